Source: an optimization exercise on an open RTL-to-GDS flow (aim: small area). Production flows keep margins and buffers that such runs may drop. In this exercise RTL edits were held to simulation tests only and were not proved equivalent to the original. Runs are listed by start time; runs that overlapped did not see each other's results, and the first one shown may already differ from the original design. Not every run is shown, and edits may drop behaviour that the tests do not exercise. No driver is modelled on the clock port, so clocking that relies on it looks cheaper here than on a real chip. Power is estimated from default activity; no workload was simulated.

## flow/run.sh

```bash
#!/bin/bash
# synth_recipe.tcl (not shown) runs the flow's synth.tcl, then flattens the netlist and writes it again
# the make line also repeats each setting of config.mk as NAME=value (left out here)
make -C /OpenROAD-flow-scripts/flow DESIGN_CONFIG=/design/flow/config.mk WORK_HOME=/design/flow/orfs CLKGATE_MAP_FILE= SYNTH_SCRIPT=/design/flow/synth_recipe.tcl finish
```

## flow/config.mk

```make
export PLATFORM = sky130hd
export DESIGN_NAME = gemm_datapath
export DESIGN_NICKNAME = gemm_datapath
export VERILOG_FILES = /design/flow/design.v
export SDC_FILE = /design/flow/constraint.sdc
export NUM_CORES = 4
export LEC_CHECK = 0
export CAP_MARGIN = 20
export CORE_MARGIN = 2
export CORE_UTILIZATION = 40
export SLEW_MARGIN = 20
```

## flow/constraint.sdc

```tcl
create_clock -name core_clock -period 7.0 [get_ports {clk}]
set_input_delay 1.4000 -clock core_clock [delete_from_list [all_inputs] [get_ports {clk}]]
set_output_delay 1.4000 -clock core_clock [all_outputs]
set_load 0.01 [all_outputs]
```

## flow/design.v

```verilog
`timescale 1ns/1ps
module register_sync #(
  parameter integer WIDTH                 = 8
) (
  input  wire                             clk,
  input  wire        [ WIDTH -1 : 0 ]     in,
  output wire        [ WIDTH -1 : 0 ]     out
);
  reg [ WIDTH -1 : 0 ] out_reg;
  always @(posedge clk)
  begin
      out_reg <= in;
  end
  assign out = out_reg;
endmodule
`timescale 1ns/1ps
module mem_data_sync
#(
  parameter integer DATA_WIDTH           = 8,
  parameter integer ARRAY                = 32,
  parameter integer MEM_DATA_WIDTH       = DATA_WIDTH*ARRAY
)
(
  input   wire                             clk,
  input   wire [ MEM_DATA_WIDTH  -1 : 0 ]  data_in,
  output  wire [ MEM_DATA_WIDTH  -1 : 0 ]  data_out
);
  genvar n, m;
  generate
    for (n = 0; n < ARRAY; n = n + 1)
    begin: SYNC_N
      for (m = 0; m <= n; m = m + 1)
      begin: SYNC_M
        wire [ DATA_WIDTH           -1 : 0 ]        a;
        wire [ DATA_WIDTH           -1 : 0 ]        a_dly;
        wire [ DATA_WIDTH           -1 : 0 ]        a_dly_fwd;
        assign a = data_in[n*DATA_WIDTH+:DATA_WIDTH];     
        if (m == 0)
          assign a_dly = a;
        else 
          assign a_dly = SYNC_N[n].SYNC_M[m-1].a_dly_fwd;
        if (m == n)
          assign data_out[n*DATA_WIDTH+:DATA_WIDTH] = SYNC_N[n].SYNC_M[m].a_dly_fwd; 
        register_sync #(DATA_WIDTH) read_addr_fwd (clk, a_dly, a_dly_fwd);
      end
    end
  endgenerate
  endmodule
`timescale 1ns/1ps
module mem_data_sync_out
#(
  parameter integer DATA_WIDTH           = 8,
  parameter integer ARRAY                = 32,
  parameter integer MEM_DATA_WIDTH       = DATA_WIDTH*ARRAY
)
(
  input   wire                             clk,
  input   wire [ MEM_DATA_WIDTH  -1 : 0 ]  data_in,
  output  wire [ MEM_DATA_WIDTH  -1 : 0 ]  data_out
);
  genvar n, m;
  generate
    for (n = 0; n < ARRAY; n = n + 1)
    begin: SYNC_N
      for (m = 0; m < (ARRAY - n); m = m + 1)
      begin: SYNC_M
        wire [ DATA_WIDTH           -1 : 0 ]        a;
        wire [ DATA_WIDTH           -1 : 0 ]        a_dly;
        wire [ DATA_WIDTH           -1 : 0 ]        a_dly_fwd;
        assign a = data_in[n*DATA_WIDTH+:DATA_WIDTH];     
        if (m == 0)
          assign a_dly = a;
        else 
          assign a_dly = SYNC_N[n].SYNC_M[m-1].a_dly_fwd;
        if (m == (ARRAY - 1 - n))
          assign data_out[n*DATA_WIDTH+:DATA_WIDTH] = SYNC_N[n].SYNC_M[m].a_dly_fwd; 
        register_sync #(DATA_WIDTH) read_addr_fwd (clk, a_dly, a_dly_fwd);
      end
  end
  endgenerate
  endmodule
`timescale 1ns/1ps
module pe #(
  parameter integer  INP_DATA_WIDTH                    = 8,
  parameter integer  WGT_DATA_WIDTH                    = 8,
  parameter integer  MULT_OUT_WIDTH               = INP_DATA_WIDTH + WGT_DATA_WIDTH,
  parameter integer  PE_OUT_WIDTH                 = MULT_OUT_WIDTH
) (
  input  wire                                         clk,
  input  wire  [ INP_DATA_WIDTH       -1 : 0 ]        a_in,
  output wire  [ INP_DATA_WIDTH       -1 : 0 ]        a_out,  
  input  wire                                         b_en_in,
  output wire                                         b_en_out,    
  input  wire  [ WGT_DATA_WIDTH       -1 : 0 ]        b_path_in,
  output wire  [ WGT_DATA_WIDTH       -1 : 0 ]        b_path_out, 
  input  wire                                         b_path_en_in,
  output wire                                         b_path_en_out,   
  input wire  signed  [ PE_OUT_WIDTH         -1 : 0 ]        c_in,
  output wire signed  [ PE_OUT_WIDTH         -1 : 0 ]        c_out
);
  reg signed [ PE_OUT_WIDTH       -1 : 0 ]            mult_out_reg;
  reg signed [ PE_OUT_WIDTH       -1 : 0 ]            mult_add_out;
  reg signed [ INP_DATA_WIDTH            -1 : 0 ]            a_reg;
  reg signed [ WGT_DATA_WIDTH            -1 : 0 ]            b_reg;
  reg [ WGT_DATA_WIDTH            -1 : 0 ]            b_path_reg;
  reg                                                 b_en_reg;
  reg                                                 b_path_en_reg;
  assign a_out = a_reg;
  assign b_en_out = b_en_reg;
  assign b_path_en_out = b_path_en_reg;
  assign b_path_out = b_path_reg;
  assign c_out = mult_add_out;  
  always @(posedge clk)
  begin
    a_reg <= a_in;
    b_en_reg <= b_en_in;
    b_path_en_reg <= b_path_en_in;
  end
  always @(posedge clk)
  begin
    if (b_path_en_reg)
      b_path_reg <= b_path_in;
    else
      b_path_reg <= b_path_reg;
  end
  always @(posedge clk)
  begin
    if (b_en_reg)
        b_reg <= b_path_reg;
    else
      b_reg <= b_reg;
  end
  always @(posedge clk)
  begin
    mult_out_reg <= a_reg * b_reg;
    mult_add_out <= mult_out_reg + c_in;
  end
endmodule
`timescale 1ns/1ps
module systolic_array #(
  parameter integer  ARRAY_M                      = 16,
  parameter integer  ARRAY_N                      = 16,
  parameter integer  INP_DATA_WIDTH               = 8,
  parameter integer  WGT_DATA_WIDTH               = 8,
  parameter integer  MULT_OUT_WIDTH               = INP_DATA_WIDTH + WGT_DATA_WIDTH,
  parameter integer  PE_OUT_WIDTH                 = INP_DATA_WIDTH + WGT_DATA_WIDTH + $clog2(ARRAY_N),
  parameter integer  INP_MEM_DATA_WIDTH           = ARRAY_N * INP_DATA_WIDTH,
  parameter integer  WGT_MEM_DATA_WIDTH           = ARRAY_N * WGT_DATA_WIDTH,
  parameter integer  PE_OUT_DATA_WIDTH            = ARRAY_N * PE_OUT_WIDTH 
) (
  input  wire                                         clk,
  input  wire  [ INP_MEM_DATA_WIDTH             -1 : 0 ]        a,
  input  wire  [ WGT_MEM_DATA_WIDTH             -1 : 0 ]        b,  
  input  wire  [ ARRAY_N                        -1 : 0 ]        b_en,
  input  wire  [ ARRAY_N                        -1 : 0 ]        b_path_en,  
  output wire  [ PE_OUT_DATA_WIDTH              -1 : 0 ]        systolic_out
);
genvar n, m;
generate
for (m=0; m<ARRAY_M; m=m+1)
begin: LOOP_INPUT_FORWARD
for (n=0; n<ARRAY_N; n=n+1)
begin: LOOP_OUTPUT_FORWARD
  wire [ INP_DATA_WIDTH       -1 : 0 ]        a_in;   
  wire [ INP_DATA_WIDTH       -1 : 0 ]        a_out;     
  wire                                        b_en_in;      
  wire                                        b_en_out;  
  wire [ WGT_DATA_WIDTH       -1 : 0 ]        b_path_in;
  wire [ WGT_DATA_WIDTH       -1 : 0 ]        b_path_out; 
  wire                                        b_path_en_in;   
  wire                                        b_path_en_out;   
  wire [ PE_OUT_WIDTH         -1 : 0 ]        c_in;  
  wire [ PE_OUT_WIDTH         -1 : 0 ]        c_out;     
  if (m == 0)
  begin
    assign a_in = a[n*INP_DATA_WIDTH+:INP_DATA_WIDTH];
    assign b_path_in = b[n*WGT_DATA_WIDTH+:WGT_DATA_WIDTH];
  end
  else
  begin
    assign a_in = LOOP_INPUT_FORWARD[m-1].LOOP_OUTPUT_FORWARD[n].a_out;
    assign b_path_in = LOOP_INPUT_FORWARD[m-1].LOOP_OUTPUT_FORWARD[n].b_path_out;
  end
  if (n == 0)
  begin
    assign c_in = 'd0;
    assign b_en_in = b_en[m+:1];
    assign b_path_en_in = b_path_en[m+:1];    
  end
  else
  begin
    assign c_in = LOOP_INPUT_FORWARD[m].LOOP_OUTPUT_FORWARD[n-1].c_out; 
    assign b_en_in = LOOP_INPUT_FORWARD[m].LOOP_OUTPUT_FORWARD[n-1].b_en_out;
    assign b_path_en_in = LOOP_INPUT_FORWARD[m].LOOP_OUTPUT_FORWARD[n-1].b_path_en_out;    
  end
  pe #(
    .INP_DATA_WIDTH                 ( INP_DATA_WIDTH                 ),
    .WGT_DATA_WIDTH                 ( WGT_DATA_WIDTH                 ),
    .PE_OUT_WIDTH                   ( PE_OUT_WIDTH                   )
  ) pe_inst (
    .clk                            ( clk                            ),  
    .a_in                           ( a_in                           ),  
    .a_out                          ( a_out                          ),  
    .b_en_in                        ( b_en_in                        ),  
    .b_en_out                       ( b_en_out                       ),  
    .b_path_in                      ( b_path_in                      ),  
    .b_path_out                     ( b_path_out                     ),  
    .b_path_en_in                   ( b_path_en_in                   ),  
    .b_path_en_out                  ( b_path_en_out                  ),  
    .c_in                           ( c_in                           ),  
    .c_out                          ( c_out                          )  
    );
  if (n == ARRAY_N - 1)
  begin
    assign systolic_out[m*PE_OUT_WIDTH+:PE_OUT_WIDTH] = c_out;
  end
end
end
endgenerate
endmodule
`timescale 1ns/1ps
module gemm_datapath #(
    parameter integer  ARRAY_N                            = 8,
    parameter integer  ARRAY_M                            = 8,
    parameter integer  INP_DATA_WIDTH                     = 8,
    parameter integer  WGT_DATA_WIDTH                     = 8,
    parameter integer  ACC_DATA_WIDTH                     = 32,
    parameter integer  PE_OUT_WIDTH                       = INP_DATA_WIDTH + WGT_DATA_WIDTH + $clog2(ARRAY_N),
    parameter integer  INP_MEM_DATA_WIDTH                 = ARRAY_N * INP_DATA_WIDTH,
    parameter integer  WGT_MEM_DATA_WIDTH                 = ARRAY_N * WGT_DATA_WIDTH,
    parameter integer  ACC_MEM_DATA_WIDTH                 = ARRAY_N * ACC_DATA_WIDTH,
    parameter integer  PE_OUT_DATA_WIDTH                  = ARRAY_N * PE_OUT_WIDTH
) (
    input   wire                                                      clk,
    input   wire                                                      reset_n,
    input   wire  [ INP_MEM_DATA_WIDTH              -1 : 0 ]          inp_mem_read_DOUT,
    input   wire  [ WGT_MEM_DATA_WIDTH              -1 : 0 ]          wgt_mem_read_DOUT,
    input   wire  [ ARRAY_N                         -1 : 0 ]          b_en,
    input   wire  [ ARRAY_N                         -1 : 0 ]          b_path_en,
    input   wire  [ ACC_MEM_DATA_WIDTH              -1 : 0 ]          acc_mem_read_DOUT,
    output  wire  [ ACC_MEM_DATA_WIDTH              -1 : 0 ]          acc_mem_write_DIN
);
  wire  [ INP_MEM_DATA_WIDTH        -1 : 0 ]        inp_mem_DOUT_dly;
  wire  [ WGT_MEM_DATA_WIDTH        -1 : 0 ]        wgt_mem_read_DOUT_dly;
  wire  [ PE_OUT_DATA_WIDTH         -1 : 0 ]        systolic_out;
  wire  [ PE_OUT_DATA_WIDTH         -1 : 0 ]        systolic_out_dly;
  mem_data_sync #(
    .DATA_WIDTH                       ( INP_DATA_WIDTH                ),
    .ARRAY                            ( ARRAY_M                       )
  ) inp_sync (
    .clk                              ( clk                           ),
    .data_in                          ( inp_mem_read_DOUT             ),
    .data_out                         ( inp_mem_DOUT_dly              )
    );
  mem_data_sync #(
    .DATA_WIDTH                       ( WGT_DATA_WIDTH                ),
    .ARRAY                            ( ARRAY_M                       )
  ) wgt_sync (
    .clk                              ( clk                           ),
    .data_in                          ( wgt_mem_read_DOUT             ),
    .data_out                         ( wgt_mem_read_DOUT_dly         )
    );
  mem_data_sync_out #(
    .DATA_WIDTH                       ( PE_OUT_WIDTH                  ),
    .ARRAY                            ( ARRAY_M                       )
  ) acc_sync (
    .clk                              ( clk                           ),
    .data_in                          ( systolic_out                  ),
    .data_out                         ( systolic_out_dly              )
    );
  systolic_array #(
    .ARRAY_M                          ( ARRAY_M                       ),
    .ARRAY_N                          ( ARRAY_N                       ),
    .INP_DATA_WIDTH                   ( INP_DATA_WIDTH                ),
    .WGT_DATA_WIDTH                   ( WGT_DATA_WIDTH                )
  ) systolic_array (
    .clk                              ( clk                           ),
    .a                                ( inp_mem_DOUT_dly              ),
    .b                                ( wgt_mem_read_DOUT_dly         ),
    .b_en                             ( b_en                          ),
    .b_path_en                        ( b_path_en                     ),
    .systolic_out                     ( systolic_out                  )
    );
genvar p;
generate
for (p=0; p<ARRAY_M; p=p+1)
begin: ADD
  wire signed [ ACC_DATA_WIDTH                 -1 : 0 ]        acc_in;
  reg  signed [ ACC_DATA_WIDTH                 -1 : 0 ]        acc_out;
  wire signed [ PE_OUT_WIDTH                   -1 : 0 ]        acc_systolic;
  assign acc_systolic = systolic_out_dly[p*PE_OUT_WIDTH+:PE_OUT_WIDTH];
  assign acc_in = acc_mem_read_DOUT[p*ACC_DATA_WIDTH+:ACC_DATA_WIDTH];
  always @(posedge clk)
  begin
    if(!reset_n)
      acc_out <= 'd0;
    else
      acc_out <= acc_in + acc_systolic;
  end
  assign acc_mem_write_DIN[p*ACC_DATA_WIDTH+:ACC_DATA_WIDTH] = acc_out;
end
endgenerate
endmodule
```

==> results of run 1 <==
## critical path: cells and delay by family (launching register included)
kind	cells	cell delay [ps]
compound gates	7	1300
xor+xnor	1	130
fa+ha+maj	5	2320
buf+inv	4	190
flops	1	520
simple gates	2	290
## through the flow
| step | util [%] | instances | setup WS [ps] | hold WS [ps] | instance area (um^2) |
|---|---|---|---|---|---|
| 2_1_floorplan | - | 30700 | 2640 | 310 | 328000 |
| 3_3_place_gp | 42.6 | 42100 | 1760 | 310 | 348000 |
| 3_5_place_dp | 42.6 | 42100 | 1760 | 312 | 348000 |
| 4_1_cts | 45.2 | 43200 | 2130 | 261 | 370000 |
| 5_1_grt | 45.2 | 43300 | 1770 | 265 | 370000 |
| 6_report | 45.2 | 43300 | 2140 | 264 | 370000 |
## cell type report
cell class,count,share of cell area [%]
Antenna cell,28,0.0189
Timing Repair Buffer,661,1.79
Clock buffer,778,4.56
Multi-Input combinational cell,19400,50.8
Tap cell,10900,3.67
Clock inverter,338,1.24
Sequential cell,5396,32.0
Inverter,5839,5.93
## cell usage in the layout, fill, tap and decap left out, types with 44 or more instances in the layout
cell and n:
sky130_fd_sc_hd__o41a_1 45, sky130_fd_sc_hd__nand4_1 44, sky130_fd_sc_hd__nor2b_1 556, sky130_fd_sc_hd__a211oi_1 69, sky130_fd_sc_hd__clkbuf_16 619, sky130_fd_sc_hd__ha_1 3096
sky130_fd_sc_hd__edfxtp_1 1024, sky130_fd_sc_hd__nand3_1 182, sky130_fd_sc_hd__or2_2 49, sky130_fd_sc_hd__a21boi_0 231, sky130_fd_sc_hd__or3_1 73, sky130_fd_sc_hd__xor2_1 317
sky130_fd_sc_hd__a21oi_1 1062, sky130_fd_sc_hd__clkbuf_8 77, sky130_fd_sc_hd__o31a_1 49, sky130_fd_sc_hd__clkinv_2 93, sky130_fd_sc_hd__o31ai_1 85, sky130_fd_sc_hd__bufinv_16 56
sky130_fd_sc_hd__o21ai_0 718, sky130_fd_sc_hd__and2_1 2747, sky130_fd_sc_hd__o21a_1 158, sky130_fd_sc_hd__mux2_2 58, sky130_fd_sc_hd__nor2_1 1261, sky130_fd_sc_hd__a21o_1 393
sky130_fd_sc_hd__and3_1 74, sky130_fd_sc_hd__clkdlybuf4s50_1 656, sky130_fd_sc_hd__nand2b_1 328, sky130_fd_sc_hd__nor3_1 282, sky130_fd_sc_hd__dfxtp_1 4372, sky130_fd_sc_hd__a31oi_1 59
sky130_fd_sc_hd__inv_1 5837, sky130_fd_sc_hd__fa_1 3584, sky130_fd_sc_hd__xnor2_1 1709, sky130_fd_sc_hd__nand2_1 1591, sky130_fd_sc_hd__clkbuf_1 82, sky130_fd_sc_hd__o21bai_1 110
## cells by family (layout without fill, tap and decap cells)
logic type	count (synthesis)	count (layout)	synth area share [%]
muxes	70	70	0.236
buffers and inverters	5889	7616	6.73
AOI/OAI and AO/OA	3329	3329	6.42
and+or+nand+nor	7263	7263	11.5
xor gates and xnor gates	2026	2026	5.41
other	0	28	0
adders and majority gates	6680	6680	33.7
DFF	5396	5396	36.0
## metal layers
layer / vias to the layer above / track usage (%) / share of wire, %
met5: - / 0 / 0.019
met4: 20 / 4.61 / 2.8
met3: 998 / 2.00 / 3.6
met2: 3051 / 30.0 / 49
met1: 99900 / 22.6 / 45
li1: 98900 / - / -
## power groups by stage
stage / sequential [mW] / clock [mW] / combinational [mW]
after detailed placement: 50.5 / 0 / 89.4
after floorplan: 46.5 / 0 / 69.1
after CTS: 49.8 / 34.3 / 90.1
after global routing: 50.2 / 35.5 / 102
final: 49.4 / 33.2 / 88.9
after global placement: 50.4 / 0 / 88.1
## final timing paths
path	slack [ps]	depth (start not counted)	end	from
worst max register to register	2140	19	flip-flop	flip-flop
worst min-delay path	260	0	flip-flop	flip-flop
worst max-delay path	2140	19	flip-flop	flip-flop
worst min register to register	260	0	flip-flop	flip-flop
==> metrics list, run 1 <==
* Boundary pin count: between 600 and 700
- In this run, synthesis inferred 1024 flip-flops with an integrated enable.
- Power per cell area: between 400 and 500 mW/mm^2
* Hold Path Class: flip-flop to flip-flop
* Starting utilization of the core area: approximately two fifths
* Die Y: 910 um
- Static Leakage: approximately 170 nW
- Max-Cap Viols: 0
* Core area: between 0.8 and 0.9 mm^2
- Clock-pin transition on the worst setup and hold timing paths: around 60 ps
- Count of hold-fix buffers inserted at cts: 0
* Period minus WS final: between 4000 and 5000 ps
- The final layout contains routed wiring with a total length of 709000 um.
- The flow ran to the end and the layout has no timing, DRC or antenna violations.
* Detailed Route Iter0 Violations: 8844
- Comb pwr share: 51.8%
* RSZ-0062 raised after global routing: no
* Clock network power share: about a fifth
* Pin count of the biggest net entering global routing: 110
- Worst EP arrival: about 5900 ps
* First-pass GRT wire length: around 1100000 um
- Area taken by multi-input logic gates: roughly 0.19 mm^2
* Total Neg Setup Slack: 0 ps
- In the global route stage, overall resource usage came out at approximately 17%.
- Antenna violations before repair: 53
* Sort of element at the start of the critical path: flip-flop
- Final max-slew violation count: 0
- Final global-route overflow total: 0
* Worst path required time: 7980 ps
- Net Sw Power: roughly 68 mW
* Port Buffers: around 660
* Vias per Instance: ~4.7
* Number of cells produced by synthesis: around 31000
* Count of antenna-violating nets left after detailed routing: 0
* Post-cts sizing count: 0
* Die width: a little over 900 um
* Capturing element type of the critical path: flip-flop
- Switching portion of total power: 39.8%
* CTS root buf: sky130_fd_sc_hd__clkbuf_16
* Tot Pwr: 171 mW
- Max IR drop VDD: between 0.3 and 0.4 mV
- Among all cell types in the netlist, the one instantiated most often is sky130_fd_sc_hd__inv_1.
- Clock skew on the completed layout was measured at 77.9 ps.
* Detailed-routing iteration count for the pre-antenna-repair pass: 6
* Clock latency reported for the late side of the worst-skew pair: between 1000 and 1500 ps
- GP Congestion: 0.874
* Avg Inst Size Synth: about 11 um^2
- In the post-synthesis netlist, the biggest area contributors are sky130_fd_sc_hd__dfxtp_1, sky130_fd_sc_hd__fa_1, sky130_fd_sc_hd__ha_1.
- Total CTS buffers: 600
- Clock Sinks: ~5400
- Portion of total power attributed to sequential cells: between 20% and 30%
- Summed over its instances, the top area cell type makes up a little over a quarter of the synthesized netlist area.
- Final-report setup violation count: 0
- The final route contains between 200k and 250k vias.
- At the pin with the least slew margin, the transition time is around 900 ps.
- For this design, the slowest cell found on the critical path is sky130_fd_sc_hd__fa_1.
- The number of hold-slack violations in the final timing report is 0.
* Routed wirelength normalized by instance count: around 16 um
* Area added between synthesis and finish: 12.7%
* Via count of the first global-routing pass: 212000
* Post-CTS Repair Setup Buffers: 0
- In this run the tightest slew margin relative to its limit is a little under two fifths.
* Filler Cells Inserted: 76000
- Crit Path Category: flip-flop to flip-flop
- CP Cell Sequence: and2_1 > fa_1 > inv_1 > fa_1 > inv_1 > fa_1 > inv_1 > fa_1 > inv_1 > ha_1 > o21ai_0 > a21boi_0 > o21ai_0 > a21boi_0 > o21a_1 > o21ai_0 > nand2b_1 > a21oi_1 > xnor2_1
* Top cells by count, synth: sky130_fd_sc_hd__inv_1, sky130_fd_sc_hd__dfxtp_1, sky130_fd_sc_hd__fa_1
- Number of nets in the final layout: slightly below 40000
* Area of the mapped netlist: ~0.33 mm^2
* DRC errors left: 0
- Sequential area share after synthesis: between 30% and 40%
* Period utilisation layout: between 60% and 70%
* Die area: around 0.83 mm^2
* Internal Power: just over 100 mW
- Register cell area after layout: between 0.1 and 0.15 mm^2
* Synth Register Bits: 5396
* Share of layout cells above drive strength 1: under 10%
- For this run, the top clock speed supported by timing is just over 0.2 GHz.
- In this run the worst path has a maximum fanout of 8.
* Cell taking the most area after synthesis: sky130_fd_sc_hd__dfxtp_1
- Netlist cell types: 84
- TritonCTS built the clock tree.
* Yosys warning count: 4
- Delay of the slowest critical-path stage: ~540 ps
- Estimated wirelength of the detail-placed design: approximately 590000 um
- For this run, the leading register cell type out of synthesis is sky130_fd_sc_hd__dfxtp_1.
- The clock passes through at most 4 buffers.
- The H-tree was split into 6 levels.
- Floorplan row count: about 330
- Share of flip-flops with an asynchronous set or reset after synthesis: 0%
==> run 2, diff against run 1 <==
==> flow/design.v (replaced) <==
module gemm_dot8 (
  input  wire [31:0] one, two, neg,
  input  wire [ 9:0] nsum,
  input  wire [63:0] w,
  output wire [18:0] s
);
  wire t0 = (one[0] & w[0]) ^ neg[0];
  wire t1 = ((one[0] & w[1]) | (two[0] & w[0])) ^ neg[0];
  wire t2 = ((one[0] & w[2]) | (two[0] & w[1])) ^ neg[0];
  wire t3 = ((one[0] & w[3]) | (two[0] & w[2])) ^ neg[0];
  wire t4 = ((one[0] & w[4]) | (two[0] & w[3])) ^ neg[0];
  wire t5 = ((one[0] & w[5]) | (two[0] & w[4])) ^ neg[0];
  wire t6 = ((one[0] & w[6]) | (two[0] & w[5])) ^ neg[0];
  wire t7 = ((one[0] & w[7]) | (two[0] & w[6])) ^ neg[0];
  wire t8 = ~(((one[0] & w[7]) | (two[0] & w[7])) ^ neg[0]);
  wire t9 = (one[1] & w[0]) ^ neg[1];
  wire t10 = ((one[1] & w[1]) | (two[1] & w[0])) ^ neg[1];
  wire t11 = ((one[1] & w[2]) | (two[1] & w[1])) ^ neg[1];
  wire t12 = ((one[1] & w[3]) | (two[1] & w[2])) ^ neg[1];
  wire t13 = ((one[1] & w[4]) | (two[1] & w[3])) ^ neg[1];
  wire t14 = ((one[1] & w[5]) | (two[1] & w[4])) ^ neg[1];
  wire t15 = ((one[1] & w[6]) | (two[1] & w[5])) ^ neg[1];
  wire t16 = ((one[1] & w[7]) | (two[1] & w[6])) ^ neg[1];
  wire t17 = ~(((one[1] & w[7]) | (two[1] & w[7])) ^ neg[1]);
  wire t18 = (one[2] & w[0]) ^ neg[2];
  wire t19 = ((one[2] & w[1]) | (two[2] & w[0])) ^ neg[2];
  wire t20 = ((one[2] & w[2]) | (two[2] & w[1])) ^ neg[2];
  wire t21 = ((one[2] & w[3]) | (two[2] & w[2])) ^ neg[2];
  wire t22 = ((one[2] & w[4]) | (two[2] & w[3])) ^ neg[2];
  wire t23 = ((one[2] & w[5]) | (two[2] & w[4])) ^ neg[2];
  wire t24 = ((one[2] & w[6]) | (two[2] & w[5])) ^ neg[2];
  wire t25 = ((one[2] & w[7]) | (two[2] & w[6])) ^ neg[2];
  wire t26 = ~(((one[2] & w[7]) | (two[2] & w[7])) ^ neg[2]);
  wire t27 = (one[3] & w[0]) ^ neg[3];
  wire t28 = ((one[3] & w[1]) | (two[3] & w[0])) ^ neg[3];
  wire t29 = ((one[3] & w[2]) | (two[3] & w[1])) ^ neg[3];
  wire t30 = ((one[3] & w[3]) | (two[3] & w[2])) ^ neg[3];
  wire t31 = ((one[3] & w[4]) | (two[3] & w[3])) ^ neg[3];
  wire t32 = ((one[3] & w[5]) | (two[3] & w[4])) ^ neg[3];
  wire t33 = ((one[3] & w[6]) | (two[3] & w[5])) ^ neg[3];
  wire t34 = ((one[3] & w[7]) | (two[3] & w[6])) ^ neg[3];
  wire t35 = ~(((one[3] & w[7]) | (two[3] & w[7])) ^ neg[3]);
  wire t36 = (one[4] & w[8]) ^ neg[4];
  wire t37 = ((one[4] & w[9]) | (two[4] & w[8])) ^ neg[4];
  wire t38 = ((one[4] & w[10]) | (two[4] & w[9])) ^ neg[4];
  wire t39 = ((one[4] & w[11]) | (two[4] & w[10])) ^ neg[4];
  wire t40 = ((one[4] & w[12]) | (two[4] & w[11])) ^ neg[4];
  wire t41 = ((one[4] & w[13]) | (two[4] & w[12])) ^ neg[4];
  wire t42 = ((one[4] & w[14]) | (two[4] & w[13])) ^ neg[4];
  wire t43 = ((one[4] & w[15]) | (two[4] & w[14])) ^ neg[4];
  wire t44 = ~(((one[4] & w[15]) | (two[4] & w[15])) ^ neg[4]);
  wire t45 = (one[5] & w[8]) ^ neg[5];
  wire t46 = ((one[5] & w[9]) | (two[5] & w[8])) ^ neg[5];
  wire t47 = ((one[5] & w[10]) | (two[5] & w[9])) ^ neg[5];
  wire t48 = ((one[5] & w[11]) | (two[5] & w[10])) ^ neg[5];
  wire t49 = ((one[5] & w[12]) | (two[5] & w[11])) ^ neg[5];
  wire t50 = ((one[5] & w[13]) | (two[5] & w[12])) ^ neg[5];
  wire t51 = ((one[5] & w[14]) | (two[5] & w[13])) ^ neg[5];
  wire t52 = ((one[5] & w[15]) | (two[5] & w[14])) ^ neg[5];
  wire t53 = ~(((one[5] & w[15]) | (two[5] & w[15])) ^ neg[5]);
  wire t54 = (one[6] & w[8]) ^ neg[6];
  wire t55 = ((one[6] & w[9]) | (two[6] & w[8])) ^ neg[6];
  wire t56 = ((one[6] & w[10]) | (two[6] & w[9])) ^ neg[6];
  wire t57 = ((one[6] & w[11]) | (two[6] & w[10])) ^ neg[6];
  wire t58 = ((one[6] & w[12]) | (two[6] & w[11])) ^ neg[6];
  wire t59 = ((one[6] & w[13]) | (two[6] & w[12])) ^ neg[6];
  wire t60 = ((one[6] & w[14]) | (two[6] & w[13])) ^ neg[6];
  wire t61 = ((one[6] & w[15]) | (two[6] & w[14])) ^ neg[6];
  wire t62 = ~(((one[6] & w[15]) | (two[6] & w[15])) ^ neg[6]);
  wire t63 = (one[7] & w[8]) ^ neg[7];
  wire t64 = ((one[7] & w[9]) | (two[7] & w[8])) ^ neg[7];
  wire t65 = ((one[7] & w[10]) | (two[7] & w[9])) ^ neg[7];
  wire t66 = ((one[7] & w[11]) | (two[7] & w[10])) ^ neg[7];
  wire t67 = ((one[7] & w[12]) | (two[7] & w[11])) ^ neg[7];
  wire t68 = ((one[7] & w[13]) | (two[7] & w[12])) ^ neg[7];
  wire t69 = ((one[7] & w[14]) | (two[7] & w[13])) ^ neg[7];
  wire t70 = ((one[7] & w[15]) | (two[7] & w[14])) ^ neg[7];
  wire t71 = ~(((one[7] & w[15]) | (two[7] & w[15])) ^ neg[7]);
  wire t72 = (one[8] & w[16]) ^ neg[8];
  wire t73 = ((one[8] & w[17]) | (two[8] & w[16])) ^ neg[8];
  wire t74 = ((one[8] & w[18]) | (two[8] & w[17])) ^ neg[8];
  wire t75 = ((one[8] & w[19]) | (two[8] & w[18])) ^ neg[8];
  wire t76 = ((one[8] & w[20]) | (two[8] & w[19])) ^ neg[8];
  wire t77 = ((one[8] & w[21]) | (two[8] & w[20])) ^ neg[8];
  wire t78 = ((one[8] & w[22]) | (two[8] & w[21])) ^ neg[8];
  wire t79 = ((one[8] & w[23]) | (two[8] & w[22])) ^ neg[8];
  wire t80 = ~(((one[8] & w[23]) | (two[8] & w[23])) ^ neg[8]);
  wire t81 = (one[9] & w[16]) ^ neg[9];
  wire t82 = ((one[9] & w[17]) | (two[9] & w[16])) ^ neg[9];
  wire t83 = ((one[9] & w[18]) | (two[9] & w[17])) ^ neg[9];
  wire t84 = ((one[9] & w[19]) | (two[9] & w[18])) ^ neg[9];
  wire t85 = ((one[9] & w[20]) | (two[9] & w[19])) ^ neg[9];
  wire t86 = ((one[9] & w[21]) | (two[9] & w[20])) ^ neg[9];
  wire t87 = ((one[9] & w[22]) | (two[9] & w[21])) ^ neg[9];
  wire t88 = ((one[9] & w[23]) | (two[9] & w[22])) ^ neg[9];
  wire t89 = ~(((one[9] & w[23]) | (two[9] & w[23])) ^ neg[9]);
  wire t90 = (one[10] & w[16]) ^ neg[10];
  wire t91 = ((one[10] & w[17]) | (two[10] & w[16])) ^ neg[10];
  wire t92 = ((one[10] & w[18]) | (two[10] & w[17])) ^ neg[10];
  wire t93 = ((one[10] & w[19]) | (two[10] & w[18])) ^ neg[10];
  wire t94 = ((one[10] & w[20]) | (two[10] & w[19])) ^ neg[10];
  wire t95 = ((one[10] & w[21]) | (two[10] & w[20])) ^ neg[10];
  wire t96 = ((one[10] & w[22]) | (two[10] & w[21])) ^ neg[10];
  wire t97 = ((one[10] & w[23]) | (two[10] & w[22])) ^ neg[10];
  wire t98 = ~(((one[10] & w[23]) | (two[10] & w[23])) ^ neg[10]);
  wire t99 = (one[11] & w[16]) ^ neg[11];
  wire t100 = ((one[11] & w[17]) | (two[11] & w[16])) ^ neg[11];
  wire t101 = ((one[11] & w[18]) | (two[11] & w[17])) ^ neg[11];
  wire t102 = ((one[11] & w[19]) | (two[11] & w[18])) ^ neg[11];
  wire t103 = ((one[11] & w[20]) | (two[11] & w[19])) ^ neg[11];
  wire t104 = ((one[11] & w[21]) | (two[11] & w[20])) ^ neg[11];
  wire t105 = ((one[11] & w[22]) | (two[11] & w[21])) ^ neg[11];
  wire t106 = ((one[11] & w[23]) | (two[11] & w[22])) ^ neg[11];
  wire t107 = ~(((one[11] & w[23]) | (two[11] & w[23])) ^ neg[11]);
  wire t108 = (one[12] & w[24]) ^ neg[12];
  wire t109 = ((one[12] & w[25]) | (two[12] & w[24])) ^ neg[12];
  wire t110 = ((one[12] & w[26]) | (two[12] & w[25])) ^ neg[12];
  wire t111 = ((one[12] & w[27]) | (two[12] & w[26])) ^ neg[12];
  wire t112 = ((one[12] & w[28]) | (two[12] & w[27])) ^ neg[12];
  wire t113 = ((one[12] & w[29]) | (two[12] & w[28])) ^ neg[12];
  wire t114 = ((one[12] & w[30]) | (two[12] & w[29])) ^ neg[12];
  wire t115 = ((one[12] & w[31]) | (two[12] & w[30])) ^ neg[12];
  wire t116 = ~(((one[12] & w[31]) | (two[12] & w[31])) ^ neg[12]);
  wire t117 = (one[13] & w[24]) ^ neg[13];
  wire t118 = ((one[13] & w[25]) | (two[13] & w[24])) ^ neg[13];
  wire t119 = ((one[13] & w[26]) | (two[13] & w[25])) ^ neg[13];
  wire t120 = ((one[13] & w[27]) | (two[13] & w[26])) ^ neg[13];
  wire t121 = ((one[13] & w[28]) | (two[13] & w[27])) ^ neg[13];
  wire t122 = ((one[13] & w[29]) | (two[13] & w[28])) ^ neg[13];
  wire t123 = ((one[13] & w[30]) | (two[13] & w[29])) ^ neg[13];
  wire t124 = ((one[13] & w[31]) | (two[13] & w[30])) ^ neg[13];
  wire t125 = ~(((one[13] & w[31]) | (two[13] & w[31])) ^ neg[13]);
  wire t126 = (one[14] & w[24]) ^ neg[14];
  wire t127 = ((one[14] & w[25]) | (two[14] & w[24])) ^ neg[14];
  wire t128 = ((one[14] & w[26]) | (two[14] & w[25])) ^ neg[14];
  wire t129 = ((one[14] & w[27]) | (two[14] & w[26])) ^ neg[14];
  wire t130 = ((one[14] & w[28]) | (two[14] & w[27])) ^ neg[14];
  wire t131 = ((one[14] & w[29]) | (two[14] & w[28])) ^ neg[14];
  wire t132 = ((one[14] & w[30]) | (two[14] & w[29])) ^ neg[14];
  wire t133 = ((one[14] & w[31]) | (two[14] & w[30])) ^ neg[14];
  wire t134 = ~(((one[14] & w[31]) | (two[14] & w[31])) ^ neg[14]);
  wire t135 = (one[15] & w[24]) ^ neg[15];
  wire t136 = ((one[15] & w[25]) | (two[15] & w[24])) ^ neg[15];
  wire t137 = ((one[15] & w[26]) | (two[15] & w[25])) ^ neg[15];
  wire t138 = ((one[15] & w[27]) | (two[15] & w[26])) ^ neg[15];
  wire t139 = ((one[15] & w[28]) | (two[15] & w[27])) ^ neg[15];
  wire t140 = ((one[15] & w[29]) | (two[15] & w[28])) ^ neg[15];
  wire t141 = ((one[15] & w[30]) | (two[15] & w[29])) ^ neg[15];
  wire t142 = ((one[15] & w[31]) | (two[15] & w[30])) ^ neg[15];
  wire t143 = ~(((one[15] & w[31]) | (two[15] & w[31])) ^ neg[15]);
  wire t144 = (one[16] & w[32]) ^ neg[16];
  wire t145 = ((one[16] & w[33]) | (two[16] & w[32])) ^ neg[16];
  wire t146 = ((one[16] & w[34]) | (two[16] & w[33])) ^ neg[16];
  wire t147 = ((one[16] & w[35]) | (two[16] & w[34])) ^ neg[16];
  wire t148 = ((one[16] & w[36]) | (two[16] & w[35])) ^ neg[16];
  wire t149 = ((one[16] & w[37]) | (two[16] & w[36])) ^ neg[16];
  wire t150 = ((one[16] & w[38]) | (two[16] & w[37])) ^ neg[16];
  wire t151 = ((one[16] & w[39]) | (two[16] & w[38])) ^ neg[16];
  wire t152 = ~(((one[16] & w[39]) | (two[16] & w[39])) ^ neg[16]);
  wire t153 = (one[17] & w[32]) ^ neg[17];
  wire t154 = ((one[17] & w[33]) | (two[17] & w[32])) ^ neg[17];
  wire t155 = ((one[17] & w[34]) | (two[17] & w[33])) ^ neg[17];
  wire t156 = ((one[17] & w[35]) | (two[17] & w[34])) ^ neg[17];
  wire t157 = ((one[17] & w[36]) | (two[17] & w[35])) ^ neg[17];
  wire t158 = ((one[17] & w[37]) | (two[17] & w[36])) ^ neg[17];
  wire t159 = ((one[17] & w[38]) | (two[17] & w[37])) ^ neg[17];
  wire t160 = ((one[17] & w[39]) | (two[17] & w[38])) ^ neg[17];
  wire t161 = ~(((one[17] & w[39]) | (two[17] & w[39])) ^ neg[17]);
  wire t162 = (one[18] & w[32]) ^ neg[18];
  wire t163 = ((one[18] & w[33]) | (two[18] & w[32])) ^ neg[18];
  wire t164 = ((one[18] & w[34]) | (two[18] & w[33])) ^ neg[18];
  wire t165 = ((one[18] & w[35]) | (two[18] & w[34])) ^ neg[18];
  wire t166 = ((one[18] & w[36]) | (two[18] & w[35])) ^ neg[18];
  wire t167 = ((one[18] & w[37]) | (two[18] & w[36])) ^ neg[18];
  wire t168 = ((one[18] & w[38]) | (two[18] & w[37])) ^ neg[18];
  wire t169 = ((one[18] & w[39]) | (two[18] & w[38])) ^ neg[18];
  wire t170 = ~(((one[18] & w[39]) | (two[18] & w[39])) ^ neg[18]);
  wire t171 = (one[19] & w[32]) ^ neg[19];
  wire t172 = ((one[19] & w[33]) | (two[19] & w[32])) ^ neg[19];
  wire t173 = ((one[19] & w[34]) | (two[19] & w[33])) ^ neg[19];
  wire t174 = ((one[19] & w[35]) | (two[19] & w[34])) ^ neg[19];
  wire t175 = ((one[19] & w[36]) | (two[19] & w[35])) ^ neg[19];
  wire t176 = ((one[19] & w[37]) | (two[19] & w[36])) ^ neg[19];
  wire t177 = ((one[19] & w[38]) | (two[19] & w[37])) ^ neg[19];
  wire t178 = ((one[19] & w[39]) | (two[19] & w[38])) ^ neg[19];
  wire t179 = ~(((one[19] & w[39]) | (two[19] & w[39])) ^ neg[19]);
  wire t180 = (one[20] & w[40]) ^ neg[20];
  wire t181 = ((one[20] & w[41]) | (two[20] & w[40])) ^ neg[20];
  wire t182 = ((one[20] & w[42]) | (two[20] & w[41])) ^ neg[20];
  wire t183 = ((one[20] & w[43]) | (two[20] & w[42])) ^ neg[20];
  wire t184 = ((one[20] & w[44]) | (two[20] & w[43])) ^ neg[20];
  wire t185 = ((one[20] & w[45]) | (two[20] & w[44])) ^ neg[20];
  wire t186 = ((one[20] & w[46]) | (two[20] & w[45])) ^ neg[20];
  wire t187 = ((one[20] & w[47]) | (two[20] & w[46])) ^ neg[20];
  wire t188 = ~(((one[20] & w[47]) | (two[20] & w[47])) ^ neg[20]);
  wire t189 = (one[21] & w[40]) ^ neg[21];
  wire t190 = ((one[21] & w[41]) | (two[21] & w[40])) ^ neg[21];
  wire t191 = ((one[21] & w[42]) | (two[21] & w[41])) ^ neg[21];
  wire t192 = ((one[21] & w[43]) | (two[21] & w[42])) ^ neg[21];
  wire t193 = ((one[21] & w[44]) | (two[21] & w[43])) ^ neg[21];
  wire t194 = ((one[21] & w[45]) | (two[21] & w[44])) ^ neg[21];
  wire t195 = ((one[21] & w[46]) | (two[21] & w[45])) ^ neg[21];
  wire t196 = ((one[21] & w[47]) | (two[21] & w[46])) ^ neg[21];
  wire t197 = ~(((one[21] & w[47]) | (two[21] & w[47])) ^ neg[21]);
  wire t198 = (one[22] & w[40]) ^ neg[22];
  wire t199 = ((one[22] & w[41]) | (two[22] & w[40])) ^ neg[22];
  wire t200 = ((one[22] & w[42]) | (two[22] & w[41])) ^ neg[22];
  wire t201 = ((one[22] & w[43]) | (two[22] & w[42])) ^ neg[22];
  wire t202 = ((one[22] & w[44]) | (two[22] & w[43])) ^ neg[22];
  wire t203 = ((one[22] & w[45]) | (two[22] & w[44])) ^ neg[22];
  wire t204 = ((one[22] & w[46]) | (two[22] & w[45])) ^ neg[22];
  wire t205 = ((one[22] & w[47]) | (two[22] & w[46])) ^ neg[22];
  wire t206 = ~(((one[22] & w[47]) | (two[22] & w[47])) ^ neg[22]);
  wire t207 = (one[23] & w[40]) ^ neg[23];
  wire t208 = ((one[23] & w[41]) | (two[23] & w[40])) ^ neg[23];
  wire t209 = ((one[23] & w[42]) | (two[23] & w[41])) ^ neg[23];
  wire t210 = ((one[23] & w[43]) | (two[23] & w[42])) ^ neg[23];
  wire t211 = ((one[23] & w[44]) | (two[23] & w[43])) ^ neg[23];
  wire t212 = ((one[23] & w[45]) | (two[23] & w[44])) ^ neg[23];
  wire t213 = ((one[23] & w[46]) | (two[23] & w[45])) ^ neg[23];
  wire t214 = ((one[23] & w[47]) | (two[23] & w[46])) ^ neg[23];
  wire t215 = ~(((one[23] & w[47]) | (two[23] & w[47])) ^ neg[23]);
  wire t216 = (one[24] & w[48]) ^ neg[24];
  wire t217 = ((one[24] & w[49]) | (two[24] & w[48])) ^ neg[24];
  wire t218 = ((one[24] & w[50]) | (two[24] & w[49])) ^ neg[24];
  wire t219 = ((one[24] & w[51]) | (two[24] & w[50])) ^ neg[24];
  wire t220 = ((one[24] & w[52]) | (two[24] & w[51])) ^ neg[24];
  wire t221 = ((one[24] & w[53]) | (two[24] & w[52])) ^ neg[24];
  wire t222 = ((one[24] & w[54]) | (two[24] & w[53])) ^ neg[24];
  wire t223 = ((one[24] & w[55]) | (two[24] & w[54])) ^ neg[24];
  wire t224 = ~(((one[24] & w[55]) | (two[24] & w[55])) ^ neg[24]);
  wire t225 = (one[25] & w[48]) ^ neg[25];
  wire t226 = ((one[25] & w[49]) | (two[25] & w[48])) ^ neg[25];
  wire t227 = ((one[25] & w[50]) | (two[25] & w[49])) ^ neg[25];
  wire t228 = ((one[25] & w[51]) | (two[25] & w[50])) ^ neg[25];
  wire t229 = ((one[25] & w[52]) | (two[25] & w[51])) ^ neg[25];
  wire t230 = ((one[25] & w[53]) | (two[25] & w[52])) ^ neg[25];
  wire t231 = ((one[25] & w[54]) | (two[25] & w[53])) ^ neg[25];
  wire t232 = ((one[25] & w[55]) | (two[25] & w[54])) ^ neg[25];
  wire t233 = ~(((one[25] & w[55]) | (two[25] & w[55])) ^ neg[25]);
  wire t234 = (one[26] & w[48]) ^ neg[26];
  wire t235 = ((one[26] & w[49]) | (two[26] & w[48])) ^ neg[26];
  wire t236 = ((one[26] & w[50]) | (two[26] & w[49])) ^ neg[26];
  wire t237 = ((one[26] & w[51]) | (two[26] & w[50])) ^ neg[26];
  wire t238 = ((one[26] & w[52]) | (two[26] & w[51])) ^ neg[26];
  wire t239 = ((one[26] & w[53]) | (two[26] & w[52])) ^ neg[26];
  wire t240 = ((one[26] & w[54]) | (two[26] & w[53])) ^ neg[26];
  wire t241 = ((one[26] & w[55]) | (two[26] & w[54])) ^ neg[26];
  wire t242 = ~(((one[26] & w[55]) | (two[26] & w[55])) ^ neg[26]);
  wire t243 = (one[27] & w[48]) ^ neg[27];
  wire t244 = ((one[27] & w[49]) | (two[27] & w[48])) ^ neg[27];
  wire t245 = ((one[27] & w[50]) | (two[27] & w[49])) ^ neg[27];
  wire t246 = ((one[27] & w[51]) | (two[27] & w[50])) ^ neg[27];
  wire t247 = ((one[27] & w[52]) | (two[27] & w[51])) ^ neg[27];
  wire t248 = ((one[27] & w[53]) | (two[27] & w[52])) ^ neg[27];
  wire t249 = ((one[27] & w[54]) | (two[27] & w[53])) ^ neg[27];
  wire t250 = ((one[27] & w[55]) | (two[27] & w[54])) ^ neg[27];
  wire t251 = ~(((one[27] & w[55]) | (two[27] & w[55])) ^ neg[27]);
  wire t252 = (one[28] & w[56]) ^ neg[28];
  wire t253 = ((one[28] & w[57]) | (two[28] & w[56])) ^ neg[28];
  wire t254 = ((one[28] & w[58]) | (two[28] & w[57])) ^ neg[28];
  wire t255 = ((one[28] & w[59]) | (two[28] & w[58])) ^ neg[28];
  wire t256 = ((one[28] & w[60]) | (two[28] & w[59])) ^ neg[28];
  wire t257 = ((one[28] & w[61]) | (two[28] & w[60])) ^ neg[28];
  wire t258 = ((one[28] & w[62]) | (two[28] & w[61])) ^ neg[28];
  wire t259 = ((one[28] & w[63]) | (two[28] & w[62])) ^ neg[28];
  wire t260 = ~(((one[28] & w[63]) | (two[28] & w[63])) ^ neg[28]);
  wire t261 = (one[29] & w[56]) ^ neg[29];
  wire t262 = ((one[29] & w[57]) | (two[29] & w[56])) ^ neg[29];
  wire t263 = ((one[29] & w[58]) | (two[29] & w[57])) ^ neg[29];
  wire t264 = ((one[29] & w[59]) | (two[29] & w[58])) ^ neg[29];
  wire t265 = ((one[29] & w[60]) | (two[29] & w[59])) ^ neg[29];
  wire t266 = ((one[29] & w[61]) | (two[29] & w[60])) ^ neg[29];
  wire t267 = ((one[29] & w[62]) | (two[29] & w[61])) ^ neg[29];
  wire t268 = ((one[29] & w[63]) | (two[29] & w[62])) ^ neg[29];
  wire t269 = ~(((one[29] & w[63]) | (two[29] & w[63])) ^ neg[29]);
  wire t270 = (one[30] & w[56]) ^ neg[30];
  wire t271 = ((one[30] & w[57]) | (two[30] & w[56])) ^ neg[30];
  wire t272 = ((one[30] & w[58]) | (two[30] & w[57])) ^ neg[30];
  wire t273 = ((one[30] & w[59]) | (two[30] & w[58])) ^ neg[30];
  wire t274 = ((one[30] & w[60]) | (two[30] & w[59])) ^ neg[30];
  wire t275 = ((one[30] & w[61]) | (two[30] & w[60])) ^ neg[30];
  wire t276 = ((one[30] & w[62]) | (two[30] & w[61])) ^ neg[30];
  wire t277 = ((one[30] & w[63]) | (two[30] & w[62])) ^ neg[30];
  wire t278 = ~(((one[30] & w[63]) | (two[30] & w[63])) ^ neg[30]);
  wire t279 = (one[31] & w[56]) ^ neg[31];
  wire t280 = ((one[31] & w[57]) | (two[31] & w[56])) ^ neg[31];
  wire t281 = ((one[31] & w[58]) | (two[31] & w[57])) ^ neg[31];
  wire t282 = ((one[31] & w[59]) | (two[31] & w[58])) ^ neg[31];
  wire t283 = ((one[31] & w[60]) | (two[31] & w[59])) ^ neg[31];
  wire t284 = ((one[31] & w[61]) | (two[31] & w[60])) ^ neg[31];
  wire t285 = ((one[31] & w[62]) | (two[31] & w[61])) ^ neg[31];
  wire t286 = ((one[31] & w[63]) | (two[31] & w[62])) ^ neg[31];
  wire t287 = ~(((one[31] & w[63]) | (two[31] & w[63])) ^ neg[31]);
  wire t288, t289;
  gemm_fa u0 (.a(nsum[0]), .b(t0), .c(t36), .s(t288), .co(t289));
  wire t290, t291;
  gemm_fa u1 (.a(t72), .b(t108), .c(t144), .s(t290), .co(t291));
  wire t292, t293;
  gemm_fa u2 (.a(t180), .b(t216), .c(t252), .s(t292), .co(t293));
  wire t294, t295;
  gemm_fa u3 (.a(t288), .b(t290), .c(t292), .s(t294), .co(t295));
  wire t296, t297;
  gemm_fa u4 (.a(nsum[1]), .b(t1), .c(t37), .s(t296), .co(t297));
  wire t298, t299;
  gemm_fa u5 (.a(t73), .b(t109), .c(t145), .s(t298), .co(t299));
  wire t300, t301;
  gemm_fa u6 (.a(t181), .b(t217), .c(t253), .s(t300), .co(t301));
  wire t302, t303;
  gemm_fa u7 (.a(t289), .b(t291), .c(t293), .s(t302), .co(t303));
  wire t304, t305;
  gemm_fa u8 (.a(t296), .b(t298), .c(t300), .s(t304), .co(t305));
  wire t306, t307;
  gemm_fa u9 (.a(t295), .b(t302), .c(t304), .s(t306), .co(t307));
  wire t308, t309;
  gemm_fa u10 (.a(nsum[2]), .b(t2), .c(t9), .s(t308), .co(t309));
  wire t310, t311;
  gemm_fa u11 (.a(t38), .b(t45), .c(t74), .s(t310), .co(t311));
  wire t312, t313;
  gemm_fa u12 (.a(t81), .b(t110), .c(t117), .s(t312), .co(t313));
  wire t314, t315;
  gemm_fa u13 (.a(t146), .b(t153), .c(t182), .s(t314), .co(t315));
  wire t316, t317;
  gemm_fa u14 (.a(t189), .b(t218), .c(t225), .s(t316), .co(t317));
  wire t318, t319;
  gemm_fa u15 (.a(t254), .b(t261), .c(t297), .s(t318), .co(t319));
  wire t320, t321;
  gemm_fa u16 (.a(t299), .b(t301), .c(t308), .s(t320), .co(t321));
  wire t322, t323;
  gemm_fa u17 (.a(t310), .b(t312), .c(t314), .s(t322), .co(t323));
  wire t324, t325;
  gemm_fa u18 (.a(t316), .b(t303), .c(t305), .s(t324), .co(t325));
  wire t326, t327;
  gemm_fa u19 (.a(t318), .b(t320), .c(t322), .s(t326), .co(t327));
  wire t328, t329;
  gemm_fa u20 (.a(t307), .b(t324), .c(t326), .s(t328), .co(t329));
  wire t330, t331;
  gemm_fa u21 (.a(nsum[3]), .b(t3), .c(t10), .s(t330), .co(t331));
  wire t332, t333;
  gemm_fa u22 (.a(t39), .b(t46), .c(t75), .s(t332), .co(t333));
  wire t334, t335;
  gemm_fa u23 (.a(t82), .b(t111), .c(t118), .s(t334), .co(t335));
  wire t336, t337;
  gemm_fa u24 (.a(t147), .b(t154), .c(t183), .s(t336), .co(t337));
  wire t338, t339;
  gemm_fa u25 (.a(t190), .b(t219), .c(t226), .s(t338), .co(t339));
  wire t340, t341;
  gemm_fa u26 (.a(t255), .b(t262), .c(t309), .s(t340), .co(t341));
  wire t342, t343;
  gemm_fa u27 (.a(t311), .b(t313), .c(t315), .s(t342), .co(t343));
  wire t344, t345;
  gemm_fa u28 (.a(t317), .b(t330), .c(t332), .s(t344), .co(t345));
  wire t346, t347;
  gemm_fa u29 (.a(t334), .b(t336), .c(t338), .s(t346), .co(t347));
  wire t348, t349;
  gemm_fa u30 (.a(t319), .b(t321), .c(t323), .s(t348), .co(t349));
  wire t350, t351;
  gemm_fa u31 (.a(t340), .b(t342), .c(t344), .s(t350), .co(t351));
  wire t352, t353;
  gemm_fa u32 (.a(t346), .b(t325), .c(t327), .s(t352), .co(t353));
  wire t354, t355;
  gemm_fa u33 (.a(t348), .b(t350), .c(t329), .s(t354), .co(t355));
  wire t356, t357;
  gemm_fa u34 (.a(nsum[4]), .b(t4), .c(t11), .s(t356), .co(t357));
  wire t358, t359;
  gemm_fa u35 (.a(t18), .b(t40), .c(t47), .s(t358), .co(t359));
  wire t360, t361;
  gemm_fa u36 (.a(t54), .b(t76), .c(t83), .s(t360), .co(t361));
  wire t362, t363;
  gemm_fa u37 (.a(t90), .b(t112), .c(t119), .s(t362), .co(t363));
  wire t364, t365;
  gemm_fa u38 (.a(t126), .b(t148), .c(t155), .s(t364), .co(t365));
  wire t366, t367;
  gemm_fa u39 (.a(t162), .b(t184), .c(t191), .s(t366), .co(t367));
  wire t368, t369;
  gemm_fa u40 (.a(t198), .b(t220), .c(t227), .s(t368), .co(t369));
  wire t370, t371;
  gemm_fa u41 (.a(t234), .b(t256), .c(t263), .s(t370), .co(t371));
  wire t372, t373;
  gemm_fa u42 (.a(t270), .b(t331), .c(t333), .s(t372), .co(t373));
  wire t374, t375;
  gemm_fa u43 (.a(t335), .b(t337), .c(t339), .s(t374), .co(t375));
  wire t376, t377;
  gemm_fa u44 (.a(t356), .b(t358), .c(t360), .s(t376), .co(t377));
  wire t378, t379;
  gemm_fa u45 (.a(t362), .b(t364), .c(t366), .s(t378), .co(t379));
  wire t380, t381;
  gemm_fa u46 (.a(t368), .b(t370), .c(t341), .s(t380), .co(t381));
  wire t382, t383;
  gemm_fa u47 (.a(t343), .b(t345), .c(t347), .s(t382), .co(t383));
  wire t384, t385;
  gemm_fa u48 (.a(t372), .b(t374), .c(t376), .s(t384), .co(t385));
  wire t386, t387;
  gemm_fa u49 (.a(t378), .b(t349), .c(t380), .s(t386), .co(t387));
  wire t388, t389;
  gemm_fa u50 (.a(t351), .b(t382), .c(t384), .s(t388), .co(t389));
  wire t390, t391;
  gemm_fa u51 (.a(t353), .b(t386), .c(t388), .s(t390), .co(t391));
  wire t392, t393;
  gemm_fa u52 (.a(nsum[5]), .b(t5), .c(t12), .s(t392), .co(t393));
  wire t394, t395;
  gemm_fa u53 (.a(t19), .b(t41), .c(t48), .s(t394), .co(t395));
  wire t396, t397;
  gemm_fa u54 (.a(t55), .b(t77), .c(t84), .s(t396), .co(t397));
  wire t398, t399;
  gemm_fa u55 (.a(t91), .b(t113), .c(t120), .s(t398), .co(t399));
  wire t400, t401;
  gemm_fa u56 (.a(t127), .b(t149), .c(t156), .s(t400), .co(t401));
  wire t402, t403;
  gemm_fa u57 (.a(t163), .b(t185), .c(t192), .s(t402), .co(t403));
  wire t404, t405;
  gemm_fa u58 (.a(t199), .b(t221), .c(t228), .s(t404), .co(t405));
  wire t406, t407;
  gemm_fa u59 (.a(t235), .b(t257), .c(t264), .s(t406), .co(t407));
  wire t408, t409;
  gemm_fa u60 (.a(t271), .b(t357), .c(t359), .s(t408), .co(t409));
  wire t410, t411;
  gemm_fa u61 (.a(t361), .b(t363), .c(t365), .s(t410), .co(t411));
  wire t412, t413;
  gemm_fa u62 (.a(t367), .b(t369), .c(t371), .s(t412), .co(t413));
  wire t414, t415;
  gemm_fa u63 (.a(t392), .b(t394), .c(t396), .s(t414), .co(t415));
  wire t416, t417;
  gemm_fa u64 (.a(t398), .b(t400), .c(t402), .s(t416), .co(t417));
  wire t418, t419;
  gemm_fa u65 (.a(t404), .b(t406), .c(t373), .s(t418), .co(t419));
  wire t420, t421;
  gemm_fa u66 (.a(t375), .b(t377), .c(t379), .s(t420), .co(t421));
  wire t422, t423;
  gemm_fa u67 (.a(t408), .b(t410), .c(t412), .s(t422), .co(t423));
  wire t424, t425;
  gemm_fa u68 (.a(t414), .b(t416), .c(t381), .s(t424), .co(t425));
  wire t426, t427;
  gemm_fa u69 (.a(t383), .b(t418), .c(t385), .s(t426), .co(t427));
  wire t428, t429;
  gemm_fa u70 (.a(t420), .b(t422), .c(t387), .s(t428), .co(t429));
  wire t430, t431;
  gemm_fa u71 (.a(t424), .b(t389), .c(t426), .s(t430), .co(t431));
  wire t432, t433;
  gemm_fa u72 (.a(t428), .b(t391), .c(t430), .s(t432), .co(t433));
  wire t434, t435;
  gemm_fa u73 (.a(nsum[6]), .b(t6), .c(t13), .s(t434), .co(t435));
  wire t436, t437;
  gemm_fa u74 (.a(t20), .b(t27), .c(t42), .s(t436), .co(t437));
  wire t438, t439;
  gemm_fa u75 (.a(t49), .b(t56), .c(t63), .s(t438), .co(t439));
  wire t440, t441;
  gemm_fa u76 (.a(t78), .b(t85), .c(t92), .s(t440), .co(t441));
  wire t442, t443;
  gemm_fa u77 (.a(t99), .b(t114), .c(t121), .s(t442), .co(t443));
  wire t444, t445;
  gemm_fa u78 (.a(t128), .b(t135), .c(t150), .s(t444), .co(t445));
  wire t446, t447;
  gemm_fa u79 (.a(t157), .b(t164), .c(t171), .s(t446), .co(t447));
  wire t448, t449;
  gemm_fa u80 (.a(t186), .b(t193), .c(t200), .s(t448), .co(t449));
  wire t450, t451;
  gemm_fa u81 (.a(t207), .b(t222), .c(t229), .s(t450), .co(t451));
  wire t452, t453;
  gemm_fa u82 (.a(t236), .b(t243), .c(t258), .s(t452), .co(t453));
  wire t454, t455;
  gemm_fa u83 (.a(t265), .b(t272), .c(t279), .s(t454), .co(t455));
  wire t456, t457;
  gemm_fa u84 (.a(t393), .b(t395), .c(t397), .s(t456), .co(t457));
  wire t458, t459;
  gemm_fa u85 (.a(t399), .b(t401), .c(t403), .s(t458), .co(t459));
  wire t460, t461;
  gemm_fa u86 (.a(t405), .b(t407), .c(t434), .s(t460), .co(t461));
  wire t462, t463;
  gemm_fa u87 (.a(t436), .b(t438), .c(t440), .s(t462), .co(t463));
  wire t464, t465;
  gemm_fa u88 (.a(t442), .b(t444), .c(t446), .s(t464), .co(t465));
  wire t466, t467;
  gemm_fa u89 (.a(t448), .b(t450), .c(t452), .s(t466), .co(t467));
  wire t468, t469;
  gemm_fa u90 (.a(t454), .b(t409), .c(t411), .s(t468), .co(t469));
  wire t470, t471;
  gemm_fa u91 (.a(t413), .b(t415), .c(t417), .s(t470), .co(t471));
  wire t472, t473;
  gemm_fa u92 (.a(t456), .b(t458), .c(t460), .s(t472), .co(t473));
  wire t474, t475;
  gemm_fa u93 (.a(t462), .b(t464), .c(t466), .s(t474), .co(t475));
  wire t476, t477;
  gemm_fa u94 (.a(t419), .b(t421), .c(t423), .s(t476), .co(t477));
  wire t478, t479;
  gemm_fa u95 (.a(t468), .b(t470), .c(t472), .s(t478), .co(t479));
  wire t480, t481;
  gemm_fa u96 (.a(t474), .b(t425), .c(t427), .s(t480), .co(t481));
  wire t482, t483;
  gemm_fa u97 (.a(t476), .b(t478), .c(t429), .s(t482), .co(t483));
  wire t484, t485;
  gemm_fa u98 (.a(t431), .b(t480), .c(t482), .s(t484), .co(t485));
  wire t486, t487;
  gemm_fa u99 (.a(nsum[7]), .b(t7), .c(t14), .s(t486), .co(t487));
  wire t488, t489;
  gemm_fa u100 (.a(t21), .b(t28), .c(t43), .s(t488), .co(t489));
  wire t490, t491;
  gemm_fa u101 (.a(t50), .b(t57), .c(t64), .s(t490), .co(t491));
  wire t492, t493;
  gemm_fa u102 (.a(t79), .b(t86), .c(t93), .s(t492), .co(t493));
  wire t494, t495;
  gemm_fa u103 (.a(t100), .b(t115), .c(t122), .s(t494), .co(t495));
  wire t496, t497;
  gemm_fa u104 (.a(t129), .b(t136), .c(t151), .s(t496), .co(t497));
  wire t498, t499;
  gemm_fa u105 (.a(t158), .b(t165), .c(t172), .s(t498), .co(t499));
  wire t500, t501;
  gemm_fa u106 (.a(t187), .b(t194), .c(t201), .s(t500), .co(t501));
  wire t502, t503;
  gemm_fa u107 (.a(t208), .b(t223), .c(t230), .s(t502), .co(t503));
  wire t504, t505;
  gemm_fa u108 (.a(t237), .b(t244), .c(t259), .s(t504), .co(t505));
  wire t506, t507;
  gemm_fa u109 (.a(t266), .b(t273), .c(t280), .s(t506), .co(t507));
  wire t508, t509;
  gemm_fa u110 (.a(t435), .b(t437), .c(t439), .s(t508), .co(t509));
  wire t510, t511;
  gemm_fa u111 (.a(t441), .b(t443), .c(t445), .s(t510), .co(t511));
  wire t512, t513;
  gemm_fa u112 (.a(t447), .b(t449), .c(t451), .s(t512), .co(t513));
  wire t514, t515;
  gemm_fa u113 (.a(t453), .b(t455), .c(t486), .s(t514), .co(t515));
  wire t516, t517;
  gemm_fa u114 (.a(t488), .b(t490), .c(t492), .s(t516), .co(t517));
  wire t518, t519;
  gemm_fa u115 (.a(t494), .b(t496), .c(t498), .s(t518), .co(t519));
  wire t520, t521;
  gemm_fa u116 (.a(t500), .b(t502), .c(t504), .s(t520), .co(t521));
  wire t522, t523;
  gemm_fa u117 (.a(t506), .b(t457), .c(t459), .s(t522), .co(t523));
  wire t524, t525;
  gemm_fa u118 (.a(t461), .b(t463), .c(t465), .s(t524), .co(t525));
  wire t526, t527;
  gemm_fa u119 (.a(t467), .b(t508), .c(t510), .s(t526), .co(t527));
  wire t528, t529;
  gemm_fa u120 (.a(t512), .b(t514), .c(t516), .s(t528), .co(t529));
  wire t530, t531;
  gemm_fa u121 (.a(t518), .b(t520), .c(t469), .s(t530), .co(t531));
  wire t532, t533;
  gemm_fa u122 (.a(t471), .b(t522), .c(t473), .s(t532), .co(t533));
  wire t534, t535;
  gemm_fa u123 (.a(t475), .b(t524), .c(t526), .s(t534), .co(t535));
  wire t536, t537;
  gemm_fa u124 (.a(t528), .b(t477), .c(t530), .s(t536), .co(t537));
  wire t538, t539;
  gemm_fa u125 (.a(t479), .b(t532), .c(t534), .s(t538), .co(t539));
  wire t540, t541;
  gemm_fa u126 (.a(t481), .b(t536), .c(t538), .s(t540), .co(t541));
  wire t542, t543;
  gemm_fa u127 (.a(t483), .b(t540), .c(t485), .s(t542), .co(t543));
  wire t544, t545;
  gemm_fa u128 (.a(nsum[8]), .b(t8), .c(t15), .s(t544), .co(t545));
  wire t546, t547;
  gemm_fa u129 (.a(t22), .b(t29), .c(t44), .s(t546), .co(t547));
  wire t548, t549;
  gemm_fa u130 (.a(t51), .b(t58), .c(t65), .s(t548), .co(t549));
  wire t550, t551;
  gemm_fa u131 (.a(t80), .b(t87), .c(t94), .s(t550), .co(t551));
  wire t552, t553;
  gemm_fa u132 (.a(t101), .b(t116), .c(t123), .s(t552), .co(t553));
  wire t554, t555;
  gemm_fa u133 (.a(t130), .b(t137), .c(t152), .s(t554), .co(t555));
  wire t556, t557;
  gemm_fa u134 (.a(t159), .b(t166), .c(t173), .s(t556), .co(t557));
  wire t558, t559;
  gemm_fa u135 (.a(t188), .b(t195), .c(t202), .s(t558), .co(t559));
  wire t560, t561;
  gemm_fa u136 (.a(t209), .b(t224), .c(t231), .s(t560), .co(t561));
  wire t562, t563;
  gemm_fa u137 (.a(t238), .b(t245), .c(t260), .s(t562), .co(t563));
  wire t564, t565;
  gemm_fa u138 (.a(t267), .b(t274), .c(t281), .s(t564), .co(t565));
  wire t566, t567;
  gemm_fa u139 (.a(t487), .b(t489), .c(t491), .s(t566), .co(t567));
  wire t568, t569;
  gemm_fa u140 (.a(t493), .b(t495), .c(t497), .s(t568), .co(t569));
  wire t570, t571;
  gemm_fa u141 (.a(t499), .b(t501), .c(t503), .s(t570), .co(t571));
  wire t572, t573;
  gemm_fa u142 (.a(t505), .b(t507), .c(t544), .s(t572), .co(t573));
  wire t574, t575;
  gemm_fa u143 (.a(t546), .b(t548), .c(t550), .s(t574), .co(t575));
  wire t576, t577;
  gemm_fa u144 (.a(t552), .b(t554), .c(t556), .s(t576), .co(t577));
  wire t578, t579;
  gemm_fa u145 (.a(t558), .b(t560), .c(t562), .s(t578), .co(t579));
  wire t580, t581;
  gemm_fa u146 (.a(t564), .b(t509), .c(t511), .s(t580), .co(t581));
  wire t582, t583;
  gemm_fa u147 (.a(t513), .b(t515), .c(t517), .s(t582), .co(t583));
  wire t584, t585;
  gemm_fa u148 (.a(t519), .b(t521), .c(t566), .s(t584), .co(t585));
  wire t586, t587;
  gemm_fa u149 (.a(t568), .b(t570), .c(t572), .s(t586), .co(t587));
  wire t588, t589;
  gemm_fa u150 (.a(t574), .b(t576), .c(t578), .s(t588), .co(t589));
  wire t590, t591;
  gemm_fa u151 (.a(t523), .b(t525), .c(t527), .s(t590), .co(t591));
  wire t592, t593;
  gemm_fa u152 (.a(t580), .b(t529), .c(t582), .s(t592), .co(t593));
  wire t594, t595;
  gemm_fa u153 (.a(t584), .b(t586), .c(t588), .s(t594), .co(t595));
  wire t596, t597;
  gemm_fa u154 (.a(t531), .b(t533), .c(t535), .s(t596), .co(t597));
  wire t598, t599;
  gemm_fa u155 (.a(t590), .b(t592), .c(t594), .s(t598), .co(t599));
  wire t600, t601;
  gemm_fa u156 (.a(t537), .b(t539), .c(t596), .s(t600), .co(t601));
  wire t602, t603;
  gemm_fa u157 (.a(t598), .b(t600), .c(t541), .s(t602), .co(t603));
  wire t604, t605;
  gemm_fa u158 (.a(nsum[9]), .b(t16), .c(t23), .s(t604), .co(t605));
  wire t606, t607;
  gemm_fa u159 (.a(t30), .b(t52), .c(t59), .s(t606), .co(t607));
  wire t608, t609;
  gemm_fa u160 (.a(t66), .b(t88), .c(t95), .s(t608), .co(t609));
  wire t610, t611;
  gemm_fa u161 (.a(t102), .b(t124), .c(t131), .s(t610), .co(t611));
  wire t612, t613;
  gemm_fa u162 (.a(t138), .b(t160), .c(t167), .s(t612), .co(t613));
  wire t614, t615;
  gemm_fa u163 (.a(t174), .b(t196), .c(t203), .s(t614), .co(t615));
  wire t616, t617;
  gemm_fa u164 (.a(t210), .b(t232), .c(t239), .s(t616), .co(t617));
  wire t618, t619;
  gemm_fa u165 (.a(t246), .b(t268), .c(t275), .s(t618), .co(t619));
  wire t620, t621;
  gemm_fa u166 (.a(t282), .b(t545), .c(t547), .s(t620), .co(t621));
  wire t622, t623;
  gemm_fa u167 (.a(t549), .b(t551), .c(t553), .s(t622), .co(t623));
  wire t624, t625;
  gemm_fa u168 (.a(t555), .b(t557), .c(t559), .s(t624), .co(t625));
  wire t626, t627;
  gemm_fa u169 (.a(t561), .b(t563), .c(t565), .s(t626), .co(t627));
  wire t628, t629;
  gemm_fa u170 (.a(t604), .b(t606), .c(t608), .s(t628), .co(t629));
  wire t630, t631;
  gemm_fa u171 (.a(t610), .b(t612), .c(t614), .s(t630), .co(t631));
  wire t632, t633;
  gemm_fa u172 (.a(t616), .b(t618), .c(t567), .s(t632), .co(t633));
  wire t634, t635;
  gemm_fa u173 (.a(t569), .b(t571), .c(t573), .s(t634), .co(t635));
  wire t636, t637;
  gemm_fa u174 (.a(t575), .b(t577), .c(t579), .s(t636), .co(t637));
  wire t638, t639;
  gemm_fa u175 (.a(t620), .b(t622), .c(t624), .s(t638), .co(t639));
  wire t640, t641;
  gemm_fa u176 (.a(t626), .b(t628), .c(t630), .s(t640), .co(t641));
  wire t642, t643;
  gemm_fa u177 (.a(t581), .b(t583), .c(t585), .s(t642), .co(t643));
  wire t644, t645;
  gemm_fa u178 (.a(t632), .b(t587), .c(t589), .s(t644), .co(t645));
  wire t646, t647;
  gemm_fa u179 (.a(t634), .b(t636), .c(t638), .s(t646), .co(t647));
  wire t648, t649;
  gemm_fa u180 (.a(t640), .b(t591), .c(t593), .s(t648), .co(t649));
  wire t650, t651;
  gemm_fa u181 (.a(t642), .b(t595), .c(t644), .s(t650), .co(t651));
  wire t652, t653;
  gemm_fa u182 (.a(t646), .b(t597), .c(t648), .s(t652), .co(t653));
  wire t654, t655;
  gemm_fa u183 (.a(t599), .b(t650), .c(t601), .s(t654), .co(t655));
  wire t656, t657;
  gemm_fa u184 (.a(t652), .b(t654), .c(t603), .s(t656), .co(t657));
  wire t658, t659;
  gemm_fa u185 (.a(t17), .b(t24), .c(t31), .s(t658), .co(t659));
  wire t660, t661;
  gemm_fa u186 (.a(t53), .b(t60), .c(t67), .s(t660), .co(t661));
  wire t662, t663;
  gemm_fa u187 (.a(t89), .b(t96), .c(t103), .s(t662), .co(t663));
  wire t664, t665;
  gemm_fa u188 (.a(t125), .b(t132), .c(t139), .s(t664), .co(t665));
  wire t666, t667;
  gemm_fa u189 (.a(t161), .b(t168), .c(t175), .s(t666), .co(t667));
  wire t668, t669;
  gemm_fa u190 (.a(t197), .b(t204), .c(t211), .s(t668), .co(t669));
  wire t670, t671;
  gemm_fa u191 (.a(t233), .b(t240), .c(t247), .s(t670), .co(t671));
  wire t672, t673;
  gemm_fa u192 (.a(t269), .b(t276), .c(t283), .s(t672), .co(t673));
  wire t674, t675;
  gemm_fa u193 (.a(t605), .b(t607), .c(t609), .s(t674), .co(t675));
  wire t676, t677;
  gemm_fa u194 (.a(t611), .b(t613), .c(t615), .s(t676), .co(t677));
  wire t678, t679;
  gemm_fa u195 (.a(t617), .b(t619), .c(t658), .s(t678), .co(t679));
  wire t680, t681;
  gemm_fa u196 (.a(t660), .b(t662), .c(t664), .s(t680), .co(t681));
  wire t682, t683;
  gemm_fa u197 (.a(t666), .b(t668), .c(t670), .s(t682), .co(t683));
  wire t684, t685;
  gemm_fa u198 (.a(t672), .b(t621), .c(t623), .s(t684), .co(t685));
  wire t686, t687;
  gemm_fa u199 (.a(t625), .b(t627), .c(t629), .s(t686), .co(t687));
  wire t688, t689;
  gemm_fa u200 (.a(t631), .b(t674), .c(t676), .s(t688), .co(t689));
  wire t690, t691;
  gemm_fa u201 (.a(t678), .b(t680), .c(t682), .s(t690), .co(t691));
  wire t692, t693;
  gemm_fa u202 (.a(t633), .b(t635), .c(t637), .s(t692), .co(t693));
  wire t694, t695;
  gemm_fa u203 (.a(t639), .b(t684), .c(t641), .s(t694), .co(t695));
  wire t696, t697;
  gemm_fa u204 (.a(t686), .b(t688), .c(t690), .s(t696), .co(t697));
  wire t698, t699;
  gemm_fa u205 (.a(t643), .b(t645), .c(t647), .s(t698), .co(t699));
  wire t700, t701;
  gemm_fa u206 (.a(t692), .b(t694), .c(t696), .s(t700), .co(t701));
  wire t702, t703;
  gemm_fa u207 (.a(t649), .b(t651), .c(t698), .s(t702), .co(t703));
  wire t704, t705;
  gemm_fa u208 (.a(t700), .b(t653), .c(t702), .s(t704), .co(t705));
  wire t706, t707;
  gemm_fa u209 (.a(t655), .b(t704), .c(t657), .s(t706), .co(t707));
  wire t708, t709;
  gemm_fa u210 (.a(1'b1), .b(t25), .c(t32), .s(t708), .co(t709));
  wire t710, t711;
  gemm_fa u211 (.a(t61), .b(t68), .c(t97), .s(t710), .co(t711));
  wire t712, t713;
  gemm_fa u212 (.a(t104), .b(t133), .c(t140), .s(t712), .co(t713));
  wire t714, t715;
  gemm_fa u213 (.a(t169), .b(t176), .c(t205), .s(t714), .co(t715));
  wire t716, t717;
  gemm_fa u214 (.a(t212), .b(t241), .c(t248), .s(t716), .co(t717));
  wire t718, t719;
  gemm_fa u215 (.a(t277), .b(t284), .c(t659), .s(t718), .co(t719));
  wire t720, t721;
  gemm_fa u216 (.a(t661), .b(t663), .c(t665), .s(t720), .co(t721));
  wire t722, t723;
  gemm_fa u217 (.a(t667), .b(t669), .c(t671), .s(t722), .co(t723));
  wire t724, t725;
  gemm_fa u218 (.a(t673), .b(t708), .c(t710), .s(t724), .co(t725));
  wire t726, t727;
  gemm_fa u219 (.a(t712), .b(t714), .c(t716), .s(t726), .co(t727));
  wire t728, t729;
  gemm_fa u220 (.a(t675), .b(t677), .c(t679), .s(t728), .co(t729));
  wire t730, t731;
  gemm_fa u221 (.a(t681), .b(t683), .c(t718), .s(t730), .co(t731));
  wire t732, t733;
  gemm_fa u222 (.a(t720), .b(t722), .c(t724), .s(t732), .co(t733));
  wire t734, t735;
  gemm_fa u223 (.a(t726), .b(t685), .c(t687), .s(t734), .co(t735));
  wire t736, t737;
  gemm_fa u224 (.a(t689), .b(t691), .c(t728), .s(t736), .co(t737));
  wire t738, t739;
  gemm_fa u225 (.a(t730), .b(t732), .c(t693), .s(t738), .co(t739));
  wire t740, t741;
  gemm_fa u226 (.a(t695), .b(t734), .c(t697), .s(t740), .co(t741));
  wire t742, t743;
  gemm_fa u227 (.a(t736), .b(t738), .c(t699), .s(t742), .co(t743));
  wire t744, t745;
  gemm_fa u228 (.a(t701), .b(t740), .c(t703), .s(t744), .co(t745));
  wire t746, t747;
  gemm_fa u229 (.a(t742), .b(t705), .c(t744), .s(t746), .co(t747));
  wire t748, t749;
  gemm_fa u230 (.a(1'b1), .b(t26), .c(t33), .s(t748), .co(t749));
  wire t750, t751;
  gemm_fa u231 (.a(t62), .b(t69), .c(t98), .s(t750), .co(t751));
  wire t752, t753;
  gemm_fa u232 (.a(t105), .b(t134), .c(t141), .s(t752), .co(t753));
  wire t754, t755;
  gemm_fa u233 (.a(t170), .b(t177), .c(t206), .s(t754), .co(t755));
  wire t756, t757;
  gemm_fa u234 (.a(t213), .b(t242), .c(t249), .s(t756), .co(t757));
  wire t758, t759;
  gemm_fa u235 (.a(t278), .b(t285), .c(t709), .s(t758), .co(t759));
  wire t760, t761;
  gemm_fa u236 (.a(t711), .b(t713), .c(t715), .s(t760), .co(t761));
  wire t762, t763;
  gemm_fa u237 (.a(t717), .b(t748), .c(t750), .s(t762), .co(t763));
  wire t764, t765;
  gemm_fa u238 (.a(t752), .b(t754), .c(t756), .s(t764), .co(t765));
  wire t766, t767;
  gemm_fa u239 (.a(t719), .b(t721), .c(t723), .s(t766), .co(t767));
  wire t768, t769;
  gemm_fa u240 (.a(t725), .b(t727), .c(t758), .s(t768), .co(t769));
  wire t770, t771;
  gemm_fa u241 (.a(t760), .b(t762), .c(t764), .s(t770), .co(t771));
  wire t772, t773;
  gemm_fa u242 (.a(t729), .b(t731), .c(t766), .s(t772), .co(t773));
  wire t774, t775;
  gemm_fa u243 (.a(t733), .b(t768), .c(t770), .s(t774), .co(t775));
  wire t776, t777;
  gemm_fa u244 (.a(t735), .b(t737), .c(t772), .s(t776), .co(t777));
  wire t778, t779;
  gemm_fa u245 (.a(t774), .b(t739), .c(t741), .s(t778), .co(t779));
  wire t780, t781;
  gemm_fa u246 (.a(t776), .b(t743), .c(t778), .s(t780), .co(t781));
  wire t782, t783;
  gemm_fa u247 (.a(t745), .b(t780), .c(t747), .s(t782), .co(t783));
  wire t784, t785;
  gemm_fa u248 (.a(t34), .b(t70), .c(t106), .s(t784), .co(t785));
  wire t786, t787;
  gemm_fa u249 (.a(t142), .b(t178), .c(t214), .s(t786), .co(t787));
  wire t788, t789;
  gemm_fa u250 (.a(t250), .b(t286), .c(t749), .s(t788), .co(t789));
  wire t790, t791;
  gemm_fa u251 (.a(t751), .b(t753), .c(t755), .s(t790), .co(t791));
  wire t792, t793;
  gemm_fa u252 (.a(t757), .b(t784), .c(t786), .s(t792), .co(t793));
  wire t794, t795;
  gemm_fa u253 (.a(t759), .b(t761), .c(t763), .s(t794), .co(t795));
  wire t796, t797;
  gemm_fa u254 (.a(t765), .b(t788), .c(t790), .s(t796), .co(t797));
  wire t798, t799;
  gemm_fa u255 (.a(t792), .b(t767), .c(t769), .s(t798), .co(t799));
  wire t800, t801;
  gemm_fa u256 (.a(t771), .b(t794), .c(t796), .s(t800), .co(t801));
  wire t802, t803;
  gemm_fa u257 (.a(t773), .b(t798), .c(t775), .s(t802), .co(t803));
  wire t804, t805;
  gemm_fa u258 (.a(t800), .b(t777), .c(t802), .s(t804), .co(t805));
  wire t806, t807;
  gemm_fa u259 (.a(t779), .b(t804), .c(t781), .s(t806), .co(t807));
  wire t808, t809;
  gemm_fa u260 (.a(1'b1), .b(t35), .c(t71), .s(t808), .co(t809));
  wire t810, t811;
  gemm_fa u261 (.a(t107), .b(t143), .c(t179), .s(t810), .co(t811));
  wire t812, t813;
  gemm_fa u262 (.a(t215), .b(t251), .c(t287), .s(t812), .co(t813));
  wire t814, t815;
  gemm_fa u263 (.a(t785), .b(t787), .c(t808), .s(t814), .co(t815));
  wire t816, t817;
  gemm_fa u264 (.a(t810), .b(t812), .c(t789), .s(t816), .co(t817));
  wire t818, t819;
  gemm_fa u265 (.a(t791), .b(t793), .c(t814), .s(t818), .co(t819));
  wire t820, t821;
  gemm_fa u266 (.a(t795), .b(t797), .c(t816), .s(t820), .co(t821));
  wire t822, t823;
  gemm_fa u267 (.a(t818), .b(t799), .c(t801), .s(t822), .co(t823));
  wire t824, t825;
  gemm_fa u268 (.a(t820), .b(t803), .c(t822), .s(t824), .co(t825));
  wire t826, t827;
  gemm_fa u269 (.a(t824), .b(t805), .c(t807), .s(t826), .co(t827));
  wire t828, t829;
  gemm_fa u270 (.a(t809), .b(t811), .c(t813), .s(t828), .co(t829));
  wire t830, t831;
  gemm_fa u271 (.a(t815), .b(t828), .c(t817), .s(t830), .co(t831));
  wire t832, t833;
  gemm_fa u272 (.a(t819), .b(t821), .c(t830), .s(t832), .co(t833));
  wire t834, t835;
  gemm_fa u273 (.a(t823), .b(t832), .c(t825), .s(t834), .co(t835));
  wire t836, t837;
  gemm_fa u274 (.a(1'b1), .b(t829), .c(t831), .s(t836), .co(t837));
  wire t838, t839;
  gemm_fa u275 (.a(t836), .b(t833), .c(t835), .s(t838), .co(t839));
  wire [18:0] ra = {1'b1, t837, t838, t827, t826, t783, t782, t707, t706, t656, t543, t542, t433, t432, t355, t352, t328, t306, t294};
  wire [18:0] rb = {1'b0, t839, 1'b0, t834, 1'b0, t806, 1'b0, t746, 1'b0, 1'b0, t602, 1'b0, t484, 1'b0, t390, t354, 1'b0, 1'b0, 1'b0};
  assign s = ra + rb;
endmodule
module gemm_negsum (
  input  wire [31:0] neg,
  output wire [ 9:0] nsum
);
  wire n0, n1;
  gemm_fa u0 (.a(neg[0]), .b(neg[4]), .c(neg[8]), .s(n0), .co(n1));
  wire n2, n3;
  gemm_fa u1 (.a(neg[12]), .b(neg[16]), .c(neg[20]), .s(n2), .co(n3));
  wire n4, n5;
  gemm_fa u2 (.a(neg[24]), .b(neg[28]), .c(n0), .s(n4), .co(n5));
  wire n6, n7;
  gemm_fa u3 (.a(n1), .b(n3), .c(n5), .s(n6), .co(n7));
  wire n8, n9;
  gemm_fa u4 (.a(neg[1]), .b(neg[5]), .c(neg[9]), .s(n8), .co(n9));
  wire n10, n11;
  gemm_fa u5 (.a(neg[13]), .b(neg[17]), .c(neg[21]), .s(n10), .co(n11));
  wire n12, n13;
  gemm_fa u6 (.a(neg[25]), .b(neg[29]), .c(n8), .s(n12), .co(n13));
  wire n14, n15;
  gemm_fa u7 (.a(n10), .b(n12), .c(n7), .s(n14), .co(n15));
  wire n16, n17;
  gemm_fa u8 (.a(n9), .b(n11), .c(n13), .s(n16), .co(n17));
  wire n18, n19;
  gemm_fa u9 (.a(neg[2]), .b(neg[6]), .c(neg[10]), .s(n18), .co(n19));
  wire n20, n21;
  gemm_fa u10 (.a(neg[14]), .b(neg[18]), .c(neg[22]), .s(n20), .co(n21));
  wire n22, n23;
  gemm_fa u11 (.a(neg[26]), .b(neg[30]), .c(n18), .s(n22), .co(n23));
  wire n24, n25;
  gemm_fa u12 (.a(n20), .b(n22), .c(n17), .s(n24), .co(n25));
  wire n26, n27;
  gemm_fa u13 (.a(n19), .b(n21), .c(n23), .s(n26), .co(n27));
  wire n28, n29;
  gemm_fa u14 (.a(neg[3]), .b(neg[7]), .c(neg[11]), .s(n28), .co(n29));
  wire n30, n31;
  gemm_fa u15 (.a(neg[15]), .b(neg[19]), .c(neg[23]), .s(n30), .co(n31));
  wire n32, n33;
  gemm_fa u16 (.a(neg[27]), .b(neg[31]), .c(n28), .s(n32), .co(n33));
  wire n34, n35;
  gemm_fa u17 (.a(n30), .b(n32), .c(n27), .s(n34), .co(n35));
  wire n36, n37;
  gemm_fa u18 (.a(n29), .b(n31), .c(n33), .s(n36), .co(n37));
  wire [9:0] ra = {1'b0, n37, n35, n34, n25, n24, n15, n14, n6, n2};
  wire [9:0] rb = {1'b0, 1'b0, n36, 1'b0, n26, 1'b0, n16, 1'b0, 1'b0, n4};
  assign nsum = ra + rb;
endmodule
module gemm_fa (input wire a, b, c, output wire s, co);
  assign s  = a ^ b ^ c;
  assign co = (a & b) | (c & (a ^ b));
endmodule
`timescale 1ns/1ps
module gemm_datapath (
    input   wire              clk,
    input   wire              reset_n,
    input   wire  [ 63 : 0 ]  inp_mem_read_DOUT,
    input   wire  [ 63 : 0 ]  wgt_mem_read_DOUT,
    input   wire  [  7 : 0 ]  b_en,
    input   wire  [  7 : 0 ]  b_path_en,
    input   wire  [255 : 0 ]  acc_mem_read_DOUT,
    output  wire  [255 : 0 ]  acc_mem_write_DIN
);
  localparam integer XD = 18;    
  localparam integer WD = 17;    
  localparam integer ED = 17;    
  genvar k, m, j;
  wire [63:0] xl [0:XD-1];
  assign xl[0] = inp_mem_read_DOUT;
  generate for (k = 1; k < XD; k = k + 1) begin: XLINE
    reg [63:0] r;
    always @(posedge clk) r <= xl[k-1];
    assign xl[k] = r;
  end endgenerate
  wire [63:0] wl [0:WD];
  assign wl[0] = wgt_mem_read_DOUT;
  generate for (k = 1; k <= WD; k = k + 1) begin: WLINE
    reg [63:0] r;
    always @(posedge clk) r <= wl[k-1];
    assign wl[k] = r;
  end endgenerate
  wire [7:0] bel [0:ED];
  wire [7:0] pel [0:ED];
  assign bel[0] = b_en;
  assign pel[0] = b_path_en;
  generate for (k = 1; k <= ED; k = k + 1) begin: ELINE
    reg [7:0] b, p;
    always @(posedge clk) begin
      b <= bel[k-1];
      p <= pel[k-1];
    end
    assign bel[k] = b;
    assign pel[k] = p;
  end endgenerate
  wire [31:0] one_d, two_d, neg_d;
  generate for (j = 0; j < 8; j = j + 1) begin: ENC
    wire [8:0] xe = {xl[XD-1][8*j+:8], 1'b0};
    for (k = 0; k < 4; k = k + 1) begin: DIG
      wire b2 = xe[2*k+2], b1 = xe[2*k+1], b0 = xe[2*k];
      assign one_d[4*j+k] = b1 ^ b0;
      assign two_d[4*j+k] = (b2 & ~b1 & ~b0) | (~b2 & b1 & b0);
      assign neg_d[4*j+k] = b2;
    end
  end endgenerate
  wire [9:0] nsum_d;
  gemm_negsum negsum (.neg(neg_d), .nsum(nsum_d));
  reg [31:0] one, two, neg;
  reg [ 9:0] nsum;
  always @(posedge clk) begin
    one  <= one_d;
    two  <= two_d;
    neg  <= neg_d;
    nsum <= nsum_d;
  end
  wire [63:0] sw_d [0:8];
  assign sw_d[0] = wl[WD];
  generate for (m = 0; m < 8; m = m + 1) begin: ROW
    wire pen = pel[ED-m][m];
    wire ben = bel[ED-m][m];
    reg  [63:0] sw;    
    reg  [63:0] aw;    
    assign sw_d[m+1] = pen ? sw_d[m] : sw;
    always @(posedge clk) begin
      sw <= sw_d[m+1];
      if (ben) aw <= sw;
    end
    wire [18:0] dot;
    gemm_dot8 dot8 (.one(one), .two(two), .neg(neg), .nsum(nsum), .w(aw), .s(dot));
    reg  [18:0] sum;
    always @(posedge clk) sum <= dot;
    reg [31:0] acc_out;
    always @(posedge clk)
      if (!reset_n) acc_out <= 32'd0;
      else          acc_out <= acc_mem_read_DOUT[32*m+:32] + {{13{sum[18]}}, sum};
    assign acc_mem_write_DIN[32*m+:32] = acc_out;
  end endgenerate
endmodule
--- a/flow/config.mk
+++ b/flow/config.mk
@@ -9,3 +9,6 @@
 export CORE_MARGIN = 2
-export CORE_UTILIZATION = 40
+export CORE_UTILIZATION = 55
+export PLACE_DENSITY = 0.65
 export SLEW_MARGIN = 20
+export SYNTH_HIERARCHICAL = 1
+export SYNTH_MINIMUM_KEEP_SIZE = 0
==> run 2 against run 1 <==
Compared with the run above: register-to-register slack lost 2000 ps; design area down 39%; global-route usage grew 18 points; final cell count decreased by 52%; hold slack gained 25 ps.
==> metrics list, run 2 <==
- Highest-count cells in the layout ignoring fill and taps: sky130_fd_sc_hd__dfxtp_1, sky130_fd_sc_hd__fa_1, sky130_fd_sc_hd__xnor2_1, sky130_fd_sc_hd__a22oi_1, sky130_fd_sc_hd__clkdlybuf4s50_1 (was sky130_fd_sc_hd__inv_1, sky130_fd_sc_hd__dfxtp_1, sky130_fd_sc_hd__fa_1, sky130_fd_sc_hd__ha_1, sky130_fd_sc_hd__and2_1)
- Total CTS buffers: 372 (was 600)
* Final-report setup violation count: 0 (unchanged)
- The top cell type's share of synthesized area was 34.3% (was 26.7%).
- Max-Cap Viols: 0 (unchanged)
* Clock latency reported for the late side of the worst-skew pair: 980 ps (was 1140 ps)
* Yosys warning count: 7 (was 4)
- The top-level I/O count is 658 (unchanged).
- The area added between synthesis and finish came to 14.8% (was 12.7%).
- Clock skew: 89.6 ps (was 77.9 ps)
* Crit Path Category: flip-flop to flip-flop (unchanged)
- Cell with the most instances after synthesis: sky130_fd_sc_hd__dfxtp_1 (was sky130_fd_sc_hd__inv_1)
- The time the final worst path needs with I/O delays and setup is 6870 ps (was 4860 ps).
* Number of hold violations in the final report: 0 (unchanged)
* Regs by FF count: WLINE.r: 1088 flops, XLINE.r: 1088 flops
- The initial standard-cell utilization of the core was 55.1% (was 40.2%).
- The routing usage on met1 was 47.1% (was 22.6%).
- Outcome: timing/DRC/antenna clean (unchanged)
* Slew at the pin closest to its max-slew limit: 1090 ps (was 904 ps)
- Die area: 0.361 mm^2 (was 0.828 mm^2)
- Port Buffers: 657 (unchanged)
- The number of global-route vias before repair was 127000 (was 212000).
- Top cells by area in the synthesized netlist: sky130_fd_sc_hd__dfxtp_1, sky130_fd_sc_hd__fa_1, sky130_fd_sc_hd__xnor2_1 (was sky130_fd_sc_hd__dfxtp_1, sky130_fd_sc_hd__fa_1, sky130_fd_sc_hd__ha_1)
* Pin count of the biggest net entering global routing: 90 (was 110)
* Final global-route overflow total: 0 (unchanged)
- The share of post-route cells with drive strength above 1 is 12.2% (was 3.58%).
- CTS tree: yes (unchanged)
* Total via count after detailed routing: 126000 (was 203000)
* Global-route usage over all layers: 35.4% (was 17.2%)
- Share of flip-flops with an asynchronous set or reset after synthesis: 0% (unchanged)
- Number of nets in the final layout: 18700 (was 38900)
- The total length of routed wires is 658000 um (was 709000 um).
* Primary FF master, synth: sky130_fd_sc_hd__dfxtp_1 (unchanged)
- The width of the die was 601 um (was 910 um).
- Period utilisation layout: 98.2% (was 69.5%)
- Total placed instance area: 0.211 mm^2 (was 0.348 mm^2)
- The gate count after technology mapping is 15300 (was 30700).
- The number of buffers between clock root and the deepest sink came to 4 (unchanged).
- Detailed-routing iteration count for the pre-antenna-repair pass: 7 (was 6)
- The cell area after synthesis was 0.196 mm^2 (was 0.328 mm^2).
* Filler Cells Inserted: 27300 (was 76000)
* Estimated wirelength of the detail-placed design: 501000 um (was 586000 um)
- H-Tree Level Count: 5 (was 6)
* GP Congestion: 1.03 (was 0.874)
- Worst path required time: 7810 ps (was 7980 ps)
* CTS root buf: sky130_fd_sc_hd__clkbuf_16 (unchanged)
* Area of all placed cells without fillers: 0.225 mm^2 (was 0.370 mm^2)
* Top cells by count, synth: sky130_fd_sc_hd__dfxtp_1, sky130_fd_sc_hd__fa_1, sky130_fd_sc_hd__xnor2_1 (was sky130_fd_sc_hd__inv_1, sky130_fd_sc_hd__dfxtp_1, sky130_fd_sc_hd__fa_1)
- DRC errors left: 0 (unchanged)
- The number of clock sinks seen by CTS came to 3930 (was 5396).
* Die Y: 601 um (was 910 um)
- First-pass GRT wire length: 915000 um (was 1150000 um)
* Netlist cell types: 83 (was 84)
- The placeable core region came to 0.355 mm^2 (was 0.818 mm^2).
- Cell taking the most area after synthesis: sky130_fd_sc_hd__dfxtp_1 (unchanged)
- The count of routing violations after the opening detailed-route iteration is 16200 (was 8844).
- Highest net fanout along the worst path: 27 (was 8)
- The met2 global-route usage came to 51.4% (was 30.0%).
- Layer with the highest usage after global routing: met2 (unchanged)
- Avg Inst Size Synth: 12.8 um^2 (was 10.7 um^2)
- The post-route antenna net violation count came to 0 (unchanged).
* Routed wirelength normalized by instance count: 31.6 um (was 16.4 um)
- Routing usage on met3: 9.26% (was 2.00%)
- Peak clock frequency supported by timing: 0.145 GHz (was 0.206 GHz)
- The placement row count came to 219 (was 332).
* Antenna violations before repair: 29 (was 53)
- The number of storage elements in the synthesis netlist came to 3930 (was 5396).
- The count of flip-flops with a built-in enable after synthesis is 576 (was 1024).
* Worst EP arrival: 7680 ps (was 5850 ps)
* Worst slew margin relative to its limit: 27.6% (was 38.1%)
- RSZ-0062 raised after global routing: yes (was no).
- The nature of the critical path startpoint was a flip-flop (unchanged).
- Sequential area share after synthesis: 43.1% (was 36.0%)
- The number of buffers inserted for hold repair after clock tree synthesis came to 0 (unchanged).
- Most frequent standard cell in the layout excluding fill and tap cells: sky130_fd_sc_hd__dfxtp_1 (was sky130_fd_sc_hd__inv_1)
- The via-per-instance ratio was 6.07 (was 4.69).
- Final max-slew violation count: 0 (unchanged)
- The type of element capturing the critical path is a flip-flop (unchanged).
* Hold Path Class: flip-flop to flip-flop (unchanged)
- Clock-pin transition on the worst setup and hold timing paths: 70 ps (was 60 ps)
-- run 2: metrics by stage --
| stage | TNS (ps) | hold slack (ps) | utilization [%] | std cells | setup WS (ps) |
|---|---|---|---|---|---|
| 2_1_floorplan | 0 | 310 | - | 15400 | 716 |
| 4_1_cts | 0 | 285 | 63.1 | 20800 | 19.4 |
| 3_3_place_gp | 0 | 309 | 59.4 | 20100 | 91.0 |
| 6_report | 0 | 289 | 63.3 | 20800 | 126 |
| 5_1_grt | -102 | 291 | 63.3 | 20800 | -70.0 |
| 3_5_place_dp | 0 | 312 | 59.4 | 20100 | 46.7 |
-- run 2: cell families after synthesis --
| logic type | Yosys count | share of synthesized area (%) |
|---|---|---|
| buffers and inverters | 1449 | 2.88 |
| XOR/XNOR | 2614 | 11.7 |
| other | 8 | 0.0153 |
| AO/OA/AOI/OAI | 3029 | 10.8 |
| adder cells (fa/ha/maj) | 2560 | 24.9 |
| multiplexers | 457 | 3.42 |
| AND/OR/NAND/NOR | 1282 | 3.20 |
| flip-flops | 3930 | 43.1 |
-- run 2: worst paths after layout --
| kind | start | to | slack [ps] | cells after the start |
|---|---|---|---|---|
| setup reg to reg | two[16]$_DFF_P_ | ROW[3].sum[15]$_DFF_P_ | 130 | 18 |
| hold reg to reg | ELINE[14].b[2]$_DFF_P_ | ELINE[15].b[2]$_DFF_P_ | 290 | 0 |
| hold / removal | ELINE[14].b[2]$_DFF_P_ | ELINE[15].b[2]$_DFF_P_ | 290 | 0 |
| setup / recovery | two[16]$_DFF_P_ | ROW[3].sum[15]$_DFF_P_ | 130 | 18 |
-- run 2: timing repair --
item                                    CTS  global route
buffers inserted                          0            20
endpoints found under the setup margin    0            32
hold endpoints to repair                  0             0
gates resized for setup                   0            38
-- run 2: worst max-delay path, stage by stage (launching register included) --
cell and delay [ps]:
sky130_fd_sc_hd__dfxtp_4 370, sky130_fd_sc_hd__buf_16 160, sky130_fd_sc_hd__buf_4 280, sky130_fd_sc_hd__o21ai_1 150, sky130_fd_sc_hd__xor2_1 310, sky130_fd_sc_hd__fa_1 520
sky130_fd_sc_hd__fa_1 570, sky130_fd_sc_hd__fa_1 450, sky130_fd_sc_hd__fa_1 400, sky130_fd_sc_hd__fa_1 440, sky130_fd_sc_hd__fa_1 480, sky130_fd_sc_hd__fa_1 410
sky130_fd_sc_hd__fa_1 420, sky130_fd_sc_hd__fa_1 390, sky130_fd_sc_hd__ha_1 370, sky130_fd_sc_hd__and2_1 200, sky130_fd_sc_hd__nor3b_1 160, sky130_fd_sc_hd__a221oi_1 310
sky130_fd_sc_hd__o311ai_1 140
-- run 2: modules after synthesis, one instance, submodules excluded --
module,cells,flip-flops and latches,cell area (um^2),times used
gemm_datapath,6578,3930,106000,1
gemm_dot8,812,0,5680,8
gemm_fa,1,0,20.0,2227
gemm_negsum,28,0,235,1
-- run 2: area by class of cell --
type / instances / area (um^2) / share of cell area, %
clock inverters: 162 / 2150 / 0.954
multi-input cells: 9974 / 106000 / 47.2
clock buffers: 525 / 10700 / 4.77
diodes: 14 / 35.0 / 0.0156
flip-flops and latches: 3930 / 84700 / 37.7
well taps: 4751 / 5940 / 2.64
inverters: 71 / 274 / 0.122
repair buffers: 1375 / 15000 / 6.68
-- run 2: layer usage --
metal  wire length, um  vias up
li1                  -    53000
met4             52000        6
met2            277000     7952
met3             79000     1646
met1            250000    63700
met5               314        -
Power of run 2 is left out: the tool's default activity adds up to more than one toggle a clock period on the data nets, which glitch-free logic cannot reach.
==> run 3, diff against run 2 <==
--- a/flow/design.v
+++ b/flow/design.v
@@ -896,2 +896,93 @@
 endmodule
+module gemm_acc (
+  input  wire        rst_n,
+  input  wire [31:0] a,
+  input  wire [18:0] s,
+  output wire [31:0] y
+);
+  wire k0 = a[0] ^ s[0];
+  wire k1 = a[0] & s[0];
+  wire k2, k3;
+  gemm_fa u0 (.a(a[1]), .b(s[1]), .c(k1), .s(k2), .co(k3));
+  wire k4, k5;
+  gemm_fa u1 (.a(a[2]), .b(s[2]), .c(k3), .s(k4), .co(k5));
+  wire k6, k7;
+  gemm_fa u2 (.a(a[3]), .b(s[3]), .c(k5), .s(k6), .co(k7));
+  wire k8, k9;
+  gemm_fa u3 (.a(a[4]), .b(s[4]), .c(k7), .s(k8), .co(k9));
+  wire k10, k11;
+  gemm_fa u4 (.a(a[5]), .b(s[5]), .c(k9), .s(k10), .co(k11));
+  wire k12, k13;
+  gemm_fa u5 (.a(a[6]), .b(s[6]), .c(k11), .s(k12), .co(k13));
+  wire k14 = a[7] ^ s[7];
+  wire k15 = a[7] & s[7];
+  wire k16, k17;
+  gemm_fa u6 (.a(a[8]), .b(s[8]), .c(k15), .s(k16), .co(k17));
+  wire k18, k19;
+  gemm_fa u7 (.a(a[9]), .b(s[9]), .c(k17), .s(k18), .co(k19));
+  wire k20, k21;
+  gemm_fa u8 (.a(a[10]), .b(s[10]), .c(k19), .s(k20), .co(k21));
+  wire k22, k23;
+  gemm_fa u9 (.a(a[11]), .b(s[11]), .c(k21), .s(k22), .co(k23));
+  wire k24, k25;
+  gemm_fa u10 (.a(a[12]), .b(s[12]), .c(k23), .s(k24), .co(k25));
+  wire k26 = ~(a[7] ^ s[7]);
+  wire k27 = a[7] | s[7];
+  wire k28, k29;
+  gemm_fa u11 (.a(a[8]), .b(s[8]), .c(k27), .s(k28), .co(k29));
+  wire k30, k31;
+  gemm_fa u12 (.a(a[9]), .b(s[9]), .c(k29), .s(k30), .co(k31));
+  wire k32, k33;
+  gemm_fa u13 (.a(a[10]), .b(s[10]), .c(k31), .s(k32), .co(k33));
+  wire k34, k35;
+  gemm_fa u14 (.a(a[11]), .b(s[11]), .c(k33), .s(k34), .co(k35));
+  wire k36, k37;
+  gemm_fa u15 (.a(a[12]), .b(s[12]), .c(k35), .s(k36), .co(k37));
+  wire k38 = a[13] ^ s[13];
+  wire k39 = a[13] & s[13];
+  wire k40, k41;
+  gemm_fa u16 (.a(a[14]), .b(s[14]), .c(k39), .s(k40), .co(k41));
+  wire k42, k43;
+  gemm_fa u17 (.a(a[15]), .b(s[15]), .c(k41), .s(k42), .co(k43));
+  wire k44, k45;
+  gemm_fa u18 (.a(a[16]), .b(s[16]), .c(k43), .s(k44), .co(k45));
+  wire k46, k47;
+  gemm_fa u19 (.a(a[17]), .b(s[17]), .c(k45), .s(k46), .co(k47));
+  wire k48, k49;
+  gemm_fa u20 (.a(a[18]), .b(s[18]), .c(k47), .s(k48), .co(k49));
+  wire k50 = ~(a[13] ^ s[13]);
+  wire k51 = a[13] | s[13];
+  wire k52, k53;
+  gemm_fa u21 (.a(a[14]), .b(s[14]), .c(k51), .s(k52), .co(k53));
+  wire k54, k55;
+  gemm_fa u22 (.a(a[15]), .b(s[15]), .c(k53), .s(k54), .co(k55));
+  wire k56, k57;
+  gemm_fa u23 (.a(a[16]), .b(s[16]), .c(k55), .s(k56), .co(k57));
+  wire k58, k59;
+  gemm_fa u24 (.a(a[17]), .b(s[17]), .c(k57), .s(k58), .co(k59));
+  wire k60, k61;
+  gemm_fa u25 (.a(a[18]), .b(s[18]), .c(k59), .s(k60), .co(k61));
+  wire c7 = k13;
+  wire [6:0] lo0 = {k12, k10, k8, k6, k4, k2, k0};
+  wire [5:0] lo1 = c7 ? {k36, k34, k32, k30, k28, k26} : {k24, k22, k20, k18, k16, k14};
+  wire c13 = c7 ? k37 : k25;
+  wire [5:0] lo2 = c13 ? {k60, k58, k56, k54, k52, k50} : {k48, k46, k44, k42, k40, k38};
+  wire c19 = c13 ? k61 : k49;
+  wire [12:0] ah = a[31:19];
+  wire [12:0] allone, allzero;    
+  assign allone[0] = 1'b1;
+  assign allzero[0] = 1'b1;
+  genvar i;
+  generate for (i = 1; i < 13; i = i + 1) begin: P
+    assign allone[i]  = allone[i-1] & ah[i-1];
+    assign allzero[i] = allzero[i-1] & ~ah[i-1];
+  end endgenerate
+  wire inc = c19 & ~s[18];
+  wire dec = ~c19 & s[18];
+  wire [12:0] hi = ah ^ (({13{inc}} & allone) | ({13{dec}} & allzero));
+  assign y = {32{rst_n}} & {hi, lo2, lo1, lo0};
+endmodule
+module gemm_mux64 (input wire s, input wire [63:0] a, b, output wire [63:0] y);
+  assign y = s ? a : b;
+endmodule
 module gemm_fa (input wire a, b, c, output wire s, co);
@@ -969,3 +1060,3 @@
     reg  [63:0] aw;    
-    assign sw_d[m+1] = pen ? sw_d[m] : sw;
+    gemm_mux64 swmux (.s(pen), .a(sw_d[m]), .b(sw), .y(sw_d[m+1]));
     always @(posedge clk) begin
@@ -978,6 +1069,6 @@
     always @(posedge clk) sum <= dot;
+    wire [31:0] acc_d;    
+    gemm_acc acc (.rst_n(reset_n), .a(acc_mem_read_DOUT[32*m+:32]), .s(sum), .y(acc_d));
     reg [31:0] acc_out;
-    always @(posedge clk)
-      if (!reset_n) acc_out <= 32'd0;
-      else          acc_out <= acc_mem_read_DOUT[32*m+:32] + {{13{sum[18]}}, sum};
+    always @(posedge clk) acc_out <= acc_d;
     assign acc_mem_write_DIN[32*m+:32] = acc_out;
--- a/flow/config.mk
+++ b/flow/config.mk
@@ -10,2 +10,4 @@
 export CORE_UTILIZATION = 55
+export CTS_CLUSTER_DIAMETER = 60
+export CTS_CLUSTER_SIZE = 30
 export PLACE_DENSITY = 0.65
==> run 3 against run 2 <==
Compared with the run above: via count is 5.6% lower; clock skew shrank 16 ps; clock-buffer cell count down 232; core utilization is 1.7 points lower; setup slack improved by 26 ps; hold slack lost 3.5 ps; still clean on timing, DRC and antenna; wire length fell by 0.38%; non-clock buffer count shrank 175; synthesized cell count fell by 5.5%; final cell count is 6.4% lower; sequential share of layout area is 1.2 points higher.
==> metrics list, run 3 <==
- Outcome: timing/DRC/antenna clean (unchanged)
- The number of storage elements in the synthesis netlist is 3930 (unchanged).
- The count of vias placed by the detailed router came to 119000 (was 126000).
- The end of the worst register-to-register path was ROW[6].sum[15]$_DFF_P_ (was ROW[3].sum[15]$_DFF_P_).
* Sort of element at the start of the critical path: flip-flop (unchanged)
- Detailed Route Iter0 Violations: 14200 (was 16200)
* Sequential area share after synthesis: 43.2% (was 43.1%)
- Cell taking the most area after synthesis: sky130_fd_sc_hd__dfxtp_1 (unchanged)
* Number of buffer and inverter stages on the critical path: 4 (was 2)
* Die Y: 598 um (was 601 um)
* Compound-Gate Fraction of Synth Area: 8.58% (was 10.8%)
- Largest family of logic cells by synthesized area: adder cells (unchanged)
- Total Neg Setup Slack: 0 ps (unchanged)
- The number of H-tree branching levels came to 5 (unchanged).
* Slew at the pin closest to its max-slew limit: 1200 ps (was 1090 ps)
* Floorplan row count: 218 (was 219)
* Port Buffers: 657 (unchanged)
* Adder and majority gate portion of the synthesized area: 26.0% (was 24.9%)
* Vias per Instance: 6.12 (was 6.07)
- Core area: 0.352 mm^2 (was 0.355 mm^2)
- Number of enable-type register cells in the synthesized netlist: 512 (was 576)
- DRC errors left: 0 (unchanged)
- Cell count of the worst reg-to-reg path: 20 (was 18)
- Netlist cell types: 61 (was 83)
- Highest-count cells in the layout ignoring fill and taps: sky130_fd_sc_hd__dfxtp_1, sky130_fd_sc_hd__fa_1, sky130_fd_sc_hd__xnor2_1, sky130_fd_sc_hd__a22oi_1, sky130_fd_sc_hd__clkdlybuf4s50_1 (unchanged).
- Maximum buffer depth of the clock tree: 4 (unchanged)
- Area fraction of the dominant cell type after synthesis: 35.2% (was 34.3%)
- Boundary pin count: 658 (unchanged)
* Share of layout cells above drive strength 1: 11.9% (was 12.2%)
* DRT Wirelength: 656000 um (was 658000 um)
- CTS root buf: sky130_fd_sc_hd__clkbuf_16 (unchanged)
- Die area: 0.358 mm^2 (was 0.361 mm^2)
* Estimated wirelength of the detail-placed design: 507000 um (was 501000 um)
* Cell with the largest stage delay on the worst path: sky130_fd_sc_hd__fa_1 (unchanged)
* Period minus WS final: 6850 ps (was 6870 ps)
- The number of global-route vias before repair came to 125000 (was 127000).
* Detailed-routing iteration count for the pre-antenna-repair pass: 7 (unchanged)
- Clock latency reported for the late side of the worst-skew pair: 970 ps (was 980 ps)
- Share of synthesized cell area in and, or, nand and nor gates: 2.82% (was 3.20%)
- The number of setup violations in the final report was 0 (unchanged).
- Multiplexer share of the synthesized area: 4.57% (was 3.42%)
* Gate family responsible for the most delay along the worst path: adder cells (unchanged)
- The type of element capturing the critical path is a flip-flop (unchanged).
- Top cells by area in the synthesized netlist: sky130_fd_sc_hd__dfxtp_1, sky130_fd_sc_hd__fa_1, sky130_fd_sc_hd__xnor2_1 (unchanged).
* Hold Path Class: flip-flop to flip-flop (unchanged)
- The gate count after technology mapping came to 14500 (was 15300).
- The clock transition at the registers of the reported paths is 100 ps (was 70 ps).
* Starting utilization of the core area: 55.2% (was 55.1%)
* Most frequent standard cell in the layout excluding fill and tap cells: sky130_fd_sc_hd__dfxtp_1 (unchanged)
- FF-to-FF setup slack: 150 ps (was 130 ps)
* Number of hold violations in the final report: 0 (unchanged)
- Top cells by count, synth: sky130_fd_sc_hd__dfxtp_1, sky130_fd_sc_hd__fa_1, sky130_fd_sc_hd__xnor2_1 (unchanged).
* Worst path required time: 7790 ps (was 7810 ps)
* Worst EP arrival: 7640 ps (was 7680 ps)
* Number of gates on the worst path with buffers counted: 20 (was 18)
- Clock skew: 73.4 ps (was 89.6 ps)
* Max-Cap Viols: 0 (unchanged)
- The average footprint of a synthesized cell came to 13.4 um^2 (was 12.8 um^2).
* Period utilisation layout: 97.8% (was 98.2%)
- Worst slew margin relative to its limit: 20.1% (was 27.6%)
* Yosys warning count: 7 (unchanged)
- Area added between synthesis and finish: 11.6% (was 14.8%)
- GP Congestion: 1.02 (was 1.03)
* Number of nets in the final layout: 17600 (was 18700)
* Share of flip-flops with an asynchronous set or reset after synthesis: 0% (unchanged)
- The delay of the slowest cell on the worst path is 500 ps (was 570 ps).
* Area of the mapped netlist: 0.194 mm^2 (was 0.196 mm^2)
- RSZ-0062 raised after global routing: no (was yes)
- The worst flop-to-flop path startpoint was one[12]$_DFF_P_ (was two[16]$_DFF_P_).
- Worst setup startpoint: one[12]$_DFF_P_ (was two[16]$_DFF_P_)
- Filler Cells Inserted: 26800 (was 27300)
* Die width: 598 um (was 601 um)
- Regs by FF count: WLINE.r: 1088 flops, XLINE.r: 1088 flops (unchanged)
- The most used standard cell by instance count after synthesis is sky130_fd_sc_hd__dfxtp_1 (unchanged).
* Crit Path Category: flip-flop to flip-flop (unchanged)
- CTS tree: yes (unchanged)
- Pin count of the biggest net entering global routing: 65 (was 90)
- The termination of the worst setup path is ROW[6].sum[15]$_DFF_P_ (was ROW[3].sum[15]$_DFF_P_).
- Clock Sinks: 3930 (unchanged)
- Highest net fanout along the worst path: 18 (was 27)
- Antenna violations before repair: 39 (was 29)
* Global-route usage over all layers: 36.5% (was 35.4%)
* Final global-route overflow total: 0 (unchanged)
- The count of pins over their slew limit is 0 (unchanged).
- The achievable frequency was 0.146 GHz (was 0.145 GHz).
- Cell depth of the worst min-delay path: 0 (unchanged)
- The prevailing post-synth register cell is sky130_fd_sc_hd__dfxtp_1 (unchanged).
- The per-cell routed wire length came to 33.7 um (was 31.6 um).
- The wire length of the first global-routing pass came to 920000 um (was 915000 um).
* Count of antenna-violating nets left after detailed routing: 0 (unchanged)
- CP Cell Sequence: buf_12 > buf_12 > buf_4 > a22oi_1 > xnor2_1 > fa_1 > fa_1 > fa_1 > fa_1 > fa_1 > fa_1 > fa_1 > fa_1 > fa_1 > ha_1 > nand3_1 > nor2_1 > buf_4 > a211o_2 > o2111ai_1 (was buf_16 > buf_4 > o21ai_1 > xor2_1 > fa_1 > fa_1 > fa_1 > fa_1 > fa_1 > fa_1 > fa_1 > fa_1 > fa_1 > ha_1 > and2_1 > nor3b_1 > a221oi_1 > o311ai_1).
* Critical path's most frequent cell: sky130_fd_sc_hd__fa_1 (unchanged)
* Area share of xor/xnor cells in the synthesized design: 11.2% (was 11.7%)
- Total CTS buffers: 265 (was 372)
## run 3: what timing repair did
action | in CTS | in global routing
endpoints found under the setup margin | 0 | 10
resized for setup | 0 | 5
buffers inserted | 0 | 12
hold buffers | 0 | 0
## run 3: worst min-delay path by stage
stage	endpoint	slack (ps)	from
after floorplan	ELINE[10].b[0]$_DFF_P_	310	ELINE[9].b[0]$_DFF_P_
after CTS	WLINE[14].r[46]$_DFF_P_	280	WLINE[13].r[46]$_DFF_P_
after global placement	XLINE[7].r[56]$_DFF_P_	310	XLINE[6].r[56]$_DFF_P_
after global routing	WLINE[16].r[49]$_DFF_P_	290	WLINE[15].r[49]$_DFF_P_
after detailed placement	ELINE[11].b[6]$_DFF_P_	310	ELINE[10].b[6]$_DFF_P_
final	WLINE[7].r[5]$_DFF_P_	290	WLINE[6].r[5]$_DFF_P_
## run 3: cell type report
type / count / area [um^2] / share of cell area, %
Antenna cell: 27 / 67.6 / 0.0312
Clock buffer: 293 / 6970 / 3.22
Clock inverter: 182 / 2800 / 1.29
Inverter: 137 / 514 / 0.237
Multi-Input combinational cell: 9079 / 103000 / 47.7
Sequential cell: 3930 / 84100 / 38.8
Tap cell: 4620 / 5780 / 2.67
Timing Repair Buffer: 1200 / 13100 / 6.03
## run 3: per-layer routing
layer	share of wire [%]	vias up	routed length [um]	track usage (%)
met3	12	1774	78800	12.1
met4	6.7	26	43900	20.3
met5	0.17	-	1090	1.04
met1	38	61100	248000	46.8
met2	43	7722	284000	54.4
li1	-	48600	-	-
## run 3: stage by stage
stage	instances	hold WS, ps	utilization, %	setup WS, ps	area (um^2)
6_report	19500	286	61.6	152	217000
5_1_grt	19400	290	61.6	9.76	217000
4_1_cts	19400	278	61.5	81.8	217000
3_5_place_dp	19000	312	58.8	95.5	207000
3_3_place_gp	19000	309	58.8	130	207000
2_1_floorplan	14500	310	-	807	194000
## run 3: cells by family (layout without fill, tap and decap cells)
kind of cell,Yosys count,after routing
adders and majority gates,2568,2568
buffers and inverters,1497,1812
other,8,59
DFF,3930,3930
and+or+nand+nor,1055,1055
muxes,640,640
AOI/OAI and AO/OA,2297,2297
xor gates and xnor gates,2487,2487
## run 3: Yosys stat by module, one instance, submodules excluded
module         cells inside  times used  cell area (um^2)  flip-flops and latches
gemm_acc                126           8               850                       0
gemm_datapath          4034           1             84500                    3930
gemm_negsum              29           1               240                       0
gemm_dot8               801           8              5650                       0
gemm_fa                   1        2435              20.0                       0
gemm_mux64               71           8              1080                       0
## run 3: worst register-to-register path: stages (launching register included)
cell and delay, ps:
sky130_fd_sc_hd__dfxtp_2 390, sky130_fd_sc_hd__buf_12 200, sky130_fd_sc_hd__buf_12 240, sky130_fd_sc_hd__buf_4 230, sky130_fd_sc_hd__a22oi_1 100, sky130_fd_sc_hd__xnor2_1 230, sky130_fd_sc_hd__fa_1 500, sky130_fd_sc_hd__fa_1 470
sky130_fd_sc_hd__fa_1 410, sky130_fd_sc_hd__fa_1 470, sky130_fd_sc_hd__fa_1 450, sky130_fd_sc_hd__fa_1 460, sky130_fd_sc_hd__fa_1 470, sky130_fd_sc_hd__fa_1 420, sky130_fd_sc_hd__fa_1 430, sky130_fd_sc_hd__ha_1 350
sky130_fd_sc_hd__nand3_1 120, sky130_fd_sc_hd__nor2_1 70, sky130_fd_sc_hd__buf_4 150, sky130_fd_sc_hd__a211o_2 320, sky130_fd_sc_hd__o2111ai_1 210
Power of run 3 is left out for the same reason.
==> run 4, diff against run 3 <==
--- a/flow/design.v
+++ b/flow/design.v
@@ -4,3 +4,5 @@
   input  wire [63:0] w,
-  output wire [18:0] s
+  output wire [9:0] lo,      
+  output wire         co,      
+  output wire [18:10] ha, hb   
 );
@@ -848,3 +850,5 @@
   wire [18:0] rb = {1'b0, t839, 1'b0, t834, 1'b0, t806, 1'b0, t746, 1'b0, 1'b0, t602, 1'b0, t484, 1'b0, t390, t354, 1'b0, 1'b0, 1'b0};
-  assign s = ra + rb;
+  assign {co, lo} = ra[9:0] + rb[9:0];
+  assign ha = ra[18:10];
+  assign hb = rb[18:10];
 endmodule
@@ -899,5 +903,9 @@
   input  wire [31:0] a,
-  input  wire [18:0] s,
+  input  wire [9:0] slo,         
+  input  wire        sc,
+  input  wire [18:10] sha, shb,
   output wire [31:0] y
 );
+  wire [18:10] shi = sha + shb + {8'd0, sc};
+  wire [18:0] s = {shi, slo};
   wire k0 = a[0] ^ s[0];
@@ -1053,3 +1061,3 @@
   end
-  wire [63:0] sw_d [0:8];
+  wire [63:0] sw_d [0:7];
   assign sw_d[0] = wl[WD];
@@ -1060,13 +1068,26 @@
     reg  [63:0] aw;    
-    gemm_mux64 swmux (.s(pen), .a(sw_d[m]), .b(sw), .y(sw_d[m+1]));
+    if (m < 7) begin: CHAIN
+      gemm_mux64 swmux (.s(pen), .a(sw_d[m]), .b(sw), .y(sw_d[m+1]));
+      always @(posedge clk) sw <= sw_d[m+1];
+    end else begin: LAST
+      always @(posedge clk) if (pen) sw <= sw_d[m];
+    end
+    always @(posedge clk) if (ben) aw <= sw;
+    wire [9:0]  dlo;
+    wire        dco;
+    wire [18:10] dha, dhb;
+    gemm_dot8 dot8 (.one(one), .two(two), .neg(neg), .nsum(nsum), .w(aw),
+                    .lo(dlo), .co(dco), .ha(dha), .hb(dhb));
+    reg  [9:0]  slo;
+    reg         sc;
+    reg  [18:10] sha, shb;
     always @(posedge clk) begin
-      sw <= sw_d[m+1];
-      if (ben) aw <= sw;
+      slo <= dlo;
+      sc  <= dco;
+      sha <= dha;
+      shb <= dhb;
     end
-    wire [18:0] dot;
-    gemm_dot8 dot8 (.one(one), .two(two), .neg(neg), .nsum(nsum), .w(aw), .s(dot));
-    reg  [18:0] sum;
-    always @(posedge clk) sum <= dot;
     wire [31:0] acc_d;    
-    gemm_acc acc (.rst_n(reset_n), .a(acc_mem_read_DOUT[32*m+:32]), .s(sum), .y(acc_d));
+    gemm_acc acc (.rst_n(reset_n), .a(acc_mem_read_DOUT[32*m+:32]),
+                  .slo(slo), .sc(sc), .sha(sha), .shb(shb), .y(acc_d));
     reg [31:0] acc_out;
==> flow/flow/run.sh (new file) <==
#!/bin/bash
# Layout flow: the standard flow (standard.sh, ORFS from synthesis to the
# final layout) with the standard synthesis unchanged and three changes to the
# layout steps, made through ORFS's own hooks:
#  - the port buffers are buf_1 cells (BUFFER_PORTS_ARGS);
#  - clock tree synthesis inserts no dummy loads and may use smaller clock
#    buffers (CTS_ARGS);
#  - after clock tree synthesis, cells on paths with timing slack are
#    downsized and the placement legalized again (post_cts.tcl).
# Every tool's full output goes to ORFS's logs (orfs/logs/...) and this
# script's own output to flow.log, in the folder it runs in.
set -euo pipefail
here=$(pwd)
export BUFFER_PORTS_ARGS="-buffer_cell sky130_fd_sc_hd__buf_1"
export CTS_ARGS="-sink_clustering_enable -repair_clock_nets -dont_use_dummy_load -sink_clustering_size 30 -sink_clustering_max_diameter 60 -buf_list {sky130_fd_sc_hd__clkbuf_4 sky130_fd_sc_hd__clkbuf_8 sky130_fd_sc_hd__clkbuf_16}"
export POST_CTS_TCL="$here/flow/post_cts.tcl"
bash standard.sh > "$here/flow.log" 2>&1
==> flow/flow/post_cts.tcl (new file) <==
# Downsize cells on paths with slack (keeping 0.15 ns of setup margin), then
# legalize the placement again.
repair_timing -recover_power 100 -setup_margin 0.15 -verbose
detailed_placement
check_placement -verbose
==> flow/standard.sh (new file) <==
#!/bin/bash
# synth_recipe.tcl (not shown) runs the flow's synth.tcl, then flattens the netlist and writes it again
# the make line also repeats each setting of config.mk as NAME=value (left out here)
make -C /OpenROAD-flow-scripts/flow DESIGN_CONFIG=/design/flow/config.mk WORK_HOME=/design/flow/orfs CLKGATE_MAP_FILE= SYNTH_SCRIPT=/design/flow/synth_recipe.tcl "${@:-finish}"
--- a/flow/config.mk
+++ b/flow/config.mk
@@ -10,4 +10,2 @@
 export CORE_UTILIZATION = 55
-export CTS_CLUSTER_DIAMETER = 60
-export CTS_CLUSTER_SIZE = 30
 export PLACE_DENSITY = 0.65
removed: flow/run.sh
==> run 4 against run 3 <==
Compared with the run above: synthesized cell count grew 0.95%; maximum frequency rose by 2.6%; sequential cell count up 80; sequential share of layout area up 2.8 points; die area grew 1.4%; synthesized area rose by 1.4%; clock-buffer cell count fell by 50; critical endpoint is now ROW[5].slo[9]$_DFF_P_.
==> metrics list, run 4 <==
- The total length of routed wires came to 672000 um (was 656000 um).
* Worst path required time: 7770 ps (was 7790 ps)
* Share of flip-flops with an asynchronous set or reset after synthesis: 0% (unchanged)
- The prevailing post-synth register cell is sky130_fd_sc_hd__dfxtp_1 (unchanged).
* Final max-slew violation count: 0 (unchanged)
- Share of layout cells above drive strength 1: 5.24% (was 11.9%)
- Delay of the slowest critical-path stage: 1220 ps (was 500 ps)
- The fraction of the mapped netlist area in compound gates is 8.24% (was 8.58%).
- The arrival time at the worst endpoint was 7440 ps (was 7640 ps).
- Capturing element type of the critical path: flip-flop (unchanged)
- The per-cell routed wire length came to 35.0 um (was 33.7 um).
- Regs by FF count: WLINE.r: 1088 flops, XLINE.r: 1088 flops (unchanged).
* Die Y: 602 um (was 598 um)
- Count of antenna-violating nets left after detailed routing: 0 (unchanged)
- The time the final worst path needs with I/O delays and setup was 6680 ps (was 6850 ps).
- Pin count of the biggest net entering global routing: 149 (was 65)
- The post-synthesis mux area share is 4.03% (was 4.57%).
- Die width: 602 um (was 598 um)
- The worst clock skew is 167 ps (was 73.4 ps).
- Hold Path Class: flip-flop to flip-flop (unchanged)
- First-pass GRT wire length: 938000 um (was 920000 um)
* GP Congestion: 1.00 (was 1.02)
- Number of hold violations in the final report: 0 (unchanged)
- Highest net fanout along the worst path: 11 (was 18)
- Antenna violations before repair: 38 (was 39)
* Final-report setup violation count: 0 (unchanged)
- Outcome: timing/DRC/antenna clean (unchanged)
- Register cell area after layout: 0.0864 mm^2 (was 0.0841 mm^2)
* Top cells by count, synth: sky130_fd_sc_hd__dfxtp_1, sky130_fd_sc_hd__fa_1, sky130_fd_sc_hd__xnor2_1 (unchanged)
* Netlist cell types: 61 (unchanged)
- The register area share after synthesis came to 43.7% (was 43.2%).
- The placement row count was 219 (was 218).
- The cell area after synthesis came to 0.197 mm^2 (was 0.194 mm^2).
- Final global-route overflow total: 0 (unchanged)
- Highest-count cells in the layout ignoring fill and taps: sky130_fd_sc_hd__dfxtp_1, sky130_fd_sc_hd__fa_1, sky130_fd_sc_hd__xnor2_1, sky130_fd_sc_hd__a22oi_1, sky130_fd_sc_hd__buf_1 (was sky130_fd_sc_hd__dfxtp_1, sky130_fd_sc_hd__fa_1, sky130_fd_sc_hd__xnor2_1, sky130_fd_sc_hd__a22oi_1, sky130_fd_sc_hd__clkdlybuf4s50_1).
* Via count of the first global-routing pass: 123000 (was 125000)
- Filler Cells Inserted: 28400 (was 26800)
- CP Cell Sequence: clkbuf_1 > nand2_1 > xnor2_1 > fa_1 > fa_1 > fa_1 > fa_1 > fa_1 > fa_1 > fa_1 > fa_1 > and4b_1 > a31oi_1 > nand4_1 (was buf_12 > buf_12 > buf_4 > a22oi_1 > xnor2_1 > fa_1 > fa_1 > fa_1 > fa_1 > fa_1 > fa_1 > fa_1 > fa_1 > fa_1 > ha_1 > nand3_1 > nor2_1 > buf_4 > a211o_2 > o2111ai_1).
- The area added between synthesis and finish is 5.55% (was 11.6%).
* Boundary pin count: 658 (unchanged)
- The most repeated library cell on the critical path was sky130_fd_sc_hd__fa_1 (unchanged).
* Avg Inst Size Synth: 13.5 um^2 (was 13.4 um^2)
- The achievable frequency was 0.150 GHz (was 0.146 GHz).
* Number of cells produced by synthesis: 14600 (was 14500)
- The share of the clock period used by the worst path came to 95.4% (was 97.8%).
* Crit Path Category: flip-flop to flip-flop (unchanged)
- The accumulated negative setup slack came to 0 ps (unchanged).
- The synthesized-area fraction occupied by and/or/nand/nor cells was 2.69% (was 2.82%).
- Clock latency reported for the late side of the worst-skew pair: 1020 ps (was 970 ps)
- Vias per Instance: 6.16 (was 6.12)
- Synth Register Bits: 4010 (was 3930)
* Die area: 0.363 mm^2 (was 0.358 mm^2)
* Port Buffers: 657 (unchanged)
* CTS tree: yes (unchanged)
* Global-route usage over all layers: 36.9% (was 36.5%)
* Slew at the pin closest to its max-slew limit: 1340 ps (was 1200 ps)
- The largest family of logic cells by synthesized area was adder cells (unchanged).
- The number of iterations in the first detailed-routing pass is 9 (was 7).
- The nature of the critical path startpoint is a flip-flop (unchanged).
* Starting utilization of the core area: 55.3% (was 55.2%)
- Area taken by multi-input logic gates: 0.101 mm^2 (was 0.103 mm^2)
- The cell type with the largest total area after synthesis is sky130_fd_sc_hd__dfxtp_1 (unchanged).
* Number of buffer and inverter stages on the critical path: 1 (was 4)
* Number of nets in the final layout: 17500 (was 17600)
- Adder and majority gate portion of the synthesized area: 26.0% (about the same)
* Area share of xor/xnor cells in the synthesized design: 11.3% (was 11.2%)
* Area fraction of the dominant cell type after synthesis: 34.9% (was 35.2%)
- The tightest slew margin relative to the limit came to 10.7% (was 20.1%).
- Max-Cap Viols: 0 (unchanged)
* Detailed Route Iter0 Violations: 15000 (was 14200)
- Top cells by area in the synthesized netlist: sky130_fd_sc_hd__dfxtp_1, sky130_fd_sc_hd__fa_1, sky130_fd_sc_hd__xnor2_1 (unchanged)
- DRC errors left: 0 (unchanged)
- The most common cell after layout, fill and taps aside was sky130_fd_sc_hd__dfxtp_1 (unchanged).
- The number of clock sinks seen by CTS was 4010 (was 3930).
- The gate family responsible for the most delay along the worst path is adder cells (unchanged).
* Cell with the largest stage delay on the worst path: sky130_fd_sc_hd__dfxtp_1 (was sky130_fd_sc_hd__fa_1)
- The count of vias placed by the detailed router is 118000 (was 119000).
- The placeable core region came to 0.356 mm^2 (was 0.352 mm^2).
* Cell with the most instances after synthesis: sky130_fd_sc_hd__dfxtp_1 (unchanged)
- The clock transition at the registers of the reported paths was 100 ps (about the same).
* Estimated wirelength of the detail-placed design: 512000 um (was 507000 um)
- RSZ-0062 raised after global routing: no (unchanged)
- The yosys synthesis warning count is 7 (unchanged).
- The count of flip-flops with a built-in enable after synthesis is 576 (was 512).
run 4: cell families (layout without fill, tap and decap cells):
logic type,count (synthesis),in the layout
adder cells (fa/ha/maj),2616,2616
buffers and inverters,1642,1431
multiplexers,576,576
AND/OR/NAND/NOR,959,959
flip-flops,4010,4010
other,16,91
XOR/XNOR,2535,2535
AO/OA/AOI/OAI,2265,2265
run 4: metrics by stage:
step	utilization, %	cells	instance area (um^2)	hold slack (ps)	worst slack, ps
global route	58.4	19200	208000	248	237
detailed placement	57.0	19000	203000	312	323
global placement	57.0	19000	203000	310	429
finish	58.4	19200	208000	257	325
floorplan	-	14700	197000	310	713
run 4: layout make-up:
type	count	area share [%]
Antenna cell	11	0.0133
Clock buffer	243	2.93
Inverter	153	0.276
Multi-Input combinational cell	9031	48.9
Sequential cell	4010	41.6
Tap cell	4751	2.86
Timing Repair Buffer	1035	3.46
run 4: final timing paths:
kind	end	slack [ps]	startpoint	cells past startpoint
min reg2reg	WLINE[5].r[63]$_DFF_P_	260	WLINE[4].r[63]$_DFF_P_	0
max reg2reg	ROW[5].slo[9]$_DFF_P_	320	one[7]$_DFF_P_	14
max	ROW[5].slo[9]$_DFF_P_	320	one[7]$_DFF_P_	14
min	WLINE[5].r[63]$_DFF_P_	260	WLINE[4].r[63]$_DFF_P_	0
run 4: modules after synthesis, one instance, submodules excluded:
module,cells,times used
gemm_negsum,29,1
gemm_acc,162,8
gemm_dot8,781,8
gemm_datapath,4114,1
gemm_mux64,71,7
gemm_fa,1,2435
run 4: per-layer routing:
metal	vias to the layer above	wire length [um]	track usage [%]
met4	18	44700	19.9
met5	-	189	0.159
li1	47900	-	-
met2	7685	291000	55.0
met1	61000	259000	48.3
met3	1775	77500	11.2
Power of run 4 is left out for the same reason.
==> run 5, diff against run 4 <==
==> flow/flow/post_cts.tcl (replaced) <==
# Downsize cells on paths with slack (keeping 0.1 ns of setup margin), then
# legalize the placement again.
repair_timing -recover_power 100 -setup_margin 0.1 -verbose
detailed_placement
check_placement -verbose
--- a/flow/config.mk
+++ b/flow/config.mk
@@ -7,3 +7,3 @@
 export LEC_CHECK = 0
-export CAP_MARGIN = 20
+export CAP_MARGIN = 5
 export CORE_MARGIN = 2
@@ -11,3 +11,3 @@
 export PLACE_DENSITY = 0.65
-export SLEW_MARGIN = 20
+export SLEW_MARGIN = 5
 export SYNTH_HIERARCHICAL = 1
==> run 5 against run 4 <==
Compared with the run above: clock-buffer cell count increased by 20; via count increased by 0.25%; still clean on timing, DRC and antenna; final cell count increased by 0.18%; maximum frequency increased by 0.34%; non-clock buffer count unchanged; critical path depth decreased by 1.
==> metrics list, run 5 <==
- The average footprint of a synthesized cell is 13.5 um^2 (unchanged).
* Crit Path Category: flip-flop to flip-flop (unchanged)
- The number of distinct standard cells referenced by the synthesized netlist came to 61 (unchanged).
- Period minus WS final: 6650 ps (was 6680 ps)
* Highest-count cells in the layout ignoring fill and taps: sky130_fd_sc_hd__dfxtp_1, sky130_fd_sc_hd__fa_1, sky130_fd_sc_hd__xnor2_1, sky130_fd_sc_hd__a22oi_1, sky130_fd_sc_hd__buf_1 (unchanged)
* Peak clock frequency supported by timing: 0.150 GHz (about the same)
* Filler Cells Inserted: 28300 (was 28400)
- Number of cells produced by synthesis: 14600 (unchanged)
- Total via count after detailed routing: 119000 (was 118000)
* Share of synthesized cell area in and, or, nand and nor gates: 2.69% (unchanged)
* Synth Register Bits: 4010 (unchanged)
- RSZ-0062 raised after global routing: no (unchanged)
- The per-cell routed wire length was 34.9 um (was 35.0 um).
- Global-route usage over all layers: 37.0% (was 36.9%)
- Share of layout cells above drive strength 1: 5.35% (was 5.24%)
- Final global-route overflow total: 0 (unchanged)
- The number of maximum-capacitance violations was 0 (unchanged).
- Area taken by multi-input logic gates: 0.101 mm^2 (unchanged)
- The placement row count was 219 (unchanged).
* Critical path's most frequent cell: sky130_fd_sc_hd__fa_1 (unchanged)
- Period utilisation layout: 95.0% (was 95.4%)
- Worst path required time: 7820 ps (was 7770 ps)
- Vias per Instance: 6.16 (about the same)
- The accumulated negative setup slack came to 0 ps (unchanged).
* Boundary pin count: 658 (unchanged)
- The count of pins over their slew limit is 0 (unchanged).
- The tightest slew margin relative to the limit came to 9.44% (was 10.7%).
- First-pass GRT wire length: 940000 um (was 938000 um)
- Cell taking the most area after synthesis: sky130_fd_sc_hd__dfxtp_1 (unchanged)
- The area added between synthesis and finish came to 5.82% (was 5.55%).
- Area of the mapped netlist: 0.197 mm^2 (unchanged)
- Compound-Gate Fraction of Synth Area: 8.24% (unchanged)
- Register cell area after layout: 0.0864 mm^2 (about the same)
- The top fanout value on the critical path came to 11 (unchanged).
- The nature of the critical path startpoint was a flip-flop (unchanged).
- The post-route antenna net violation count was 0 (unchanged).
- Clock-pin transition on the worst setup and hold timing paths: 100 ps (about the same)
- Hold Path Class: flip-flop to flip-flop (unchanged)
- Pin count of the biggest net entering global routing: 149 (unchanged)
* Clock Sinks: 4010 (unchanged)
* Pre-CTS setup slack: 330 ps (was 323 ps)
- Fin util: 58.5% (was 58.4%)
- The number of antenna violations at the first check in global routing is 47 (was 38).
- The die area is 0.363 mm^2 (unchanged).
- The count of flip-flops with a built-in enable after synthesis is 576 (unchanged).
- CP Cell Sequence: clkbuf_1 > nand2_1 > xnor2_1 > fa_1 > fa_1 > fa_1 > fa_1 > fa_1 > fa_1 > fa_1 > fa_1 > or4b_1 > nand4_1 (was clkbuf_1 > nand2_1 > xnor2_1 > fa_1 > fa_1 > fa_1 > fa_1 > fa_1 > fa_1 > fa_1 > fa_1 > and4b_1 > a31oi_1 > nand4_1).
- Final Non-Filler Cells: 19300 (was 19200)
* Cell with the largest stage delay on the worst path: sky130_fd_sc_hd__dfxtp_1 (unchanged)
* Via count of the first global-routing pass: 124000 (was 123000)
- The width of the die was 602 um (unchanged).
- The number of placed instances with taps included is 19000 (unchanged).
- Most frequent standard cell in the layout excluding fill and tap cells: sky130_fd_sc_hd__dfxtp_1 (unchanged)
- Slew at the pin closest to its max-slew limit: 1360 ps (was 1340 ps)
- The most used standard cell by instance count after synthesis was sky130_fd_sc_hd__dfxtp_1 (unchanged).
- The largest family of logic cells by synthesized area is adder cells (unchanged).
- The share of flip-flops with an asynchronous set or reset came to 0% (unchanged).
* Delay of the slowest critical-path stage: 1240 ps (was 1220 ps)
* Number of nets in the final layout: 17500 (about the same)
* CTS tree: yes (unchanged)
* Detailed Route Iter0 Violations: 15600 (was 15000)
* DRC errors left: 0 (unchanged)
* Top cells by count, synth: sky130_fd_sc_hd__dfxtp_1, sky130_fd_sc_hd__fa_1, sky130_fd_sc_hd__xnor2_1 (unchanged)
- The prevailing post-synth register cell is sky130_fd_sc_hd__dfxtp_1 (unchanged).
- The source-to-sink clock delay at the later pin of the worst-skew pair came to 940 ps (was 1020 ps).
* Worst EP arrival: 7470 ps (was 7440 ps)
- The post-synthesis xor/xnor area fraction is 11.3% (unchanged).
- Smallest setup slack after layout: 347 ps (was 325 ps)
* Starting utilization of the core area: 55.3% (unchanged)
- The number of iterations in the first detailed-routing pass came to 8 (was 9).
* GP Congestion: 1.00 (unchanged)
- Top cells by area in the synthesized netlist: sky130_fd_sc_hd__dfxtp_1, sky130_fd_sc_hd__fa_1, sky130_fd_sc_hd__xnor2_1 (unchanged)
* DRT Wirelength: 673000 um (was 672000 um)
- Core area: 0.356 mm^2 (unchanged)
- Clock skew: 96.9 ps (was 167 ps)
- Yosys warning count: 7 (unchanged)
- The register area share after synthesis was 43.7% (unchanged).
- The number of hold-slack violations in the final timing report came to 0 (unchanged).
- Regs by FF count: WLINE.r: 1088 flops, XLINE.r: 1088 flops (unchanged)
- The type of element capturing the critical path was a flip-flop (unchanged).
* Area fraction of the dominant cell type after synthesis: 34.9% (unchanged)
- The post-synthesis mux area share is 4.03% (unchanged).
- Final-report setup violation count: 0 (unchanged)
- Adder and majority gate portion of the synthesized area: 26.0% (unchanged)
- Outcome: timing/DRC/antenna clean (unchanged)
* Die Y: 602 um (unchanged)
* Estimated wirelength of the detail-placed design: 512000 um (about the same)
- Port Buffers: 657 (unchanged)
## run 5: cell count changes in the layout (fill, tap and decap cells not counted), sizes merged
cell | before | now
clkbuf | 268 | 287
diode | 11 | 26
buf | 1010 | 1011
## run 5: per-layer routing
layer / GRT usage (%) / part of all wire, %
met1: 48.1 / 38
met2: 54.6 / 43
met3: 11.8 / 12
met4: 20.9 / 7.0
met5: 0 / 0.019
## run 5: layout make-up
class                           count  share of cell area (%)
Inverter                          153                   0.276
Sequential cell                  4010                    41.5
Timing Repair Buffer             1035                    3.44
Antenna cell                       26                  0.0312
Clock buffer                      263                    3.16
Tap cell                         4751                    2.85
Multi-Input combinational cell   9031                    48.7
## run 5: Yosys stat by module, one instance, submodules excluded
module         flip-flops and latches  cell area (um^2)  cells inside
gemm_datapath                    4010             86700          4114
gemm_dot8                           0              5490           781
gemm_acc                            0              1200           162
gemm_mux64                          0              1080            71
gemm_negsum                         0               240            29
gemm_fa                             0              20.0             1
## run 5: cells by family (layout without fill, tap and decap cells)
| kind of cell | count (synthesis) | in the layout |
|---|---|---|
| buffers and inverters | 1642 | 1451 |
| multiplexers | 576 | 576 |
| flip-flops | 4010 | 4010 |
| XOR/XNOR | 2535 | 2535 |
| adder cells (fa/ha/maj) | 2616 | 2616 |
| AND/OR/NAND/NOR | 959 | 959 |
| other | 16 | 106 |
| AO/OA/AOI/OAI | 2265 | 2265 |
## run 5: worst max-delay path, delay by kind of cell (launching register included)
| family | cells | cell delay (ps) |
|---|---|---|
| XOR/XNOR | 1 | 200 |
| adder cells (fa/ha/maj) | 8 | 3960 |
| buffers and inverters | 1 | 460 |
| flip-flops | 1 | 1240 |
| AND/OR/NAND/NOR | 3 | 700 |
## run 5: path summary, 6_finish.rpt
path | start | to | slack, ps | depth (start not counted)
worst max-delay path | one[7]$_DFF_P_ | ROW[5].slo[9]$_DFF_P_ | 350 | 13
worst min-delay path | ELINE[10].b[5]$_DFF_P_ | ELINE[11].b[5]$_DFF_P_ | 270 | 0
worst max register to register | one[7]$_DFF_P_ | ROW[5].slo[9]$_DFF_P_ | 350 | 13
worst min register to register | ELINE[10].b[5]$_DFF_P_ | ELINE[11].b[5]$_DFF_P_ | 270 | 0
## run 5: metrics by stage
step | hold WS, ps | area, um^2
3_3_place_gp | 310 | 203000
6_report | 268 | 208000
5_1_grt | 267 | 208000
3_5_place_dp | 312 | 203000
2_1_floorplan | 310 | 197000
Power of run 5 is left out for the same reason.
==> run 6, diff against run 5 <==
--- a/flow/design.v
+++ b/flow/design.v
@@ -900,9 +900,10 @@
 endmodule
-module gemm_acc (
-  input  wire        rst_n,
-  input  wire [31:0] a,
-  input  wire [9:0] slo,         
+module gemm_acci (
+  input  wire [14:0] a,
+  input  wire [9:0] slo,
   input  wire        sc,
   input  wire [18:10] sha, shb,
-  output wire [31:0] y
+  output wire [14:0] y,       
+  output wire        co,      
+  output wire [18:15] sh       
 );
@@ -924,57 +925,40 @@
   gemm_fa u5 (.a(a[6]), .b(s[6]), .c(k11), .s(k12), .co(k13));
-  wire k14 = a[7] ^ s[7];
-  wire k15 = a[7] & s[7];
+  wire k14, k15;
+  gemm_fa u6 (.a(a[7]), .b(s[7]), .c(k13), .s(k14), .co(k15));
   wire k16, k17;
-  gemm_fa u6 (.a(a[8]), .b(s[8]), .c(k15), .s(k16), .co(k17));
+  gemm_fa u7 (.a(a[8]), .b(s[8]), .c(k15), .s(k16), .co(k17));
   wire k18, k19;
-  gemm_fa u7 (.a(a[9]), .b(s[9]), .c(k17), .s(k18), .co(k19));
+  gemm_fa u8 (.a(a[9]), .b(s[9]), .c(k17), .s(k18), .co(k19));
   wire k20, k21;
-  gemm_fa u8 (.a(a[10]), .b(s[10]), .c(k19), .s(k20), .co(k21));
+  gemm_fa u9 (.a(a[10]), .b(s[10]), .c(k19), .s(k20), .co(k21));
   wire k22, k23;
-  gemm_fa u9 (.a(a[11]), .b(s[11]), .c(k21), .s(k22), .co(k23));
+  gemm_fa u10 (.a(a[11]), .b(s[11]), .c(k21), .s(k22), .co(k23));
   wire k24, k25;
-  gemm_fa u10 (.a(a[12]), .b(s[12]), .c(k23), .s(k24), .co(k25));
-  wire k26 = ~(a[7] ^ s[7]);
-  wire k27 = a[7] | s[7];
+  gemm_fa u11 (.a(a[12]), .b(s[12]), .c(k23), .s(k24), .co(k25));
+  wire k26, k27;
+  gemm_fa u12 (.a(a[13]), .b(s[13]), .c(k25), .s(k26), .co(k27));
   wire k28, k29;
-  gemm_fa u11 (.a(a[8]), .b(s[8]), .c(k27), .s(k28), .co(k29));
-  wire k30, k31;
-  gemm_fa u12 (.a(a[9]), .b(s[9]), .c(k29), .s(k30), .co(k31));
-  wire k32, k33;
-  gemm_fa u13 (.a(a[10]), .b(s[10]), .c(k31), .s(k32), .co(k33));
-  wire k34, k35;
-  gemm_fa u14 (.a(a[11]), .b(s[11]), .c(k33), .s(k34), .co(k35));
-  wire k36, k37;
-  gemm_fa u15 (.a(a[12]), .b(s[12]), .c(k35), .s(k36), .co(k37));
-  wire k38 = a[13] ^ s[13];
-  wire k39 = a[13] & s[13];
-  wire k40, k41;
-  gemm_fa u16 (.a(a[14]), .b(s[14]), .c(k39), .s(k40), .co(k41));
-  wire k42, k43;
-  gemm_fa u17 (.a(a[15]), .b(s[15]), .c(k41), .s(k42), .co(k43));
-  wire k44, k45;
-  gemm_fa u18 (.a(a[16]), .b(s[16]), .c(k43), .s(k44), .co(k45));
-  wire k46, k47;
-  gemm_fa u19 (.a(a[17]), .b(s[17]), .c(k45), .s(k46), .co(k47));
-  wire k48, k49;
-  gemm_fa u20 (.a(a[18]), .b(s[18]), .c(k47), .s(k48), .co(k49));
-  wire k50 = ~(a[13] ^ s[13]);
-  wire k51 = a[13] | s[13];
-  wire k52, k53;
-  gemm_fa u21 (.a(a[14]), .b(s[14]), .c(k51), .s(k52), .co(k53));
-  wire k54, k55;
-  gemm_fa u22 (.a(a[15]), .b(s[15]), .c(k53), .s(k54), .co(k55));
-  wire k56, k57;
-  gemm_fa u23 (.a(a[16]), .b(s[16]), .c(k55), .s(k56), .co(k57));
-  wire k58, k59;
-  gemm_fa u24 (.a(a[17]), .b(s[17]), .c(k57), .s(k58), .co(k59));
-  wire k60, k61;
-  gemm_fa u25 (.a(a[18]), .b(s[18]), .c(k59), .s(k60), .co(k61));
-  wire c7 = k13;
-  wire [6:0] lo0 = {k12, k10, k8, k6, k4, k2, k0};
-  wire [5:0] lo1 = c7 ? {k36, k34, k32, k30, k28, k26} : {k24, k22, k20, k18, k16, k14};
-  wire c13 = c7 ? k37 : k25;
-  wire [5:0] lo2 = c13 ? {k60, k58, k56, k54, k52, k50} : {k48, k46, k44, k42, k40, k38};
-  wire c19 = c13 ? k61 : k49;
-  wire [12:0] ah = a[31:19];
+  gemm_fa u13 (.a(a[14]), .b(s[14]), .c(k27), .s(k28), .co(k29));
+  assign y = {k28, k26, k24, k22, k20, k18, k16, k14, k12, k10, k8, k6, k4, k2, k0};
+  assign co = k29;
+  assign sh = s[18:15];
+endmodule
+module gemm_acco (
+  input  wire        rst,
+  input  wire [14:0] y,
+  input  wire        ci,
+  input  wire [31:15] ah,
+  input  wire [18:15] sh,
+  output wire [31:0] o
+);
+  wire k0, k1;
+  gemm_fa u0 (.a(ah[15]), .b(sh[15]), .c(ci), .s(k0), .co(k1));
+  wire k2, k3;
+  gemm_fa u1 (.a(ah[16]), .b(sh[16]), .c(k1), .s(k2), .co(k3));
+  wire k4, k5;
+  gemm_fa u2 (.a(ah[17]), .b(sh[17]), .c(k3), .s(k4), .co(k5));
+  wire k6, k7;
+  gemm_fa u3 (.a(ah[18]), .b(sh[18]), .c(k5), .s(k6), .co(k7));
+  wire c19 = k7;
+  wire [12:0] ahi = ah[31:19];
   wire [12:0] allone, allzero;    
@@ -984,9 +968,9 @@
   generate for (i = 1; i < 13; i = i + 1) begin: P
-    assign allone[i]  = allone[i-1] & ah[i-1];
-    assign allzero[i] = allzero[i-1] & ~ah[i-1];
+    assign allone[i]  = allone[i-1] & ahi[i-1];
+    assign allzero[i] = allzero[i-1] & ~ahi[i-1];
   end endgenerate
-  wire inc = c19 & ~s[18];
-  wire dec = ~c19 & s[18];
-  wire [12:0] hi = ah ^ (({13{inc}} & allone) | ({13{dec}} & allzero));
-  assign y = {32{rst_n}} & {hi, lo2, lo1, lo0};
+  wire inc = c19 & ~sh[18];
+  wire dec = ~c19 & sh[18];
+  wire [12:0] hi = ahi ^ (({13{inc}} & allone) | ({13{dec}} & allzero));
+  assign o = {32{~rst}} & {hi, k6, k4, k2, k0, y};
 endmodule
@@ -1061,2 +1045,4 @@
   end
+  reg rst_q;
+  always @(posedge clk) rst_q <= ~reset_n;
   wire [63:0] sw_d [0:7];
@@ -1089,8 +1075,19 @@
     end
-    wire [31:0] acc_d;    
-    gemm_acc acc (.rst_n(reset_n), .a(acc_mem_read_DOUT[32*m+:32]),
-                  .slo(slo), .sc(sc), .sha(sha), .shb(shb), .y(acc_d));
-    reg [31:0] acc_out;
-    always @(posedge clk) acc_out <= acc_d;
-    assign acc_mem_write_DIN[32*m+:32] = acc_out;
+    wire [14:0] accl_d;
+    wire        accc_d;
+    wire [18:15] accs_d;
+    gemm_acci acci (.a(acc_mem_read_DOUT[32*m+:15]), .slo(slo), .sc(sc), .sha(sha), .shb(shb),
+                    .y(accl_d), .co(accc_d), .sh(accs_d));
+    reg  [14:0] accl;
+    reg         accc;
+    reg  [31:15] acch;
+    reg  [18:15] accs;
+    always @(posedge clk) begin
+      accl <= accl_d;
+      accc <= accc_d;
+      acch <= acc_mem_read_DOUT[32*m+15+:17];
+      accs <= accs_d;
+    end
+    gemm_acco acco (.rst(rst_q), .y(accl), .ci(accc), .ah(acch), .sh(accs),
+                    .o(acc_mem_write_DIN[32*m+:32]));
   end endgenerate
==> flow/flow/post_cts.tcl (replaced) <==
# Downsize cells on paths with slack (keeping 0.15 ns of setup margin), then
# legalize the placement again.
repair_timing -recover_power 100 -setup_margin 0.15 -verbose
detailed_placement
check_placement -verbose
--- a/flow/config.mk
+++ b/flow/config.mk
@@ -7,3 +7,3 @@
 export LEC_CHECK = 0
-export CAP_MARGIN = 5
+export CAP_MARGIN = 20
 export CORE_MARGIN = 2
@@ -11,3 +11,3 @@
 export PLACE_DENSITY = 0.65
-export SLEW_MARGIN = 5
+export SLEW_MARGIN = 20
 export SYNTH_HIERARCHICAL = 1
==> run 6 against run 5 <==
Compared with the run above: global-route usage grew 0.41 points; sequential cell count grew 41; via count down 1.2%; largest cell class unchanged; hold slack got worse by 24 ps; register-to-register slack lost 80 ps.
==> metrics list, run 6 <==
- Outcome: timing/DRC/antenna clean (unchanged).
- Share of flip-flops with an asynchronous set or reset after synthesis: 0% (unchanged)
* Cell with the most instances after synthesis: sky130_fd_sc_hd__dfxtp_1 (unchanged)
- The post-synthesis mux area share came to 3.65% (was 4.03%).
* Hold Path Class: flip-flop to flip-flop (unchanged)
- The placement row count was 218 (was 219).
- Area share of xor/xnor cells in the synthesized design: 11.1% (was 11.3%)
* Worst setup startpoint: neg[8]$_DFF_P_ (was one[7]$_DFF_P_)
- The design area came to 0.205 mm^2 (was 0.208 mm^2).
* Gate family responsible for the most delay along the worst path: adder cells (unchanged)
- The number of clock sinks seen by CTS is 4051 (was 4010).
* Sequential area share after synthesis: 44.4% (was 43.7%)
* Number of gates on the worst path with buffers counted: 15 (was 13)
- CP Cell Sequence: buf_12 > clkbuf_1 > xnor2_1 > fa_1 > fa_1 > fa_1 > fa_1 > fa_1 > fa_1 > fa_1 > fa_1 > ha_1 > nand2_1 > or3b_1 > nand4_1 (was clkbuf_1 > nand2_1 > xnor2_1 > fa_1 > fa_1 > fa_1 > fa_1 > fa_1 > fa_1 > fa_1 > fa_1 > or4b_1 > nand4_1).
- Cell count of the worst reg-to-reg path: 15 (was 13)
- The yosys synthesis warning count is 7 (unchanged).
- Worst slew margin relative to its limit: 20.1% (was 9.44%)
- Netlist cell types: 56 (was 61)
* Worst EP arrival: 7650 ps (was 7470 ps)
- Share of layout cells above drive strength 1: 5.38% (was 5.35%)
* Vias per Instance: 6.17 (was 6.16)
- The placer congestion estimate came to 1.02 (was 1.00).
- DRC errors left: 0 (unchanged)
- Number of cells produced by synthesis: 14500 (was 14600)
- The delay of the slowest cell on the worst path is 1110 ps (was 1240 ps).
- The slack of the worst reg-to-reg path was 270 ps (was 350 ps).
- The top fanout value on the critical path was 28 (was 11).
* Boundary pin count: 658 (unchanged)
- The count of input and output buffers is 657 (unchanged).
* Clock-pin transition on the worst setup and hold timing paths: 100 ps (about the same)
* Primary FF master, synth: sky130_fd_sc_hd__dfxtp_1 (unchanged)
* Period utilisation layout: 96.1% (was 95.0%)
- CTS tree: yes (unchanged)
- Synth Register Bits: 4051 (was 4010)
- Final max-slew violation count: 0 (unchanged)
- Number of hold violations in the final report: 0 (unchanged)
- The die height came to 600 um (was 602 um).
- The total cell area at the placement stage is 0.201 mm^2 (was 0.203 mm^2).
- The initial standard-cell utilization of the core was 55.4% (was 55.3%).
- Count of antenna-violating nets left after detailed routing: 0 (unchanged)
- First-pass GRT wire length: 942000 um (was 940000 um)
* Regs by FF count: WLINE.r: 1088 flops, XLINE.r: 1088 flops (unchanged)
- Area of the mapped netlist: 0.196 mm^2 (was 0.197 mm^2)
- The time the final worst path needs with I/O delays and setup came to 6730 ps (was 6650 ps).
- The count of vias placed by the detailed router came to 117000 (was 119000).
- Pin count of the biggest net entering global routing: 141 (was 149)
- The end of the worst register-to-register path was ROW[6].slo[9]$_DFF_P_ (was ROW[5].slo[9]$_DFF_P_).
- The post-placement worst setup slack was -270 ps (was 330 ps).
- The average footprint of a synthesized cell is 13.4 um^2 (was 13.5 um^2).
- Worst path required time: 7920 ps (was 7820 ps)
- Most frequent standard cell in the layout excluding fill and tap cells: sky130_fd_sc_hd__dfxtp_1 (unchanged)
- Estimated wirelength of the detail-placed design: 507000 um (was 512000 um)
- The count of routing violations after the opening detailed-route iteration was 14900 (was 15600).
- Adder and majority gate portion of the synthesized area: 25.3% (was 26.0%)
- The termination of the worst setup path was ROW[6].slo[9]$_DFF_P_ (was ROW[5].slo[9]$_DFF_P_).
* Final global-route overflow total: 0 (unchanged)
- The worst clock skew is 185 ps (was 96.9 ps).
* Area taken by multi-input logic gates: 0.0985 mm^2 (was 0.101 mm^2)
* Die width: 600 um (was 602 um)
- Largest family of logic cells by synthesized area: adder cells (unchanged)
* Final Non-Filler Cells: 19000 (was 19300)
- Cell taking the most area after synthesis: sky130_fd_sc_hd__dfxtp_1 (unchanged)
- Detailed-routing iteration count for the pre-antenna-repair pass: 6 (was 8)
* Global-route usage over all layers: 37.4% (was 37.0%)
* Smallest setup slack after layout: 270 ps (was 347 ps)
- Top cells by count, synth: sky130_fd_sc_hd__dfxtp_1, sky130_fd_sc_hd__fa_1, sky130_fd_sc_hd__xnor2_1 (unchanged)
- Cell Count Post-Placement: 18700 (was 19000)
- Die area: 0.360 mm^2 (was 0.363 mm^2)
* Share of synthesized cell area in and, or, nand and nor gates: 2.65% (was 2.69%)
* Number of buffer and inverter stages on the critical path: 2 (was 1)
* Critical path's most frequent cell: sky130_fd_sc_hd__fa_1 (unchanged)
- Min-Delay Startpoint: WLINE[3].r[27]$_DFF_P_ (was ELINE[10].b[5]$_DFF_P_)
- The layout net count came to 17100 (was 17500).
- The achievable frequency is 0.149 GHz (was 0.150 GHz).
* Sort of element at the start of the critical path: flip-flop (unchanged)
- The number of antenna violations at the first check in global routing was 75 (was 47).
* Highest-count cells in the layout ignoring fill and taps: sky130_fd_sc_hd__dfxtp_1, sky130_fd_sc_hd__fa_1, sky130_fd_sc_hd__xnor2_1, sky130_fd_sc_hd__a22oi_1, sky130_fd_sc_hd__buf_1 (unchanged)
- Area fraction of the dominant cell type after synthesis: 35.6% (was 34.9%)
* Top cells by area in the synthesized netlist: sky130_fd_sc_hd__dfxtp_1, sky130_fd_sc_hd__fa_1, sky130_fd_sc_hd__xnor2_1 (unchanged)
* Slew at the pin closest to its max-slew limit: 1200 ps (was 1360 ps)
- Area added between synthesis and finish: 4.98% (was 5.82%)
- The category of the most critical setup path is flip-flop to flip-flop (unchanged).
- Compound-Gate Fraction of Synth Area: 8.45% (was 8.24%)
* Register cell area after layout: 0.0872 mm^2 (was 0.0864 mm^2)
* Routed wirelength normalized by instance count: 35.7 um (was 34.9 um)
- The cell with the largest stage delay on the worst path was sky130_fd_sc_hd__dfxtp_1 (unchanged).
- DRT Wirelength: 679000 um (was 673000 um)
* Core area: 0.353 mm^2 (was 0.356 mm^2)
- The number of setup violations in the final report was 0 (unchanged).
- Worst flop-to-flop path startpoint: neg[8]$_DFF_P_ (was one[7]$_DFF_P_)
- Via count of the first global-routing pass: 122000 (was 124000)
- Capturing element type of the critical path: flip-flop (unchanged)
* Filler Cells Inserted: 28200 (was 28300)
* Number of enable-type register cells in the synthesized netlist: 576 (unchanged)
* Max-Cap Viols: 0 (unchanged)
- The source-to-sink clock delay at the later pin of the worst-skew pair is 1030 ps (was 940 ps).
* RSZ-0062 raised after global routing: no (unchanged)
## run 6: cell types whose count changed after synthesis, moves of 32 or more
cell | before | now
sky130_fd_sc_hd__and3_1 | 32 | 0
sky130_fd_sc_hd__nor2b_1 | 104 | 192
sky130_fd_sc_hd__nor3_1 | 41 | 129
sky130_fd_sc_hd__nor2_1 | 49 | 105
sky130_fd_sc_hd__and2_1 | 168 | 0
sky130_fd_sc_hd__o21a_1 | 8 | 40
sky130_fd_sc_hd__inv_1 | 153 | 90
sky130_fd_sc_hd__dfxtp_1 | 3434 | 3475
sky130_fd_sc_hd__fa_1 | 2459 | 2395
sky130_fd_sc_hd__buf_4 | 168 | 320
sky130_fd_sc_hd__xnor2_1 | 2195 | 2139
sky130_fd_sc_hd__ha_1 | 157 | 117
sky130_fd_sc_hd__mux2i_1 | 120 | 24
## run 6: stage by stage
| step | hold slack (ps) | setup TNS (ps) | utilization (%) |
|---|---|---|---|
| finish | 244 | 0 | 58.1 |
| global route | 233 | 0 | 58.1 |
| detailed placement | 312 | -2530 | 56.8 |
| global placement | 309 | -3310 | 56.8 |
| floorplan | 310 | 0 | - |
## run 6: worst min path at each step
stage | slack (ps) | cells past startpoint | to
6_report | 240 | 0 | WLINE[4].r[27]$_DFF_P_
5_1_grt | 230 | 0 | XLINE[17].r[11]$_DFF_P_
3_5_place_dp | 310 | 0 | ELINE[11].b[6]$_DFF_P_
3_3_place_gp | 310 | 0 | XLINE[7].r[8]$_DFF_P_
2_1_floorplan | 310 | 0 | ELINE[10].b[0]$_DFF_P_
## run 6: cell type report
type	count	share of cell area, %
well taps	4730	2.88
inverters	90	0.165
flip-flops and latches	4051	42.5
repair buffers	1008	3.50
multi-input cells	8839	48.0
clock buffers	242	2.95
diodes	46	0.0561
## run 6: cells by family (layout without fill, tap and decap cells)
kind of cell,count (synthesis),in the layout
simple gates,975,975
fa+ha+maj,2512,2512
compound gates,2305,2305
other cells,16,126
xor+xnor,2471,2471
mux,496,496
flops,4051,4051
buf+inv,1723,1340
## run 6: per-module statistics from Yosys (local to each module, per instance)
module	cells	copies in the design	cell area (um^2)	flip-flops and latches
gemm_fa	1	2371	20.0	0
gemm_datapath	4156	1	87600	4051
gemm_acci	61	8	508	0
gemm_negsum	29	1	240	0
gemm_acco	95	8	598	0
gemm_dot8	781	8	5490	0
gemm_mux64	71	7	1080	0
## run 6: routing by layer
metal	share of wire, %	track usage (%)	vias to the layer above
met5	0.029	0	-
met4	6.9	21.4	32
met1	38	49.5	60600
met3	12	11.4	1714
li1	-	-	47200
met2	43	54.5	7757
Power of run 6 is left out for the same reason.

what the ideal ports hide:
No port has a modelled driver above. Below, the same layouts with a new extraction and two added sets of constraints.
Step 1 sets driving cells, clkbuf_16 on the clock port and buf_2 on the other inputs (assumed; they add their load-dependent delay and slew).
Step 2 times the ports against the registers' clock, not the clock port: input delays grow and output delays shrink by t, the midpoint of the rising clock arrivals with the driver on.
Slacks: ideal / step 1 / step 2; pairs: ideal / step 1.
run	t (ns)	slack for setup (ns)	latest minus earliest clock arrival (ns)	slew at the worst register clock pin (ns)	worst slew at a driven data input, ns
run 1	1.209	2.136 / 2.136 / 1.637	0.131 / 0.130	0.08 / 0.08	0.22
run 2	1.043	0.126 / 0.126 / 0.126	0.092 / 0.092	0.08 / 0.08	0.11
run 3	1.059	0.152 / 0.152 / 0.152	0.074 / 0.074	0.11 / 0.11	0.16
run 4	1.060	0.325 / 0.325 / -0.407	0.175 / 0.176	0.11 / 0.11	0.10
run 5	1.022	0.347 / 0.347 / -0.428	0.119 / 0.118	0.12 / 0.12	0.09
run 6	1.055	0.270 / 0.270 / -0.503	0.189 / 0.189	0.12 / 0.12	0.16
Met with ideal ports but missed after step 2: setup timing in run 4, run 5 and run 6. The setup slack of run 5, which loses most, moves by 0.000 ns with the drivers and by -0.775 ns with both steps.
